What follows belongs to an exercise in optimizing a design on an open flow for small area and a short achievable clock period; a production flow would make more cautious choices.
In this exercise RTL edits were held to simulation tests only and were not proved equivalent to the original.
Order is by start time. A run may have started before the one above it ended, and the first run may already hold edits.
Some runs may be left out. An edit can pass the tests and still lose a function that they never use.
No activity file was given, so power comes from the tool's default toggle rates.

$ cat flow/design.v
module gnrl_dfflrd # (
  parameter DW = 32
) (
  input               lden, 
  input      [DW-1:0] dnxt,
  output     [DW-1:0] qout,
  input      [DW-1:0] def,
  input               clk,
  input               rst_n
);
reg [DW-1:0] qout_r;
always @(posedge clk or negedge rst_n)
begin : DFFLRS_PROC
  if (rst_n == 1'b0)
    qout_r <= def;
  else if (lden == 1'b1)
    qout_r <= dnxt;
end
assign qout = qout_r;
endmodule
module gnrl_dfflrs # (
  parameter DW = 32
) (
  input               lden, 
  input      [DW-1:0] dnxt,
  output     [DW-1:0] qout,
  input               clk,
  input               rst_n
);
reg [DW-1:0] qout_r;
always @(posedge clk or negedge rst_n)
begin : DFFLRS_PROC
  if (rst_n == 1'b0)
    qout_r <= {DW{1'b1}};
  else if (lden == 1'b1)
    qout_r <= dnxt;
end
assign qout = qout_r;
endmodule
module gnrl_dfflr # (
  parameter DW = 32
) (
  input               lden, 
  input      [DW-1:0] dnxt,
  output     [DW-1:0] qout,
  input               clk,
  input               rst_n
);
reg [DW-1:0] qout_r;
always @(posedge clk or negedge rst_n)
begin : DFFLR_PROC
  if (rst_n == 1'b0)
    qout_r <= {DW{1'b0}};
  else if (lden == 1'b1)
    qout_r <= dnxt;
end
assign qout = qout_r;
endmodule
module gnrl_dffl # (
  parameter DW = 32
) (
  input               lden, 
  input      [DW-1:0] dnxt,
  output     [DW-1:0] qout,
  input               clk 
);
reg [DW-1:0] qout_r;
always @(posedge clk)
begin : DFFL_PROC
  if (lden == 1'b1)
    qout_r <= dnxt;
end
assign qout = qout_r;
endmodule
module gnrl_dffrs # (
  parameter DW = 32
) (
  input      [DW-1:0] dnxt,
  output     [DW-1:0] qout,
  input               clk,
  input               rst_n
);
reg [DW-1:0] qout_r;
always @(posedge clk or negedge rst_n)
begin : DFFRS_PROC
  if (rst_n == 1'b0)
    qout_r <= {DW{1'b1}};
  else                  
    qout_r <=dnxt;
end
assign qout = qout_r;
endmodule
module gnrl_dffr # (
  parameter DW = 32
) (
  input      [DW-1:0] dnxt,
  output     [DW-1:0] qout,
  input               clk,
  input               rst_n
);
reg [DW-1:0] qout_r;
always @(posedge clk or negedge rst_n)
begin : DFFR_PROC
  if (rst_n == 1'b0)
    qout_r <= {DW{1'b0}};
  else                  
    qout_r <= dnxt;
end
assign qout = qout_r;
endmodule
module gnrl_sgnl_edge_probe(
	input clk,
	input signal,
	input polarity, 
	output res
    );
		reg signal_delay1;
		reg res_internal;
        assign res = res_internal;
 always @(posedge clk)
 begin
	   signal_delay1 <= signal;
 end
 always@*
 begin
 case (polarity)
 	1'b1:
 		res_internal = signal&(~signal_delay1);
 	1'b0:
 	   	res_internal = signal_delay1&(~signal);
 	default:
 		res_internal = signal&(~signal_delay1);
 	endcase
 end
endmodule
module regfile(
	input  wire								     we,
	input  wire[5-1:0]		     waddr,
	input  wire[32-1:0]				     wdata,
	input  wire								     re1,
	input  wire[5-1:0]		     raddr1,
	output wire[32-1:0]                   rdata1,
	input  wire								     re2,
	input  wire[5-1:0]		     raddr2,
	output wire[32-1:0]                  rdata2,
    input	wire					             clk,
	input   wire					             rst_n
);
reg[32-1:0]  regs[0:32-1];
always@(posedge clk)
begin
    if(we)
        regs[waddr] <=  wdata;
end
assign rdata1 = regs[raddr1];
assign rdata2 = regs[raddr2];
endmodule
module reghilo(
	input  wire								     wehi,
	input  wire[32-1:0]				     wdatahi,
	input  wire								     welo,
	input  wire[32-1:0]				     wdatalo,
	input  wire								     rehi,
	output wire[32-1:0]                  rdatahi,
	input  wire								     relo,
	output wire[32-1:0]                  rdatalo,
    input	wire					             clk,
	input   wire					             rst_n
);
reg[32-1:0]  reghi;
reg[32-1:0]  reglo;
always@(posedge clk or negedge rst_n)
begin
    if(rst_n == 1'b0)
        reghi <=  'b0;
    else if(wehi)
        reghi <=  wdatahi;
end
always@(posedge clk)
begin
    if(rst_n == 1'b0)
        reglo <=  'b0;
    else if(welo)
        reglo <=  wdatalo;
end
assign rdatahi = {32{rehi}}&reghi;
assign rdatalo = {32{relo}}&reglo;
endmodule
module regLLbit(
	input  								     weLLbit,
	input                  				     wdataLLbit,
	input  							         reLLbit,
	output                                   rdataLLbit,
    input						             clk,
	input   					             rst_n
    );
    reg LLbit;
    always@(posedge clk)
    begin
        if(rst_n == 1'b0)
            LLbit <=  'b0;
        else if(weLLbit)
            LLbit <=  wdataLLbit;
    end
    assign rdataLLbit = {{reLLbit}}&LLbit;
endmodule
module oitf(
    input                              wreg,
    input  [5-1:0]             wreg_i_rdidx,
    input                              wreg_wb,
    input [5-1:0]             wreg_wb_i_rdidx,
    input                              readen1,
    input  [5-1:0]             readidx1,
    input                              readen2,
    input  [5-1:0]             readidx2,
    output                             oitfrd_match_disprs1,
    output                             oitfrd_match_disprs2,
	input 							   clk,
	input 							   rst_n
);
    wire [2-1:0] vld_set;
    wire [2-1:0] vld_clr;
    wire [2-1:0] vld_ena;
    wire [2-1:0] vld_nxt;
    wire [2-1:0] vld_r;
    wire [5-1:0] rdidx_r[2-1:0];
    wire [1-1:0] alc_ptr_r;
    wire [1-1:0] ret_ptr_r;
    wire [1-1:0] alc_ptr_nxt; 
    wire [1-1:0] ret_ptr_nxt; 
    wire alc_ptr_ena = wreg; 
    wire ret_ptr_ena = wreg_wb; 
    assign alc_ptr_nxt = alc_ptr_ena ? (alc_ptr_r + 1'b1) :1'b0 ;
    gnrl_dfflr #(5) alc_ptr_dfflrs(wreg, alc_ptr_nxt, alc_ptr_r, clk, rst_n);
    assign ret_ptr_nxt = ret_ptr_ena ? (ret_ptr_r + 1'b1) :1'b0 ;
    gnrl_dfflr #(5) ret_ptr_dfflrs(ret_ptr_ena, ret_ptr_nxt, ret_ptr_r, clk, rst_n);
  wire [2-1:0] rd_match_rs1idx;
  wire [2-1:0] rd_match_rs2idx;
  genvar i;
  generate  
      for (i=0; i<2; i=i+1) begin:oitf_entries 
        assign vld_set[i] = alc_ptr_ena & (alc_ptr_r == i);
        assign vld_clr[i] = ret_ptr_ena & (ret_ptr_r == i)&(rdidx_r[i] == wreg_wb_i_rdidx);
        assign vld_ena[i] = vld_set[i] |   vld_clr[i];
        assign vld_nxt[i] = vld_set[i] | (~vld_clr[i]);
        gnrl_dfflr #(1) vld_dfflrs(vld_ena[i], vld_nxt[i], vld_r[i], clk, rst_n);
        gnrl_dffl #(5) rdidx_dfflrs(vld_set[i], wreg_i_rdidx, rdidx_r[i], clk);
        assign rd_match_rs1idx[i] = vld_r[i] & readen1 & (rdidx_r[i] == readidx1);
        assign rd_match_rs2idx[i] = vld_r[i] & readen2 & (rdidx_r[i] == readidx2);
      end 
  endgenerate 
    assign oitfrd_match_disprs1 = |rd_match_rs1idx;
    assign oitfrd_match_disprs2 = |rd_match_rs2idx;
endmodule
module oitfhi(
    input                              wreg,
    input                              wreg_wb,
    input                              readenhi,
    output                             oitfhi_match,
	input 							   clk,
	input 							   rst_n
);
    wire [2-1:0] vld_set;
    wire [2-1:0] vld_clr;
    wire [2-1:0] vld_ena;
    wire [2-1:0] vld_nxt;
    wire [2-1:0] vld_r;
    wire [1-1:0] alc_ptr_r;
    wire [1-1:0] ret_ptr_r;
    wire [1-1:0] alc_ptr_nxt; 
    wire [1-1:0] ret_ptr_nxt; 
    wire alc_ptr_ena = wreg;
    wire ret_ptr_ena = wreg_wb;
    assign alc_ptr_nxt = alc_ptr_ena ? (alc_ptr_r + 1'b1) :1'b0 ;
    gnrl_dfflr #(5) alc_ptr_dfflrs(alc_ptr_ena, alc_ptr_nxt, alc_ptr_r, clk, rst_n);
    assign ret_ptr_nxt = ret_ptr_ena ? (ret_ptr_r + 1'b1) :1'b0 ;
    gnrl_dfflr #(5) ret_ptr_dfflrs(ret_ptr_ena, ret_ptr_nxt, ret_ptr_r, clk, rst_n);
  wire [2-1:0] rd_match_rs1idx;
  genvar i;
  generate  
      for (i=0; i<2; i=i+1) begin:oitf_entries 
        assign vld_set[i] = alc_ptr_ena & (alc_ptr_r == i);
        assign vld_clr[i] = ret_ptr_ena & (ret_ptr_r == i);
        assign vld_ena[i] = vld_set[i] |   vld_clr[i];
        assign vld_nxt[i] = vld_set[i] | (~vld_clr[i]);
        gnrl_dfflr #(1) vld_dfflrs(vld_ena[i], vld_nxt[i], vld_r[i], clk, rst_n);
        assign rd_match_rs1idx[i] = vld_r[i] & readenhi;
      end 
  endgenerate 
    assign oitfhi_match = |rd_match_rs1idx;
endmodule
module oitflo(
    input                              wreg,
    input                              wreg_wb,
    input                              readenlo,
    output                             oitflo_match,
	input 							   clk,
	input 							   rst_n
);
    wire [2-1:0] vld_set;
    wire [2-1:0] vld_clr;
    wire [2-1:0] vld_ena;
    wire [2-1:0] vld_nxt;
    wire [2-1:0] vld_r;
    wire [1-1:0] alc_ptr_r;
    wire [1-1:0] ret_ptr_r;
    wire [1-1:0] alc_ptr_nxt; 
    wire [1-1:0] ret_ptr_nxt; 
    wire alc_ptr_ena = wreg;
    wire ret_ptr_ena = wreg_wb;
    assign alc_ptr_nxt = alc_ptr_ena ? (alc_ptr_r + 1'b1) :1'b0 ;
    gnrl_dfflr #(5) alc_ptr_dfflrs(alc_ptr_ena, alc_ptr_nxt, alc_ptr_r, clk, rst_n);
    assign ret_ptr_nxt = ret_ptr_ena ? (ret_ptr_r + 1'b1) :1'b0 ;
    gnrl_dfflr #(5) ret_ptr_dfflrs(ret_ptr_ena, ret_ptr_nxt, ret_ptr_r, clk, rst_n);
  wire [2-1:0] rd_match_rs1idx;
  genvar i;
  generate  
      for (i=0; i<2; i=i+1) begin:oitf_entries 
        assign vld_set[i] = alc_ptr_ena & (alc_ptr_r == i);
        assign vld_clr[i] = ret_ptr_ena & (ret_ptr_r == i);
        assign vld_ena[i] = vld_set[i] |   vld_clr[i];
        assign vld_nxt[i] = vld_set[i] | (~vld_clr[i]);
        gnrl_dfflr #(1) vld_dfflrs(vld_ena[i], vld_nxt[i], vld_r[i], clk, rst_n);
        assign rd_match_rs1idx[i] = vld_r[i] & readenlo;
      end 
  endgenerate 
    assign oitflo_match = |rd_match_rs1idx;
endmodule
module oitfLLbit(
    input                              wreg,
    input                              wreg_wb,
    input                              readenLLbit,
    output                             oitfLLbit_match,
	input 							   clk,
	input 							   rst_n
);
    wire [2-1:0] vld_set;
    wire [2-1:0] vld_clr;
    wire [2-1:0] vld_ena;
    wire [2-1:0] vld_nxt;
    wire [2-1:0] vld_r;
    wire [1-1:0] alc_ptr_r;
    wire [1-1:0] ret_ptr_r;
    wire [1-1:0] alc_ptr_nxt; 
    wire [1-1:0] ret_ptr_nxt; 
    wire alc_ptr_ena = wreg;
    wire ret_ptr_ena = wreg_wb;
    assign alc_ptr_nxt = alc_ptr_ena ? (alc_ptr_r + 1'b1) :1'b0 ;
    gnrl_dfflr #(5) alc_ptr_dfflrs(alc_ptr_ena, alc_ptr_nxt, alc_ptr_r, clk, rst_n);
    assign ret_ptr_nxt = ret_ptr_ena ? (ret_ptr_r + 1'b1) :1'b0 ;
    gnrl_dfflr #(5) ret_ptr_dfflrs(ret_ptr_ena, ret_ptr_nxt, ret_ptr_r, clk, rst_n);
  wire [2-1:0] rd_match_rs1idx;
  genvar i;
  generate 
      for (i=0; i<2; i=i+1) begin:oitf_entries
        assign vld_set[i] = alc_ptr_ena & (alc_ptr_r == i);
        assign vld_clr[i] = ret_ptr_ena & (ret_ptr_r == i);
        assign vld_ena[i] = vld_set[i] |   vld_clr[i];
        assign vld_nxt[i] = vld_set[i] | (~vld_clr[i]);
        gnrl_dfflr #(1) vld_dfflrs(vld_ena[i], vld_nxt[i], vld_r[i], clk, rst_n);
        assign rd_match_rs1idx[i] = vld_r[i] & readenLLbit;
      end
  endgenerate
    assign oitfLLbit_match = |rd_match_rs1idx;
endmodule
module oitfcp0(
    input                              cp0_wreg,
    input  [5-1:0]      cp0_wreg_i_rdidx,
    input                              cp0_wreg_wb,
    input [5-1:0]       cp0_wreg_wb_i_rdidx,
    input                              cp0_readen,
    input  [5-1:0]      cp0_readidx,
    output                             cp0_oitfrd_match_disprs,
	input 							   clk,
	input 							   rst_n
);
    wire [2-1:0] vld_set;
    wire [2-1:0] vld_clr;
    wire [2-1:0] vld_ena;
    wire [2-1:0] vld_nxt;
    wire [2-1:0] vld_r;
    wire [5-1:0] rdidx_r[2-1:0];
    wire [1-1:0] alc_ptr_r;
    wire [1-1:0] ret_ptr_r;
    wire [1-1:0] alc_ptr_nxt; 
    wire [1-1:0] ret_ptr_nxt; 
    wire alc_ptr_ena = cp0_wreg;
    wire ret_ptr_ena = cp0_wreg_wb;
    assign alc_ptr_nxt = alc_ptr_ena ? (alc_ptr_r + 1'b1) :1'b0 ;
    gnrl_dfflr #(5) alc_ptr_dfflrs(cp0_wreg, alc_ptr_nxt, alc_ptr_r, clk, rst_n);
    assign ret_ptr_nxt = ret_ptr_ena ? (ret_ptr_r + 1'b1) :1'b0 ;
    gnrl_dfflr #(5) ret_ptr_dfflrs(ret_ptr_ena, ret_ptr_nxt, ret_ptr_r, clk, rst_n);
  wire [2-1:0] rd_match_rs1idx;
  genvar i;
  generate  
      for (i=0; i<2; i=i+1) begin:oitf_entries 
        assign vld_set[i] = alc_ptr_ena & (alc_ptr_r == i);
        assign vld_clr[i] = ret_ptr_ena & (ret_ptr_r == i)&(rdidx_r[i] == cp0_wreg_wb_i_rdidx);
        assign vld_ena[i] = vld_set[i] |   vld_clr[i];
        assign vld_nxt[i] = vld_set[i] | (~vld_clr[i]);
        gnrl_dfflr #(1) vld_dfflrs(vld_ena[i], vld_nxt[i], vld_r[i], clk, rst_n);
        gnrl_dffl #(5) rdidx_dfflrs(vld_set[i], cp0_wreg_i_rdidx, rdidx_r[i], clk);
        assign rd_match_rs1idx[i] = vld_r[i] & cp0_readen & (rdidx_r[i] == cp0_readidx);
      end 
  endgenerate 
    assign cp0_oitfrd_match_disprs = |rd_match_rs1idx;
endmodule
module cp0_reg(
	input                                  we_i,
	input      [4:0]                       waddr_i,
	input      [32-1:0]             data_i,
	input                                  rd_i,
	input      [4:0]                       raddr_i,
	output     [32-1:0]             data_o,
	input      [5:0]                       int_i,
	output     [32-1:0]             count_o,
	output     [32-1:0]             compare_o,
	output     [32-1:0]             status_o,
	output     [32-1:0]             cause_o,
	output     [32-1:0]             epc_o,
	output     [32-1:0]             config_o,
	output     [32-1:0]             prid_o,
	output                                 timer_int_o,
    input                                  exception_en,
    input                                  is_exception,
    input                                  is_interrupt,
	input [32-1:0]        excepttype_i,
	input [32-1:0]	       pc_next,
	input                                  is_slot,
    input						           clk,
	input 						           rst_n
);
wire compare_ena = we_i&(waddr_i==5'b01011);
gnrl_dfflr #(32)    compare_dfflr (compare_ena, data_i, compare_o, clk, rst_n);
wire        count_ena = we_i&(waddr_i==5'b01001);
wire [32-1:0] count_next = compare_ena?1'b0:
                                    count_ena?data_i:count_o+1'b1;
gnrl_dfflr #(32)    count_dfflr (1'b1, count_next, count_o, clk, rst_n);
wire status_ena = we_i&(waddr_i==5'b01100);
wire [32-1:0] status_next = ({32{status_ena}}&data_i)
                                    |({32{exception_en&(excepttype_i != 32'h0000000e)}}&(status_o|32'h0000_0002))
                                    |({32{exception_en&(excepttype_i == 32'h0000000e)}}&(status_o&32'hFFFF_FFFD))
                                    ;
gnrl_dfflrd #(32)   status_dfflr (status_ena|exception_en, status_next, status_o, 32'b00010000000000000000000000000000, clk, rst_n);
wire cause_ena = we_i&(waddr_i==5'b01101);
wire [32-1:0] cause_next = ({32{cause_ena}}&{cause_o[32-1:24],data_i[23:22],cause_o[21:10], data_i[9:8],cause_o[7:0]})
                                    |{cause_o[32-1:16],int_i, cause_o[9:0]}
                                    |({32{exception_en&is_interrupt}}&{is_slot, cause_o[30:7], 5'b00000,cause_o[1:0]})
                                    |({32{exception_en&is_exception&(excepttype_i != 32'h0000000e)}}&{(status_o[1] == 1'b0)?is_slot:cause_o[31], cause_o[30:7], excepttype_i[4:0],cause_o[1:0]})
                                    ;
gnrl_dfflr #(32)    cause_dfflr (1'b1, cause_next, cause_o, clk, rst_n);
wire epc_we = we_i&(waddr_i==5'b01110);
wire epc_int = exception_en&is_interrupt;
wire epc_exception = exception_en&is_exception&(status_o[1] == 1'b0)&(excepttype_i != 32'h0000000e);
wire epc_ena = epc_we|epc_int|epc_exception;
wire [32-1:0] epc_next = (
                                ({32{epc_we}}&data_i)
                                |({32{epc_int}}&pc_next)
                                |({32{epc_exception}}&pc_next)
                                );
gnrl_dfflr #(32)    epc_dfflr (epc_ena, epc_next, epc_o, clk, rst_n);
gnrl_dfflrd #(32)   config_dfflr (1'b0, data_i, config_o, 32'b00000000000000001000000000000000, clk, rst_n);
gnrl_dfflrd #(32)   prid_dfflr (1'b0, data_i, prid_o, 32'b00000000010011000000000100000010, clk, rst_n);
wire timer_int_condition = (compare_o != 32'h00000000 && count_o == compare_o);
wire timer_int_cancel_condition = compare_ena; 
wire timer_int_ena = timer_int_cancel_condition|timer_int_condition;
wire timer_int_next = (~timer_int_cancel_condition)|timer_int_condition;
gnrl_dfflr #(1)    timer_int_dfflr (timer_int_ena, timer_int_next, timer_int_o, clk, rst_n);
assign data_o = {32{rd_i}}&(
                                    ({32{(raddr_i==5'b01001)}}&count_o)
                                    |({32{(raddr_i==5'b01011)}}&compare_o)
                                    |({32{(raddr_i==5'b01100)}}&status_o)
                                    |({32{(raddr_i==5'b01101)}}&cause_o)
                                    |({32{(raddr_i==5'b01110)}}&epc_o)
                                    |({32{(raddr_i==5'b10000)}}&config_o)
                                    |({32{(raddr_i==5'b01111)}}&prid_o)
                                    )
                                    ;
endmodule
module ctrl(
    input                              exception_en,
	input  [32-1:0]   excepttype_i,
	input  [32-1:0]             cp0_epc_i,
	output [32-1:0]             pc_exception_jump,
	output                             pc_exception_flush,	
	input                              pausereq_from_id,
	input                              pausereq_from_ex,
	output [5:0]                       pause,
	input                              rst_n
);
wire [5:0]             stall_next;
assign pause = ({6{pausereq_from_id}}&6'b000011)
               |({6{pausereq_from_ex}}&6'b001111)
               ;
assign pc_exception_flush = exception_en;
assign pc_exception_jump = {32{exception_en}}&
                            (
                            ({32{excepttype_i== 32'h00000001}}&32'h00000020)
                            |({32{excepttype_i== 32'h00000008}}&32'h00000040)
                            |({32{excepttype_i== 32'h0000000a}}&32'h00000040)
                            |({32{excepttype_i== 32'h0000000c}}&32'h00000040)
                            |({32{excepttype_i== 32'h0000000d}}&32'h00000040)
                            |({32{excepttype_i== 32'h0000000e}}&cp0_epc_i)
                            )
                            ;
endmodule
module pc_reg(
    output [32-1:0]		   pc,
	output                                 ce,
	input                                  oitf_match,
	input  [5:0]                           pause,
    input  [32-1:0]         pc_jump,
	input                                  pc_flush,
    input  [32-1:0]         pc_exception_jump,
	input                                  pc_exception_flush,
	input                                  clk,
    input  							       rst_n
);
wire pc_en;
assign pc_en = (~oitf_match)&(~pause[0]);
wire[32-1:0]			 pc_next;
wire[32-1:0]			 pc_current;
wire flash_en = pc_flush;
wire flash_exception_en = pc_exception_flush;
assign pc_next = pc_en ?pc + 4'h4:pc;
assign pc = flash_exception_en?pc_exception_jump:
                        flash_en?pc_jump:pc_current;
gnrl_dfflr #(32) pc_dfflr ((ce&pc_en|flash_en), pc_next, pc_current, clk, rst_n);
wire ce_pre;
assign ce = ce_pre&pc_en; 
gnrl_dfflr #(1) ce_dfflr (1'b1, 1'b1, ce_pre, clk, rst_n);
endmodule
module id(
	input [32-1:0]			pc_i,               
	input [32-1:0]              inst_i,              
	output                                 reg1_read_o,
	output [5-1:0]          reg1_addr_o,
	input [32-1:0]                  reg1_data_i,
	output                                 reg2_read_o,     
	output [5-1:0]          reg2_addr_o, 	      
	input [32-1:0]                  reg2_data_i,
	output                                 reghi_read_o,
	input [32-1:0]                  reghi_data_i,
	output                                 reglo_read_o,
	input [32-1:0]                  reglo_data_i,
	output                                 regLLbit_read_o,
	input                                  regLLbit_data_i,
	output                                 cp0_read_o,     
	output [5-1:0]          cp0_addr_o, 	      
	input [32-1:0]                  cp0_data_i,
	output [8-1:0]            aluop_o,             
	output [4-1:0]           alusel_o,            
	output [32-1:0]                 reg1_o,              
	output [32-1:0]                 reg2_o,              
	output [5-1:0]          wd_o,                
	output                                 wreg_o,              
	output                                 wreg_hi_o,           
	output                                 wreg_lo_o,           
	output [32-1:0]                 reghi_o,             
	output [32-1:0]                 reglo_o,             
	output                                 wreg_LLbit_o,        
	output                                 regLLbit_o,          
	output [5-1:0]          wd_cp0_o,            
	output                                 wreg_cp0_o,          
	output                                 id_to_pausereq,
    input                                  oitf_match,
    input                                  oitf_hi_match,
    input                                  oitf_lo_match,
    input                                  oitf_LLbit_match,
    input                                  oitf_cp0_match,
	input  [5:0]                           pause,
	input                                  pc_flush_en,
	output  [32-1:0]        pc_o,
	output                                 pc_flush,
	output [32-1:0]                 offset,
    input  wire                            rst_n
);
function instr_ori(input [31:0] i);  instr_ori = (i[31:26]==6'b001101); endfunction
function instr_andi(input [31:0] i);  instr_andi = (i[31:26]==6'b001100); endfunction
function instr_xori(input [31:0] i);  instr_xori = (i[31:26]==6'b001110); endfunction
function instr_lui(input [31:0] i);  instr_lui = (i[31:26]==6'b001111); endfunction
function instr_and(input [31:0] i);  instr_and = ((i[31:26]==6'b000000)&(i[5:0]==6'b100100)); endfunction
function instr_or(input [31:0] i);  instr_or = ((i[31:26]==6'b000000)&(i[5:0]==6'b100101)); endfunction
function instr_xor(input [31:0] i);  instr_xor = ((i[31:26]==6'b000000)&(i[5:0]==6'b100110)); endfunction
function instr_nor(input [31:0] i);  instr_nor = ((i[31:26]==6'b000000)&(i[5:0]==6'b100111)); endfunction
function instr_sll(input [31:0] i);  instr_sll = ((i[31:26]==6'b000000)&(i[5:0]==6'b000000)); endfunction
function instr_srl(input [31:0] i);  instr_srl = ((i[31:26]==6'b000000)&(i[5:0]==6'b000010)); endfunction
function instr_sra(input [31:0] i);  instr_sra = ((i[31:26]==6'b000000)&(i[5:0]==6'b000011)); endfunction
function instr_sllv(input [31:0] i);  instr_sllv = ((i[31:26]==6'b000000)&(i[5:0]==6'b000100)); endfunction
function instr_srlv(input [31:0] i);  instr_srlv = ((i[31:26]==6'b000000)&(i[5:0]==6'b000110)); endfunction
function instr_srav(input [31:0] i);  instr_srav = ((i[31:26]==6'b000000)&(i[5:0]==6'b000111)); endfunction
function instr_pref(input [31:0] i);  instr_pref = (i[31:26]==6'b110011); endfunction
function instr_sync(input [31:0] i);  instr_sync = ((i[31:26]==6'b000000)&(i[5:0]==6'b001111)); endfunction
function instr_nop(input [31:0] i);  instr_nop = (i==32'h00000000); endfunction
function instr_movn(input [31:0] i);  instr_movn = ((i[31:26]==6'b000000)&(i[5:0]==6'b001011)); endfunction
function instr_movz(input [31:0] i);  instr_movz = ((i[31:26]==6'b000000)&(i[5:0]==6'b001010)); endfunction
function instr_mfhi(input [31:0] i);  instr_mfhi = ((i[31:26]==6'b000000)&(i[5:0]==6'b010000)); endfunction
function instr_mflo(input [31:0] i);  instr_mflo = ((i[31:26]==6'b000000)&(i[5:0]==6'b010010)); endfunction
function instr_mthi(input [31:0] i);  instr_mthi = ((i[31:26]==6'b000000)&(i[5:0]==6'b010001)); endfunction
function instr_mtlo(input [31:0] i);  instr_mtlo = ((i[31:26]==6'b000000)&(i[5:0]==6'b010011)); endfunction
function instr_add(input [31:0] i);   instr_add = ((i[31:26]==6'b000000)&(i[5:0]==6'b100000)); endfunction
function instr_addu(input [31:0] i);  instr_addu = ((i[31:26]==6'b000000)&(i[5:0]==6'b100001)); endfunction
function instr_sub(input [31:0] i);   instr_sub = ((i[31:26]==6'b000000)&(i[5:0]==6'b100010)); endfunction
function instr_subu(input [31:0] i);  instr_subu = ((i[31:26]==6'b000000)&(i[5:0]==6'b100011)); endfunction
function instr_slt(input [31:0] i);   instr_slt = ((i[31:26]==6'b000000)&(i[5:0]==6'b101010)); endfunction
function instr_sltu(input [31:0] i);  instr_sltu = ((i[31:26]==6'b000000)&(i[5:0]==6'b101011)); endfunction
function instr_addi(input [31:0] i);  instr_addi = (i[31:26]==6'b001000); endfunction
function instr_addiu(input [31:0] i);  instr_addiu = (i[31:26]==6'b001001); endfunction
function instr_slti(input [31:0] i);  instr_slti = (i[31:26]==6'b001010); endfunction
function instr_sltiu(input [31:0] i);  instr_sltiu = (i[31:26]==6'b001011); endfunction
function instr_clz(input [31:0] i);   instr_clz = ((i[31:26]==6'b011100)&(i[5:0]==6'b100000)); endfunction
function instr_clo(input [31:0] i);   instr_clo = ((i[31:26]==6'b011100)&(i[5:0]==6'b100001)); endfunction
function instr_mul(input [31:0] i);   instr_mul = ((i[31:26]==6'b011100)&(i[5:0]==6'b000010)); endfunction
function instr_mult(input [31:0] i);   instr_mult = ((i[31:26]==6'b000000)&(i[5:0]==6'b011000)); endfunction
function instr_multu(input [31:0] i);  instr_multu = ((i[31:26]==6'b000000)&(i[5:0]==6'b011001)); endfunction
function instr_madd(input [31:0] i);   instr_madd = ((i[31:26]==6'b011100)&(i[5:0]==6'b000000)); endfunction
function instr_maddu(input [31:0] i);   instr_maddu = ((i[31:26]==6'b011100)&(i[5:0]==6'b000001)); endfunction
function instr_msub(input [31:0] i);   instr_msub = ((i[31:26]==6'b011100)&(i[5:0]==6'b000100)); endfunction
function instr_msubu(input [31:0] i);   instr_msubu = ((i[31:26]==6'b011100)&(i[5:0]==6'b000101)); endfunction
function instr_div(input [31:0] i);   instr_div = ((i[31:26]==6'b000000)&(i[5:0]==6'b011010)); endfunction
function instr_divu(input [31:0] i);  instr_divu = ((i[31:26]==6'b000000)&(i[5:0]==6'b011011)); endfunction
function instr_jr(input [31:0] i);      instr_jr = ((i[31:26]==6'b000000)&(i[5:0]==6'b001000)); endfunction
function instr_jalr(input [31:0] i);    instr_jalr = ((i[31:26]==6'b000000)&(i[5:0]==6'b001001)); endfunction
function instr_j(input [31:0] i);       instr_j = (i[31:26]==6'b000010); endfunction
function instr_jal(input [31:0] i);     instr_jal = (i[31:26]==6'b000011); endfunction
function instr_beq(input [31:0] i);       instr_beq = (i[31:26]==6'b000100); endfunction
function instr_bgtz(input [31:0] i);     instr_bgtz = (i[31:26]==6'b000111); endfunction
function instr_blez(input [31:0] i);       instr_blez = (i[31:26]==6'b000110); endfunction
function instr_bne(input [31:0] i);     instr_bne = (i[31:26]==6'b000101); endfunction
function instr_bltz(input [31:0] i);      instr_bltz = ((i[31:26]==6'b000001)&({1'b0,i[20:16]}==6'b000000)); endfunction
function instr_bltzal(input [31:0] i);    instr_bltzal = ((i[31:26]==6'b000001)&({1'b0,i[20:16]}==6'b010000)); endfunction
function instr_bgez(input [31:0] i);      instr_bgez = ((i[31:26]==6'b000001)&({1'b0,i[20:16]}==6'b000001)); endfunction
function instr_bgezal(input [31:0] i);    instr_bgezal = ((i[31:26]==6'b000001)&({1'b0,i[20:16]}==6'b010001)); endfunction
function instr_lb(input [31:0] i);       instr_lb = (i[31:26]==6'b100000); endfunction
function instr_lbu(input [31:0] i);      instr_lbu = (i[31:26]==6'b100100); endfunction
function instr_lh(input [31:0] i);       instr_lh = (i[31:26]==6'b100001); endfunction
function instr_lhu(input [31:0] i);      instr_lhu = (i[31:26]==6'b100101); endfunction
function instr_lw(input [31:0] i);       instr_lw = (i[31:26]==6'b100011); endfunction
function instr_lwl(input [31:0] i);      instr_lwl = (i[31:26]==6'b100010); endfunction
function instr_lwr(input [31:0] i);      instr_lwr = (i[31:26]==6'b100110); endfunction
function instr_ll(input [31:0] i);      instr_ll = (i[31:26]==6'b110000); endfunction
function instr_sb(input [31:0] i);       instr_sb = (i[31:26]==6'b101000); endfunction
function instr_sh(input [31:0] i);       instr_sh = (i[31:26]==6'b101001); endfunction
function instr_sw(input [31:0] i);       instr_sw = (i[31:26]==6'b101011); endfunction
function instr_swl(input [31:0] i);      instr_swl = (i[31:26]==6'b101010); endfunction
function instr_swr(input [31:0] i);      instr_swr = (i[31:26]==6'b101110); endfunction
function instr_sc(input [31:0] i);      instr_sc = (i[31:26]==6'b111000); endfunction
function instr_mtc0(input [31:0] i);      instr_mtc0 = ((i[31:26]==6'b010000)&({1'b1,i[25:21]}==6'b100100)); endfunction
function instr_mfc0(input [31:0] i);      instr_mfc0 = ((i[31:26]==6'b010000)&({1'b1,i[25:21]}==6'b100000)); endfunction
function instr_teq(input [31:0] i);      instr_teq = ((i[31:26]==6'b000000)&(i[5:0]==6'b110100)); endfunction
function instr_tge(input [31:0] i);      instr_tge = ((i[31:26]==6'b000000)&(i[5:0]==6'b110000)); endfunction
function instr_tgeu(input [31:0] i);      instr_tgeu = ((i[31:26]==6'b000000)&(i[5:0]==6'b110001)); endfunction
function instr_tlt(input [31:0] i);      instr_tlt = ((i[31:26]==6'b000000)&(i[5:0]==6'b110010)); endfunction
function instr_tltu(input [31:0] i);      instr_tltu = ((i[31:26]==6'b000000)&(i[5:0]==6'b110011)); endfunction
function instr_tne(input [31:0] i);      instr_tne = ((i[31:26]==6'b000000)&(i[5:0]==6'b110110)); endfunction
function instr_teqi(input [31:0] i);    instr_teqi = ((i[31:26]==6'b000001)&({1'b0,i[20:16]}==6'b001100)); endfunction
function instr_tgei(input [31:0] i);    instr_tgei = ((i[31:26]==6'b000001)&({1'b0,i[20:16]}==6'b001000)); endfunction
function instr_tgeiu(input [31:0] i);    instr_tgeiu = ((i[31:26]==6'b000001)&({1'b0,i[20:16]}==6'b001001)); endfunction
function instr_tlti(input [31:0] i);    instr_tlti = ((i[31:26]==6'b000001)&({1'b0,i[20:16]}==6'b001010)); endfunction
function instr_tltiu(input [31:0] i);    instr_tltiu = ((i[31:26]==6'b000001)&({1'b0,i[20:16]}==6'b001011)); endfunction
function instr_tnei(input [31:0] i);    instr_tnei = ((i[31:26]==6'b000001)&({1'b0,i[20:16]}==6'b001110)); endfunction
function instr_syscall(input [31:0] i);      instr_syscall = ((i[31:26]==6'b000000)&(i[5:0]==6'b001100)); endfunction
function instr_eret(input [31:0] i);      instr_eret = (i==32'b0100_0010_0000_0000_0000_0000_0001_1000); endfunction
    wire[5:0] op = inst_i[31:26];
    wire[5:0] func = inst_i[5:0];
    wire[31:0] sa = {27'b0,inst_i[10:6]};
    wire[32-1:0]	imm;
    wire                                instruction_R;
    wire                                instruction_I;
    wire                                instruction_J;
    wire                                read_hi;
    wire                                read_lo;
    wire                                write_hi;
    wire                                write_lo;
    wire                                read_LLbit;
    wire                                write_LLbit;
    wire                                instruction_R_special;
    wire                                instruction_R_special2_r;
    wire                                instruction_R_special2_hilo;
    wire                                instruction_R_special2;
    wire                                instruction_I_regimm;
    wire                                instruction_I_regimm_exception;
    wire                                need_sa;
    wire                                exe_res_logic;
    wire                                exe_res_shift;
    wire                                exe_res_nop;
    wire                                exe_res_move;
    wire                                exe_res_arithmetic;
    wire                                exe_res_mul;
    wire                                exe_res_cmul;
    wire                                exe_res_div;
    wire                                exe_res_jump;
    wire                                exe_res_branch;
    wire                                exe_res_store;
    wire                                exe_res_load;
    wire                                exe_res_cp0;
    wire                                exe_res_exception;
    wire                                data_enable;
    wire                                data_hi_enable;
    wire                                data_lo_enable;
    wire                                data_LLbit_enable;
    wire                                data_cp0_enable;
    assign instruction_R_special = instr_and(inst_i)|instr_or(inst_i)|instr_xor(inst_i)|instr_nor(inst_i)|instr_sll(inst_i)
                                    |instr_srl(inst_i)|instr_sra(inst_i)|instr_sllv(inst_i)|instr_srlv(inst_i)|instr_srav(inst_i)
                                    |instr_sync(inst_i)
                                    |instr_movn(inst_i)|instr_movz(inst_i)|instr_mfhi(inst_i)|instr_mflo(inst_i)|instr_mthi(inst_i)|instr_mtlo(inst_i)
                                    |instr_add(inst_i)|instr_addu(inst_i)|instr_sub(inst_i)|instr_subu(inst_i)|instr_slt(inst_i)|instr_sltu(inst_i)|instr_mult(inst_i)|instr_multu(inst_i)
                                    |instr_div(inst_i)|instr_divu(inst_i)
                                    |instr_jr(inst_i)|instr_jalr(inst_i)
                                    |instr_teq(inst_i)|instr_tge(inst_i)|instr_tgeu(inst_i)|instr_tlt(inst_i)|instr_tltu(inst_i)|instr_tne(inst_i)
                                    |instr_syscall(inst_i)
                                    ;
    assign instruction_R_special2_r = instr_clz(inst_i)|instr_clo(inst_i)|instr_mul(inst_i);
    assign instruction_R_special2_hilo = instr_madd(inst_i)|instr_maddu(inst_i)|instr_msub(inst_i)|instr_msubu(inst_i);
    assign instruction_R_special2 = instruction_R_special2_r
                                    |instruction_R_special2_hilo
                                    ;
    assign instruction_R = instruction_R_special|instruction_R_special2;
    assign instruction_I_regimm = instr_bltz(inst_i)|instr_bltzal(inst_i)|instr_bgez(inst_i)|instr_bgezal(inst_i);
    assign instruction_I_regimm_exception = instr_teqi(inst_i)|instr_tgei(inst_i)|instr_tgeiu(inst_i)|instr_tlti(inst_i)|instr_tltiu(inst_i)|instr_tnei(inst_i);
    assign instruction_I = instr_ori(inst_i)|instr_andi(inst_i)|instr_xori(inst_i)|instr_lui(inst_i)
                            |instr_pref(inst_i)
                            |instr_addi(inst_i)|instr_addiu(inst_i)|instr_slti(inst_i)|instr_sltiu(inst_i)
                            |exe_res_branch
                            |exe_res_store|exe_res_load
                            |instruction_I_regimm_exception
                            ;
    assign instruction_J = instr_j(inst_i)|instr_jal(inst_i);
    assign read_hi = instr_mfhi(inst_i)
                    |instr_madd(inst_i)|instr_maddu(inst_i)|instr_msub(inst_i)|instr_msubu(inst_i)
                    ;
    assign read_lo = instr_mflo(inst_i)
                    |instr_madd(inst_i)|instr_maddu(inst_i)|instr_msub(inst_i)|instr_msubu(inst_i)
                    ;
    assign write_hi = instr_mthi(inst_i)|instr_mult(inst_i)|instr_multu(inst_i)
                    |instr_madd(inst_i)|instr_maddu(inst_i)|instr_msub(inst_i)|instr_msubu(inst_i)
                    |instr_div(inst_i)|instr_divu(inst_i)
                    ;
    assign write_lo = instr_mtlo(inst_i)|instr_mult(inst_i)|instr_multu(inst_i)
                    |instr_madd(inst_i)|instr_maddu(inst_i)|instr_msub(inst_i)|instr_msubu(inst_i)
                    |instr_div(inst_i)|instr_divu(inst_i)
                    ;
    assign read_LLbit = instr_sc(inst_i)
                        ;
    assign write_LLbit = instr_sc(inst_i)|instr_ll(inst_i)
                        ;
    assign reghi_read_o = read_hi;
    assign reglo_read_o = read_lo;
	assign regLLbit_read_o = read_LLbit;
    wire is_mfc0 = instr_mfc0(inst_i);
    wire is_mtc0 = instr_mtc0(inst_i);
    assign cp0_read_o = is_mfc0;
    assign cp0_addr_o = {5{is_mfc0}}&inst_i[15:11];
    wire is_eret = instr_eret(inst_i);
    assign need_sa = instruction_R&
                    (instr_sll(inst_i)|instr_srl(inst_i)|instr_sra(inst_i));
    assign exe_res_logic = instr_ori(inst_i)|instr_andi(inst_i)|instr_xori(inst_i)|instr_lui(inst_i)|instr_and(inst_i)|instr_or(inst_i)|instr_xor(inst_i)|instr_nor(inst_i);
    assign exe_res_shift = (~exe_res_nop)&(instr_sll(inst_i)|instr_srl(inst_i)|instr_sra(inst_i)|instr_sllv(inst_i)|instr_srlv(inst_i)|instr_srav(inst_i));
    assign exe_res_nop = instr_sync(inst_i)|instr_pref(inst_i)|instr_nop(inst_i);
    assign exe_res_move = instr_movn(inst_i)|instr_movz(inst_i)|instr_mfhi(inst_i)|instr_mflo(inst_i)|instr_mthi(inst_i)|instr_mtlo(inst_i);
    assign exe_res_arithmetic = instr_add(inst_i)|instr_addu(inst_i)|instr_sub(inst_i)|instr_subu(inst_i)|instr_slt(inst_i)|instr_sltu(inst_i)
                                |instr_addi(inst_i)|instr_addiu(inst_i)|instr_slti(inst_i)|instr_sltiu(inst_i)
                                |instr_clz(inst_i)|instr_clo(inst_i)
                                ;
    assign exe_res_mul = instr_mul(inst_i)|instr_mult(inst_i)|instr_multu(inst_i);
    assign exe_res_cmul = instr_madd(inst_i)|instr_maddu(inst_i)|instr_msub(inst_i)|instr_msubu(inst_i);
    assign exe_res_div = instr_div(inst_i)|instr_divu(inst_i);
    assign exe_res_jump = instr_jr(inst_i)|instr_jalr(inst_i)|instr_j(inst_i)|instr_jal(inst_i);
    assign exe_res_branch = instruction_I_regimm|instr_beq(inst_i)|instr_bgtz(inst_i)|instr_blez(inst_i)|instr_bne(inst_i);
    assign exe_res_load = instr_lb(inst_i)|instr_lbu(inst_i)|instr_lh(inst_i)|instr_lhu(inst_i)|instr_lw(inst_i)|instr_lwl(inst_i)|instr_lwr(inst_i)|instr_ll(inst_i);
    assign exe_res_store = instr_sb(inst_i)|instr_sh(inst_i)|instr_sw(inst_i)|instr_swl(inst_i)|instr_swr(inst_i)|instr_sc(inst_i);
    assign exe_res_cp0 = is_mtc0|is_mfc0;
    assign exe_res_exception = instr_teq(inst_i)|instr_tge(inst_i)|instr_tgeu(inst_i)|instr_tlt(inst_i)|instr_tltu(inst_i)|instr_tne(inst_i)|
                                instr_teqi(inst_i)|instr_tgei(inst_i)|instr_tgeiu(inst_i)|instr_tlti(inst_i)|instr_tltiu(inst_i)|instr_tnei(inst_i)|
                                instr_syscall(inst_i)|
                                is_eret
                                ;
    assign reg1_read_o = (~exe_res_nop) 
                        &(instruction_R|instruction_I);
    assign reg1_addr_o = inst_i[25:21];
    assign reg2_read_o = (~exe_res_nop) 
                        &((instruction_R)
                            |(exe_res_branch&(~instruction_I_regimm))
                            |(exe_res_load|exe_res_store)
                            |is_mtc0
                          );
    assign reg2_addr_o = inst_i[20:16];
    assign data_enable = (~oitf_match)&(~pause[2]);
    assign data_hi_enable = (~oitf_hi_match)&(~pause[2]);
    assign data_lo_enable = (~oitf_lo_match)&(~pause[2]);
    assign data_LLbit_enable = (~oitf_LLbit_match)&(~pause[2]);
    assign data_cp0_enable = (~oitf_cp0_match)&(~pause[2]);
    wire data_enable_all = data_lo_enable&data_hi_enable&data_LLbit_enable&data_enable&data_cp0_enable;
    wire[32-1:0] imm_pre =  ({32{instruction_I}}&{16'h0, inst_i[15:0]})
                                    |({32{instruction_J}}&{6'h0, inst_i[25:0]})
                                    ;
    wire[4-1:0]  alusel_o_pre =({4{exe_res_logic}}&4'b0001)
                                            |({4{exe_res_shift}}&4'b0010)
                                            |({4{exe_res_nop}}&4'b0000)
                                            |({4{exe_res_move}}&4'b0011)
                                            |({4{exe_res_arithmetic}}&4'b0100)
                                            |({4{exe_res_mul}}&4'b0101)
                                            |({4{exe_res_cmul}}&4'b0110)
                                            |({4{exe_res_div}}&4'b0111)
                                            |({4{exe_res_jump}}&4'b1000)
                                            |({4{exe_res_branch}}&4'b1001)
                                            |({4{exe_res_store}}&4'b1011)
                                            |({4{exe_res_load}}&4'b1010)
                                            |({4{exe_res_cp0}}&4'b1100)
                                            |({4{exe_res_exception}}&4'b1101)
                                            ;
    wire[8-1:0]   aluop_o_pre = ({8{(instruction_I&(~(instruction_I_regimm|instruction_I_regimm_exception)))|instruction_J}}&{2'b00,op})
                                            |({8{instruction_R_special}}&{2'b01,func})
                                            |({8{instruction_R_special2}}&{2'b10,func})
                                            |({8{instruction_I_regimm|instruction_I_regimm_exception}}&{2'b11,{1'b0,inst_i[20:16]}})
                                            |({8{exe_res_cp0}}&{2'b11,{1'b1,inst_i[25:21]}})
                                            |({8{is_eret}}&{2'b11,func})
                                            ;
    wire                       wreg_o_pre = ( 
                                            ((instruction_R_special&(~instr_jr(inst_i))&(~exe_res_exception))|(instruction_I&((~(exe_res_branch|exe_res_store|exe_res_exception))))))
                                            |instruction_R_special2_r
                                            |(instruction_J&instr_jal(inst_i))
                                            |(instr_bltzal(inst_i)|instr_bgezal(inst_i))
                                            |read_LLbit 
                                            |is_mfc0
                                            ;
    wire[5-1:0] wd_o_pre = ({5{instruction_I}}&inst_i[20:16])
                                            |({5{instruction_R}}&inst_i[15:11])
                                            |({5{(instruction_J&instr_jal(inst_i))|(instr_bltzal(inst_i)|instr_bgezal(inst_i))}}&5'b11111)
                                            |({5{is_mfc0}}&inst_i[20:16])
                                            ;
    wire[32-1:0]         reg1_o_pre = need_sa?sa:
                                       reg1_read_o?reg1_data_i:imm;
    wire[32-1:0]         reg2_o_pre = is_mfc0?cp0_data_i:
                                            reg2_read_o?reg2_data_i:imm;
    assign imm =     
                     imm_pre;
    assign offset = ({32{exe_res_branch}}&imm)
                    |({32{exe_res_store|exe_res_load}}&{{16{imm[15]}},imm[15:0]})
                    ;
    assign alusel_o =  
                       alusel_o_pre;
    assign aluop_o =  
                      aluop_o_pre;
    assign wreg_o = data_enable_all
                    &(~exe_res_nop)&(~write_hi)&(~write_lo)
                    &wreg_o_pre 
                    ;
    assign wd_o =  
                     wd_o_pre;
    assign reg1_o =  
                     ({32{~exe_res_nop}})
                    &reg1_o_pre;
    assign reg2_o =  
                     ({32{~exe_res_nop}})
                    &reg2_o_pre;
    assign wreg_hi_o = data_enable_all
                        &write_hi;
    assign wreg_lo_o = data_enable_all
                        &write_lo;
    assign reghi_o =  
                      reghi_data_i;
	assign reglo_o =  
                      reglo_data_i;
    assign wreg_LLbit_o = data_enable_all
                            &write_LLbit;
	assign regLLbit_o = aluop_o_pre == 8'b00110000 ? 1'b1:
                        aluop_o_pre == 8'b00111000 ? regLLbit_data_i:1'b0;          
	assign wreg_cp0_o = data_enable_all
                            &is_mtc0;
	assign wd_cp0_o = {5{is_mtc0}}&inst_i[15:11];
    assign pc_o = pc_i;
    assign pc_flush = exe_res_jump|exe_res_branch;
    assign id_to_pausereq = 1'b0; 
endmodule
module id_ex(
	input [8-1:0]         id_aluop,
	input [4-1:0]        id_alusel,
	input [32-1:0]              id_reg1,
	input [32-1:0]              id_reg2,
	input [5-1:0]       id_wd,
	input                              id_wreg,	
    input                              id_wreg_hi,
	input                              id_wreg_lo,
	input [32-1:0]              id_reghi,
	input [32-1:0]              id_reglo,
	input                              id_wreg_LLbit,
	input                              id_regLLbit,
	input [5-1:0]       id_wd_cp0,
	input                              id_wreg_cp0,
	input [32-1:0]	   id_pc,
	input                              id_pc_flush,
	input [32-1:0]              id_offset,
	output [8-1:0]         ex_aluop,
	output [4-1:0]        ex_alusel,
	output [32-1:0]              ex_reg1,
	output [32-1:0]              ex_reg2,
	output [5-1:0]       ex_wd,
	output                              ex_wreg,
    output                              ex_wreg_hi,
	output                              ex_wreg_lo,
	output [32-1:0]              ex_reghi,
	output [32-1:0]              ex_reglo,
	output                              ex_wreg_LLbit,
	output                              ex_regLLbit,
    output [5-1:0]       ex_wd_cp0,
	output                              ex_wreg_cp0,
	output [32-1:0]	    ex_pc,
	output                              ex_pc_flush,
	output [32-1:0]              ex_offset,
	input  [5:0]                        pause,
	input                               oitf_match,
    input                               oitf_hi_match,
    input                               oitf_lo_match,
    input                               oitf_LLbit_match,
	input                               oitf_cp0_match,
	output                                 pc_flush,
	input	wire							clk,
	input wire								rst_n
);
wire id_ex_en;
assign id_ex_en = (~pause[3]);
wire data_enable = (~oitf_match)&(~pause[2]);
wire data_hi_enable = (~oitf_hi_match)&(~pause[2]);
wire data_lo_enable = (~oitf_lo_match)&(~pause[2]);
wire data_LLbit_enable = (~oitf_LLbit_match)&(~pause[2]);
wire data_cp0_enable = (~oitf_cp0_match)&(~pause[2]);
wire data_enable_all = data_enable&data_hi_enable&data_lo_enable&data_LLbit_enable&data_cp0_enable;
gnrl_dfflr #(8)    aluop_dfflr (data_enable, id_aluop, ex_aluop, clk, rst_n);
gnrl_dfflr #(4)   alusel_dfflr (data_enable, id_alusel, ex_alusel, clk, rst_n);
gnrl_dfflr #(32)    reg1_dfflr (data_enable, id_reg1, ex_reg1, clk, rst_n);
gnrl_dfflr #(32)    reg2_dfflr (data_enable, id_reg2, ex_reg2, clk, rst_n);
gnrl_dfflr #(5)    wd_dfflr (data_enable, id_wd, ex_wd, clk, rst_n);
gnrl_dfflr #(1)    wreg_dfflr (id_ex_en, id_wreg, ex_wreg, clk, rst_n);
gnrl_dfflr #(1)    wreg_hi_dfflr (id_ex_en, id_wreg_hi, ex_wreg_hi, clk, rst_n);
gnrl_dfflr #(1)    wreg_lo_dfflr (id_ex_en, id_wreg_lo, ex_wreg_lo, clk, rst_n);
gnrl_dfflr #(32)    reghi_dfflr (data_hi_enable, id_reghi, ex_reghi, clk, rst_n);
gnrl_dfflr #(32)    reglo_dfflr (data_lo_enable, id_reglo, ex_reglo, clk, rst_n);
gnrl_dfflr #(32)    pc_dfflr (data_enable_all, id_pc, ex_pc, clk, rst_n);
gnrl_dfflr #(1)    pc_flush_dfflr (data_enable_all, id_pc_flush, ex_pc_flush, clk, rst_n);
gnrl_dfflr #(32)    offset_dfflr (data_enable_all, id_offset, ex_offset, clk, rst_n);
gnrl_dfflr #(1)    LLbit_dfflr (data_LLbit_enable, id_regLLbit, ex_regLLbit, clk, rst_n);
gnrl_dfflr #(1)    wreg_LLbit_dfflr (id_ex_en, id_wreg_LLbit, ex_wreg_LLbit, clk, rst_n);
gnrl_dfflr #(5)    wd_cp0_dfflr (data_cp0_enable, id_wd_cp0, ex_wd_cp0, clk, rst_n);
gnrl_dfflr #(1)    wreg_cp0_dfflr (id_ex_en, id_wreg_cp0, ex_wreg_cp0, clk, rst_n);
endmodule
module ex(	
	input [8-1:0]         aluop_i,
	input [4-1:0]        alusel_i,
	input [32-1:0]              reg1_i,
	input [32-1:0]              reg2_i,
	input [5-1:0]       wd_i,
	input                              wreg_i,
    input                              wreg_hi_i,
	input                              wreg_lo_i,
	input [32-1:0]              reghi_i,
	input [32-1:0]              reglo_i,
	input                              wreg_LLbit_i,
	input                              regLLbit_i,
	input [5-1:0]       wd_cp0_i,
	input                              wreg_cp0_i,
	input [32-1:0]	   pc_i,
	input                              pc_flush_i,
	input [32-1:0]              offset_i,
	output [5-1:0]      wd_o,
	output                             wreg_o,
	output [32-1:0]			   wdata_o,
	output                             wreg_real_o,
    output                             wreg_hi_o,
    output [32-1:0]             wdata_hi_o,
    output                             wreg_lo_o,
    output [32-1:0]             wdata_lo_o,
	output                             wreg_LLbit_o,
	output                             wreg_LLbit_wb_o,
	output                             wdata_LLbit_o,
	output [5-1:0]      wd_cp0_o,
	output                             wreg_cp0_o,
	output [32-1:0]			   wdata_cp0_o,
	output [32-1:0]	   pc_o,
	output [32-1:0]   excepttype_o,
	output                             ex_to_pausereq,	
	output                             jp_to_pausereq,	
    input                              pc_flush_en,
    output [32-1:0]             div_opdata1_o,
	output [32-1:0]             div_opdata2_o,
	output                             div_start_o,
	output                             signed_div_o,
    input  [64-1:0]       div_result_i,
	input                              div_ready_i,
	output [32-1:0]     pc_jump_o,
	output                             pc_flush_o,
	output [8-1:0]        mem_aluop_o,
    output [32-1:0]     mem_addr_o,
	output [32-1:0]             mem_reg2_o ,
	output                             mem_wreg_o,
	output                             mem_wreg_LLbit,
	output                             mem_wdata_LLbit,
	input  [32-1:0]             mem_data_i,
	input  [3:0]				       mem_sel_i,
	input                              mem_data_vaild_i,
	input                              mem_is_load_i,
	input                              mem_is_store_i,
	input                              mem_load_pause,
    input                              clk,
	input      						   rst_n
);
	wire[32-1:0] logicout;
    assign logicout =   ({32{(aluop_i==8'b00001101)|(aluop_i==8'b01100101)}}&(reg1_i | reg2_i))
                        |({32{(aluop_i==8'b00001100)|(aluop_i==8'b01100100)}}&(reg1_i & reg2_i))
                        |({32{(aluop_i==8'b00001110)|(aluop_i==8'b01100110)}}&(reg1_i ^ reg2_i))
                        |({32{(aluop_i==8'b01100111)}}&(~(reg1_i |reg2_i)))
                        |({32{(aluop_i==8'b00001111)}}&({reg2_i[15:0],16'h0}))
                        ;
	wire[32-1:0] shiftout;
    assign shiftout =   ({32{(aluop_i==8'b01000000)|(aluop_i==8'b01000100)}}&(reg2_i << reg1_i[4:0]))
                        |({32{(aluop_i==8'b01000010)|(aluop_i==8'b01000110)}}&(reg2_i >> reg1_i[4:0]))
                        |({32{(aluop_i==8'b01000011)|(aluop_i==8'b01000111)}}&(({32{reg2_i[31]}} << (6'd32-{1'b0, reg1_i[4:0]}))| (reg2_i >> reg1_i[4:0])))
                        ;
	wire[32-1:0] nopout;
    assign nopout = 32'b0;
	wire[32-1:0] moveout;
    wire                moveout_condition;
    assign moveout =   ({32{(aluop_i==8'b01001011)}}&(reg1_i))
                        |({32{(aluop_i==8'b01001010)}}&(reg1_i))
                        |({32{(aluop_i==8'b01010000)}}&(reghi_i))
                        |({32{(aluop_i==8'b01010010)}}&(reglo_i))
                        ;
    assign moveout_condition = ((aluop_i==8'b01001011)&(reg2_i != 32'b0))
                                |((aluop_i==8'b01001010)&(reg2_i == 32'b0))
                                |(aluop_i==8'b01010000)
                                |(aluop_i==8'b01010010)
                                ;
	wire[32-1:0]     arithmeticout;
    wire[32-1:0]     reg2_i_signed;
    wire[32-1:0]     reg2_i_mux;
    wire[32-1:0]     reg1_i_not;
	wire[32-1:0]     result_sum;
	wire ov_sum;
	wire reg1_eq_reg2;
	wire reg1_lt_reg2;
    assign reg2_i_signed = ((aluop_i==8'b00001000)
                            ||(aluop_i==8'b00001001)
                            ||(aluop_i==8'b00001010)
                            ||(aluop_i==8'b00001011)
                            ||(aluop_i==8'b11001100)
                            ||(aluop_i==8'b11001000)
                            ||(aluop_i==8'b11001001)
                            ||(aluop_i==8'b11001010)
                            ||(aluop_i==8'b11001011)
                            ||(aluop_i==8'b11001110)
                            )?{{16{reg2_i[15]}}, reg2_i[15:0]}:reg2_i
                            ;
    assign reg2_i_mux = (
                        (aluop_i == 8'b01100010) || (aluop_i == 8'b01100011) ||(aluop_i == 8'b01101010)
                      ||(aluop_i == 8'b01110010) || (aluop_i == 8'b11001010) ||(aluop_i == 8'b01110000)||(aluop_i == 8'b11001000)
                         ) 
                         ? (~reg2_i_signed)+1 : reg2_i_signed;
	assign result_sum = reg1_i + reg2_i_mux;										 
	assign ov_sum = ((!reg1_i[31] && !reg2_i_mux[31]) && result_sum[31]) ||
									((reg1_i[31] && reg2_i_mux[31]) && (!result_sum[31]));  
	assign reg1_lt_reg2 = ((aluop_i == 8'b01101010)
	                       ||(aluop_i == 8'b01110010) || (aluop_i == 8'b11001010) ||(aluop_i == 8'b01110000)||(aluop_i == 8'b11001000)
	                       ) ?
												 ((reg1_i[31] && !reg2_i_signed[31]) || 
												 (!reg1_i[31] && !reg2_i_signed[31] && result_sum[31])||
			                   (reg1_i[31] && reg2_i_signed[31] && result_sum[31]))
			                   :	(reg1_i < reg2_i_signed);
    assign reg1_i_not = ~reg1_i;
    assign arithmeticout = ({32{((aluop_i==8'b01101010)||(aluop_i==8'b01101011)||(aluop_i==8'b00001010)||(aluop_i==8'b00001011))}}&(reg1_lt_reg2))
                            |({32{((aluop_i==8'b01100000)||(aluop_i==8'b01100001)||(aluop_i==8'b00001000)
                                    ||(aluop_i==8'b00001001)||(aluop_i==8'b01100010)||(aluop_i==8'b01100011))}}&(result_sum))
                            |({32{(aluop_i==8'b10100000)}}&(reg1_i[31] ? 0 : reg1_i[30] ? 1 : reg1_i[29] ? 2 :
                                                                     reg1_i[28] ? 3 : reg1_i[27] ? 4 : reg1_i[26] ? 5 :
                                                                     reg1_i[25] ? 6 : reg1_i[24] ? 7 : reg1_i[23] ? 8 : 
                                                                     reg1_i[22] ? 9 : reg1_i[21] ? 10 : reg1_i[20] ? 11 :
                                                                     reg1_i[19] ? 12 : reg1_i[18] ? 13 : reg1_i[17] ? 14 : 
                                                                     reg1_i[16] ? 15 : reg1_i[15] ? 16 : reg1_i[14] ? 17 : 
                                                                     reg1_i[13] ? 18 : reg1_i[12] ? 19 : reg1_i[11] ? 20 :
                                                                     reg1_i[10] ? 21 : reg1_i[9] ? 22 : reg1_i[8] ? 23 : 
                                                                     reg1_i[7] ? 24 : reg1_i[6] ? 25 : reg1_i[5] ? 26 : 
                                                                     reg1_i[4] ? 27 : reg1_i[3] ? 28 : reg1_i[2] ? 29 : 
                                                                     reg1_i[1] ? 30 : reg1_i[0] ? 31 : 32 ))
                            |({32{(aluop_i==8'b10100001)}}&(reg1_i_not[31] ? 0 : reg1_i_not[30] ? 1 : reg1_i_not[29] ? 2 :
                                                                     reg1_i_not[28] ? 3 : reg1_i_not[27] ? 4 : reg1_i_not[26] ? 5 :
                                                                     reg1_i_not[25] ? 6 : reg1_i_not[24] ? 7 : reg1_i_not[23] ? 8 : 
                                                                     reg1_i_not[22] ? 9 : reg1_i_not[21] ? 10 : reg1_i_not[20] ? 11 :
                                                                     reg1_i_not[19] ? 12 : reg1_i_not[18] ? 13 : reg1_i_not[17] ? 14 : 
                                                                     reg1_i_not[16] ? 15 : reg1_i_not[15] ? 16 : reg1_i_not[14] ? 17 : 
                                                                     reg1_i_not[13] ? 18 : reg1_i_not[12] ? 19 : reg1_i_not[11] ? 20 :
                                                                     reg1_i_not[10] ? 21 : reg1_i_not[9] ? 22 : reg1_i_not[8] ? 23 : 
                                                                     reg1_i_not[7] ? 24 : reg1_i_not[6] ? 25 : reg1_i_not[5] ? 26 : 
                                                                     reg1_i_not[4] ? 27 : reg1_i_not[3] ? 28 : reg1_i_not[2] ? 29 : 
                                                                     reg1_i_not[1] ? 30 : reg1_i_not[0] ? 31 : 32))
                            ;
	wire[64-1:0]      mulres;
	wire[32-1:0]            opdata1_mult;
	wire[32-1:0]            opdata2_mult;
	wire[64-1:0]      hilo_temp;
    wire                           signedmul;
    wire                           overflow;
    assign overflow  = ((aluop_i == 8'b01100000) || (aluop_i == 8'b00001000) || (aluop_i == 8'b01100010)) 
                        && (ov_sum == 1'b1);
    assign signedmul = (aluop_i == 8'b01011000) || (aluop_i == 8'b10000010)
                        ||(aluop_i==8'b10000000)||(aluop_i==8'b10000100)
                        ;
    assign opdata1_mult = (signedmul
                           && (reg1_i[31] == 1'b1)) ? (~reg1_i + 1) : reg1_i;
    assign opdata2_mult = (signedmul
                            && (reg2_i[31] == 1'b1)) ? (~reg2_i + 1) : reg2_i;		
    assign hilo_temp = opdata1_mult * opdata2_mult;		
    assign mulres = (signedmul&&(reg1_i[31] ^ reg2_i[31]))?~hilo_temp + 1:hilo_temp;
	wire[64-1:0]      cmulres;
	assign cmulres = ({64{((aluop_i==8'b10000000)||(aluop_i==8'b10000001))}}&({reghi_i,reglo_i} + mulres ))
	                   |({64{((aluop_i==8'b10000100)||(aluop_i==8'b10000101))}}&({reghi_i,reglo_i} + ~mulres + 1 ))
                        ;
 	wire[64-1:0]      div;
    assign div_opdata1_o = reg1_i;
    assign div_opdata2_o = reg2_i;
    assign div_start_o = (~div_ready_i)&((aluop_i==8'b01011010)||(aluop_i==8'b01011011));
    assign signed_div_o = (~div_ready_i)&(aluop_i==8'b01011010);
 	assign div = {64{div_ready_i}}&div_result_i;
    wire[32-1:0]      jump;
    wire[32-1:0]      pc_rd;
    assign jump = ({32{((aluop_i==8'b00000010)|(aluop_i==8'b00000011))}}&{pc_rd[31:28],reg1_i[25:0],2'b00})
                    |({32{((aluop_i==8'b01001000)|(aluop_i==8'b01001001))}}&reg1_i)
                    ;
 	assign pc_rd = pc_i + 4;
    wire[32-1:0]      branch;
    wire                             branch_jump;
 	assign branch = {{14{offset_i[15]}}, offset_i[15:0], 2'b00 } + pc_i;
 	assign branch_jump = ((aluop_i==8'b00000100)&(reg1_i==reg2_i))
 	                      |((aluop_i==8'b00000111)&((reg1_i[31] == 1'b0) && (reg1_i != 32'h00000000)))
 	                      |((aluop_i==8'b00000110)&((reg1_i[31] == 1'b1) || (reg1_i == 32'h00000000)))
 	                      |((aluop_i==8'b00000101)&(reg1_i!=reg2_i))
 	                      |(((aluop_i==8'b11000000)|(aluop_i==8'b11010000))&(reg1_i[31] == 1'b1))
 	                      |(((aluop_i==8'b11000001)|(aluop_i==8'b11010001))&(reg1_i[31] == 1'b0))
 	                      ;
    wire [32-1:0]                   mem_wdata;
    assign mem_aluop_o  =  aluop_i;
    assign mem_addr_o = offset_i+reg1_i;
    assign mem_reg2_o = reg2_i;
    assign mem_wreg_o = wreg_i;
	assign mem_wreg_LLbit = wreg_LLbit_i;
	assign mem_wdata_LLbit = regLLbit_i;
    assign mem_wdata = ({32{mem_is_load_i&mem_data_vaild_i}}&{mem_sel_i[3]?mem_data_i[31:24]:reg2_i[31:24],
                                                                    mem_sel_i[2]?mem_data_i[23:16]:reg2_i[23:16],
                                                                    mem_sel_i[1]?mem_data_i[15:8]:reg2_i[15:8],
                                                                    mem_sel_i[0]?mem_data_i[7:0]:reg2_i[7:0]
                                                                    })
                        ;
    wire tr_exception;
    assign tr_exception = ({(aluop_i == 8'b01110100)|(aluop_i == 8'b11001100)}&(reg1_i == reg2_i))
                          |({(aluop_i == 8'b01110000)|(aluop_i == 8'b11001000)|(aluop_i == 8'b01110001)|(aluop_i == 8'b11001001)}&(~reg1_lt_reg2))
                          |({(aluop_i == 8'b01110010)|(aluop_i == 8'b11001010)|(aluop_i == 8'b01110011)|(aluop_i == 8'b11001011)}&(reg1_lt_reg2))
                          |({(aluop_i == 8'b01110110)|(aluop_i == 8'b11001110)}&(reg1_i != reg2_i))
                          ;
    assign wdata_o =    (
                        ({32{(alusel_i == 4'b0001)}}&logicout)
                        |({32{(alusel_i == 4'b0010)}}&shiftout)
                        |({32{(alusel_i == 4'b0000)}}&nopout)
                        |({32{(alusel_i == 4'b0011)&moveout_condition}}&moveout)
                        |({32{(alusel_i == 4'b0100)}}&arithmeticout)
                        |({32{(alusel_i == 4'b0101)}}&mulres[31:0])
                        |({32{(alusel_i == 4'b1000)|(alusel_i == 4'b1001)}}&pc_rd)
                        |({32{(alusel_i == 4'b1010)&mem_data_vaild_i}}&mem_wdata)
                        |({32{(aluop_i == 8'b00111000)}}&(wreg_LLbit_i&regLLbit_i?1'b1:1'b0))
                        |({32{(aluop_i == 8'b11100000)}}&reg2_i)
                        );
    assign wd_o = (
                    ({5{(alusel_i == 4'b0001)}}&wd_i)
                    |({5{(alusel_i == 4'b0010)}}&wd_i)
                    |({5{(alusel_i == 4'b0000)}}&wd_i)
                    |({5{(alusel_i == 4'b0011)}}&wd_i)
                    |({5{(alusel_i == 4'b0100)}}&wd_i)
                    |({5{(alusel_i == 4'b0101)}}&wd_i)
                    |({5{(alusel_i == 4'b1000)|(alusel_i == 4'b1001)}}&wd_i)
                    |({5{(alusel_i == 4'b1010)}}&wd_i)
                    |({5{(aluop_i == 8'b00111000)}}&wd_i)
                    |({5{(alusel_i == 4'b1100)}}&wd_i)
                    );
    assign wreg_o = (~ex_to_pausereq)&(
                    ({1{(alusel_i == 4'b0001)}}&wreg_i)
                    |({1{(alusel_i == 4'b0010)}}&wreg_i)
                    |({1{(alusel_i == 4'b0000)}}&1'b0)
                    |({1{(alusel_i == 4'b0011)}}&wreg_i)
                    |({1{(alusel_i == 4'b0100)}}&wreg_i)
                    |({1{(alusel_i == 4'b0101)}}&wreg_i)
                    |({1{(alusel_i == 4'b1000)|(alusel_i == 4'b1001)}}&wreg_i)
                    |({1{(alusel_i == 4'b1010)&mem_data_vaild_i}}&wreg_i)
                    |({1{(aluop_i == 8'b00111000)}}&wreg_i)
                    |({1{(alusel_i == 4'b1100)}}&wreg_i)
                    );
    assign wreg_real_o = (~ex_to_pausereq)&(
                        ((alusel_i == 4'b0001))
                        |((alusel_i == 4'b0010))
                        |((alusel_i == 4'b0000)&1'b0)
                        |((alusel_i == 4'b0011)&moveout_condition)
                        |((alusel_i == 4'b0100)&(~overflow))
                        |((alusel_i == 4'b0101))
                        |((alusel_i == 4'b1000))
                        |((alusel_i == 4'b1001))
                        |((alusel_i == 4'b1010)&mem_is_load_i)
                        |((aluop_i == 8'b00111000))
                        |((alusel_i == 4'b1100))
                        );
    assign wreg_hi_o = wreg_hi_i&
                        (
                        (aluop_i==8'b01010001)
                        |((aluop_i == 8'b01011000) || (aluop_i == 8'b01011001))
                        |((alusel_i == 4'b0110))
                        |((alusel_i == 4'b0111)&&div_ready_i)
                        );
    assign wdata_hi_o = ({32{(aluop_i==8'b01010001)}}&(reg1_i))
                        |({32{(aluop_i == 8'b01011000) || (aluop_i == 8'b01011001)}}&(mulres[63:32]))
                        |({32{(alusel_i == 4'b0110)}}&(cmulres[63:32]))
                        |({32{(alusel_i == 4'b0111)}}&(div[63:32]))
                        ;
    assign wreg_lo_o = wreg_lo_i&
                        (
                        (aluop_i==8'b01010011)
                        |((aluop_i == 8'b01011000) || (aluop_i == 8'b01011001))
                        |((alusel_i == 4'b0110))
                        |((alusel_i == 4'b0111)&&div_ready_i)
                        );
    assign wdata_lo_o = ({32{(aluop_i==8'b01010011)}}&(reg1_i))
                        |({32{(aluop_i == 8'b01011000) || (aluop_i == 8'b01011001)}}&(mulres[31:0]))
                        |({32{(alusel_i == 4'b0110)}}&(cmulres[31:0]))
                        |({32{(alusel_i == 4'b0111)}}&(div[31:0]))
                        ;
	assign wreg_LLbit_o = (aluop_i == 8'b00110000)?(mem_data_vaild_i&wreg_LLbit_i):
	                       ((aluop_i == 8'b00111000)&wreg_LLbit_i&regLLbit_i) 
	                       ;
	assign wreg_LLbit_wb_o = (aluop_i == 8'b00110000)?(mem_data_vaild_i&wreg_LLbit_i):
	                       ((aluop_i == 8'b00111000)&wreg_LLbit_i) 
	                       ;
	assign wdata_LLbit_o = (aluop_i == 8'b00110000)?(mem_data_vaild_i&regLLbit_i):1'b0
	                       ;
    assign wd_cp0_o = wd_cp0_i;
	assign wreg_cp0_o = wreg_cp0_i;
	assign wdata_cp0_o = {32{wreg_cp0_i}}&reg2_i;
	assign pc_o = pc_i;
    assign ex_to_pausereq = div_start_o | mem_load_pause;
    assign pc_jump_o = ({32{(alusel_i == 4'b1000)}}&jump)
                        |({32{(alusel_i == 4'b1001)}}&branch)
                        ;
    assign pc_flush_o = ((alusel_i == 4'b1000)&pc_flush_i)
                        |((alusel_i == 4'b1001)&pc_flush_i&branch_jump)
                        ;
    assign excepttype_o = (
                    ({32{(aluop_i == 8'b11011000)}}&32'h0000000e)
                    |({32{(aluop_i == 8'b01001100)}}&32'h00000008)
                    |({32{tr_exception}}&32'h0000000d)
                    );
endmodule
module div(
	input                           signed_div_i,
	input [32-1:0]           opdata1_i,
	input [32-1:0]  		    opdata2_i,
	input                           start_i,
	input                           annul_i,
	output [64-1:0]    result_o,
	output 			                ready_o,
    input                           clk,
	input 						    rst_n
    );
wire[32:0] div_temp;
wire[5:0]  cnt;
wire[64:0] dividend;
wire[1:0]  div_curr_state;
wire[1:0]  div_nxt_state;
wire[31:0] divisor;	 
wire[31:0] temp_op1;
wire[31:0] temp_op2;
wire [1:0] state_divfree_nxt;
wire [1:0] state_divbyzero_nxt;
wire [1:0] state_divon_nxt;
wire [1:0] state_divend_nxt;
wire state_divfree_ena;
wire state_divbyzero_ena;
wire state_divon_ena;
wire state_divend_ena;
wire dc_sta_is_divfree              = (div_curr_state == 2'b00       );
wire dc_sta_is_divbyzero            = (div_curr_state == 2'b01     );
wire dc_sta_is_divon                = (div_curr_state == 2'b10         );
wire dc_sta_is_divend               = (div_curr_state == 2'b11        );
assign state_divfree_ena = dc_sta_is_divfree&((start_i == 1'b1 && annul_i == 1'b0));
assign state_divfree_nxt = (opdata2_i == 32'h00000000)?2'b01:2'b10
                            ;
assign state_divbyzero_ena = dc_sta_is_divbyzero;
assign state_divbyzero_nxt = 2'b11;
wire  state_divon_canel_ena = dc_sta_is_divon&(annul_i != 1'b0);
wire  state_divon_calc_ena = dc_sta_is_divon&(~state_divon_canel_ena)&(cnt != 6'b100000);
wire  state_divon_calc_end_ena = dc_sta_is_divon&(~state_divon_canel_ena)&(cnt == 6'b100000);
assign state_divon_ena = (state_divon_canel_ena|state_divon_calc_end_ena);
assign state_divon_nxt = (({2{state_divon_canel_ena}})&2'b00)
                        |(({2{state_divon_calc_end_ena}})&2'b11)
                        ;
assign state_divend_ena = dc_sta_is_divend&(start_i == 1'b0);
assign state_divend_nxt = 2'b00;
wire div_state_ena = 
                state_divfree_ena     |state_divbyzero_ena    |state_divon_ena |state_divend_ena
                ;
assign div_nxt_state = 
              ({2{state_divfree_ena             }} & state_divfree_nxt          )
            | ({2{state_divbyzero_ena           }} & state_divbyzero_nxt        )
            | ({2{state_divon_ena               }} & state_divon_nxt            )
            | ({2{state_divend_ena              }} & state_divend_nxt           )
            ;
gnrl_dfflr #(2)         state_dfflr (div_state_ena, div_nxt_state, div_curr_state, clk, rst_n);
assign div_temp = {1'b0,dividend[63:32]} - {1'b0,divisor};
assign temp_op1 = {32{state_divfree_ena}}
                &((signed_div_i == 1'b1 && opdata1_i[31] == 1'b1 )?~opdata1_i + 1:opdata1_i);
assign temp_op2 = {32{state_divfree_ena}}
                &((signed_div_i == 1'b1 && opdata2_i[31] == 1'b1 )?~opdata2_i + 1:opdata2_i);
wire dividend_init_ena = (state_divfree_ena&(opdata2_i != 32'h00000000));
wire dividend_divbyzero_ena = state_divbyzero_ena;
wire dividend_divon_calc_ena = state_divon_calc_ena;
wire dividend_divon_calc_end_ena = state_divon_calc_end_ena;
wire dividend_ena = dividend_init_ena
                    |dividend_divbyzero_ena
                    |dividend_divon_calc_ena
                    |dividend_divon_calc_end_ena
                    ;
wire [31:0] dividend_next_lo =  (dividend_divon_calc_end_ena&&(signed_div_i == 1'b1) && ((opdata1_i[31] ^ opdata2_i[31]) == 1'b1))? (~dividend[31:0] + 1):dividend[31:0];
wire [31:0] dividend_next_hi =  (dividend_divon_calc_end_ena&&(signed_div_i == 1'b1) && ((opdata1_i[31] ^ dividend[64]) == 1'b1))? (~dividend[64:33] + 1):dividend[64:33];
wire [64:0] dividend_next = (({65{dividend_init_ena}})&{32'b0,temp_op1,1'b0})
                            |(({65{dividend_divbyzero_ena}})&{1'b0,32'h00000000,32'h00000000})
                            |(({65{dividend_divon_calc_ena&(div_temp[32] == 1'b1)}})&{dividend[63:0] , 1'b0})
                            |(({65{dividend_divon_calc_ena&(div_temp[32] == 1'b0)}})&{div_temp[31:0] , dividend[31:0] , 1'b1})
                            |(({65{dividend_divon_calc_end_ena}})&{dividend_next_hi, 1'b0, dividend_next_lo})
                             ;
gnrl_dfflr #(65)        dividend_dfflr (dividend_ena, dividend_next, dividend, clk, rst_n);
wire cnt_ena = state_divon_calc_ena|dividend_init_ena|state_divon_calc_end_ena;
wire [5:0] cnt_next = ({6{state_divon_calc_ena}})&(cnt + 1'b1);
gnrl_dfflr #(6)        cnt_dfflr (cnt_ena, cnt_next, cnt, clk, rst_n);
wire divisor_init_ena = dividend_init_ena;
wire divisor_ena = divisor_init_ena;
wire [31:0] divisor_next = (({32{divisor_init_ena}})&temp_op2);
gnrl_dfflr #(32)        divisor_dfflr (divisor_ena, divisor_next, divisor, clk, rst_n);
wire result_init_ena = ((~state_divfree_ena)&dc_sta_is_divfree);
wire result_divend_ena = dc_sta_is_divend&(start_i != 1'b0);
wire result_divend_out_ena = state_divend_ena;
wire result_ena = result_init_ena|result_divend_ena|result_divend_out_ena;
wire [63:0] result_next = (({64{result_init_ena|result_divend_out_ena}})&{32'h00000000,32'h00000000})
                            |(({64{result_divend_ena}})&{dividend[64:33], dividend[31:0]})
                            ;
gnrl_dfflr #(64)        result_dfflr (result_ena, result_next, result_o, clk, rst_n);
wire ready_next = ((result_init_ena|result_divend_out_ena)&1'b0)
                    |(result_divend_ena&1'b1)
                    ;
gnrl_dfflr #(1)         ready_dfflr (result_ena, ready_next, ready_o, clk, rst_n);
endmodule
module mem(
	input [8-1:0]            aluop_i,
    input [32-1:0]         ex_addr_i,
	input [32-1:0]                 reg2_i ,
    input                                 ex_wreg_i,
	input                                 ex_wreg_LLbit,
	input                                 ex_wdata_LLbit,
    input                                 oitf_match,
	output[32-1:0]                 ex_data_o,
	output [3:0]				          ex_sel_o,
	output                                ex_data_vaild_o,
	output                                ex_is_load_o,
	output                                ex_is_store_o,
	output                                ex_load_pause,
    output [32-1:0]        mem_addr_o,
	output                                mem_we_o,
	output [3:0]				          mem_sel_o,
	output [32-1:0]                mem_data_o,
	output                                mem_ce_o,
	input  [32-1:0]                mem_data_i,
    input 								  clk,
    input   							  rst_n
);
wire [8-1:0]            last_aluop_i;
wire [32-1:0]         last_ex_addr_i;
wire [32-1:0]                 last_reg2_i;
gnrl_dfflr #(8) aluop_dffr (1'b1,aluop_i, last_aluop_i, clk, rst_n);
gnrl_dfflr #(32) ex_addr_dffr (1'b1,ex_addr_i, last_ex_addr_i, clk, rst_n);
gnrl_dfflr #(32) reg2_dffr (1'b1,reg2_i, last_reg2_i, clk, rst_n);
wire is_lb = aluop_i == 8'b00100000;
wire is_lbu = aluop_i == 8'b00100100;
wire is_lh = aluop_i == 8'b00100001;
wire is_lhu = aluop_i == 8'b00100101;
wire is_lw = aluop_i == 8'b00100011;
wire is_lwl = aluop_i == 8'b00100010;
wire is_lwr = aluop_i == 8'b00100110;
wire is_ll = aluop_i == 8'b00110000;
wire is_load = is_lb|is_lbu|is_lh|is_lhu|is_lw|is_lwl|is_lwr|is_ll;
wire is_sb = aluop_i == 8'b00101000;
wire is_sh = aluop_i == 8'b00101001;
wire is_sw = aluop_i == 8'b00101011;
wire is_swl = aluop_i == 8'b00101010;
wire is_swr = aluop_i == 8'b00101110;
wire is_sc = (aluop_i == 8'b00111000)&ex_wreg_LLbit&ex_wdata_LLbit;
wire is_store = is_sb|is_sh|is_sw|is_swl|is_swr|is_sc;
    wire load_pause_en = is_load&ex_wreg_i&((aluop_i != last_aluop_i)|(ex_addr_i != last_ex_addr_i)|(reg2_i != last_reg2_i));
    gnrl_sgnl_edge_probe gnrl_sgnl_edge_probe_ex_load_pause(
	.clk(clk),
	.signal(load_pause_en),
	.polarity(1'b1), 
	.res(ex_load_pause)
    );
assign ex_is_load_o = is_load;
assign ex_is_store_o = is_store;
assign mem_addr_o = {ex_addr_i[31:2],2'b00};
assign mem_we_o = is_store;
assign mem_ce_o = is_store|is_load;
wire [1:0]          shift_addr = 2'b11 - ex_addr_i[1:0];
wire [32-1:0]    reg2_i_r_shift = (reg2_i>>{ex_addr_i[1:0],3'b000});
wire [32-1:0]    reg2_i_l_shift = (reg2_i<<{shift_addr[1:0],3'b000});
wire [32-1:0]    reg2_i_l_h_shift = (reg2_i<<{shift_addr[1],4'b0000});
assign mem_data_o = ({32{is_sb}}&reg2_i_l_shift)
                   |({32{is_sh}}&reg2_i_l_h_shift)
                   |({32{is_sw|is_sc}}&reg2_i)
                   |({32{is_swr}}&reg2_i_l_shift)
                   |({32{is_swl}}&reg2_i_r_shift)
                   ;
assign mem_sel_o = ({4{is_sw|is_sc}})
                  |({4{is_sb}}&{{shift_addr[1:0]==2'b11},
                                {shift_addr[1:0]==2'b10},
                                {shift_addr[1:0]==2'b01},
                                {shift_addr[1:0]==2'b00}
                                })
                  |({4{is_sh}}&{{2{shift_addr[1]==1'b1}},
                                {2{shift_addr[1]==1'b0}}
                                })
                  |({4{is_swr}}&{1'b1,
                                 {(ex_addr_i[1:0]>2'b00)?1'b1:1'b0},
                                 {(ex_addr_i[1:0]>2'b01)?1'b1:1'b0},
                                 {(ex_addr_i[1:0]>2'b10)?1'b1:1'b0}
                                })
                  |({4{is_swl}}&{
                                 {(ex_addr_i[1:0]<2'b01)?1'b1:1'b0},
                                 {(ex_addr_i[1:0]<2'b10)?1'b1:1'b0},
                                 {(ex_addr_i[1:0]<2'b11)?1'b1:1'b0},
                                 1'b1
                                })
                  ;
wire [32-1:0]    mem_data_i_r_shift = (mem_data_i>>{shift_addr[1:0],3'b000});
wire [32-1:0]    mem_data_i_h_r_shift = (mem_data_i>>{shift_addr[1],4'b0000});
wire [32-1:0]    mem_data_i_l_shift = (mem_data_i<<{ex_addr_i[1:0],3'b000});
wire [32-1:0]    mem_data_i_r_shift_unsigned_b = (mem_data_i_r_shift&32'h0000_00FF);
wire [32-1:0]    mem_data_i_r_shift_unsigned_h = (mem_data_i_h_r_shift&32'h0000_FFFF);
assign ex_data_o = ({32{is_lb}}&(mem_data_i_r_shift_unsigned_b|{{24{mem_data_i_r_shift_unsigned_b[7]}},8'h00}))
                   |({32{is_lbu}}&mem_data_i_r_shift_unsigned_b)
                   |({32{is_lh}}&(mem_data_i_r_shift_unsigned_h|{{16{mem_data_i_r_shift_unsigned_h[15]}},16'h00}))
                   |({32{is_lhu}}& mem_data_i_r_shift_unsigned_h)
                   |({32{is_lw|is_ll}}& mem_data_i)
                   |({32{is_lwl}}&mem_data_i_l_shift)
                   |({32{is_lwr}}&mem_data_i_r_shift)
                   ;
assign ex_sel_o = ({4{is_lb|is_lbu|is_ll|is_lh|is_lhu|is_lw}})
                  |({4{is_lwl}}&{1'b1,
                                 {(ex_addr_i[1:0]<2'b11)?1'b1:1'b0},
                                 {(ex_addr_i[1:0]<2'b10)?1'b1:1'b0},
                                 {(ex_addr_i[1:0]<2'b01)?1'b1:1'b0}
                                })
                  |({4{is_lwr}}&{
                                 {(ex_addr_i[1:0]>2'b10)?1'b1:1'b0},
                                 {(ex_addr_i[1:0]>2'b01)?1'b1:1'b0},
                                 {(ex_addr_i[1:0]>2'b00)?1'b1:1'b0},
                                 1'b1
                                })
                  ;
gnrl_dfflr #(1)    ex_data_vaild_o_dfflr (1'b1, ex_load_pause, ex_data_vaild_o, clk, rst_n); 
endmodule
module mem_wb(
    input [5-1:0]           mem_wd,
	input                                  mem_wreg,
	input [32-1:0]				   mem_wdata,
	input                                  mem_wreg_real,
    input                                  mem_wreg_hi,
    input [32-1:0]                  mem_wdata_hi,
    input                                  mem_wreg_lo,
    input [32-1:0]                  mem_wdata_lo,
	input                                  mem_wreg_LLbit,
	input                                  mem_wreg_LLbit_wb,
	input                                  mem_wdata_LLbit,
	input [5-1:0]           mem_wd_cp0,
	input                                  mem_wreg_cp0,
	input [32-1:0]			       mem_wdata_cp0,
	output [5-1:0]          wb_wd,
	output                                 wb_wreg,
	output [32-1:0]				   wb_wdata,
	output                                 wb_wreg_real,
    output                                 wb_wreg_hi,
    output [32-1:0]                 wb_wdata_hi,
    output                                 wb_wreg_lo,
    output [32-1:0]                 wb_wdata_lo,
	output                                 wb_wreg_LLbit,
	output                                 wb_wreg_LLbit_wb,
	output                                 wb_wdata_LLbit,
	output [5-1:0]          wb_wd_cp0,
	output                                 wb_wreg_cp0,
	output [32-1:0]			       wb_wdata_cp0,
	input  [5:0]                           pause,
	input [32-1:0]	       mem_pc,
	input [32-1:0]          mem_pc_jump,
	input                                  mem_pc_flush,
	input                                  ex_to_pausereq,	
	input [32-1:0]        excepttype_i,
	input [32-1:0]                  cp0_status_i,
	input [32-1:0]                  cp0_cause_i,
	input [32-1:0]                  cp0_epc_i,
	output                                 exception_en,
    output                                 is_exception,
    output                                 is_interrupt,
	output [31:0]                          excepttype_o,
	output [32-1:0]	       pc_next,
	output                                 is_slot,
    input 										clk,
	input 										rst_n
);
wire mem_wb_en;
assign mem_wb_en = (~pause[4]);
wire rst_clear_n = ~is_exception;
wire [32-1:0]	       mem_pc_last;
wire is_new_pc = (mem_pc!=mem_pc_last)&(~ex_to_pausereq);
gnrl_dfflr #(32)             pc_dfflr ((~ex_to_pausereq), mem_pc, mem_pc_last, clk, rst_n);
gnrl_dfflr #(5)      wd_dfflr (mem_wb_en, mem_wd, wb_wd, clk, rst_n);
wire wb_wreg_r;
assign wb_wreg = wb_wreg_r; 
gnrl_dfflr #(1)                     wreg_dfflr (mem_wb_en, mem_wreg, wb_wreg_r, clk, rst_n);
gnrl_dfflr #(32)             wdata_dfflr (mem_wb_en, mem_wdata, wb_wdata, clk, rst_n);
gnrl_dfflr #(1)                     wreg_real_dfflr (mem_wb_en, mem_wreg_real, wb_wreg_real, clk, rst_n);
gnrl_dfflr #(1)                     wreg_hi_dfflr (mem_wb_en, mem_wreg_hi, wb_wreg_hi, clk, rst_n);
gnrl_dfflr #(32)             wdata_hi_dfflr (mem_wb_en, mem_wdata_hi, wb_wdata_hi, clk, rst_n);
gnrl_dfflr #(1)                     wreg_lo_dfflr (mem_wb_en, mem_wreg_lo, wb_wreg_lo, clk, rst_n);
gnrl_dfflr #(32)             wdata_lo_dfflr (mem_wb_en, mem_wdata_lo, wb_wdata_lo, clk, rst_n);
gnrl_dfflr #(1)                     wreg_LLbit_dfflr (mem_wb_en, mem_wreg_LLbit, wb_wreg_LLbit, clk, rst_n);
gnrl_dfflr #(1)                     wreg_LLbit_wb_dfflr (mem_wb_en, mem_wreg_LLbit_wb, wb_wreg_LLbit_wb, clk, rst_n);
gnrl_dfflr #(1)                     wdata_LLbit_dfflr (mem_wb_en, mem_wdata_LLbit, wb_wdata_LLbit, clk, rst_n);
gnrl_dfflr #(5)      wd_cp0_dfflr (mem_wb_en, mem_wd_cp0, wb_wd_cp0, clk, rst_n);
gnrl_dfflr #(1)                     wreg_cp0_dfflr (mem_wb_en, mem_wreg_cp0, wb_wreg_cp0, clk, rst_n);
gnrl_dfflr #(32)             wdata_cp0_dfflr (mem_wb_en, mem_wdata_cp0, wb_wdata_cp0, clk, rst_n);
wire [32-1:0]	       mem_pc_jump_last;
gnrl_dfflr #(32)             pc_jump_dfflr (mem_pc_flush, mem_pc_jump, mem_pc_jump_last, clk, rst_n);
wire pc_flush_last;
wire pc_flush_last_enable = mem_pc_flush|is_new_pc;
wire pc_flush_last_next = mem_pc_flush|(~is_new_pc);
gnrl_dfflr #(1)                     pc_flush_dfflr (pc_flush_last_enable,pc_flush_last_next , pc_flush_last, clk, rst_n);
assign is_slot = pc_flush_last&is_new_pc;
assign is_exception = excepttype_i != 32'b0;
assign is_interrupt = (((cp0_cause_i[15:8] & (cp0_status_i[15:8])) != 8'h00) && (cp0_status_i[1] == 1'b0) && (cp0_status_i[0] == 1'b1))
                  &(~mem_pc_flush)  ;
assign exception_en = is_new_pc&(is_exception|(is_interrupt));
assign pc_next = exception_en?
                    is_slot?mem_pc_jump_last:mem_pc
                    :{32{1'b0}};
assign excepttype_o = is_exception?excepttype_i: 
                        is_interrupt? 32'h00000001 :32'b0;
endmodule
module mipscore(
	input       [32-1:0]         rom_data_i,
	output      [32-1:0]     rom_addr_o,
	output                                  rom_ce_o,
    output [32-1:0]          mem_addr_o,
	output                                  mem_we_o,
	output [3:0]				            mem_sel_o,
	output [32-1:0]                  mem_data_o,
	output                                  mem_ce_o,
	input  [32-1:0]                  mem_data_i,
	input [5:0]                             int_i,
    output                                  timer_int_o,
	input	                                clk,
    input                                   rst_n
);
wire[32-1:0] pc;
wire[8-1:0] id_aluop_o;
wire[4-1:0] id_alusel_o;
wire[32-1:0] id_reg1_o;
wire[32-1:0] id_reg2_o;
wire id_wreg_o;
wire[5-1:0] id_wd_o;
wire                        id_wreg_hi_o;
wire                        id_wreg_lo_o;
wire [32-1:0]        id_reg_hi_o;
wire [32-1:0]        id_reg_lo_o;
wire                        id_wreg_LLbit_o;
wire                        id_regLLbit_o;
wire [5-1:0] id_wd_cp0;
wire                        id_wreg_cp0;
wire[8-1:0] ex_aluop_i;
wire[4-1:0] ex_alusel_i;
wire[32-1:0] ex_reg1_i;
wire[32-1:0] ex_reg2_i;
wire ex_wreg_i;
wire[5-1:0] ex_wd_i;
wire                        ex_wreg_hi_i;
wire                        ex_wreg_lo_i;
wire [32-1:0]        ex_reg_hi_i;
wire [32-1:0]        ex_reg_lo_i;
wire                        ex_wreg_LLbit_i;
wire                        ex_regLLbit_i;
wire [5-1:0] ex_wd_cp0;
wire                        ex_wreg_cp0;
wire ex_wreg_o;
wire[5-1:0] ex_wd_o;
wire[32-1:0] ex_wdata_o;
wire ex_wreg_real_o;
wire                        ex_wreg_hi_o;
wire[32-1:0]         ex_wdata_hi_o;
wire                        ex_wreg_lo_o;
wire[32-1:0]         ex_wdata_lo_o;
wire                        ex_wreg_LLbit_o;
wire                        ex_wreg_LLbit_wb_o;
wire                        ex_wdata_LLbit_o;
wire [5-1:0] ex_wd_cp0_o;
wire                        ex_wreg_cp0_o;
wire [32-1:0]		ex_wdata_cp0_o;
wire [32-1:0]ex_pc;
wire [31:0]                 ex_excepttype;
wire wb_wreg_i;
wire[5-1:0] wb_wd_i;
wire[32-1:0] wb_wdata_i;
wire wb_wreg_real_i;
wire                        wb_wreg_hi_i;
wire[32-1:0]         wb_wdata_hi_i;
wire                        wb_wreg_lo_i;
wire[32-1:0]         wb_wdata_lo_i;
wire                        wb_wreg_LLbit_i;
wire                        wb_wreg_LLbit_wb_i;
wire                        wb_wdata_LLbit_i;
wire [5-1:0] wb_wd_cp0;
wire                        wb_wreg_cp0;
wire [32-1:0]		wb_wdata_cp0;
wire wreg_real; 
wire reg1_read;
wire reg2_read;
wire[32-1:0] reg1_data;
wire[32-1:0] reg2_data;
wire[5-1:0] reg1_addr;
wire[5-1:0] reg2_addr;
wire						 rehi;
wire[32-1:0]         rdatahi;
wire						 relo;
wire[32-1:0]         rdatalo;
wire                        reLLbit;
wire                        rdataLLbit;
wire                        cp0_read;     
wire [5-1:0] cp0_addr;
wire [32-1:0]        cp0_data;
wire                        oitfrd_match_disprs1;
wire                        oitfrd_match_disprs2;
wire                        oitfhi_match;
wire                        oitflo_match;
wire                        oitfLLbit_match;
wire                        oitfrd_cp0_match_disprs;
wire                        oitf_rd_match;
wire                        oitf_match;
wire[5:0]                   pause;
wire                        pausereq_from_id;	
wire                        pausereq_from_ex;
wire                        pausereq_from_jp;
wire  [32-1:0]           div_opdata1;
wire  [32-1:0]           div_opdata2; 
wire                            div_start;   
wire                            signed_div;  
wire  [64-1:0]     div_result;
wire                            div_ready;
wire     [32-1:0]     cp0_count;
wire     [32-1:0]     cp0_compare;
wire     [32-1:0]     cp0_status;
wire     [32-1:0]     cp0_cause;
wire     [32-1:0]     cp0_epc;
wire     [32-1:0]     cp0_config;
wire     [32-1:0]     cp0_prid;
wire                         exception_en;
wire [31:0]                  exception_type;
wire                         is_exception;
wire                         is_interrupt;
wire [32-1:0] pc_next;
wire                         is_slot;
wire [32-1:0]         pc_exception_jump;
wire                         pc_exception_flush;	
assign oitf_rd_match = oitfrd_match_disprs1|oitfrd_match_disprs2;
assign oitf_match = oitf_rd_match|oitfhi_match|oitflo_match|oitfLLbit_match|oitfrd_cp0_match_disprs;
assign wreg_real = wb_wreg_i&wb_wreg_real_i;
regfile u_regfile(
	.we(wreg_real),
	.waddr(wb_wd_i),
	.wdata(wb_wdata_i),
	.re1(reg1_read),
	.raddr1(reg1_addr),
	.rdata1(reg1_data),
	.re2(reg2_read),
	.raddr2(reg2_addr),
	.rdata2(reg2_data),
    .clk(clk),
	.rst_n(rst_n)
);
oitf u_oitf(
    .wreg(id_wreg_o),
    .wreg_i_rdidx(id_wd_o),
    .wreg_wb(wb_wreg_i),
    .wreg_wb_i_rdidx(wb_wd_i),
    .readen1(reg1_read),
    .readidx1(reg1_addr),
    .readen2(reg2_read),
    .readidx2(reg2_addr),
    .oitfrd_match_disprs1(oitfrd_match_disprs1),
    .oitfrd_match_disprs2(oitfrd_match_disprs2),
	.clk(clk),
	.rst_n(rst_n)
);
reghilo u_reghilo(
	.wehi(wb_wreg_hi_i),
	.wdatahi(wb_wdata_hi_i),
	.welo(wb_wreg_lo_i),
	.wdatalo(wb_wdata_lo_i),
	.rehi(rehi),
	.rdatahi(rdatahi),
	.relo(relo),
	.rdatalo(rdatalo),
    .clk(clk),
	.rst_n(rst_n)
);
oitfhi u_oitfhi(
    .wreg(id_wreg_hi_o),
    .wreg_wb(wb_wreg_hi_i),
    .readenhi(rehi),
    .oitfhi_match(oitfhi_match),
	.clk(clk),
	.rst_n(rst_n)
);
oitflo u_oitflo(
    .wreg(id_wreg_lo_o),    
    .wreg_wb(wb_wreg_lo_i),
    .readenlo(relo),
    .oitflo_match(oitflo_match),
	.clk(clk),
	.rst_n(rst_n)
);
regLLbit u_regLLbit(
	.weLLbit(wb_wreg_LLbit_i),
	.wdataLLbit(wb_wdata_LLbit_i),
	.reLLbit(reLLbit),
	.rdataLLbit(rdataLLbit),
    .clk(clk),
	.rst_n(rst_n)
    );
oitfLLbit u_oitfLLbit(
    .wreg(id_wreg_LLbit_o),
    .wreg_wb(wb_wreg_LLbit_wb_i),
    .readenLLbit(reLLbit),
    .oitfLLbit_match(oitfLLbit_match),
	.clk(clk),
	.rst_n(rst_n)
);
cp0_reg u_cp0_reg(
	.we_i(wb_wreg_cp0),
	.waddr_i(wb_wd_cp0),
	.data_i(wb_wdata_cp0),
	.rd_i(cp0_read),
	.raddr_i(cp0_addr),
	.data_o(cp0_data),
	.int_i(int_i),
	.count_o(cp0_count),
	.compare_o(cp0_compare),
	.status_o(cp0_status),
	.cause_o(cp0_cause),
	.epc_o(cp0_epc),
	.config_o(cp0_config),
	.prid_o(cp0_prid),
	.timer_int_o(timer_int_o),
    .exception_en(exception_en),
    .is_exception(is_exception),
    .is_interrupt(is_interrupt),
	.excepttype_i(exception_type),
	.pc_next(pc_next),
	.is_slot(is_slot),
    .clk(clk),
	.rst_n(rst_n)
);
oitfcp0 u_oitfcp0(
    .cp0_wreg(id_wreg_cp0),
    .cp0_wreg_i_rdidx(id_wd_cp0),
    .cp0_wreg_wb(wb_wreg_cp0),
    .cp0_wreg_wb_i_rdidx(wb_wd_cp0),
    .cp0_readen(cp0_read),
    .cp0_readidx(cp0_addr),
    .cp0_oitfrd_match_disprs(oitfrd_cp0_match_disprs),
	.clk(clk),
	.rst_n(rst_n)
);
ctrl u_ctrl(
    .exception_en(exception_en),
	.excepttype_i(exception_type),
	.cp0_epc_i(cp0_epc),
	.pc_exception_jump(pc_exception_jump),
	.pc_exception_flush(pc_exception_flush),
	.pausereq_from_id(pausereq_from_id),
	.pausereq_from_ex(pausereq_from_ex),
	.pause(pause),
	.rst_n(rst_n)
);
wire  [32-1:0]         pc_jump;
wire                                  pc_flush;
wire  [32-1:0]         id_pc_o;
wire                                  id_pc_flush;
wire  [32-1:0]                 id_offset;
wire  [32-1:0]         ex_pc_o;
wire                                  ex_pc_flush;
wire  [32-1:0]                 ex_offset;
wire                                    rom_ce_o_temp;
pc_reg u_pc_reg(
    .pc(pc),
	.ce(rom_ce_o),
	.pause(pause),
	.oitf_match(oitf_match),
    .pc_jump(pc_jump),
	.pc_flush(pc_flush),
    .pc_exception_jump(pc_exception_jump),
	.pc_exception_flush(pc_exception_flush),
	.clk(clk),
    .rst_n(rst_n)
);
assign rom_addr_o = pc;
id u_id(
		.pc_i(pc),
		.inst_i(pc_exception_flush?32'h00000000:rom_data_i),
		.reg1_data_i(reg1_data),
		.reg2_data_i(reg2_data),
		.reg1_read_o(reg1_read),
		.reg2_read_o(reg2_read), 	  
		.reg1_addr_o(reg1_addr),
		.reg2_addr_o(reg2_addr), 
        .reghi_read_o(rehi),
        .reghi_data_i(rdatahi),
        .reglo_read_o(relo),
        .reglo_data_i(rdatalo),
	    .regLLbit_read_o(reLLbit),
	    .regLLbit_data_i(rdataLLbit),
	    .cp0_read_o(cp0_read),     
	    .cp0_addr_o(cp0_addr), 	      
	    .cp0_data_i(cp0_data),
		.aluop_o(id_aluop_o),
		.alusel_o(id_alusel_o),
		.reg1_o(id_reg1_o),
		.reg2_o(id_reg2_o),
		.wd_o(id_wd_o),
		.wreg_o(id_wreg_o),
	    .wreg_hi_o(id_wreg_hi_o),            
        .wreg_lo_o(id_wreg_lo_o),            
        .reghi_o(id_reg_hi_o),               
        .reglo_o(id_reg_lo_o),               
	    .wreg_LLbit_o(id_wreg_LLbit_o),      
	    .regLLbit_o(id_regLLbit_o),          
	    .wd_cp0_o(id_wd_cp0),                
	    .wreg_cp0_o(id_wreg_cp0),              
        .id_to_pausereq(pausereq_from_id),
		.oitf_match(oitf_rd_match),
        .oitf_hi_match(oitfhi_match),
        .oitf_lo_match(oitflo_match),
        .oitf_LLbit_match(oitfLLbit_match),
        .oitf_cp0_match(oitfrd_cp0_match_disprs),
	    .pause(pause),
	    .pc_o(id_pc_o),
	    .pc_flush(id_pc_flush),
	    .offset(id_offset),
		.rst_n(rst_n)
    );
id_ex u_id_ex(
		.id_aluop(id_aluop_o),
		.id_alusel(id_alusel_o),
		.id_reg1(id_reg1_o),
		.id_reg2(id_reg2_o),
		.id_wd(id_wd_o),
		.id_wreg(id_wreg_o),
	    .id_wreg_hi(id_wreg_hi_o),
		.id_wreg_lo(id_wreg_lo_o),
		.id_reghi(id_reg_hi_o),
		.id_reglo(id_reg_lo_o),
        .id_wreg_LLbit(id_wreg_LLbit_o),
	    .id_regLLbit(id_regLLbit_o),
	    .id_wd_cp0(id_wd_cp0),
	    .id_wreg_cp0(id_wreg_cp0),
    	.id_pc(id_pc_o),
	    .id_pc_flush(id_pc_flush),
	    .id_offset(id_offset),
		.ex_aluop(ex_aluop_i),
		.ex_alusel(ex_alusel_i),
		.ex_reg1(ex_reg1_i),
		.ex_reg2(ex_reg2_i),
		.ex_wd(ex_wd_i),
		.ex_wreg(ex_wreg_i),
        .ex_wreg_hi(ex_wreg_hi_i),
    	.ex_wreg_lo(ex_wreg_lo_i),
    	.ex_reghi(ex_reg_hi_i),
    	.ex_reglo(ex_reg_lo_i),
    	.ex_wreg_LLbit(ex_wreg_LLbit_i),
	    .ex_regLLbit(ex_regLLbit_i),
        .ex_wd_cp0(ex_wd_cp0),
	    .ex_wreg_cp0(ex_wreg_cp0),
	    .ex_pc(ex_pc_o),
	    .ex_pc_flush(ex_pc_flush),
	    .ex_offset(ex_offset),
        .pause(pause),
		.oitf_match(oitf_rd_match),
        .oitf_hi_match(oitfhi_match),
        .oitf_lo_match(oitflo_match),
        .oitf_LLbit_match(oitfLLbit_match),
        .oitf_cp0_match(oitfrd_cp0_match_disprs),
		.clk(clk),
		.rst_n(rst_n) 
	);
wire [8-1:0]            ex_mem_aluop;
wire [32-1:0]         ex_mem_addr;
wire [32-1:0]                 ex_mem_reg2;
wire                                 ex_mem_wreg;
wire                                 ex_wreg_LLbit;
wire                                 ex_wdata_LLbit;
wire [32-1:0]                 ex_mem_data;
wire [3:0]				              ex_mem_sel;
wire                                 ex_mem_data_vaild;
wire                                 ex_mem_is_load;
wire                                 ex_mem_is_store;
wire                                 ex_mem_load_pause;
ex u_ex(
		.aluop_i(ex_aluop_i),
		.alusel_i(ex_alusel_i),
		.reg1_i(ex_reg1_i),
		.reg2_i(ex_reg2_i),
		.wd_i(ex_wd_i),
		.wreg_i(ex_wreg_i),
        .wreg_hi_i(ex_wreg_hi_i),
        .wreg_lo_i(ex_wreg_lo_i),
        .reghi_i(ex_reg_hi_i),
        .reglo_i(ex_reg_lo_i),
        .wreg_LLbit_i(ex_wreg_LLbit_i),
	    .regLLbit_i(ex_regLLbit_i),
	    .wd_cp0_i(ex_wd_cp0),
	    .wreg_cp0_i(ex_wreg_cp0),        
	    .pc_i(ex_pc_o),
	    .pc_flush_i(ex_pc_flush),
	    .offset_i(ex_offset),
		.wd_o(ex_wd_o),
		.wreg_o(ex_wreg_o),
		.wdata_o(ex_wdata_o),
		.wreg_real_o(ex_wreg_real_o),
        .wreg_hi_o(ex_wreg_hi_o),
        .wdata_hi_o(ex_wdata_hi_o),
        .wreg_lo_o(ex_wreg_lo_o),
        .wdata_lo_o(ex_wdata_lo_o),
	    .wreg_LLbit_o(ex_wreg_LLbit_o),
	    .wreg_LLbit_wb_o(ex_wreg_LLbit_wb_o),
	    .wdata_LLbit_o(ex_wdata_LLbit_o),        
	    .wd_cp0_o(ex_wd_cp0_o),
	    .wreg_cp0_o(ex_wreg_cp0_o),
	    .wdata_cp0_o(ex_wdata_cp0_o),
	    .pc_o(ex_pc),
	    .excepttype_o(ex_excepttype),
        .div_opdata1_o(div_opdata1),
	    .div_opdata2_o(div_opdata2),
	    .div_start_o(div_start),
	    .signed_div_o(signed_div),
        .div_result_i(div_result),
	    .div_ready_i(div_ready),
        .ex_to_pausereq(pausereq_from_ex),
        .pc_jump_o(pc_jump),
        .pc_flush_o(pc_flush),
	    .mem_aluop_o(ex_mem_aluop),
        .mem_addr_o(ex_mem_addr),
	    .mem_reg2_o(ex_mem_reg2),
	    .mem_wreg_o(ex_mem_wreg),
	    .mem_wreg_LLbit(ex_wreg_LLbit),
	    .mem_wdata_LLbit(ex_wdata_LLbit),
	    .mem_data_i(ex_mem_data),
	    .mem_sel_i(ex_mem_sel),
	    .mem_data_vaild_i(ex_mem_data_vaild),
	    .mem_is_load_i(ex_mem_is_load),
	    .mem_is_store_i(ex_mem_is_store),
	    .mem_load_pause(ex_mem_load_pause),
	    .clk(clk),
	    .rst_n(rst_n)
	);
div u_div(
	.signed_div_i(signed_div),
	.opdata1_i(div_opdata1),
	.opdata2_i(div_opdata2),
	.start_i(div_start),
	.annul_i(1'b0),
	.result_o(div_result),
	.ready_o(div_ready),
    .clk(clk),
	.rst_n(rst_n)
    );
mem u_mem(
	.aluop_i(ex_mem_aluop),
    .ex_addr_i(ex_mem_addr),
	.reg2_i(ex_mem_reg2),
	.ex_wreg_i(ex_mem_wreg),
	.ex_wreg_LLbit(ex_wreg_LLbit),
	.ex_wdata_LLbit(ex_wdata_LLbit),
    .oitf_match(oitf_match),
	.ex_data_o(ex_mem_data),
	.ex_sel_o(ex_mem_sel),
	.ex_data_vaild_o(ex_mem_data_vaild),
	.ex_is_load_o(ex_mem_is_load),
	.ex_is_store_o(ex_mem_is_store),
	.ex_load_pause(ex_mem_load_pause),
    .mem_addr_o(mem_addr_o),
	.mem_we_o(mem_we_o),
	.mem_sel_o(mem_sel_o),
	.mem_data_o(mem_data_o),
	.mem_ce_o(mem_ce_o),
	.mem_data_i(mem_data_i),
    .clk(clk),
    .rst_n(rst_n)
);
mem_wb u_mem_wb(
    .mem_wd(ex_wd_o),
	.mem_wreg(ex_wreg_o),
	.mem_wdata(ex_wdata_o),
	.mem_wreg_real(ex_wreg_real_o),
    .mem_wreg_hi(ex_wreg_hi_o),
    .mem_wdata_hi(ex_wdata_hi_o),
    .mem_wreg_lo(ex_wreg_lo_o),
    .mem_wdata_lo(ex_wdata_lo_o),
	.mem_wreg_LLbit(ex_wreg_LLbit_o),
	.mem_wreg_LLbit_wb(ex_wreg_LLbit_wb_o),
	.mem_wdata_LLbit(ex_wdata_LLbit_o),
	.mem_wd_cp0(ex_wd_cp0_o),
	.mem_wreg_cp0(ex_wreg_cp0_o),
	.mem_wdata_cp0(ex_wdata_cp0_o),
	.wb_wd(wb_wd_i),
	.wb_wreg(wb_wreg_i),
	.wb_wdata(wb_wdata_i),
	.wb_wreg_real(wb_wreg_real_i),
    .wb_wreg_hi(wb_wreg_hi_i),
    .wb_wdata_hi(wb_wdata_hi_i),
    .wb_wreg_lo(wb_wreg_lo_i),
    .wb_wdata_lo(wb_wdata_lo_i),
	.wb_wreg_LLbit(wb_wreg_LLbit_i),
	.wb_wreg_LLbit_wb(wb_wreg_LLbit_wb_i),
	.wb_wdata_LLbit(wb_wdata_LLbit_i),
	.wb_wd_cp0(wb_wd_cp0),
	.wb_wreg_cp0(wb_wreg_cp0),
	.wb_wdata_cp0(wb_wdata_cp0),
	.pause(pause),
	.mem_pc(ex_pc),
	.mem_pc_jump(pc_jump),
	.mem_pc_flush(pc_flush),
    .ex_to_pausereq(pausereq_from_ex),
	.excepttype_i(ex_excepttype),
	.cp0_status_i(cp0_status),
	.cp0_cause_i(cp0_cause),
	.cp0_epc_i(cp0_epc),
	.exception_en(exception_en),
    .is_exception(is_exception),
    .is_interrupt(is_interrupt),
	.excepttype_o(exception_type),
	.pc_next(pc_next),
	.is_slot(is_slot),
    .clk(clk),
	.rst_n(rst_n)
);
endmodule
$ cat flow/run.sh
#!/bin/bash
# synth_recipe.tcl (not shown) runs the flow's synth.tcl, then flattens the netlist and writes it again
# the make line also repeats each setting of config.mk as NAME=value (left out here)
make -C /OpenROAD-flow-scripts/flow DESIGN_CONFIG=/design/flow/config.mk WORK_HOME=/design/flow/orfs CLKGATE_MAP_FILE= SYNTH_SCRIPT=/design/flow/synth_recipe.tcl finish
$ cat flow/config.mk
export PLATFORM = sky130hd
export DESIGN_NAME = mipscore
export DESIGN_NICKNAME = mipscore
export VERILOG_FILES = /design/flow/design.v
export SDC_FILE = /design/flow/constraint.sdc
export NUM_CORES = 4
export LEC_CHECK = 0
export CAP_MARGIN = 20
export CELL_PAD_IN_SITES_DETAIL_PLACEMENT = 1
export CELL_PAD_IN_SITES_GLOBAL_PLACEMENT = 2
export CORE_MARGIN = 2
export CORE_UTILIZATION = 30
export PLACE_DENSITY = 0.45
export SLEW_MARGIN = 20
$ cat flow/constraint.sdc
create_clock -name core_clock -period 20.0 [get_ports {clk}]
set_input_delay 4.0000 -clock core_clock [delete_from_list [all_inputs] [get_ports {clk}]]
set_output_delay 4.0000 -clock core_clock [all_outputs]
set_load 0.01 [all_outputs]
==> flow_metrics.tcl, run 1 <==
set metrics [dict create \
    path_class "flop to flop" \
    die_h_um 725 \
    rr_endpoint "u_mem_wb.wdata_hi_dfflr.qout_r[29]" \
    hold-worst-slack_ns 0.374 \
    hold_path_end "u_mem_wb.wd_cp0_dfflr.qout_r[1]" \
    drive_above_1_share 0.117 \
    post_cts_resized 0 \
    start_util 0.301 \
    ctsHtreeMaxLevel 5 \
    holdPathStages 0 \
    maxSlewHeadroom 0.0605 \
    r2r_slack_ns 1.82 \
    wl_per_cell_um 41.5 \
    start_kind "flop" \
    hold_viol_final 0 \
    cts_inserted_buffers 271 \
    hp-start "u_id_ex.wd_cp0_dfflr.qout_r[1]" \
    wl_um 978000 \
    clk_pin_slew_ns 0.06 \
    cts_hold_buf 0 \
    synth_simple_gate_area_frac 0.140 \
    worst-path-max-fanout 25 \
    stdcell_count 23581 \
    synth_top_family_by_area "compound AO/OA/AOI/OAI gates" \
    cts_max_path_buffers 4 \
    max_cap_violations 0 \
    synth-seq-area-share 0.352 \
    cts_root_buf "clkbuf_16" \
    tightest_slew_ns 1.41 \
    netlist_instances 16422 \
    antenna_found_initial 114 \
    ys_types 117 \
    dp_cells 23046 \
    rr_worst_depth 51 \
    synthMuxAreaShare 0.0677 \
    pre_cts_ws_ns 2.21 \
    fin_ws_ns 1.82 \
    rsz0062_at_grt "no" \
    tritoncts "done" \
    timing.final.max_slew_violations 0 \
    run_status "finished clean" \
    synthAdderAreaFrac 0.166 \
    largest_reg_flops 1024 \
    synth_edf_count 1044 \
    die_area_sq_um 526000 \
    track_usage 0.362 \
    max_stage_delay_ns 0.95 \
    overflow 0 \
    cpMaxStageDelayCell "nor2_1" \
    reg_top3 "u_regfile.regs (1024), u_div.dividend_dfflr.qout_r (65), u_div.result_dfflr.qout_r (64)" \
    path_common_cell "fa_1" \
    areaGrowthSynthToFinish_pct 14.4 \
    final.period_utilization 0.909 \
    grt_pass1_vias 147306 \
    ys_seq_elements 1994 \
    grt_max_degree 151 \
    drt_drc_violations_left 0 \
    vias 143236 \
    hold_class "flop to flop" \
    synth.most_common_cell "nand2_1" \
    syn_avg_cell_area_sq_um 9.50 \
    ys_warn_count 39 \
    synth_compound_area_frac 0.173 \
    drtPass1Iterations 10 \
    clock_latency_ns 1.02 \
    std_cell_rows 264 \
    top_register "u_regfile.regs" \
    synth_common_cells "nand2_1 (2148), inv_1 (1309), nor2_1 (1271)" \
    portBuffers 173 \
    arrival_ns 18.98 \
    fmax_ghz 0.0550 \
    worstPathRequired_ns 20.81 \
    grt_first_pass_wirelength_um 1320000 \
    top_level_ports 176 \
    post_cts_buffers 0 \
    synth_ff_type "edfxtp_1" \
    clkSinkCount 1994 \
    hpwl_um 711000 \
    yosysTopAreaCell "edfxtp_1" \
    core-area_sq_um 517000 \
    viasPerCell 6.07 \
    synthesis.area_sq_um 156000 \
    period_minus_slack_ns 18.18 \
    nets 18008 \
    dr.first_iter.drc_count 16713 \
    synthTopCellsByArea "edfxtp_1 (20%), dfrtp_1 (15%), fa_1 (12%), nand2_1 (5.2%), ha_1 (5.0%)" \
    synth-xor-area-share 0.0380 \
    async_flop_share 0.459 \
    dieWidth_um 725 \
    setup_violations 0 \
    yosysTopAreaCellShare 0.201 \
    skew_ns 0.106 \
    endpoint_kind "flop" \
    fin_setup_tns_ns 0 \
    place.gp.congestion 0.976 \
    timing.rr.start "u_id_ex.aluop_dfflr.qout_r[4]" \
    ant_nets 0 \
]
cell usage in the layout, fill, tap and decap left out, drive strengths merged, types with 89 or more instances in the layout:
cell,netlist,layout
nand2,2152,2152
inv,1317,1326
nor2,1275,1275
edfxtp,1044,1044
o21ai,930,930
dfrtp,915,915
fa,902,902
a21oi,848,848
buf,275,750
ha,628,628
xnor2,447,447
mux2i,405,405
clkbuf,929,377
nand3,299,299
o22ai,285,285
mux4,212,212
xor2,212,212
a22oi,210,210
nor3,204,204
a31oi,178,178
o221ai,166,166
clkdlybuf4s50,0,164
a21o,153,153
mux2,152,152
and2,151,151
a221oi,148,148
a22o,135,135
a222oi,126,126
o211ai,120,120
nor4,117,117
a211oi,114,114
or3,107,107
nor2b,105,105
nand4,100,100
nand2b,94,94
o21a,93,93
clkinv,15,89
logic make-up (layout without fill, tap and decap cells):
group / Yosys count / after routing
xor gates and xnor gates: 666 / 666
muxes: 769 / 769
AOI/OAI and AO/OA: 4038 / 4038
adders and majority gates: 1530 / 1530
and+or+nand+nor: 4887 / 4887
buffers and inverters: 2536 / 2733
DFF: 1994 / 1994
other: 2 / 48
final cells by class:
type	count	area (sq um)
fill	57966	339000
multi-input combinational	11893	92900
sequential	1994	55000
tap	6916	8650
clock buffer	377	7600
timing repair buffer	914	7560
inverter	1332	5000
clock inverter	110	1510
antenna	45	113
stage by stage:
stage | util | instance area (sq um)
after floorplan | - | 156000
after global placement | 0.326 | 169000
after detailed placement | 0.327 | 169000
after CTS | 0.344 | 178000
after global routing | 0.345 | 178000
final | 0.345 | 178000
per-layer routing:
metal / vias up / track usage / share of wire
met5: - / 0 / 0.00025
met4: 38 / 0.215 / 0.071
met3: 1701 / 0.0535 / 0.066
met2: 6530 / 0.571 / 0.45
met1: 76534 / 0.471 / 0.41
li1: 58433 / - / -
how the worst max path moves through the flow:
stage,slack [ns],depth (start not counted),from,end
3_3_place_gp,2.48,55,u_id_ex.aluop_dfflr.qout_r[4],u_mem_wb.wdata_hi_dfflr.qout_r[29]
2_1_floorplan,5.67,56,u_id_ex.reg2_dfflr.qout_r[0],u_mem_wb.wdata_hi_dfflr.qout_r[29]
4_1_cts,2.12,54,u_id_ex.aluop_dfflr.qout_r[4],u_mem_wb.wdata_hi_dfflr.qout_r[29]
6_report,1.82,51,u_id_ex.aluop_dfflr.qout_r[4],u_mem_wb.wdata_hi_dfflr.qout_r[29]
5_1_grt,0.81,54,u_id_ex.aluop_dfflr.qout_r[4],u_mem_wb.wdata_hi_dfflr.qout_r[29]
3_5_place_dp,2.21,53,u_id_ex.aluop_dfflr.qout_r[4],u_mem_wb.wdata_hi_dfflr.qout_r[29]
worst max-delay path, delay by kind of cell (launching register included):
family / cells / cell delay, ns
buffers and inverters: 7 / 1.20
adder cells (fa/ha/maj): 10 / 4.16
AND/OR/NAND/NOR: 11 / 3.77
XOR/XNOR: 3 / 1.06
flip-flops: 1 / 0.74
AO/OA/AOI/OAI: 20 / 7.05
Power of run 1 is not shown: default switching activity piles up to over one toggle a cycle in this logic, so the estimate is an artifact.
## Run 2: large edit since run 1, in outline
flow/design.v: 2060 -> 5866 lines; modules unchanged: 22
  ex: edited, 308 -> 307 lines
  mulcsa: new, 3755 lines, shown in part
  mem_wb: edited, 86 -> 90 lines
  mipscore: edited, 506 -> 554 lines
==> module ex, changes in run 2 <==
@@ -20,4 +20,6 @@
 	output                             wreg_o,
 	output [32-1:0]			   wdata_o,
+	output [64-1:0]       wsum_s_o,
+	output [64-1:0]       wsum_c_o,
 	output                             wreg_real_o,
     output                             wreg_hi_o,
@@ -147,25 +149,25 @@
                                                                      reg1_i_not[1] ? 30 : reg1_i_not[0] ? 31 : 32))
                             ;
-	wire[64-1:0]      mulres;
-	wire[32-1:0]            opdata1_mult;
-	wire[32-1:0]            opdata2_mult;
-	wire[64-1:0]      hilo_temp;
-    wire                           signedmul;
     wire                           overflow;
-    assign overflow  = ((aluop_i == 8'b01100000) || (aluop_i == 8'b00001000) || (aluop_i == 8'b01100010)) 
+    wire                           signedmul;
+    wire                           is_prod;
+    wire [64-1:0]     csa_s;
+    wire [64-1:0]     csa_c;
+    assign overflow  = ((aluop_i == 8'b01100000) || (aluop_i == 8'b00001000) || (aluop_i == 8'b01100010))
                         && (ov_sum == 1'b1);
     assign signedmul = (aluop_i == 8'b01011000) || (aluop_i == 8'b10000010)
                         ||(aluop_i==8'b10000000)||(aluop_i==8'b10000100)
                         ;
-    assign opdata1_mult = (signedmul
-                           && (reg1_i[31] == 1'b1)) ? (~reg1_i + 1) : reg1_i;
-    assign opdata2_mult = (signedmul
-                            && (reg2_i[31] == 1'b1)) ? (~reg2_i + 1) : reg2_i;		
-    assign hilo_temp = opdata1_mult * opdata2_mult;		
-    assign mulres = (signedmul&&(reg1_i[31] ^ reg2_i[31]))?~hilo_temp + 1:hilo_temp;
-	wire[64-1:0]      cmulres;
-	assign cmulres = ({64{((aluop_i==8'b10000000)||(aluop_i==8'b10000001))}}&({reghi_i,reglo_i} + mulres ))
-	                   |({64{((aluop_i==8'b10000100)||(aluop_i==8'b10000101))}}&({reghi_i,reglo_i} + ~mulres + 1 ))
-                        ;
+    wire is_madd = (aluop_i==8'b10000000)||(aluop_i==8'b10000001);
+    wire is_msub = (aluop_i==8'b10000100)||(aluop_i==8'b10000101);
+    assign is_prod = (alusel_i == 4'b0101) | (alusel_i == 4'b0110);
+    mulcsa u_mulcsa(
+        .a({signedmul & reg1_i[31], reg1_i}),
+        .b({signedmul & reg2_i[31], reg2_i}),
+        .neg(is_msub),
+        .acc({64{is_madd|is_msub}} & {reghi_i, reglo_i}),
+        .s(csa_s),
+        .c(csa_c)
+    );
  	wire[64-1:0]      div;
     assign div_opdata1_o = reg1_i;
@@ -215,5 +217,4 @@
                         |({32{(alusel_i == 4'b0011)&moveout_condition}}&moveout)
                         |({32{(alusel_i == 4'b0100)}}&arithmeticout)
-                        |({32{(alusel_i == 4'b0101)}}&mulres[31:0])
                         |({32{(alusel_i == 4'b1000)|(alusel_i == 4'b1001)}}&pc_rd)
                         |({32{(alusel_i == 4'b1010)&mem_data_vaild_i}}&mem_wdata)
@@ -266,6 +267,4 @@
                         );
     assign wdata_hi_o = ({32{(aluop_i==8'b01010001)}}&(reg1_i))
-                        |({32{(aluop_i == 8'b01011000) || (aluop_i == 8'b01011001)}}&(mulres[63:32]))
-                        |({32{(alusel_i == 4'b0110)}}&(cmulres[63:32]))
                         |({32{(alusel_i == 4'b0111)}}&(div[63:32]))
                         ;
@@ -278,6 +277,4 @@
                         );
     assign wdata_lo_o = ({32{(aluop_i==8'b01010011)}}&(reg1_i))
-                        |({32{(aluop_i == 8'b01011000) || (aluop_i == 8'b01011001)}}&(mulres[31:0]))
-                        |({32{(alusel_i == 4'b0110)}}&(cmulres[31:0]))
                         |({32{(alusel_i == 4'b0111)}}&(div[31:0]))
                         ;
@@ -294,4 +291,6 @@
 	assign wdata_cp0_o = {32{wreg_cp0_i}}&reg2_i;
 	assign pc_o = pc_i;
+    assign wsum_s_o = is_prod ? csa_s : {wdata_hi_o, wdata_lo_o | wdata_o};
+    assign wsum_c_o = {64{is_prod}} & csa_c;
     assign ex_to_pausereq = div_start_o | mem_load_pause;
     assign pc_jump_o = ({32{(alusel_i == 4'b1000)}}&jump)
==> module mulcsa as of run 2, first 141 of 3755 lines <==
module mulcsa(
  input  [32:0] a,
  input  [32:0] b,
  input         neg,
  input  [63:0] acc,
  output [63:0] s,
  output [63:0] c
);
wire one0;
wire two0;
wire sg0;
wire pp0_0;
wire pp0_1;
wire pp0_2;
wire pp0_3;
wire pp0_4;
wire pp0_5;
wire pp0_6;
wire pp0_7;
wire pp0_8;
wire pp0_9;
wire pp0_10;
wire pp0_11;
wire pp0_12;
wire pp0_13;
wire pp0_14;
wire pp0_15;
wire pp0_16;
wire pp0_17;
wire pp0_18;
wire pp0_19;
wire pp0_20;
wire pp0_21;
wire pp0_22;
wire pp0_23;
wire pp0_24;
wire pp0_25;
wire pp0_26;
wire pp0_27;
wire pp0_28;
wire pp0_29;
wire pp0_30;
wire pp0_31;
wire pp0_32;
wire pp0_33;
wire one1;
wire two1;
wire sg1;
wire pp1_0;
wire pp1_1;
wire pp1_2;
wire pp1_3;
wire pp1_4;
wire pp1_5;
wire pp1_6;
wire pp1_7;
wire pp1_8;
wire pp1_9;
wire pp1_10;
wire pp1_11;
wire pp1_12;
wire pp1_13;
wire pp1_14;
wire pp1_15;
wire pp1_16;
wire pp1_17;
wire pp1_18;
wire pp1_19;
wire pp1_20;
wire pp1_21;
wire pp1_22;
wire pp1_23;
wire pp1_24;
wire pp1_25;
wire pp1_26;
wire pp1_27;
wire pp1_28;
wire pp1_29;
wire pp1_30;
wire pp1_31;
wire pp1_32;
wire pp1_33;
wire one2;
wire two2;
wire sg2;
wire pp2_0;
wire pp2_1;
wire pp2_2;
wire pp2_3;
wire pp2_4;
wire pp2_5;
wire pp2_6;
wire pp2_7;
wire pp2_8;
wire pp2_9;
wire pp2_10;
wire pp2_11;
wire pp2_12;
wire pp2_13;
wire pp2_14;
wire pp2_15;
wire pp2_16;
wire pp2_17;
wire pp2_18;
wire pp2_19;
wire pp2_20;
wire pp2_21;
wire pp2_22;
wire pp2_23;
wire pp2_24;
wire pp2_25;
wire pp2_26;
wire pp2_27;
wire pp2_28;
wire pp2_29;
wire pp2_30;
wire pp2_31;
wire pp2_32;
wire pp2_33;
wire one3;
wire two3;
wire sg3;
wire pp3_0;
wire pp3_1;
wire pp3_2;
wire pp3_3;
wire pp3_4;
wire pp3_5;
wire pp3_6;
wire pp3_7;
wire pp3_8;
wire pp3_9;
wire pp3_10;
wire pp3_11;
wire pp3_12;
wire pp3_13;
wire pp3_14;
wire pp3_15;
wire pp3_16;
wire pp3_17;
wire pp3_18;
==> module mem_wb, changes in run 2 <==
@@ -2,10 +2,9 @@
     input [5-1:0]           mem_wd,
 	input                                  mem_wreg,
-	input [32-1:0]				   mem_wdata,
+	input [64-1:0]			   mem_wsum_s,
+	input [64-1:0]			   mem_wsum_c,
 	input                                  mem_wreg_real,
     input                                  mem_wreg_hi,
-    input [32-1:0]                  mem_wdata_hi,
     input                                  mem_wreg_lo,
-    input [32-1:0]                  mem_wdata_lo,
 	input                                  mem_wreg_LLbit,
 	input                                  mem_wreg_LLbit_wb,
@@ -56,10 +55,15 @@
 assign wb_wreg = wb_wreg_r; 
 gnrl_dfflr #(1)                     wreg_dfflr (mem_wb_en, mem_wreg, wb_wreg_r, clk, rst_n);
-gnrl_dfflr #(32)             wdata_dfflr (mem_wb_en, mem_wdata, wb_wdata, clk, rst_n);
+wire [64-1:0] wb_wsum_s;
+wire [64-1:0] wb_wsum_c;
+gnrl_dfflr #(64)       wsum_s_dfflr (mem_wb_en, mem_wsum_s, wb_wsum_s, clk, rst_n);
+gnrl_dfflr #(64)       wsum_c_dfflr (mem_wb_en, mem_wsum_c, wb_wsum_c, clk, rst_n);
+wire [64-1:0] wb_wsum = wb_wsum_s + wb_wsum_c;
+assign wb_wdata = wb_wsum[31:0];
+assign wb_wdata_hi = wb_wsum[63:32];
+assign wb_wdata_lo = wb_wsum[31:0];
 gnrl_dfflr #(1)                     wreg_real_dfflr (mem_wb_en, mem_wreg_real, wb_wreg_real, clk, rst_n);
 gnrl_dfflr #(1)                     wreg_hi_dfflr (mem_wb_en, mem_wreg_hi, wb_wreg_hi, clk, rst_n);
-gnrl_dfflr #(32)             wdata_hi_dfflr (mem_wb_en, mem_wdata_hi, wb_wdata_hi, clk, rst_n);
 gnrl_dfflr #(1)                     wreg_lo_dfflr (mem_wb_en, mem_wreg_lo, wb_wreg_lo, clk, rst_n);
-gnrl_dfflr #(32)             wdata_lo_dfflr (mem_wb_en, mem_wdata_lo, wb_wdata_lo, clk, rst_n);
 gnrl_dfflr #(1)                     wreg_LLbit_dfflr (mem_wb_en, mem_wreg_LLbit, wb_wreg_LLbit, clk, rst_n);
 gnrl_dfflr #(1)                     wreg_LLbit_wb_dfflr (mem_wb_en, mem_wreg_LLbit_wb, wb_wreg_LLbit_wb, clk, rst_n);
==> module mipscore, changes in run 2 <==
@@ -46,4 +46,6 @@
 wire[5-1:0] ex_wd_o;
 wire[32-1:0] ex_wdata_o;
+wire[64-1:0] ex_wsum_s;
+wire[64-1:0] ex_wsum_c;
 wire ex_wreg_real_o;
 wire                        ex_wreg_hi_o;
@@ -125,4 +127,49 @@
 assign oitf_match = oitf_rd_match|oitfhi_match|oitflo_match|oitfLLbit_match|oitfrd_cp0_match_disprs;
 assign wreg_real = wb_wreg_i&wb_wreg_real_i;
+wire id_kill = pc_exception_flush;
+wire [8-1:0] id_aluop_o_raw;
+assign id_aluop_o = id_kill ? 8'b01000000 : id_aluop_o_raw;
+wire [4-1:0] id_alusel_o_raw;
+assign id_alusel_o = {4{~id_kill}} & id_alusel_o_raw;
+wire [32-1:0] id_reg1_o_raw;
+assign id_reg1_o = {32{~id_kill}} & id_reg1_o_raw;
+wire [32-1:0] id_reg2_o_raw;
+assign id_reg2_o = {32{~id_kill}} & id_reg2_o_raw;
+wire [5-1:0] id_wd_o_raw;
+assign id_wd_o = {5{~id_kill}} & id_wd_o_raw;
+wire id_wreg_o_raw;
+assign id_wreg_o = ~id_kill & id_wreg_o_raw;
+wire id_wreg_hi_o_raw;
+assign id_wreg_hi_o = ~id_kill & id_wreg_hi_o_raw;
+wire id_wreg_lo_o_raw;
+assign id_wreg_lo_o = ~id_kill & id_wreg_lo_o_raw;
+wire [32-1:0] id_reg_hi_o_raw;
+assign id_reg_hi_o = {32{~id_kill}} & id_reg_hi_o_raw;
+wire [32-1:0] id_reg_lo_o_raw;
+assign id_reg_lo_o = {32{~id_kill}} & id_reg_lo_o_raw;
+wire id_wreg_LLbit_o_raw;
+assign id_wreg_LLbit_o = ~id_kill & id_wreg_LLbit_o_raw;
+wire id_regLLbit_o_raw;
+assign id_regLLbit_o = ~id_kill & id_regLLbit_o_raw;
+wire [5-1:0] id_wd_cp0_raw;
+assign id_wd_cp0 = {5{~id_kill}} & id_wd_cp0_raw;
+wire id_wreg_cp0_raw;
+assign id_wreg_cp0 = ~id_kill & id_wreg_cp0_raw;
+wire id_pc_flush_raw;
+assign id_pc_flush = ~id_kill & id_pc_flush_raw;
+wire [32-1:0] id_offset_raw;
+assign id_offset = {32{~id_kill}} & id_offset_raw;
+wire oitfrd_match_disprs1_raw;
+assign oitfrd_match_disprs1 = ~id_kill & oitfrd_match_disprs1_raw;
+wire oitfrd_match_disprs2_raw;
+assign oitfrd_match_disprs2 = ~id_kill & oitfrd_match_disprs2_raw;
+wire oitfhi_match_raw;
+assign oitfhi_match = ~id_kill & oitfhi_match_raw;
+wire oitflo_match_raw;
+assign oitflo_match = ~id_kill & oitflo_match_raw;
+wire oitfLLbit_match_raw;
+assign oitfLLbit_match = ~id_kill & oitfLLbit_match_raw;
+wire oitfrd_cp0_match_disprs_raw;
+assign oitfrd_cp0_match_disprs = ~id_kill & oitfrd_cp0_match_disprs_raw;
 regfile u_regfile(
 	.we(wreg_real),
@@ -147,6 +194,6 @@
     .readen2(reg2_read),
     .readidx2(reg2_addr),
-    .oitfrd_match_disprs1(oitfrd_match_disprs1),
-    .oitfrd_match_disprs2(oitfrd_match_disprs2),
+    .oitfrd_match_disprs1(oitfrd_match_disprs1_raw),
+    .oitfrd_match_disprs2(oitfrd_match_disprs2_raw),
 	.clk(clk),
 	.rst_n(rst_n)
@@ -168,5 +215,5 @@
     .wreg_wb(wb_wreg_hi_i),
     .readenhi(rehi),
-    .oitfhi_match(oitfhi_match),
+    .oitfhi_match(oitfhi_match_raw),
 	.clk(clk),
 	.rst_n(rst_n)
@@ -176,5 +223,5 @@
     .wreg_wb(wb_wreg_lo_i),
     .readenlo(relo),
-    .oitflo_match(oitflo_match),
+    .oitflo_match(oitflo_match_raw),
 	.clk(clk),
 	.rst_n(rst_n)
@@ -192,5 +239,5 @@
     .wreg_wb(wb_wreg_LLbit_wb_i),
     .readenLLbit(reLLbit),
-    .oitfLLbit_match(oitfLLbit_match),
+    .oitfLLbit_match(oitfLLbit_match_raw),
 	.clk(clk),
 	.rst_n(rst_n)
@@ -228,5 +275,5 @@
     .cp0_readen(cp0_read),
     .cp0_readidx(cp0_addr),
-    .cp0_oitfrd_match_disprs(oitfrd_cp0_match_disprs),
+    .cp0_oitfrd_match_disprs(oitfrd_cp0_match_disprs_raw),
 	.clk(clk),
 	.rst_n(rst_n)
@@ -267,5 +314,5 @@
 id u_id(
 		.pc_i(pc),
-		.inst_i(pc_exception_flush?32'h00000000:rom_data_i),
+		.inst_i(rom_data_i),
 		.reg1_data_i(reg1_data),
 		.reg2_data_i(reg2_data),
@@ -283,18 +330,18 @@
 	    .cp0_addr_o(cp0_addr), 	      
 	    .cp0_data_i(cp0_data),
-		.aluop_o(id_aluop_o),
-		.alusel_o(id_alusel_o),
-		.reg1_o(id_reg1_o),
-		.reg2_o(id_reg2_o),
-		.wd_o(id_wd_o),
-		.wreg_o(id_wreg_o),
-	    .wreg_hi_o(id_wreg_hi_o),            
-        .wreg_lo_o(id_wreg_lo_o),            
-        .reghi_o(id_reg_hi_o),               
-        .reglo_o(id_reg_lo_o),               
-	    .wreg_LLbit_o(id_wreg_LLbit_o),      
-	    .regLLbit_o(id_regLLbit_o),          
-	    .wd_cp0_o(id_wd_cp0),                
-	    .wreg_cp0_o(id_wreg_cp0),              
+		.aluop_o(id_aluop_o_raw),
+		.alusel_o(id_alusel_o_raw),
+		.reg1_o(id_reg1_o_raw),
+		.reg2_o(id_reg2_o_raw),
+		.wd_o(id_wd_o_raw),
+		.wreg_o(id_wreg_o_raw),
+	    .wreg_hi_o(id_wreg_hi_o_raw),            
+        .wreg_lo_o(id_wreg_lo_o_raw),            
+        .reghi_o(id_reg_hi_o_raw),               
+        .reglo_o(id_reg_lo_o_raw),               
+	    .wreg_LLbit_o(id_wreg_LLbit_o_raw),      
+	    .regLLbit_o(id_regLLbit_o_raw),          
+	    .wd_cp0_o(id_wd_cp0_raw),                
+	    .wreg_cp0_o(id_wreg_cp0_raw),              
         .id_to_pausereq(pausereq_from_id),
 		.oitf_match(oitf_rd_match),
@@ -305,6 +352,6 @@
 	    .pause(pause),
 	    .pc_o(id_pc_o),
-	    .pc_flush(id_pc_flush),
-	    .offset(id_offset),
+	    .pc_flush(id_pc_flush_raw),
+	    .offset(id_offset_raw),
 		.rst_n(rst_n)
     );
@@ -386,4 +433,6 @@
 		.wreg_o(ex_wreg_o),
 		.wdata_o(ex_wdata_o),
+		.wsum_s_o(ex_wsum_s),
+		.wsum_c_o(ex_wsum_c),
 		.wreg_real_o(ex_wreg_real_o),
         .wreg_hi_o(ex_wreg_hi_o),
@@ -460,10 +509,9 @@
     .mem_wd(ex_wd_o),
 	.mem_wreg(ex_wreg_o),
-	.mem_wdata(ex_wdata_o),
+	.mem_wsum_s(ex_wsum_s),
+	.mem_wsum_c(ex_wsum_c),
 	.mem_wreg_real(ex_wreg_real_o),
     .mem_wreg_hi(ex_wreg_hi_o),
-    .mem_wdata_hi(ex_wdata_hi_o),
     .mem_wreg_lo(ex_wreg_lo_o),
-    .mem_wdata_lo(ex_wdata_lo_o),
 	.mem_wreg_LLbit(ex_wreg_LLbit_o),
 	.mem_wreg_LLbit_wb(ex_wreg_LLbit_wb_o),
--- a/flow/config.mk
+++ b/flow/config.mk
@@ -6,4 +6,5 @@
 export NUM_CORES = 4
 export LEC_CHECK = 0
+export ABC_AREA = 1
 export CAP_MARGIN = 20
 export CELL_PAD_IN_SITES_DETAIL_PLACEMENT = 1
==> run 2 against run 1 <==
Compared with the run above:
- sequential cell count is 32 higher
- register-to-register slack better by 7.9 ns
- sequential share of layout area is 3.2 points higher
- first-iteration DRC count is 8.4% lower
- die area is 8.0% lower
- worst setup slack better by 4.0 ns
- synthesized cell count is 5.7% higher
- design area is 8.3% lower
- core utilization is 0.073 points lower
- critical path depth is 15 lower
- largest cell class unchanged
==> flow_metrics.tcl, run 2 <==
set metrics [dict create \
    wl_met3_um 63200 \
    mostFrequentLayoutCells "nand2_1 (3117), inv_1 (1986), o21ai_0 (1259), a21oi_1 (1171), nor2_1 (1051)" \
    worstSetupStartpoint "u_id_ex.aluop_dfflr.qout_r[5]" \
    areaGrowthSynthToFinish_pct 14.1 \
    vias 139351 \
    setup_violations 0 \
    ctsHtreeMaxLevel 5 \
    post_cts_buffers 0 \
    wl_um 907000 \
    synthesis.area_sq_um 143000 \
    start_util 0.302 \
    cts_inserted_buffers 274 \
    path_common_cell "nand2_1" \
    largest_reg_flops 1024 \
    post_cts_resized 0 \
    async_flop_share 0.468 \
    tritoncts "done" \
    yosysTopAreaCell "edfxtp_1" \
    synth-seq-area-share 0.389 \
    yosysTopAreaCellShare 0.219 \
    period_minus_slack_ns 14.18 \
    maxSlewHeadroom 0.123 \
    hold_viol_final 0 \
    final_util 0.344 \
    synth_edf_count 1044 \
    tightest_slew_ns 1.31 \
    routed.top_layer "met5" \
    drt-met1-wl_um 402000 \
    grt_pass1_vias 138108 \
    worst-path-max-fanout 51 \
    grt_max_degree 166 \
    clkSinkCount 2026 \
    std_cell_rows 253 \
    clk_pin_slew_ns 0.06 \
    layout_commonest_cell "nand2_1" \
    synth.most_common_cell "nand2_1" \
    reg_top3 "u_regfile.regs (1024), u_div.dividend_dfflr.qout_r (65)" \
    ys_types 79 \
    wl_per_cell_um 38.0 \
    cts_max_path_buffers 4 \
    timing.final.max_slew_violations 0 \
    grt_first_pass_wirelength_um 1230000 \
    nets 18199 \
    synth_common_cells "nand2_1 (3137), inv_1 (2023), o21ai_0 (1274)" \
    fin_setup_tns_ns 0 \
    dieWidth_um 695 \
    clock_latency_ns 1.00 \
    worstPathRequired_ns 16.00 \
    drtPass1Iterations 6 \
    portBuffers 173 \
    synth_ff_type "edfxtp_1" \
    top_register "u_regfile.regs" \
    overflow 0 \
    power_density_nw_per_um2 188 \
    path_class "flop to output pin" \
    rsz0062_at_grt "no" \
    drt_drc_violations_left 0 \
    vdd_drop_max_mv 0.395 \
    core-area_sq_um 475000 \
    die_area_sq_um 484000 \
    ant_nets 0 \
    leakage_nw 66.9 \
    netlist_instances 17357 \
    cts_root_buf "clkbuf_16" \
    ys_seq_elements 2026 \
    hold_class "flop to flop" \
    cts_hold_buf 0 \
    top_level_ports 176 \
    syn_avg_cell_area_sq_um 8.26 \
    drive_above_1_share 0.0801 \
    hpwl_um 655000 \
    endpoint_kind "output pin" \
    track_usage 0.365 \
    timing.rr.start "u_id_ex.aluop_dfflr.qout_r[5]" \
    max_cap_violations 0 \
    cpMaxStageDelayCell "clkdlybuf4s50_1" \
    hp-start "u_cp0_reg.cause_dfflr.qout_r[27]" \
    start_kind "flop" \
    die_h_um 695 \
    viasPerCell 5.84 \
    skew_ns 0.111 \
    arrival_ns 10.18 \
    ys_warn_count 39 \
    place.gp.congestion 1.02 \
    synthTopCellsByArea "edfxtp_1 (22%), dfrtp_1 (17%), nand2_1 (8.2%), fa_1 (7.5%), inv_1 (5.3%)" \
    max_stage_delay_ns 0.66 \
    final.period_utilization 0.709 \
    dr.first_iter.drc_count 15312 \
    run_status "finished clean" \
    wl_met2_um 394000 \
    fmax_ghz 0.0705 \
    antenna_found_initial 92 \
]
[run 2: worst max-delay path: cells and delay by family (launching register included)]
family	cells	cell delay, ns
buffers and inverters	6	1.80
AOI/OAI and AO/OA	5	1.76
xor gates and xnor gates	1	0.16
adders and majority gates	1	0.35
and+or+nand+nor	23	4.64
DFF	1	0.46
[run 2: layout make-up]
class | count | area, sq um
clock inverter | 135 | 1600
inverter | 2092 | 7900
fill | 55537 | 312000
multi-input combinational | 12054 | 76300
clock buffer | 361 | 7460
timing repair buffer | 773 | 6520
sequential | 2026 | 55800
tap | 6375 | 7980
antenna | 37 | 92.6
[run 2: kinds of logic (layout without fill, tap and decap cells)]
family / Yosys count / in the layout / share of synthesized area
AOI/OAI and AO/OA: 4576 / 4576 / 0.196
xor gates and xnor gates: 907 / 907 / 0.0559
adders and majority gates: 906 / 906 / 0.107
buffers and inverters: 3278 / 3361 / 0.0876
DFF: 2026 / 2026 / 0.389
muxes: 12 / 12 / 0.000838
other: 2 / 40 / 0.0000524
and+or+nand+nor: 5650 / 5650 / 0.164
[run 2: final timing paths]
path,endpoint,slack (ns),cells past startpoint
setup / recovery,rom_addr_o[29],5.82,36
min in group asynchronous,u_pc_reg.pc_dfflr.qout_r[20],2.95,1
hold / removal,u_cp0_reg.cause_dfflr.qout_r[27],0.37,0
setup reg to reg,u_oitfcp0.oitf_entries[1].rdidx_dfflrs.qout_r[0],9.69,39
hold reg to reg,u_cp0_reg.cause_dfflr.qout_r[27],0.37,0
max in group asynchronous,u_mem_wb.wsum_s_dfflr.qout_r[27],13.35,5
[run 2: through the flow]
stage               power, W  cell area (sq um)  std cells  setup slack, ns  hold slack [ns]
floorplan             0.0171             143000      17358             9.70            0.349
finish                0.0307             164000      23853             5.82            0.375
global placement      0.0258             154000      23311             6.31            0.357
global route          0.0334             164000      23821             5.05            0.385
detailed placement    0.0258             154000      23316             6.30            0.367
CTS                   0.0311             163000      23812             5.91            0.380
[run 2: routing by layer]
metal	global-route usage	vias up
li1	-	59515
met1	0.504	72970
met2	0.559	5517
met3	0.0627	1335
met4	0.163	14
met5	0	-
[run 2: power by group]
group,switching [W],leakage [nW],internal [W]
combinational,0.0131,39.7,0.00746
clock,0.00215,4.43,0.00297
sequential,0.000257,22.8,0.00483
total,0.0155,66.9,0.0153
==> run 3: changes to the inputs <==
--- a/flow/config.mk
+++ b/flow/config.mk
@@ -11,5 +11,5 @@
 export CELL_PAD_IN_SITES_GLOBAL_PLACEMENT = 2
 export CORE_MARGIN = 2
-export CORE_UTILIZATION = 30
-export PLACE_DENSITY = 0.45
+export CORE_UTILIZATION = 55
+export PLACE_DENSITY = 0.65
 export SLEW_MARGIN = 20
==> run 3 against run 2 <==
Compared with the run above:
- synthesized cell count stayed put
- area after synthesis stayed put
- the run now fails in global placement without I/O
==> flow_metrics.tcl, run 3 <==
set metrics [dict create \
    dieWidth_um 515 \
    ys_warn_count 39 \
    synthesis.area_sq_um 143000 \
    syn_avg_cell_area_sq_um 8.26 \
    start_util 0.553 \
    run_status "did not finish" \
    lastStage "global placement without I/O" \
    synthTopCellsByArea "edfxtp_1 (22%), dfrtp_1 (17%), nand2_1 (8.2%), fa_1 (7.5%), inv_1 (5.3%)" \
    die_h_um 515 \
    synth_edf_count 1044 \
    yosysTopAreaCellShare 0.219 \
    synth_ff_type "edfxtp_1" \
    async_flop_share 0.468 \
    std_cell_rows 187 \
    error "[ERROR GPL-0301] Utilization 101.623 % exceeds 100%." \
    ys_seq_elements 2026 \
    synth_common_cells "nand2_1 (3137), inv_1 (2023), o21ai_0 (1274)" \
    synth-seq-area-share 0.389 \
    netlist_instances 17357 \
    yosysTopAreaCell "edfxtp_1" \
    ys_types 79 \
    synth.most_common_cell "nand2_1" \
]
[run 3: cell counts after synthesis]
No cell type changed its count.
[run 3: kinds of logic after synthesis]
| group | synth area share |
|---|---|
| multiplexers | 0.000838 |
| adder cells (fa/ha/maj) | 0.107 |
| buffers and inverters | 0.0876 |
| AND/OR/NAND/NOR | 0.164 |
| other | 0.0000524 |
| flip-flops | 0.389 |
| XOR/XNOR | 0.0559 |
| AO/OA/AOI/OAI | 0.196 |
==> run 4: changes to the inputs <==
--- a/flow/design.v
+++ b/flow/design.v
@@ -147,12 +147,33 @@
 	input   wire					             rst_n
 );
-reg[32-1:0]  regs[0:32-1];
-always@(posedge clk)
+reg  [32-1:0] regs [0:32-1];
+wire [32-1:0]   sel1;
+wire [32-1:0]   sel2;
+reg  [32-1:0] rd1;
+reg  [32-1:0] rd2;
+genvar i;
+generate
+    for (i = 0; i < 32; i = i + 1) begin : g_reg
+        always @(posedge clk)
+        begin
+            if (we && (waddr == i))
+                regs[i] <= wdata;
+        end
+        assign sel1[i] = (raddr1 == i);
+        assign sel2[i] = (raddr2 == i);
+    end
+endgenerate
+integer k;
+always @*
 begin
-    if(we)
-        regs[waddr] <=  wdata;
+    rd1 = {32{1'b0}};
+    rd2 = {32{1'b0}};
+    for (k = 0; k < 32; k = k + 1) begin
+        rd1 = rd1 | ({32{sel1[k]}} & regs[k]);
+        rd2 = rd2 | ({32{sel2[k]}} & regs[k]);
+    end
 end
-assign rdata1 = regs[raddr1];
-assign rdata2 = regs[raddr2];
+assign rdata1 = rd1;
+assign rdata2 = rd2;
 endmodule
 module reghilo(
@@ -216,4 +237,6 @@
     output                             oitfrd_match_disprs1,
     output                             oitfrd_match_disprs2,
+    output [2-1:0]            vld_o,
+    output [2*5-1:0] idx_o,
 	input 							   clk,
 	input 							   rst_n
@@ -250,4 +273,6 @@
       end 
   endgenerate 
+    assign vld_o = vld_r;
+    assign idx_o = {rdidx_r[1], rdidx_r[0]};
     assign oitfrd_match_disprs1 = |rd_match_rs1idx;
     assign oitfrd_match_disprs2 = |rd_match_rs2idx;
@@ -258,4 +283,5 @@
     input                              readenhi,
     output                             oitfhi_match,
+    output                             busy_o,
 	input 							   clk,
 	input 							   rst_n
@@ -288,4 +314,5 @@
       end 
   endgenerate 
+    assign busy_o = |vld_r;
     assign oitfhi_match = |rd_match_rs1idx;
 endmodule
@@ -295,4 +322,5 @@
     input                              readenlo,
     output                             oitflo_match,
+    output                             busy_o,
 	input 							   clk,
 	input 							   rst_n
@@ -325,4 +353,5 @@
       end 
   endgenerate 
+    assign busy_o = |vld_r;
     assign oitflo_match = |rd_match_rs1idx;
 endmodule
@@ -332,4 +361,5 @@
     input                              readenLLbit,
     output                             oitfLLbit_match,
+    output                             busy_o,
 	input 							   clk,
 	input 							   rst_n
@@ -362,4 +392,5 @@
       end
   endgenerate
+    assign busy_o = |vld_r;
     assign oitfLLbit_match = |rd_match_rs1idx;
 endmodule
@@ -372,4 +403,6 @@
     input  [5-1:0]      cp0_readidx,
     output                             cp0_oitfrd_match_disprs,
+    output [2-1:0]            vld_o,
+    output [2*5-1:0] idx_o,
 	input 							   clk,
 	input 							   rst_n
@@ -404,4 +437,6 @@
       end 
   endgenerate 
+    assign vld_o = vld_r;
+    assign idx_o = {rdidx_r[1], rdidx_r[0]};
     assign cp0_oitfrd_match_disprs = |rd_match_rs1idx;
 endmodule
@@ -449,5 +484,7 @@
                                     |({32{exception_en&is_exception&(excepttype_i != 32'h0000000e)}}&{(status_o[1] == 1'b0)?is_slot:cause_o[31], cause_o[30:7], excepttype_i[4:0],cause_o[1:0]})
                                     ;
-gnrl_dfflr #(32)    cause_dfflr (1'b1, cause_next, cause_o, clk, rst_n);
+wire [15:0] cause_r;
+gnrl_dfflr #(16)    cause_dfflr (1'b1, {cause_next[31], cause_next[23:22], cause_next[15:8], cause_next[6:2]}, cause_r, clk, rst_n);
+assign cause_o = {cause_r[15], 7'b0, cause_r[14:13], 6'b0, cause_r[12:5], 1'b0, cause_r[4:0], 2'b0};
 wire epc_we = we_i&(waddr_i==5'b01110);
 wire epc_int = exception_en&is_interrupt;
@@ -508,4 +545,5 @@
     output [32-1:0]		   pc,
 	output                                 ce,
+	output                                 ce_pre_o,
 	input                                  oitf_match,
 	input  [5:0]                           pause,
@@ -528,5 +566,6 @@
 gnrl_dfflr #(32) pc_dfflr ((ce&pc_en|flash_en), pc_next, pc_current, clk, rst_n);
 wire ce_pre;
-assign ce = ce_pre&pc_en; 
+assign ce = ce_pre&pc_en;
+assign ce_pre_o = ce_pre; 
 gnrl_dfflr #(1) ce_dfflr (1'b1, 1'b1, ce_pre, clk, rst_n);
 endmodule
@@ -1015,8 +1054,20 @@
                         ;
 	wire[32-1:0] shiftout;
-    assign shiftout =   ({32{(aluop_i==8'b01000000)|(aluop_i==8'b01000100)}}&(reg2_i << reg1_i[4:0]))
-                        |({32{(aluop_i==8'b01000010)|(aluop_i==8'b01000110)}}&(reg2_i >> reg1_i[4:0]))
-                        |({32{(aluop_i==8'b01000011)|(aluop_i==8'b01000111)}}&(({32{reg2_i[31]}} << (6'd32-{1'b0, reg1_i[4:0]}))| (reg2_i >> reg1_i[4:0])))
-                        ;
+    wire sh_left = (aluop_i==8'b01000000)|(aluop_i==8'b01000100);
+    wire sh_right = (aluop_i==8'b01000010)|(aluop_i==8'b01000110);
+    wire sh_arith = (aluop_i==8'b01000011)|(aluop_i==8'b01000111);
+    wire [32-1:0] sh_in;
+    wire [32-1:0] sh_res;
+    wire [32-1:0] sh_out;
+    genvar gi;
+    generate
+        for (gi = 0; gi < 32; gi = gi + 1) begin : g_shrev
+            assign sh_in[gi] = sh_left ? reg2_i[32-1-gi] : reg2_i[gi];
+            assign sh_out[gi] = sh_left ? sh_res[32-1-gi] : sh_res[gi];
+        end
+    endgenerate
+    wire [2*32-1:0] sh_full = {{32{sh_arith & reg2_i[31]}}, sh_in} >> reg1_i[4:0];
+    assign sh_res = sh_full[32-1:0];
+    assign shiftout = {32{sh_left|sh_right|sh_arith}} & sh_out;
 	wire[32-1:0] nopout;
     assign nopout = 32'b0;
@@ -1035,5 +1086,4 @@
 	wire[32-1:0]     arithmeticout;
     wire[32-1:0]     reg2_i_signed;
-    wire[32-1:0]     reg2_i_mux;
     wire[32-1:0]     reg1_i_not;
 	wire[32-1:0]     result_sum;
@@ -1053,45 +1103,31 @@
                             )?{{16{reg2_i[15]}}, reg2_i[15:0]}:reg2_i
                             ;
-    assign reg2_i_mux = (
-                        (aluop_i == 8'b01100010) || (aluop_i == 8'b01100011) ||(aluop_i == 8'b01101010)
-                      ||(aluop_i == 8'b01110010) || (aluop_i == 8'b11001010) ||(aluop_i == 8'b01110000)||(aluop_i == 8'b11001000)
-                         ) 
-                         ? (~reg2_i_signed)+1 : reg2_i_signed;
-	assign result_sum = reg1_i + reg2_i_mux;										 
-	assign ov_sum = ((!reg1_i[31] && !reg2_i_mux[31]) && result_sum[31]) ||
-									((reg1_i[31] && reg2_i_mux[31]) && (!result_sum[31]));  
-	assign reg1_lt_reg2 = ((aluop_i == 8'b01101010)
-	                       ||(aluop_i == 8'b01110010) || (aluop_i == 8'b11001010) ||(aluop_i == 8'b01110000)||(aluop_i == 8'b11001000)
-	                       ) ?
-												 ((reg1_i[31] && !reg2_i_signed[31]) || 
-												 (!reg1_i[31] && !reg2_i_signed[31] && result_sum[31])||
-			                   (reg1_i[31] && reg2_i_signed[31] && result_sum[31]))
-			                   :	(reg1_i < reg2_i_signed);
+    wire sub_sel = (aluop_i == 8'b01100010) || (aluop_i == 8'b01100011) ||(aluop_i == 8'b01101010)
+                      ||(aluop_i == 8'b01110010) || (aluop_i == 8'b11001010) ||(aluop_i == 8'b01110000)||(aluop_i == 8'b11001000);
+    wire [32:0] sum_ci = {reg1_i, 1'b1} + {reg2_i_signed ^ {32{sub_sel}}, sub_sel};
+	assign result_sum = sum_ci[32:1];
+    wire reg2_mux31 = sub_sel ? (~reg2_i_signed[31] ^ (reg2_i_signed[30:0] == 31'b0)) : reg2_i_signed[31];
+	assign ov_sum = ((!reg1_i[31] && !reg2_mux31) && result_sum[31]) ||
+									((reg1_i[31] && reg2_mux31) && (!result_sum[31]));
+    wire lt_signed = (aluop_i == 8'b01101010)
+	                       ||(aluop_i == 8'b01110010) || (aluop_i == 8'b11001010) ||(aluop_i == 8'b01110000)||(aluop_i == 8'b11001000);
+	assign reg1_lt_reg2 = {reg1_i[31] ^ lt_signed, reg1_i[30:0]} < {reg2_i_signed[31] ^ lt_signed, reg2_i_signed[30:0]};
     assign reg1_i_not = ~reg1_i;
+    wire [31:0] clz_x  = reg1_i ^ {32{aluop_i==8'b10100001}};
+    wire        clz_n4 = (clz_x[31:16] == 16'b0);
+    wire [15:0] clz_y4 = clz_n4 ? clz_x[15:0] : clz_x[31:16];
+    wire        clz_n3 = (clz_y4[15:8] == 8'b0);
+    wire [7:0]  clz_y3 = clz_n3 ? clz_y4[7:0] : clz_y4[15:8];
+    wire        clz_n2 = (clz_y3[7:4] == 4'b0);
+    wire [3:0]  clz_y2 = clz_n2 ? clz_y3[3:0] : clz_y3[7:4];
+    wire        clz_n1 = (clz_y2[3:2] == 2'b0);
+    wire [1:0]  clz_y1 = clz_n1 ? clz_y2[1:0] : clz_y2[3:2];
+    wire        clz_n0 = ~clz_y1[1];
+    wire        clz_all = (clz_x == 32'b0);
+    wire [5:0]  clz_out = clz_all ? 6'd32 : {1'b0, clz_n4, clz_n3, clz_n2, clz_n1, clz_n0};
     assign arithmeticout = ({32{((aluop_i==8'b01101010)||(aluop_i==8'b01101011)||(aluop_i==8'b00001010)||(aluop_i==8'b00001011))}}&(reg1_lt_reg2))
                             |({32{((aluop_i==8'b01100000)||(aluop_i==8'b01100001)||(aluop_i==8'b00001000)
                                     ||(aluop_i==8'b00001001)||(aluop_i==8'b01100010)||(aluop_i==8'b01100011))}}&(result_sum))
-                            |({32{(aluop_i==8'b10100000)}}&(reg1_i[31] ? 0 : reg1_i[30] ? 1 : reg1_i[29] ? 2 :
-                                                                     reg1_i[28] ? 3 : reg1_i[27] ? 4 : reg1_i[26] ? 5 :
-                                                                     reg1_i[25] ? 6 : reg1_i[24] ? 7 : reg1_i[23] ? 8 : 
-                                                                     reg1_i[22] ? 9 : reg1_i[21] ? 10 : reg1_i[20] ? 11 :
-                                                                     reg1_i[19] ? 12 : reg1_i[18] ? 13 : reg1_i[17] ? 14 : 
-                                                                     reg1_i[16] ? 15 : reg1_i[15] ? 16 : reg1_i[14] ? 17 : 
-                                                                     reg1_i[13] ? 18 : reg1_i[12] ? 19 : reg1_i[11] ? 20 :
-                                                                     reg1_i[10] ? 21 : reg1_i[9] ? 22 : reg1_i[8] ? 23 : 
-                                                                     reg1_i[7] ? 24 : reg1_i[6] ? 25 : reg1_i[5] ? 26 : 
-                                                                     reg1_i[4] ? 27 : reg1_i[3] ? 28 : reg1_i[2] ? 29 : 
-                                                                     reg1_i[1] ? 30 : reg1_i[0] ? 31 : 32 ))
-                            |({32{(aluop_i==8'b10100001)}}&(reg1_i_not[31] ? 0 : reg1_i_not[30] ? 1 : reg1_i_not[29] ? 2 :
-                                                                     reg1_i_not[28] ? 3 : reg1_i_not[27] ? 4 : reg1_i_not[26] ? 5 :
-                                                                     reg1_i_not[25] ? 6 : reg1_i_not[24] ? 7 : reg1_i_not[23] ? 8 : 
-                                                                     reg1_i_not[22] ? 9 : reg1_i_not[21] ? 10 : reg1_i_not[20] ? 11 :
-                                                                     reg1_i_not[19] ? 12 : reg1_i_not[18] ? 13 : reg1_i_not[17] ? 14 : 
-                                                                     reg1_i_not[16] ? 15 : reg1_i_not[15] ? 16 : reg1_i_not[14] ? 17 : 
-                                                                     reg1_i_not[13] ? 18 : reg1_i_not[12] ? 19 : reg1_i_not[11] ? 20 :
-                                                                     reg1_i_not[10] ? 21 : reg1_i_not[9] ? 22 : reg1_i_not[8] ? 23 : 
-                                                                     reg1_i_not[7] ? 24 : reg1_i_not[6] ? 25 : reg1_i_not[5] ? 26 : 
-                                                                     reg1_i_not[4] ? 27 : reg1_i_not[3] ? 28 : reg1_i_not[2] ? 29 : 
-                                                                     reg1_i_not[1] ? 30 : reg1_i_not[0] ? 31 : 32))
+                            |({32{(aluop_i==8'b10100000)|(aluop_i==8'b10100001)}}&{26'b0, clz_out})
                             ;
     wire                           overflow;
@@ -5099,5 +5135,5 @@
                             |(({64{result_divend_ena}})&{dividend[64:33], dividend[31:0]})
                             ;
-gnrl_dfflr #(64)        result_dfflr (result_ena, result_next, result_o, clk, rst_n);
+assign result_o = {64{ready_o}} & {dividend[64:33], dividend[31:0]};
 wire ready_next = ((result_init_ena|result_divend_out_ena)&1'b0)
                     |(result_divend_ena&1'b1)
@@ -5108,4 +5144,6 @@
 	input [8-1:0]            aluop_i,
     input [32-1:0]         ex_addr_i,
+    input [32-1:0]                 ex_off_i,
+    input [32-1:0]                 ex_base_i,
 	input [32-1:0]                 reg2_i ,
     input                                 ex_wreg_i,
@@ -5150,5 +5188,7 @@
 wire is_sc = (aluop_i == 8'b00111000)&ex_wreg_LLbit&ex_wdata_LLbit;
 wire is_store = is_sb|is_sh|is_sw|is_swl|is_swr|is_sc;
-    wire load_pause_en = is_load&ex_wreg_i&((aluop_i != last_aluop_i)|(ex_addr_i != last_ex_addr_i)|(reg2_i != last_reg2_i));
+    wire [32-1:0] addr_k = {(ex_off_i[30:0] & ex_base_i[30:0]) | ((ex_off_i[30:0] ^ ex_base_i[30:0]) & ~last_ex_addr_i[30:0]), 1'b0};
+    wire addr_same = ((ex_off_i ^ ex_base_i ^ addr_k) == last_ex_addr_i);
+    wire load_pause_en = is_load&ex_wreg_i&((aluop_i != last_aluop_i)|(~addr_same)|(reg2_i != last_reg2_i));
     gnrl_sgnl_edge_probe gnrl_sgnl_edge_probe_ex_load_pause(
 	.clk(clk),
@@ -5273,5 +5313,5 @@
 wire is_new_pc = (mem_pc!=mem_pc_last)&(~ex_to_pausereq);
 gnrl_dfflr #(32)             pc_dfflr ((~ex_to_pausereq), mem_pc, mem_pc_last, clk, rst_n);
-gnrl_dfflr #(5)      wd_dfflr (mem_wb_en, mem_wd, wb_wd, clk, rst_n);
+gnrl_dffl #(5)       wd_dfflr (mem_wb_en, mem_wd, wb_wd, clk);
 wire wb_wreg_r;
 assign wb_wreg = wb_wreg_r; 
@@ -5279,6 +5319,6 @@
 wire [64-1:0] wb_wsum_s;
 wire [64-1:0] wb_wsum_c;
-gnrl_dfflr #(64)       wsum_s_dfflr (mem_wb_en, mem_wsum_s, wb_wsum_s, clk, rst_n);
-gnrl_dfflr #(64)       wsum_c_dfflr (mem_wb_en, mem_wsum_c, wb_wsum_c, clk, rst_n);
+gnrl_dffl #(64)        wsum_s_dfflr (mem_wb_en, mem_wsum_s, wb_wsum_s, clk);
+gnrl_dffl #(64)        wsum_c_dfflr (mem_wb_en, mem_wsum_c, wb_wsum_c, clk);
 wire [64-1:0] wb_wsum = wb_wsum_s + wb_wsum_c;
 assign wb_wdata = wb_wsum[31:0];
@@ -5291,9 +5331,9 @@
 gnrl_dfflr #(1)                     wreg_LLbit_wb_dfflr (mem_wb_en, mem_wreg_LLbit_wb, wb_wreg_LLbit_wb, clk, rst_n);
 gnrl_dfflr #(1)                     wdata_LLbit_dfflr (mem_wb_en, mem_wdata_LLbit, wb_wdata_LLbit, clk, rst_n);
-gnrl_dfflr #(5)      wd_cp0_dfflr (mem_wb_en, mem_wd_cp0, wb_wd_cp0, clk, rst_n);
+gnrl_dffl #(5)       wd_cp0_dfflr (mem_wb_en, mem_wd_cp0, wb_wd_cp0, clk);
 gnrl_dfflr #(1)                     wreg_cp0_dfflr (mem_wb_en, mem_wreg_cp0, wb_wreg_cp0, clk, rst_n);
-gnrl_dfflr #(32)             wdata_cp0_dfflr (mem_wb_en, mem_wdata_cp0, wb_wdata_cp0, clk, rst_n);
+gnrl_dffl #(32)              wdata_cp0_dfflr (mem_wb_en, mem_wdata_cp0, wb_wdata_cp0, clk);
 wire [32-1:0]	       mem_pc_jump_last;
-gnrl_dfflr #(32)             pc_jump_dfflr (mem_pc_flush, mem_pc_jump, mem_pc_jump_last, clk, rst_n);
+gnrl_dffl #(32)              pc_jump_dfflr (mem_pc_flush, mem_pc_jump, mem_pc_jump_last, clk);
 wire pc_flush_last;
 wire pc_flush_last_enable = mem_pc_flush|is_new_pc;
@@ -5508,4 +5548,6 @@
     .oitfrd_match_disprs1(oitfrd_match_disprs1_raw),
     .oitfrd_match_disprs2(oitfrd_match_disprs2_raw),
+    .vld_o(oitf_vld),
+    .idx_o(oitf_idx),
 	.clk(clk),
 	.rst_n(rst_n)
@@ -5528,4 +5570,5 @@
     .readenhi(rehi),
     .oitfhi_match(oitfhi_match_raw),
+    .busy_o(hi_busy),
 	.clk(clk),
 	.rst_n(rst_n)
@@ -5536,4 +5579,5 @@
     .readenlo(relo),
     .oitflo_match(oitflo_match_raw),
+    .busy_o(lo_busy),
 	.clk(clk),
 	.rst_n(rst_n)
@@ -5552,4 +5596,5 @@
     .readenLLbit(reLLbit),
     .oitfLLbit_match(oitfLLbit_match_raw),
+    .busy_o(ll_busy),
 	.clk(clk),
 	.rst_n(rst_n)
@@ -5588,4 +5633,6 @@
     .cp0_readidx(cp0_addr),
     .cp0_oitfrd_match_disprs(oitfrd_cp0_match_disprs_raw),
+    .vld_o(cp0_vld),
+    .idx_o(cp0_idx),
 	.clk(clk),
 	.rst_n(rst_n)
@@ -5611,7 +5658,15 @@
 wire  [32-1:0]                 ex_offset;
 wire                                    rom_ce_o_temp;
+wire                                    rom_ce_pre;
+wire                                    pc_ce_unused;
+wire [1:0]                              oitf_vld;
+wire [9:0]                              oitf_idx;
+wire [1:0]                              cp0_vld;
+wire [9:0]                              cp0_idx;
+wire                                    hi_busy, lo_busy, ll_busy;
 pc_reg u_pc_reg(
     .pc(pc),
-	.ce(rom_ce_o),
+	.ce(pc_ce_unused),
+	.ce_pre_o(rom_ce_pre),
 	.pause(pause),
 	.oitf_match(oitf_match),
@@ -5624,4 +5679,32 @@
 );
 assign rom_addr_o = pc;
+localparam [63:0] CE_SPEC_FN = 64'h005f0cff0f0f9fdd;
+localparam [63:0] CE_SP2_FN  = 64'h0000000300000037;
+localparam [63:0] CE_I_OP    = 64'h01094f7f0000fff0;
+localparam [31:0] CE_RIMM_RT = 32'h00035f03;
+localparam [63:0] CE_RE2_OP  = 64'h01014f7f000000f0;
+wire [5:0] ce_op = rom_data_i[31:26];
+wire [5:0] ce_fn = rom_data_i[5:0];
+wire [4:0] ce_rs = rom_data_i[25:21];
+wire [4:0] ce_rt = rom_data_i[20:16];
+wire [4:0] ce_rd = rom_data_i[15:11];
+wire ce_op_sp  = (ce_op == 6'h00);
+wire ce_op_sp2 = (ce_op == 6'h1c);
+wire ce_op_c0  = (ce_op == 6'h10);
+wire ce_nop = (rom_data_i == 32'h0) | (ce_op_sp & (ce_fn == 6'h0f)) | (ce_op == 6'h33);
+wire ce_r = (ce_op_sp & CE_SPEC_FN[ce_fn]) | (ce_op_sp2 & CE_SP2_FN[ce_fn]);
+wire ce_re1 = ~ce_nop & (ce_r | CE_I_OP[ce_op] | ((ce_op == 6'h01) & CE_RIMM_RT[ce_rt]));
+wire ce_re2 = ~ce_nop & (ce_r | CE_RE2_OP[ce_op] | (ce_op_c0 & (ce_rs == 5'h04)));
+wire ce_hilo = ce_op_sp2 & (ce_fn[5:3] == 3'b000) & ~ce_fn[1];
+wire ce_rehi = ce_hilo | (ce_op_sp & (ce_fn == 6'h10));
+wire ce_relo = ce_hilo | (ce_op_sp & (ce_fn == 6'h12));
+wire ce_rell = (ce_op == 6'h38);
+wire ce_mfc0 = ce_op_c0 & (ce_rs == 5'h00);
+wire ce_hit_rs = (oitf_vld[0] & (oitf_idx[4:0] == ce_rs)) | (oitf_vld[1] & (oitf_idx[9:5] == ce_rs));
+wire ce_hit_rt = (oitf_vld[0] & (oitf_idx[4:0] == ce_rt)) | (oitf_vld[1] & (oitf_idx[9:5] == ce_rt));
+wire ce_hit_c0 = (cp0_vld[0] & (cp0_idx[4:0] == ce_rd)) | (cp0_vld[1] & (cp0_idx[9:5] == ce_rd));
+wire ce_stall = (ce_re1 & ce_hit_rs) | (ce_re2 & ce_hit_rt) | (ce_rehi & hi_busy) | (ce_relo & lo_busy)
+              | (ce_rell & ll_busy) | (ce_mfc0 & ce_hit_c0);
+assign rom_ce_o = rom_ce_pre & ~pause[0] & (id_kill | ~ce_stall);
 id u_id(
 		.pc_i(pc),
@@ -5798,4 +5881,6 @@
 	.aluop_i(ex_mem_aluop),
     .ex_addr_i(ex_mem_addr),
+    .ex_off_i(ex_offset),
+    .ex_base_i(ex_reg1_i),
 	.reg2_i(ex_mem_reg2),
 	.ex_wreg_i(ex_mem_wreg),
==> flow/flow/run.sh (new file) <==
#!/bin/bash
# Own flow: the standard layout (standard.sh, unchanged synthesis and steps),
# with the resizer's setup repair aiming for a margin below the clock period
# so that it sizes and buffers the longest paths instead of stopping at 20 ns.
set -euo pipefail
bash standard.sh SETUP_SLACK_MARGIN=9 TNS_END_PERCENT=5 finish > standard_flow.log 2>&1
==> flow/standard.sh (new file) <==
#!/bin/bash
# synth_recipe.tcl (not shown) runs the flow's synth.tcl, then flattens the netlist and writes it again
# the make line also repeats each setting of config.mk as NAME=value (left out here)
make -C /OpenROAD-flow-scripts/flow DESIGN_CONFIG=/design/flow/config.mk WORK_HOME=/design/flow/orfs CLKGATE_MAP_FILE= SYNTH_SCRIPT=/design/flow/synth_recipe.tcl "${@:-finish}"
--- a/flow/config.mk
+++ b/flow/config.mk
@@ -11,5 +11,5 @@
 export CELL_PAD_IN_SITES_GLOBAL_PLACEMENT = 2
 export CORE_MARGIN = 2
-export CORE_UTILIZATION = 55
-export PLACE_DENSITY = 0.65
+export CORE_UTILIZATION = 30
+export PLACE_DENSITY = 0.45
 export SLEW_MARGIN = 20
removed: flow/run.sh
==> run 4 against run 3 <==
Compared with the run above:
- the run now finishes clean
- synthesized cell count fell by 5.9%
- area after synthesis fell by 4.7%
==> flow_metrics.tcl, run 4 <==
set metrics [dict create \
    netlist_instances 16339 \
    worstPathRequired_ns 16.00 \
    cp_top_family "buffers and inverters" \
    cpMaxStageDelayCell "clkdlybuf4s50_1" \
    hold_class "flop to flop" \
    wl_per_cell_um 41.6 \
    grt_pass1_vias 137458 \
    viasPerCell 6.04 \
    clock_latency_ns 1.07 \
    synth_edf_count 1076 \
    ys_seq_elements 1946 \
    stdcell_count 22749 \
    power_density_nw_per_um2 146 \
    place.gp.congestion 1.04 \
    maxSlewHeadroom 0.0756 \
    dr.first_iter.drc_count 16924 \
    overflow 0 \
    yosysTopAreaCell "edfxtp_1" \
    nets 17490 \
    fmax_ghz 0.0906 \
    synthTopCellsByArea "edfxtp_1 (24%), dfrtp_1 (12%), nand2_1 (8.3%), fa_1 (7.8%), inv_1 (6.2%)" \
    timing.final.max_slew_violations 0 \
    yosysTopAreaCellShare 0.236 \
    async_flop_share 0.342 \
    max_stage_delay_ns 0.55 \
    crit_chain "clkdlybuf4s15_2, inv_2, nand2_1, inv_1, nand2_1, buf_4, a21oi_1, inv_1, nand2_2, inv_1, nand2_1, o311ai_4, a31oi_4, nor2_1, clkdlybuf4s50_1" \
    ys_warn_count 42 \
    critPathBufInv 7 \
    top_level_ports 176 \
    rr_worst_depth 32 \
    tritoncts "done" \
    clkSinkCount 1946 \
    dp_cells 22221 \
    final.period_utilization 0.552 \
    cts_inserted_buffers 244 \
    ctsHtreeMaxLevel 4 \
    skew_ns 0.143 \
    nFillCells 52723 \
    synth_common_cells "nand2_1 (3038), inv_1 (2273), o21ai_0 (1188)" \
    worst-path-max-fanout 14 \
    max_cap_violations 0 \
    cp.depth 15 \
    period_minus_slack_ns 11.03 \
    vdd_drop_max_mv 0.225 \
    synth-seq-area-share 0.388 \
    core-area_sq_um 453000 \
    holdPathStages 0 \
    vias 137321 \
    layout_commonest_cell "nand2_1" \
    grt_first_pass_wirelength_um 1260000 \
    syn_avg_cell_area_sq_um 8.37 \
    ys_types 84 \
    leakage_nw 64.2 \
    endpoint_kind "output pin" \
    tightest_slew_ns 1.39 \
    path_class "primary input to output pin" \
    drtPass1Iterations 6 \
    start_util 0.302 \
    setup_violations 0 \
    antenna_found_initial 119 \
    start_kind "primary input" \
    wl_um 946000 \
    synth_ff_type "edfxtp_1" \
    hpwl_um 689000 \
    die_area_sq_um 461000 \
    clk_pin_slew_ns 0.06 \
    top_register "u_regfile.regs" \
    rsz0062_at_grt "yes" \
    drt_drc_violations_left 0 \
    hold_viol_final 0 \
    std_cell_rows 247 \
    grt_max_degree 133 \
    fin_setup_tns_ns 0 \
    portBuffers 173 \
    reg_top3 "u_regfile.regs (1024), u_div.dividend_dfflr.qout_r (65)" \
    die_h_um 679 \
    run_status "finished clean" \
    synth.most_common_cell "nand2_1" \
    areaGrowthSynthToFinish_pct 15.3 \
    synthesis.area_sq_um 137000 \
    r2r_slack_ns 11.96 \
    arrival_ns 7.03 \
    finalPower_w 0.0230 \
    largest_reg_flops 1024 \
    drive_above_1_share 0.0959 \
    mostFrequentLayoutCells "nand2_1 (3021), inv_1 (2224), o21ai_0 (1174), edfxtp_1 (1076), nor2_1 (938)" \
    ant_nets 0 \
    cts_root_buf "clkbuf_16" \
    dieWidth_um 679 \
    cts_max_path_buffers 4 \
    track_usage 0.399 \
]
==> run 4: changes by cell type after synthesis, sizes merged, moves of 82 or more <==
cell	delta
a21oi	-471
xor2	-129
dfrtp	-282
o21ai	-88
o221ai	-82
dfxtp	+170
xnor2	+142
inv	+266
nor3	-360
a221oi	+211
clkbuf	-186
==> run 4: cell families after synthesis <==
family                   Yosys count  synth area share
adder cells (fa/ha/maj)          907             0.112
XOR/XNOR                         915            0.0586
flip-flops                      1946             0.388
buffers and inverters           3313            0.0934
AO/OA/AOI/OAI                   4114             0.190
other                              2         0.0000549
AND/OR/NAND/NOR                 5133             0.157
multiplexers                       9          0.000659
==> run 4: worst paths after layout <==
check	from	endpoint
max	rom_data_i[16]	rom_ce_o
min	u_cp0_reg.cause_dfflr.qout_r[4]	u_cp0_reg.cause_dfflr.qout_r[4]
max reg2reg	u_id_ex.aluop_dfflr.qout_r[5]	u_oitfhi.alc_ptr_dfflrs.qout_r[0]
min reg2reg	u_cp0_reg.cause_dfflr.qout_r[4]	u_cp0_reg.cause_dfflr.qout_r[4]
max in group asynchronous	rst_n	u_cp0_reg.cause_dfflr.qout_r[4]
min in group asynchronous	rst_n	u_mem.ex_addr_dffr.qout_r[9]
==> run 4: per-stage QoR <==
stage	util	hold WS (ns)	cell area [sq um]	worst slack, ns
after floorplan	-	0.347	137000	10.45
after detailed placement	0.328	0.356	149000	7.96
after CTS	0.347	0.373	157000	8.88
after global routing	0.348	0.373	157000	8.87
final	0.348	0.377	158000	8.97
after global placement	0.328	0.357	148000	7.59
==> run 4: where the power goes <==
group / total, W / switching [W] / internal [W]
combinational: 0.0135 / 0.00888 / 0.00464
clock: 0.00468 / 0.00203 / 0.00265
sequential: 0.00479 / 0.000251 / 0.00454
total: 0.0230 / 0.0112 / 0.0118
==> run 4: timing repair <==
item,4_1_cts,5_1_grt
pin swaps,4,5
hold buffers,0,0
gates cloned,0,0
setup endpoints to repair,31,31
buffers inserted,2,6
resized for setup,53,31
==> run 4: layer usage <==
layer / vias to the layer above / share of wire / GRT usage
met1: 71103 / 0.40 / 0.500
met2: 7660 / 0.43 / 0.599
met3: 2207 / 0.085 / 0.0889
met5: - / 0.00025 / 0
li1: 56317 / - / -
met4: 34 / 0.091 / 0.300
==> run 4: layout make-up <==
class                           count  area [sq um]  share of cell area
Antenna cell                       57           143            0.000905
Clock buffer                      324          6800              0.0432
Clock inverter                    127          1380             0.00877
Inverter                         2360          8880              0.0563
Multi-Input combinational cell  11081         72600               0.461
Sequential cell                  1946         53100               0.337
Tap cell                         5976          7480              0.0475
Timing Repair Buffer              878          7180              0.0456
==> run 5: changes to the inputs <==
--- a/flow/design.v
+++ b/flow/design.v
@@ -186,4 +186,6 @@
 	input  wire								     relo,
 	output wire[32-1:0]                  rdatalo,
+	output wire[32-1:0]                  hi_o,
+	output wire[32-1:0]                  lo_o,
     input	wire					             clk,
 	input   wire					             rst_n
@@ -205,4 +207,6 @@
         reglo <=  wdatalo;
 end
+assign hi_o = reghi;
+assign lo_o = reglo;
 assign rdatahi = {32{rehi}}&reghi;
 assign rdatalo = {32{relo}}&reglo;
@@ -477,5 +481,6 @@
                                     |({32{exception_en&(excepttype_i == 32'h0000000e)}}&(status_o&32'hFFFF_FFFD))
                                     ;
-gnrl_dfflrd #(32)   status_dfflr (status_ena|exception_en, status_next, status_o, 32'b00010000000000000000000000000000, clk, rst_n);
+gnrl_dfflrs #(1)           status28_dfflr (status_ena|exception_en, status_next[28], status_o[28], clk, rst_n);
+gnrl_dfflr #(31)           status_dfflr (status_ena|exception_en, {status_next[31:29], status_next[27:0]}, {status_o[31:29], status_o[27:0]}, clk, rst_n);
 wire cause_ena = we_i&(waddr_i==5'b01101);
 wire [32-1:0] cause_next = ({32{cause_ena}}&{cause_o[32-1:24],data_i[23:22],cause_o[21:10], data_i[9:8],cause_o[7:0]})
@@ -497,6 +502,6 @@
                                 );
 gnrl_dfflr #(32)    epc_dfflr (epc_ena, epc_next, epc_o, clk, rst_n);
-gnrl_dfflrd #(32)   config_dfflr (1'b0, data_i, config_o, 32'b00000000000000001000000000000000, clk, rst_n);
-gnrl_dfflrd #(32)   prid_dfflr (1'b0, data_i, prid_o, 32'b00000000010011000000000100000010, clk, rst_n);
+assign config_o = 32'b00000000000000001000000000000000;
+assign prid_o = 32'b00000000010011000000000100000010;
 wire timer_int_condition = (compare_o != 32'h00000000 && count_o == compare_o);
 wire timer_int_cancel_condition = compare_ena; 
@@ -5436,4 +5441,6 @@
 wire						 rehi;
 wire[32-1:0]         rdatahi;
+wire[32-1:0]         hilo_hi;
+wire[32-1:0]         hilo_lo;
 wire						 relo;
 wire[32-1:0]         rdatalo;
@@ -5560,4 +5567,6 @@
 	.rehi(rehi),
 	.rdatahi(rdatahi),
+	.hi_o(hilo_hi),
+	.lo_o(hilo_lo),
 	.relo(relo),
 	.rdatalo(rdatalo),
@@ -5816,6 +5825,6 @@
         .wreg_hi_i(ex_wreg_hi_i),
         .wreg_lo_i(ex_wreg_lo_i),
-        .reghi_i(ex_reg_hi_i),
-        .reglo_i(ex_reg_lo_i),
+        .reghi_i(hilo_hi),
+        .reglo_i(hilo_lo),
         .wreg_LLbit_i(ex_wreg_LLbit_i),
 	    .regLLbit_i(ex_regLLbit_i),
==> flow/flow/run.sh (replaced) <==
#!/bin/bash
# Own flow: the standard layout (standard.sh: unchanged synthesis and steps), with
#  - the resizer's setup repair aiming for a margin below the clock period, so that it
#    sizes and buffers the longest paths instead of stopping once 20 ns is met, and
#    free to resize cells to any footprint;
#  - every input and output port still buffered, with buf_4 instead of a delay buffer;
#  - the instruction-word input pins placed next to rom_ce_o, which is combinational in
#    them, and the fetch-address output pins kept together.
set -euo pipefail
bash standard.sh SETUP_SLACK_MARGIN=10 TNS_END_PERCENT=5 MATCH_CELL_FOOTPRINT=0 \
  "BUFFER_PORTS_ARGS=-inputs -outputs -buffer_cell sky130_fd_sc_hd__buf_4" \
  "PLACE_PINS_ARGS=-group_pins {rom_ce_o rom_data_i[0] rom_data_i[1] rom_data_i[2] rom_data_i[3] rom_data_i[4] rom_data_i[5] rom_data_i[6] rom_data_i[7] rom_data_i[8] rom_data_i[9] rom_data_i[10] rom_data_i[11] rom_data_i[12] rom_data_i[13] rom_data_i[14] rom_data_i[15] rom_data_i[16] rom_data_i[17] rom_data_i[18] rom_data_i[19] rom_data_i[20] rom_data_i[21] rom_data_i[22] rom_data_i[23] rom_data_i[24] rom_data_i[25] rom_data_i[26] rom_data_i[27] rom_data_i[28] rom_data_i[29] rom_data_i[30] rom_data_i[31]} -group_pins {rom_addr_o[0] rom_addr_o[1] rom_addr_o[2] rom_addr_o[3] rom_addr_o[4] rom_addr_o[5] rom_addr_o[6] rom_addr_o[7] rom_addr_o[8] rom_addr_o[9] rom_addr_o[10] rom_addr_o[11] rom_addr_o[12] rom_addr_o[13] rom_addr_o[14] rom_addr_o[15] rom_addr_o[16] rom_addr_o[17] rom_addr_o[18] rom_addr_o[19] rom_addr_o[20] rom_addr_o[21] rom_addr_o[22] rom_addr_o[23] rom_addr_o[24] rom_addr_o[25] rom_addr_o[26] rom_addr_o[27] rom_addr_o[28] rom_addr_o[29] rom_addr_o[30] rom_addr_o[31]}" \
  finish > standard_flow.log 2>&1
==> run 5 against run 4 <==
Compared with the run above:
- maximum frequency grew 10%
- sequential share of layout area shrank 0.30 points
- global-route usage shrank 0.51 points
- largest cell class unchanged
- die area shrank 1.7%
- highest routed layer unchanged
- sequential power shrank 3%
==> flow_metrics.tcl, run 5 <==
set metrics [dict create \
    grt_first_pass_wirelength_um 1220000 \
    viasPerCell 6.01 \
    reg_top3 "u_regfile.regs (1024), u_div.dividend_dfflr.qout_r (65)" \
    start_kind "primary input" \
    top_level_ports 176 \
    path_class "primary input to output pin" \
    die_area_sq_um 453000 \
    fmax_ghz 0.0997 \
    clk_pin_slew_ns 0.06 \
    power_density_nw_per_um2 140 \
    die_h_um 673 \
    grt_pass1_vias 134868 \
    fin_setup_tns_ns 0 \
    synth_ff_type "edfxtp_1" \
    rr_endpoint "u_mem_wb.wsum_s_dfflr.qout_r[24]" \
    areaGrowthSynthToFinish_pct 14.8 \
    clock_latency_ns 1.05 \
    ys_warn_count 42 \
    dieWidth_um 673 \
    portBuffers 173 \
    vias 135445 \
    tightest_slew_ns 1.38 \
    arrival_ns 6.03 \
    synth-seq-area-share 0.383 \
    ant_nets 0 \
    start_util 0.301 \
    mostFrequentLayoutCells "nand2_1 (3023), inv_1 (2265), o21ai_0 (1117), edfxtp_1 (1076), nor2_1 (989)" \
    timing.final.max_slew_violations 0 \
    netlist_instances 16215 \
    grt_max_degree 89 \
    vdd_drop_max_mv 0.379 \
    cts_max_path_buffers 4 \
    maxSlewHeadroom 0.0674 \
    timing.rr.start "u_id_ex.aluop_dfflr.qout_r[6]" \
    synthesis.area_sq_um 134000 \
    final.period_utilization 0.501 \
    worstSetupStartpoint "rom_data_i[3]" \
    nFillCells 52226 \
    rsz0062_at_grt "yes" \
    finalPower_w 0.0215 \
    leakage_nw 63.2 \
    async_flop_share 0.320 \
    register_area_sq_um 51500 \
    synth_edf_count 1076 \
    syn_avg_cell_area_sq_um 8.28 \
    std_cell_rows 245 \
    endpoint "rom_ce_o" \
    place.gp.congestion 0.998 \
    hpwl_um 667000 \
    yosysTopAreaCellShare 0.241 \
    synth.most_common_cell "nand2_1" \
    dr.first_iter.drc_count 17155 \
    wl_um 917000 \
    ys_seq_elements 1882 \
    hold_viol_final 0 \
    yosysTopAreaCell "edfxtp_1" \
    track_usage 0.394 \
    drive_above_1_share 0.100 \
    core-area_sq_um 446000 \
    ys_types 77 \
    run_status "finished clean" \
    worst-path-max-fanout 9 \
    stdcell_area_sq_um 154000 \
    largest_reg_flops 1024 \
    skew_ns 0.152 \
    synthTopCellsByArea "edfxtp_1 (24%), dfrtp_1 (11%), nand2_1 (8.5%), fa_1 (8.0%), inv_1 (6.5%)" \
    layout_commonest_cell "nand2_1" \
    worstPathRequired_ns 16.00 \
    cts_inserted_buffers 239 \
    stdcell_count 22538 \
    synth_common_cells "nand2_1 (3051), inv_1 (2324), o21ai_0 (1134)" \
    multi_input_area_sq_um 71700 \
    setup_violations 0 \
    tritoncts "done" \
    top_register "u_regfile.regs" \
    r2r_slack_ns 12.29 \
    ctsHtreeMaxLevel 4 \
    max_cap_violations 0 \
    cts_hold_buf 0 \
    wl_per_cell_um 40.7 \
    drtPass1Iterations 6 \
    nets 17350 \
    period_minus_slack_ns 10.03 \
    dp_cells 22019 \
    clkSinkCount 1882 \
    drt_drc_violations_left 0 \
    overflow 0 \
    antenna_found_initial 99 \
    place_area_sq_um 145000 \
    hold_class "flop to flop" \
    cts_root_buf "clkbuf_16" \
    endpoint_kind "output pin" \
    rr_worst_depth 19 \
    final_util 0.346 \
]
## run 5: cell count changes after synthesis, moves of 18 or more
cell,delta
o22ai_1,+37
nor2_1,+51
inv_1,+51
dfrtp_1,-64
a21oi_1,-51
xor2_1,+19
o211ai_1,-18
nand3_1,+36
clkbuf_1,-42
o21ai_0,-54
o31ai_1,-55
nor3_1,-19
xnor2_1,-26
## run 5: where the power goes
group	internal (W)	switching (W)
clock network	0.00262	0.00196
registers	0.00442	0.000207
logic	0.00425	0.00807
## run 5: logic make-up after synthesis
kind of cell / after synthesis / share of synthesized area
buffers and inverters: 3316 / 0.0948
other: 2 / 0.0000559
AOI/OAI and AO/OA: 3974 / 0.186
and+or+nand+nor: 5213 / 0.162
muxes: 13 / 0.000969
adders and majority gates: 907 / 0.114
xor gates and xnor gates: 908 / 0.0592
DFF: 1882 / 0.383
## run 5: critical path: stages
cell and delay, ns:
buf_4 0.16, nor2_1 0.21, inv_2 0.10, buf_12 0.14
nor2_2 0.22, inv_1 0.09, nor3_1 0.32, o21ai_0 0.15
nand4_1 0.18, a221oi_2 0.06, o21ai_1 0.18, nor2_2 0.07
buf_4 0.15
## run 5: how the worst min path moves through the flow
stage | cells past startpoint | to | from
global route | 0 | u_mem_wb.wd_cp0_dfflr.qout_r[3] | u_id_ex.wd_cp0_dfflr.qout_r[3]
CTS | 0 | u_mem_wb.wd_cp0_dfflr.qout_r[1] | u_id_ex.wd_cp0_dfflr.qout_r[1]
detailed placement | 0 | u_mem_wb.wd_cp0_dfflr.qout_r[4] | u_id_ex.wd_cp0_dfflr.qout_r[4]
floorplan | 0 | u_mem_wb.wd_cp0_dfflr.qout_r[0] | u_id_ex.wd_cp0_dfflr.qout_r[0]
global placement | 0 | u_mem_wb.wd_cp0_dfflr.qout_r[0] | u_id_ex.wd_cp0_dfflr.qout_r[0]
finish | 0 | u_mem_wb.wd_cp0_dfflr.qout_r[1] | u_id_ex.wd_cp0_dfflr.qout_r[1]
## run 5: routing by layer
| metal | part of all wire | global-route usage |
|---|---|---|
| met1 | 0.42 | 0.525 |
| met2 | 0.42 | 0.582 |
| met3 | 0.093 | 0.0929 |
| met4 | 0.067 | 0.226 |
| met5 | 0.00020 | 0 |
## run 5: through the flow
step / hold WS [ns] / worst slack [ns]
after global routing: 0.389 / 9.92
after floorplan: 0.347 / 10.34
after detailed placement: 0.360 / 8.65
after CTS: 0.369 / 9.98
final: 0.367 / 9.97
after global placement: 0.354 / 8.64
## run 5: repair_timing
action	in CTS	in global routing
buffers inserted	26	7
setup endpoints to repair	33	33
resized for setup	100	29
pin swaps	18	7
gates cloned	2	0
## run 5: final cells by class
cell class,instances,share of cell area
well taps,5928,0.0481
inverters,2410,0.0592
diodes,39,0.000633
repair buffers,820,0.0418
clock inverters,119,0.00880
flip-flops and latches,1882,0.334
clock buffers,322,0.0427
multi-input cells,11018,0.465
==> run 6: changes to the inputs <==
--- a/flow/design.v
+++ b/flow/design.v
@@ -5174,7 +5174,7 @@
 wire [32-1:0]         last_ex_addr_i;
 wire [32-1:0]                 last_reg2_i;
-gnrl_dfflr #(8) aluop_dffr (1'b1,aluop_i, last_aluop_i, clk, rst_n);
-gnrl_dfflr #(32) ex_addr_dffr (1'b1,ex_addr_i, last_ex_addr_i, clk, rst_n);
-gnrl_dfflr #(32) reg2_dffr (1'b1,reg2_i, last_reg2_i, clk, rst_n);
+gnrl_dffl #(8) aluop_dffr (1'b1,aluop_i, last_aluop_i, clk);
+gnrl_dffl #(32) ex_addr_dffr (1'b1,ex_addr_i, last_ex_addr_i, clk);
+gnrl_dffl #(32) reg2_dffr (1'b1,reg2_i, last_reg2_i, clk);
 wire is_lb = aluop_i == 8'b00100000;
 wire is_lbu = aluop_i == 8'b00100100;
@@ -5317,5 +5317,5 @@
 wire [32-1:0]	       mem_pc_last;
 wire is_new_pc = (mem_pc!=mem_pc_last)&(~ex_to_pausereq);
-gnrl_dfflr #(32)             pc_dfflr ((~ex_to_pausereq), mem_pc, mem_pc_last, clk, rst_n);
+gnrl_dffl #(32)              pc_dfflr ((~ex_to_pausereq), mem_pc, mem_pc_last, clk);
 gnrl_dffl #(5)       wd_dfflr (mem_wb_en, mem_wd, wb_wd, clk);
 wire wb_wreg_r;
==> run 6 against run 5 <==
Compared with the run above:
- still clean
- via count is 1.0% higher
- worst setup slack worse by 0.017 ns
- cell count is 0.11% higher
- maximum frequency is 0.17% lower
- global-route usage is 0.27 points higher
- first-iteration DRC count is 8.1% higher
- clock-buffer cell count is 21 lower
- sequential cell count stayed put
- core utilization hardly changed
==> flow_metrics.tcl, run 6 <==
set metrics [dict create \
    run_status "finished clean" \
    synthesis.area_sq_um 134000 \
    swShare 0.489 \
    wl_um 925000 \
    power_density_nw_per_um2 160 \
    fmax_ghz 0.0996 \
    portBuffers 173 \
    vias 136834 \
    track_usage 0.396 \
    nets 17358 \
    stdcell_area_sq_um 154000 \
    reg_top3 "u_regfile.regs (1024), u_div.dividend_dfflr.qout_r (65)" \
    core-area_sq_um 445000 \
    rsz0062_at_grt "yes" \
    power_frac_comb 0.614 \
    cts_hold_buf 0 \
    r2r_slack_ns 11.23 \
    std_cell_rows 245 \
    synth.most_common_cell "nand2_1" \
    synth_common_cells "nand2_1 (3278), inv_1 (2152), o21ai_0 (1130)" \
    ctsHtreeMaxLevel 4 \
    overflow 0 \
    tightest_slew_ns 1.37 \
    ys_seq_elements 1882 \
    largest_reg_flops 1024 \
    final.period_utilization 0.502 \
    viasPerCell 6.06 \
    pwr-share-clk 0.194 \
    cts_root_buf "clkbuf_16" \
    drtPass1Iterations 6 \
    max_cap_violations 0 \
    start_util 0.301 \
    path_class "primary input to output pin" \
    netlist_instances 16219 \
    endpoint_kind "output pin" \
    clock_latency_ns 1.07 \
    die_area_sq_um 452000 \
    start_kind "primary input" \
    clk_pin_slew_ns 0.06 \
    ys_types 85 \
    cts_max_path_buffers 4 \
    arrival_ns 6.04 \
    skew_ns 0.176 \
    maxSlewHeadroom 0.0818 \
    areaGrowthSynthToFinish_pct 15.0 \
    pwr-share-seq 0.192 \
    synth_ff_type "edfxtp_1" \
    dr.first_iter.drc_count 18549 \
    worstPathRequired_ns 16.00 \
    fin_setup_tns_ns 0 \
    internal_power_w 0.0126 \
    setup_violations 0 \
    dieWidth_um 672 \
    top_level_ports 176 \
    worst-path-max-fanout 14 \
    ys_warn_count 43 \
    grt_pass1_vias 135543 \
    synth_edf_count 1108 \
    async_flop_share 0.265 \
    place_area_sq_um 145000 \
    synthTopCellsByArea "edfxtp_1 (25%), dfrtp_1 (9.3%), nand2_1 (9.2%), fa_1 (8.0%), inv_1 (6.0%)" \
    period_minus_slack_ns 10.04 \
    yosysTopAreaCellShare 0.248 \
    syn_avg_cell_area_sq_um 8.26 \
    drive_above_1_share 0.100 \
    leakage_nw 63.0 \
    wl_per_cell_um 41.0 \
    drt_drc_violations_left 0 \
    synth-seq-area-share 0.382 \
    mostFrequentLayoutCells "nand2_1 (3250), inv_1 (2106), o21ai_0 (1115), edfxtp_1 (1108), nor2_1 (950)" \
    clkSinkCount 1882 \
    ant_nets 0 \
    cts_inserted_buffers 241 \
    die_h_um 672 \
    grt_first_pass_wirelength_um 1230000 \
    tritoncts "done" \
    antenna_found_initial 124 \
    vdd_drop_max_mv 0.795 \
    place.gp.congestion 0.989 \
    top_register "u_regfile.regs" \
    hpwl_um 667000 \
    layout_commonest_cell "nand2_1" \
    timing.final.max_slew_violations 0 \
    hold_viol_final 0 \
    grt_max_degree 137 \
    p_sw_w 0.0120 \
    hold_class "flop to flop" \
    yosysTopAreaCell "edfxtp_1" \
]
==> run 6: kinds of logic (layout without fill, tap and decap cells) <==
family,after synthesis,count (layout),share of synthesized area
adder cells (fa/ha/maj),907,907,0.115
other,2,47,0.0000560
buffers and inverters,3164,3531,0.0909
AND/OR/NAND/NOR,5482,5485,0.172
XOR/XNOR,913,913,0.0597
multiplexers,9,9,0.000672
flip-flops,1882,1882,0.382
AO/OA/AOI/OAI,3860,3860,0.180
==> run 6: stage by stage <==
stage / power (W) / setup WS [ns] / hold WS (ns) / cells / util
after global placement: 0.0195 / 8.59 / 0.358 / 22033 / 0.326
after CTS: 0.0246 / 9.78 / 0.364 / 22505 / 0.345
after floorplan: 0.0131 / 10.44 / 0.347 / 16220 / -
after detailed placement: 0.0197 / 8.53 / 0.357 / 22038 / 0.326
after global routing: 0.0262 / 9.92 / 0.383 / 22525 / 0.346
final: 0.0246 / 9.96 / 0.356 / 22562 / 0.346
==> run 6: repair_timing <==
action                                  4_1_cts  5_1_grt
resized for setup                            28       56
endpoints found under the setup margin       33       33
endpoints found under the hold margin         0        0
buffers inserted                             11       11
pin swaps                                     5        7
cloned                                        2        1
==> run 6: final timing paths <==
check / startpoint / cells past startpoint / end
max in group asynchronous: rst_n / 5 / u_div.cnt_dfflr.qout_r[4]
min in group asynchronous: rst_n / 1 / u_pc_reg.pc_dfflr.qout_r[26]
worst max-delay path: rom_data_i[21] / 11 / rom_ce_o
worst max register to register: u_id_ex.aluop_dfflr.qout_r[5] / 24 / u_mem_wb.wsum_s_dfflr.qout_r[30]
worst min-delay path: u_id_ex.wd_cp0_dfflr.qout_r[0] / 0 / u_mem_wb.wd_cp0_dfflr.qout_r[0]
worst min register to register: u_id_ex.wd_cp0_dfflr.qout_r[0] / 0 / u_mem_wb.wd_cp0_dfflr.qout_r[0]
==> run 6: power groups by stage <==
stage | clock network, W | logic [W] | registers [W]
6_report | 0.00478 | 0.0151 | 0.00472
5_1_grt | 0.00495 | 0.0165 | 0.00474
4_1_cts | 0.00483 | 0.0150 | 0.00472
3_5_place_dp | 0 | 0.0149 | 0.00480
3_3_place_gp | 0 | 0.0147 | 0.00479
2_1_floorplan | 0 | 0.00844 | 0.00471
==> run 6: cell type report <==
class                   count  area [sq um]
fillers                 52220        291000
multi-input cells       11177         72000
flip-flops and latches   1882         51300
inverters                2252          8510
well taps                5928          7420
clock buffers             301          6490
repair buffers            825          6440
clock inverters           153          1910
diodes                     44           110
==> run 6: critical path: stages <==
cell	delay, ns
buf_4	0.15
nor2_2	0.26
nand3_1	0.22
buf_6	0.26
inv_8	0.21
nand2_4	0.16
a21oi_2	0.18
nor4_2	0.08
a31oi_1	0.28
nor2_1	0.07
buf_4	0.15
==> run 6: layer usage <==
metal | up-vias | track usage | part of all wire | wire [um]
met2 | 7917 | 0.577 | 0.41 | 383000
met5 | - | 0 | 0.00027 | 249
li1 | 55744 | - | - | -
met3 | 1855 | 0.101 | 0.10 | 92100
met4 | 36 | 0.216 | 0.066 | 60700
met1 | 71282 | 0.536 | 0.42 | 389000
## Run 7: large edit since run 6, in outline
flow/design.v: 5960 -> 5417 lines; modules unchanged: 24
  id_ex: edited, 71 -> 71 lines
  mulcsa: edited, 3755 -> 3212 lines, shown in part
==> module id_ex, changes in run 7 <==
@@ -54,18 +54,18 @@
 gnrl_dfflr #(8)    aluop_dfflr (data_enable, id_aluop, ex_aluop, clk, rst_n);
 gnrl_dfflr #(4)   alusel_dfflr (data_enable, id_alusel, ex_alusel, clk, rst_n);
-gnrl_dfflr #(32)    reg1_dfflr (data_enable, id_reg1, ex_reg1, clk, rst_n);
-gnrl_dfflr #(32)    reg2_dfflr (data_enable, id_reg2, ex_reg2, clk, rst_n);
-gnrl_dfflr #(5)    wd_dfflr (data_enable, id_wd, ex_wd, clk, rst_n);
+gnrl_dffl  #(32)    reg1_dfflr (data_enable, id_reg1, ex_reg1, clk);
+gnrl_dffl  #(32)    reg2_dfflr (data_enable, id_reg2, ex_reg2, clk);
+gnrl_dffl  #(5)    wd_dfflr (data_enable, id_wd, ex_wd, clk);
 gnrl_dfflr #(1)    wreg_dfflr (id_ex_en, id_wreg, ex_wreg, clk, rst_n);
 gnrl_dfflr #(1)    wreg_hi_dfflr (id_ex_en, id_wreg_hi, ex_wreg_hi, clk, rst_n);
 gnrl_dfflr #(1)    wreg_lo_dfflr (id_ex_en, id_wreg_lo, ex_wreg_lo, clk, rst_n);
-gnrl_dfflr #(32)    reghi_dfflr (data_hi_enable, id_reghi, ex_reghi, clk, rst_n);
-gnrl_dfflr #(32)    reglo_dfflr (data_lo_enable, id_reglo, ex_reglo, clk, rst_n);
+gnrl_dffl  #(32)    reghi_dfflr (data_hi_enable, id_reghi, ex_reghi, clk);
+gnrl_dffl  #(32)    reglo_dfflr (data_lo_enable, id_reglo, ex_reglo, clk);
 gnrl_dfflr #(32)    pc_dfflr (data_enable_all, id_pc, ex_pc, clk, rst_n);
 gnrl_dfflr #(1)    pc_flush_dfflr (data_enable_all, id_pc_flush, ex_pc_flush, clk, rst_n);
-gnrl_dfflr #(32)    offset_dfflr (data_enable_all, id_offset, ex_offset, clk, rst_n);
+gnrl_dffl  #(32)    offset_dfflr (data_enable_all, id_offset, ex_offset, clk);
 gnrl_dfflr #(1)    LLbit_dfflr (data_LLbit_enable, id_regLLbit, ex_regLLbit, clk, rst_n);
 gnrl_dfflr #(1)    wreg_LLbit_dfflr (id_ex_en, id_wreg_LLbit, ex_wreg_LLbit, clk, rst_n);
-gnrl_dfflr #(5)    wd_cp0_dfflr (data_cp0_enable, id_wd_cp0, ex_wd_cp0, clk, rst_n);
+gnrl_dffl  #(5)    wd_cp0_dfflr (data_cp0_enable, id_wd_cp0, ex_wd_cp0, clk);
 gnrl_dfflr #(1)    wreg_cp0_dfflr (id_ex_en, id_wreg_cp0, ex_wreg_cp0, clk, rst_n);
 endmodule
==> module mulcsa, changes in run 7, first 35 of 1722 lines <==
@@ -2447,154 +2447,93 @@
 assign s3 = acc[23] ^ pp0_23;
 assign c4 = acc[23] & pp0_23;
-assign s5 = sg12 ^ acc[24] ^ pp0_24;
-assign c6 = (sg12 & acc[24]) | (sg12 & pp0_24) | (acc[24] & pp0_24);
+assign {c6, s5} = {1'b0, sg12} + {1'b0, acc[24]} + {1'b0, pp0_24};
 assign s7 = pp1_22 ^ pp2_20;
 assign c8 = pp1_22 & pp2_20;
-assign s9 = acc[25] ^ pp0_25 ^ pp1_23;
-assign c10 = (acc[25] & pp0_25) | (acc[25] & pp1_23) | (pp0_25 & pp1_23);
+assign {c10, s9} = {1'b0, acc[25]} + {1'b0, pp0_25} + {1'b0, pp1_23};
 assign s11 = pp2_21 ^ pp3_19;
 assign c12 = pp2_21 & pp3_19;
-assign s13 = sg13 ^ acc[26] ^ pp0_26;
-assign c14 = (sg13 & acc[26]) | (sg13 & pp0_26) | (acc[26] & pp0_26);
-assign s15 = pp1_24 ^ pp2_22 ^ pp3_20;
-assign c16 = (pp1_24 & pp2_22) | (pp1_24 & pp3_20) | (pp2_22 & pp3_20);
+assign {c14, s13} = {1'b0, sg13} + {1'b0, acc[26]} + {1'b0, pp0_26};
+assign {c16, s15} = {1'b0, pp1_24} + {1'b0, pp2_22} + {1'b0, pp3_20};
 assign s17 = pp4_18 ^ pp5_16;
 assign c18 = pp4_18 & pp5_16;
-assign s19 = acc[27] ^ pp0_27 ^ pp1_25;
-assign c20 = (acc[27] & pp0_27) | (acc[27] & pp1_25) | (pp0_27 & pp1_25);
-assign s21 = pp2_23 ^ pp3_21 ^ pp4_19;
-assign c22 = (pp2_23 & pp3_21) | (pp2_23 & pp4_19) | (pp3_21 & pp4_19);
+assign {c20, s19} = {1'b0, acc[27]} + {1'b0, pp0_27} + {1'b0, pp1_25};
+assign {c22, s21} = {1'b0, pp2_23} + {1'b0, pp3_21} + {1'b0, pp4_19};
 assign s23 = pp5_17 ^ pp6_15;
 assign c24 = pp5_17 & pp6_15;
-assign s25 = sg14 ^ acc[28] ^ pp0_28;
-assign c26 = (sg14 & acc[28]) | (sg14 & pp0_28) | (acc[28] & pp0_28);
-assign s27 = pp1_26 ^ pp2_24 ^ pp3_22;
-assign c28 = (pp1_26 & pp2_24) | (pp1_26 & pp3_22) | (pp2_24 & pp3_22);
-assign s29 = pp4_20 ^ pp5_18 ^ pp6_16;
-assign c30 = (pp4_20 & pp5_18) | (pp4_20 & pp6_16) | (pp5_18 & pp6_16);
--- a/flow/flow/run.sh
+++ b/flow/flow/run.sh
@@ -4,9 +4,10 @@
 #    sizes and buffers the longest paths instead of stopping once 20 ns is met, and
 #    free to resize cells to any footprint;
+#  - the buffers that synthesis inserted removed at floorplan (repair adds back what is needed);
 #  - every input and output port still buffered, with buf_4 instead of a delay buffer;
 #  - the instruction-word input pins placed next to rom_ce_o, which is combinational in
 #    them, and the fetch-address output pins kept together.
 set -euo pipefail
-bash standard.sh SETUP_SLACK_MARGIN=10 TNS_END_PERCENT=5 MATCH_CELL_FOOTPRINT=0 \
+bash standard.sh SETUP_SLACK_MARGIN=10 TNS_END_PERCENT=5 MATCH_CELL_FOOTPRINT=0 REMOVE_ABC_BUFFERS=1 \
   "BUFFER_PORTS_ARGS=-inputs -outputs -buffer_cell sky130_fd_sc_hd__buf_4" \
   "PLACE_PINS_ARGS=-group_pins {rom_ce_o rom_data_i[0] rom_data_i[1] rom_data_i[2] rom_data_i[3] rom_data_i[4] rom_data_i[5] rom_data_i[6] rom_data_i[7] rom_data_i[8] rom_data_i[9] rom_data_i[10] rom_data_i[11] rom_data_i[12] rom_data_i[13] rom_data_i[14] rom_data_i[15] rom_data_i[16] rom_data_i[17] rom_data_i[18] rom_data_i[19] rom_data_i[20] rom_data_i[21] rom_data_i[22] rom_data_i[23] rom_data_i[24] rom_data_i[25] rom_data_i[26] rom_data_i[27] rom_data_i[28] rom_data_i[29] rom_data_i[30] rom_data_i[31]} -group_pins {rom_addr_o[0] rom_addr_o[1] rom_addr_o[2] rom_addr_o[3] rom_addr_o[4] rom_addr_o[5] rom_addr_o[6] rom_addr_o[7] rom_addr_o[8] rom_addr_o[9] rom_addr_o[10] rom_addr_o[11] rom_addr_o[12] rom_addr_o[13] rom_addr_o[14] rom_addr_o[15] rom_addr_o[16] rom_addr_o[17] rom_addr_o[18] rom_addr_o[19] rom_addr_o[20] rom_addr_o[21] rom_addr_o[22] rom_addr_o[23] rom_addr_o[24] rom_addr_o[25] rom_addr_o[26] rom_addr_o[27] rom_addr_o[28] rom_addr_o[29] rom_addr_o[30] rom_addr_o[31]}" \
--- a/flow/config.mk
+++ b/flow/config.mk
@@ -6,5 +6,4 @@
 export NUM_CORES = 4
 export LEC_CHECK = 0
-export ABC_AREA = 1
 export CAP_MARGIN = 20
 export CELL_PAD_IN_SITES_DETAIL_PLACEMENT = 1
@@ -12,4 +11,5 @@
 export CORE_MARGIN = 2
 export CORE_UTILIZATION = 30
+export CTS_BUF_LIST = sky130_fd_sc_hd__clkbuf_8
 export PLACE_DENSITY = 0.45
 export SLEW_MARGIN = 20
==> run 7 against run 6 <==
Compared with the run above:
- highest routed layer unchanged
- critical path depth rose by 7
- register-to-register slack gained 1.1 ns
- via count down 14%
- worst setup slack worse by 0.13 ns
- maximum frequency decreased by 1.3%
- synthesized cell count shrank 25%
- critical path type is now flop to output pin
==> flow_metrics.tcl, run 7 <==
set metrics [dict create \
    synthAdderAreaFrac 0.121 \
    fin_setup_tns_ns 0 \
    maxSlewHeadroom 0.117 \
    nFillCells 46247 \
    ys_types 111 \
    hp-start "u_id_ex.wd_cp0_dfflr.qout_r[4]" \
    setup_violations 0 \
    synthTopCellsByArea "edfxtp_1 (29%), fa_1 (8.4%), dfrtp_1 (7.8%), a22oi_1 (6.1%), xnor2_1 (5.6%)" \
    cts_hold_buf 0 \
    worst-path-max-fanout 20 \
    yosysTopAreaCell "edfxtp_1" \
    run_status "finished clean" \
    layout_commonest_cell "edfxtp_1" \
    track_usage 0.377 \
    portBuffers 173 \
    synthesis.area_sq_um 127000 \
    worstPathRequired_ns 16.00 \
    place.gp.congestion 1.01 \
    start_util 0.302 \
    clock_latency_ns 1.19 \
    ant_nets 0 \
    grt_pass1_vias 118632 \
    hpwl_um 576000 \
    timing.rr.start "u_id_ex.aluop_dfflr.qout_r[2]" \
    wl_per_cell_um 45.3 \
    drt_drc_violations_left 0 \
    ys_seq_elements 1882 \
    skew_ns 0.143 \
    tightest_slew_ns 1.31 \
    async_flop_share 0.211 \
    clkSinkCount 1882 \
    endpoint_kind "output pin" \
    ctsHtreeMaxLevel 5 \
    cts_inserted_buffers 363 \
    netlist_instances 12227 \
    overflow 0 \
    start_kind "flop" \
    die_h_um 655 \
    timing.final.max_slew_violations 0 \
    syn_avg_cell_area_sq_um 10.4 \
    final.period_utilization 0.509 \
    vias 117278 \
    hold_path_end "u_mem_wb.wd_cp0_dfflr.qout_r[4]" \
    hold_class "flop to flop" \
    synth_common_cells "edfxtp_1 (1209), a22oi_1 (1036), clkbuf_1 (878)" \
    cts_root_buf "clkbuf_8" \
    top_level_ports 176 \
    period_minus_slack_ns 10.18 \
    rr_worst_depth 15 \
    synth-xor-area-share 0.0778 \
    tritoncts "done" \
    grt_first_pass_wirelength_um 1100000 \
    dp_cells 17615 \
    top_register "u_regfile.regs" \
    viasPerCell 6.39 \
    antenna_found_initial 74 \
    arrival_ns 6.18 \
    dieWidth_um 655 \
    dr.first_iter.drc_count 16219 \
    synthMuxAreaShare 0.0284 \
    grt_max_degree 74 \
    synth.most_common_cell "edfxtp_1" \
    std_cell_rows 238 \
    synth_ff_type "edfxtp_1" \
    nets 13351 \
    clk_pin_slew_ns 0.06 \
    drive_above_1_share 0.147 \
    synth_compound_area_frac 0.214 \
    largest_reg_flops 1024 \
    yosysTopAreaCellShare 0.286 \
    max_cap_violations 0 \
    cts_max_path_buffers 4 \
    hold_viol_final 0 \
    r2r_slack_ns 12.33 \
    reg_top3 "u_regfile.regs (1024), u_div.dividend_dfflr.qout_r (65)" \
    synth_top_family_by_area "compound AO/OA/AOI/OAI gates" \
    areaGrowthSynthToFinish_pct 15.5 \
    wl_um 832000 \
    mostFrequentLayoutCells "edfxtp_1 (1209), a22oi_1 (1036), xnor2_1 (779), buf_4 (777), nand2_1 (651)" \
    synth-seq-area-share 0.407 \
    die_area_sq_um 429000 \
    holdPathStages 0 \
    fmax_ghz 0.0982 \
    stdcell_count 18344 \
    rr_endpoint "u_mem_wb.wsum_s_dfflr.qout_r[30]" \
    core-area_sq_um 421000 \
    path_class "flop to output pin" \
    synth_edf_count 1209 \
    ys_warn_count 43 \
    synth_simple_gate_area_frac 0.102 \
    drtPass1Iterations 9 \
    rsz0062_at_grt "yes" \
]
==> run 7: cell count changes in the layout (fill, tap and decap cells not counted), moves of 241 or more <==
cell / previous run / this run
nand2_1: 3250 / 651
clkbuf_8: 18 / 403
o22ai_1: 836 / 29
a22oi_1: 83 / 1036
a21oi_1: 702 / 440
nand3_1: 494 / 205
nor2_1: 950 / 566
clkbuf_16: 244 / 3
inv_1: 2106 / 621
xnor2_1: 366 / 779
a22o_1: 21 / 352
o21ai_0: 1115 / 495
==> run 7: logic make-up (layout without fill, tap and decap cells) <==
| group | Yosys count | count (layout) |
|---|---|---|
| compound gates | 3743 | 3743 |
| simple gates | 2626 | 2626 |
| flops | 1882 | 1882 |
| buf+inv | 1601 | 2054 |
| xor+xnor | 1127 | 1127 |
| fa+ha+maj | 906 | 906 |
| mux | 340 | 340 |
| other cells | 2 | 26 |
==> run 7: worst max-delay path by stage <==
stage / startpoint / end / slack (ns)
finish: u_id_ex.reg2_dfflr.qout_r[19] / rom_addr_o[27] / 9.82
global route: rom_data_i[0] / rom_ce_o / 9.84
CTS: rom_data_i[27] / rom_ce_o / 9.83
detailed placement: rom_data_i[26] / rom_ce_o / 9.21
global placement: rom_data_i[26] / rom_ce_o / 9.11
floorplan: u_id_ex.aluop_dfflr.qout_r[3] / u_mem_wb.wsum_s_dfflr.qout_r[29] / 7.03
==> run 7: cell type report <==
class / count / area (sq um) / share of cell area
diodes: 23 / 57.6 / 0.000392
clock buffers: 402 / 5530 / 0.0377
clock inverters: 271 / 2170 / 0.0148
inverters: 551 / 2110 / 0.0144
multi-input cells: 8745 / 71400 / 0.487
flip-flops and latches: 1882 / 51800 / 0.353
well taps: 5640 / 7060 / 0.0481
repair buffers: 830 / 6620 / 0.0451
==> run 7: what timing repair did <==
action,4_1_cts,5_1_grt
pin swaps,11,13
buffers inserted,17,9
cloned,4,0
resized for setup,101,50
setup endpoints to repair,40,38
==> run 7: routing by layer <==
layer  vias to the layer above  wire length, um  track usage
li1                      46324                -            -
met1                     62288           341000        0.496
met2                      6890           371000        0.589
met3                      1758            64600       0.0603
met4                        18            55500        0.212
met5                         -              130            0
==> run 7: stage by stage <==
step | util | hold WS, ns | instance area [sq um] | setup slack (ns)
2_1_floorplan | - | 0.323 | 123000 | 7.03
3_3_place_gp | 0.327 | 0.327 | 138000 | 9.11
3_5_place_dp | 0.328 | 0.329 | 138000 | 9.21
4_1_cts | 0.348 | 0.342 | 146000 | 9.83
5_1_grt | 0.349 | 0.349 | 147000 | 9.84
6_report | 0.349 | 0.341 | 147000 | 9.82
==> run 7: worst max-delay path, stage by stage, from the launching register on <==
cell	delay [ns]
edfxtp_1	0.52
buf_4	0.24
inv_1	0.42
ha_1	0.40
nor4_1	0.69
nand2_1	0.11
nor3_1	0.34
mux2i_2	0.22
xnor2_2	0.20
a31oi_4	0.25
buf_12	0.23
nand4b_4	0.18
a31oi_4	0.22
buf_12	0.16
buf_12	0.17
nor2_1	0.08
a32oi_2	0.23
inv_1	0.12
buf_4	0.16
Power of run 7 is not shown: the default activity estimate is doubtful for this run.

afterwards: timing with drivers on the ports:
The results above use ideal ports. As a check the final layouts listed here were re-extracted and re-timed, cells and wires unchanged.
Step 1: set_driving_cell puts a clkbuf_16 on clk and a buf_2 on each other input, an assumption about the parent block.
Step 2 times the ports against the registers' clock, not the clock port: input delays grow and output delays shrink by t, the midpoint of the rising clock arrivals with the driver on.
Three values: ideal ports, drivers, drivers and shift; two values: the first two.
run | shift t [ns] | setup WS [ns] | hold slack, ns | slew at the worst register clock pin (ns) | worst slew at a driven data input, ns
run 1 | 1.091 | 1.825 / 1.825 / 1.825 | 0.374 / 0.374 / 0.374 | 0.07 / 0.07 | 0.32
run 2 | 1.081 | 5.821 / 5.685 / 6.172 | 0.375 / 0.375 / 0.375 | 0.07 / 0.07 | 0.09
run 4 | 1.121 | 8.967 / 8.794 / 8.794 | 0.377 / 0.377 / 0.377 | 0.08 / 0.08 | 0.21
run 5 | 1.079 | 9.973 / 9.723 / 9.723 | 0.367 / 0.367 / 0.367 | 0.07 / 0.07 | 0.30
run 6 | 1.099 | 9.956 / 9.908 / 9.908 | 0.356 / 0.356 / 0.356 | 0.08 / 0.08 | 0.09
run 7 | 1.247 | 9.822 / 9.707 / 9.871 | 0.341 / 0.341 / 0.341 | 0.08 / 0.08 | 0.10
After both steps every run listed still meets setup and hold. The setup slack of run 5, which loses most, moves by -0.250 ns with the drivers and by -0.250 ns with both steps.
